Source: an optimization exercise on an open RTL-to-GDS flow (aim: small area and a short achievable clock period). Production flows keep margins and buffers that such runs may drop.
RTL that was checked went through simulation tests only; none was proved equivalent to the original.
The runs stand in the order in which they began. Some may have run side by side, so a run need not build on the results above it, and the first need not be the original design.
Not every run is shown, and edits may drop behaviour that the tests do not exercise.
The RTL of runs 2 to 5 was laid out without a check of its function.
Power and IR drop assume default switching activity.

[flow/config.mk]
export PLATFORM = sky130hd
export DESIGN_NAME = arm_core
export DESIGN_NICKNAME = arm_core
export VERILOG_FILES = /design/flow/design.v
export SDC_FILE = /design/flow/constraint.sdc
export NUM_CORES = 4
export LEC_CHECK = 0
export CAP_MARGIN = 20
export CORE_MARGIN = 2
export CORE_UTILIZATION = 40
export SLEW_MARGIN = 20
[flow/constraint.sdc]
create_clock -name core_clock -period 10.0 [get_ports {clk}]
set_input_delay 2.0000 -clock core_clock [delete_from_list [all_inputs] [get_ports {clk}]]
set_output_delay 2.0000 -clock core_clock [all_outputs]
set_load 0.01 [all_outputs]
[flow/design.v]
module flopr #(parameter int unsigned N = 64)
    (input logic clk,
     input logic reset,
     input logic [N-1:0] d,
     output logic [N-1:0] q );
    always_ff @(posedge clk, posedge reset)
        if (reset) q <= '0;
        else q <= d;
endmodule
module flopenr #(parameter int unsigned N = 64)
    (input logic clk,
     input logic reset,
     input logic enable,         
     input logic [N-1:0] d,
     output logic [N-1:0] q );
    always_ff @(posedge clk, posedge reset) begin
        if (reset)
            q <= '0;               
        else if (enable)
            q <= d;                
    end
endmodule
module mux2 #(parameter N = 64)
                (input logic [N-1:0] d0, d1,
                input logic s,
                output logic [N-1:0] y);
    assign y = s ? d1 : d0;
endmodule
module adder #(parameter N = 64)
                    (input logic [N-1:0] a, b,
                    output logic [N-1:0] y);
    assign y = a + b;
endmodule
module sl2 #(parameter N = 64)
				(input logic [N-1:0] a,
				output logic [N-1:0] y);
	assign y[0] = 1'b0;
	assign y[1] = 1'b0;
	assign y[63:2] = a[61:0];
endmodule
module signext (
    input logic [31:0] a,
    output logic [63:0] y );
    always_comb
        casez (a[31:21])
             11'b111_1100_0010: y = {{55{a[20]}}, a[20:12]};         
             11'b111_1100_0000: y = {{55{a[20]}}, a[20:12]};         
             11'b101_1010_0???: y = {{45{a[23]}}, a[23:5]};          
             11'b010_1010_0???: y = {{45{a[23]}}, a[23:5]};          
             11'b1001000100?: y = {{52'b0}, a[21:10]};               
             11'b1101000100?: y = {{52'b0}, a[21:10]};               
             11'b1011000100?: y = {{52'b0}, a[21:10]};               
             11'b1111000100?: y = {{52'b0}, a[21:10]};               
             default: y = '0;
        endcase
endmodule
module regfile(
    input logic clk,
    input logic we3,              
    input logic [4:0] ra1, ra2,   
    input logic [4:0] wa3,        
    input logic [63:0] wd3,       
    output logic [63:0] rd1, rd2  
    );
    logic [63:0] regs [0:30];
    always_comb begin
        rd1 = (we3 && wa3 !== 31 && wa3 === ra1 ? wd3 : (ra1 == 5'd31 ? 64'd0 : regs[ra1]));
        rd2 = (we3 && wa3 !== 31 && wa3 === ra2 ? wd3 : (ra2 == 5'd31 ? 64'd0 : regs[ra2]));
    end
    always_ff @(posedge clk) begin
        if (we3 === '1 & wa3 < 32'd31 & wa3 >= '0) begin
            regs[wa3] <= wd3;
        end
    end
endmodule
module alu
    #(parameter int unsigned N = 64)
    (input logic [N-1:0] a, b,
     input logic [3:0] ALUControl,
     output logic [N-1:0] result,
     output logic zero, zero_flag,
     output logic negative,
     output logic carry,
     output logic overflow,
     output logic write_flags);
    logic [N:0] aux_result;  
    always_comb begin
        aux_result = '0;
        write_flags = ALUControl[3];
        zero = 1'b0;
        zero_flag = 1'b0;
        negative = 1'b0;
        carry = 1'b0;
        overflow = 1'b0;
        casez (ALUControl)
            4'b0000: aux_result = a & b;   
            4'b0001: aux_result = a | b;   
            4'b0111: aux_result = b;       
            4'b?010: begin  
                aux_result = a + b;
                if (write_flags === '1) begin  
                    overflow = (((~a[N-1]) && (~b[N-1]) && (aux_result[N-1])) ||
                                ((a[N-1])  && (b[N-1]) && (~aux_result[N-1])));
                end
            end
            4'b?110: begin  
                logic [N-1:0] complemento_b;         
                complemento_b = ~b + 1'b1;           
                aux_result = a + complemento_b;      
                if (write_flags === '1) begin  
                    overflow = (((~a[N-1]) && (b[N-1]) && (aux_result[N-1])) ||
                                ((a[N-1]) && (~b[N-1]) && (~aux_result[N-1])));
                end
            end
            default: result = '0;
        endcase
        if (write_flags === 1) begin  
            carry = (aux_result[N] === '1);
            zero_flag = (aux_result[N-1:0] === '0) ? 1'b1 : 1'b0;
            negative = aux_result[N-1];
        end
        zero = (aux_result[N-1:0] === '0) ? 1'b1 : 1'b0;
        result = aux_result[N-1:0];
    end
endmodule
module aludec (input  logic [10:0] funct,
                    input  logic [1:0]  aluop,
                    output logic [3:0] alucontrol);
    always_comb
        if (aluop == 2'b00) alucontrol = 4'b0010;                                            
        else if (aluop == 2'b01) alucontrol = 4'b0111;                                       
        else if((aluop == 2'b10)  & (funct == 11'b10001011000)) alucontrol = 4'b0010;        
        else if((aluop == 2'b10)  & (funct == 11'b11001011000)) alucontrol = 4'b0110;        
        else if((aluop == 2'b10)  & (funct == 11'b10001010000)) alucontrol = 4'b0000;        
        else if((aluop == 2'b10)  & (funct == 11'b10101010000)) alucontrol = 4'b0001;        
        else if((aluop == 2'b11)  & (funct[10:1] == 10'b1001000100)) alucontrol = 4'b0010;   
        else if((aluop == 2'b11)  & (funct[10:1] == 10'b1101000100)) alucontrol = 4'b0110;   
        else if((aluop == 2'b11)  & (funct[10:1] == 10'b1011000100)) alucontrol = 4'b1010;   
        else if((aluop == 2'b11)  & (funct[10:1] == 10'b1111000100)) alucontrol = 4'b1110;   
        else if((aluop == 2'b10)  & (funct == 11'b10101011000)) alucontrol = 4'b1010;        
        else if((aluop == 2'b10)  & (funct == 11'b11101011000)) alucontrol = 4'b1110;        
        else alucontrol = 4'b0000;
endmodule
module maindec(
    input logic [10:0] Op,
    output logic Reg2Loc, ALUSrc, MemtoReg, RegWrite, MemRead, MemWrite, Branch, condBranch,
    output logic [1:0] ALUOp);
    localparam logic [9:0] OS_R    = 10'b0_0_0_1_0_0_0_0_10;  
    localparam logic [9:0] OS_LDUR = 10'b0_1_1_1_1_0_0_0_00;  
    localparam logic [9:0] OS_STUR = 10'b1_1_0_0_0_1_0_0_00;  
    localparam logic [9:0] OS_CBZ  = 10'b1_0_0_0_0_0_1_0_01;  
    localparam logic [9:0] OS_I    = 10'b0_1_0_1_0_0_0_0_11;  
    localparam logic [9:0] OS_BC   = 10'b0_0_0_0_0_0_1_1_01;  
    localparam logic [9:0] OS_DEF  = 10'b0_0_0_0_0_0_0_0_00;  
    logic [9:0] res;
    assign {Reg2Loc,
            ALUSrc,
            MemtoReg,
            RegWrite,
            MemRead,
            MemWrite,
            Branch,
            condBranch,
            ALUOp } = res;
    always_comb begin
        casez (Op)
            11'b101_0101_1000,  
            11'b111_0101_1000,  
            11'b100_0101_1000,
            11'b110_0101_1000,
            11'b100_0101_0000,
            11'b101_0101_0000: res = OS_R;
            11'b111_1100_0010: res = OS_LDUR;
            11'b111_1100_0000: res = OS_STUR;
            11'b101_1010_0???: res = OS_CBZ;
            11'b101_1000_100?,  
            11'b1111_000_100?,  
            11'b100_1000_100?,  
            11'b110_1000_100?:  
                    res = OS_I;
            11'b010_1010_0???: res = OS_BC;
            default: res = OS_DEF;
        endcase
    end
endmodule
module controller(input logic [10:0] instr,
                        output logic [3:0] AluControl,
                        output logic reg2loc, regWrite, AluSrc, Branch,
                                    memtoReg, memRead, memWrite, condBranch);
    logic [1:0] AluOp_s;
    maindec     decPpal     (.Op(instr),
                            .Reg2Loc(reg2loc),
                            .ALUSrc(AluSrc),
                            .MemtoReg(memtoReg),
                            .RegWrite(regWrite),
                            .MemRead(memRead),
                            .MemWrite(memWrite),
                            .Branch(Branch),
                            .condBranch(condBranch),
                            .ALUOp(AluOp_s));
    aludec     decAlu     (.funct(instr),
                            .aluop(AluOp_s),
                            .alucontrol(AluControl));
endmodule
module bCondCheck (
    input logic zero,
    input logic negative,
    input logic carry,
    input logic overflow,
    input logic bCondCheck,
    input logic [4:0] Rt_B_cond,
    output logic B_cond_is);
    always_comb begin
        B_cond_is = 0;
        if (bCondCheck) begin
            casez (Rt_B_cond)
                5'b00000: B_cond_is = zero;                                              
                5'b00001: B_cond_is = (zero === 0);                                      
                5'b00010: B_cond_is = carry;                                             
                5'b00011: B_cond_is = (carry === 0);                                     
                5'b00100: B_cond_is = negative;                                          
                5'b00101: B_cond_is = (negative === 0);                                  
                5'b00110: B_cond_is = overflow;                                          
                5'b00111: B_cond_is = (overflow === 0);                                  
                5'b01000: B_cond_is = ((zero === 0) && carry);                           
                5'b01001: B_cond_is = ~((zero === 0) && carry);                          
                5'b01010: B_cond_is = (negative === overflow);                           
                5'b01011: B_cond_is = (negative !== overflow);                           
                5'b01100: B_cond_is = ((zero === 0) && (negative === overflow));         
                5'b01101: B_cond_is = ~((zero === 0) && (negative === overflow));        
                default: B_cond_is = 0;
            endcase
        end
    end
endmodule
module fetch
    #(parameter int unsigned N = 64)
    (input logic PCSrc_F, clk, reset,
     input logic [N-1:0] PCBranch_F,
     output logic [N-1:0] imem_addr_F );
    logic [N-1:0] output_adder,output_mux, output_PC;
    mux2 #(N) MUX(.d0(output_adder),
                    .d1(PCBranch_F),
                    .s(PCSrc_F),
                    .y(output_mux));
    flopr #(N) PC(.clk(clk),
                    .reset(reset),
                    .d(output_mux),
                    .q(output_PC));
    adder #(N) Add(.a(output_PC),
                     .b(64'd4),
                     .y(output_adder));
    assign imem_addr_F = output_PC;
endmodule
module decode #(parameter N = 64)
					(input logic regWrite_D, reg2loc_D, clk,
					input logic [N-1:0] writeData3_D,
					input logic [31:0] instr_D,
					output logic [N-1:0] signImm_D, readData1_D, readData2_D, 
					input logic [4:0] wa3_D);  
	logic [4:0] ra2;
	mux2 	#(5) 	ra2mux	(.d0(instr_D[20:16]), .d1(instr_D[4:0]), .s(reg2loc_D), .y(ra2));
	regfile 		registers(.clk(clk), .we3(regWrite_D), .ra1(instr_D[9:5]), .ra2(ra2), .wa3(wa3_D),
								 .wd3(writeData3_D), .rd1(readData1_D), .rd2(readData2_D));
	signext 		ext		(.a(instr_D), .y(signImm_D));
endmodule
module execute
    #(parameter int unsigned N = 64)
    (
     input logic reset, clk,
     input logic AluSrc,
     input logic [3:0] AluControl,
     input logic [N-1:0] PC_E, signImm_E, readData1_E, readData2_E,
     output logic [N-1:0] PCBranch_E, aluResult_E, writeData_E,
     output logic zero_E, zero_flag_E, negative_E, carry_E, overflow_E);
    logic [N-1:0] output_sl2, output_mux;
    logic write_flags_ALU;
    logic zero_flag_ALU, negative_ALU, carry_ALU, overflow_ALU;
    adder #(N) Add(.a(PC_E),
                    .b(output_sl2),
                    .y(PCBranch_E));
    sl2  #(N) ShiftLeft2(.a(signImm_E),
                          .y(output_sl2));
    mux2 #(N) MUX(.d0(readData2_E),
                   .d1(signImm_E),
                   .s(AluSrc),
                   .y(output_mux));
    alu #(N) ALU(.a(readData1_E),
                   .b(output_mux),
                   .ALUControl(AluControl),
                   .result(aluResult_E),
                   .write_flags(write_flags_ALU),
                   .zero(zero_E),
                   .zero_flag(zero_flag_ALU),
                   .negative(negative_ALU),
                   .carry(carry_ALU),
                   .overflow(overflow_ALU));
    flopenr   #(4)      CPSR_flags (.clk(clk),
                                    .reset(reset),
                                    .enable(write_flags_ALU),
                                    .d({
                                        zero_flag_ALU,
                                        negative_ALU,
                                        carry_ALU,
                                        overflow_ALU
                                    }),
                                    .q({
                                        zero_flag_E,
                                        negative_E,
                                        carry_E,
                                        overflow_E
                                    }));
    assign writeData_E = readData2_E;
endmodule
module memory     (input logic Branch_M, zero_M, zero_flag, negative, overflow, carry, bCondCheck,
                    input logic [4:0] Rt_B_cond,
                    output logic PCSrc_M);
    logic B_cond_is;
    logic PCSrc_M_aux_;
    bCondCheck B_cond_check(
        .zero(zero_flag),
        .negative(negative),
        .carry(carry),
        .overflow(overflow),
        .bCondCheck(bCondCheck),
        .Rt_B_cond(Rt_B_cond),
        .B_cond_is(B_cond_is)
    );
    assign PCSrc_M_aux_ = Branch_M && zero_M;
    mux2 #(1) MUX2 (.d0(PCSrc_M_aux_), .d1(B_cond_is), .s(bCondCheck), .y(PCSrc_M));
endmodule
module writeback #(parameter N = 64)
                    (input logic [N-1:0] aluResult_W, DM_readData_W,
                    input logic memtoReg,
                    output logic [N-1:0] writeData3_W);
    mux2 #(64) MtoRmux (.d0(aluResult_W), .d1(DM_readData_W), .s(memtoReg), .y(writeData3_W));
endmodule
module datapath #(parameter N = 64)
                    (input logic reset, clk,
                    input logic reg2loc,
                    input logic AluSrc,
                    input logic [3:0] AluControl,
                    input logic    Branch,
                    input logic memRead,
                    input logic memWrite,
                    input logic regWrite,
                    input logic memtoReg,
                    input logic condBranch,
                    input logic [31:0] IM_readData,
                    input logic [N-1:0] DM_readData,
                    output logic [N-1:0] IM_addr, DM_addr, DM_writeData,
                    output logic DM_writeEnable, DM_readEnable );
    logic PCSrc;
    logic [N-1:0] PCBranch_E, aluResult_E, writeData_E, writeData3;
    logic [N-1:0] signImm_D, readData1_D, readData2_D;
    logic zero_E, zero_flag_E, negative_E, carry_E, overflow_E;
    logic [95:0] qIF_ID;
    logic [271:0] qID_EX;
    logic [207:0] qEX_MEM;
    logic [134:0] qMEM_WB;
    fetch     #(64)     FETCH     (.PCSrc_F(PCSrc),
                                        .clk(clk),
                                        .reset(reset),
                                        .PCBranch_F(qEX_MEM[197:134]),
                                        .imem_addr_F(IM_addr));
    flopr     #(96)        IF_ID     (.clk(clk),
                                        .reset(reset),
                                        .d({
                                            IM_addr,
                                            IM_readData
                                        }),
                                        .q(qIF_ID));
    decode     #(64)     DECODE     (.regWrite_D(qMEM_WB[134]),
                                        .reg2loc_D(reg2loc),
                                        .clk(clk),
                                        .writeData3_D(writeData3),
                                        .instr_D(qIF_ID[31:0]),
                                        .signImm_D(signImm_D),
                                        .readData1_D(readData1_D),
                                        .readData2_D(readData2_D),
                                        .wa3_D(qMEM_WB[4:0]));
    flopr     #(272)    ID_EX     (.clk(clk),
                                        .reset(reset),
                                        .d({condBranch,
                                            AluSrc,
                                            AluControl,
                                            Branch,
                                            memRead,
                                            memWrite,
                                            regWrite,
                                            memtoReg,
                                            qIF_ID[95:32],
                                            signImm_D,
                                            readData1_D,
                                            readData2_D,
                                            qIF_ID[4:0]
                                        }),
                                        .q(qID_EX));
    execute     #(64)     EXECUTE     ( .clk(clk),
                                        .reset(reset),
                                       .AluSrc(qID_EX[270]),
                                       .AluControl(qID_EX[269:266]),
                                       .PC_E(qID_EX[260:197]),
                                       .signImm_E(qID_EX[196:133]),
                                       .readData1_E(qID_EX[132:69]),
                                       .readData2_E(qID_EX[68:5]),
                                       .PCBranch_E(PCBranch_E),
                                       .aluResult_E(aluResult_E),
                                       .writeData_E(writeData_E),
                                       .zero_E(zero_E),
                                       .zero_flag_E(zero_flag_E),
                                       .negative_E(negative_E),
                                       .carry_E(carry_E),
                                       .overflow_E(overflow_E));
    flopr     #(208)    EX_MEM          (.clk(clk),
                                        .reset(reset),
                                        .d({qID_EX[271],  
                                            zero_flag_E,
                                            negative_E,
                                            carry_E,
                                            overflow_E,
                                            qID_EX[265:261],
                                            PCBranch_E,
                                            zero_E,
                                            aluResult_E,
                                            writeData_E,
                                            qID_EX[4:0]  
                                        }),
                                        .q(qEX_MEM));
    memory                MEMORY   (.Branch_M(qEX_MEM[202]),
                                    .zero_M(qEX_MEM[133]),
                                    .PCSrc_M(PCSrc),
                                    .overflow(qEX_MEM[203]),
                                    .carry(qEX_MEM[204]),
                                    .negative(qEX_MEM[205]),
                                    .zero_flag(qEX_MEM[206]),
                                    .bCondCheck(qEX_MEM[207]),
                                    .Rt_B_cond(qEX_MEM[4:0]));
    assign DM_writeData = qEX_MEM[68:5];
    assign DM_addr = qEX_MEM[132:69];
    assign DM_writeEnable = qEX_MEM[200];
    assign DM_readEnable = qEX_MEM[201];
    flopr     #(135)    MEM_WB     (.clk(clk),
                                        .reset(reset),
                                        .d({
                                            qEX_MEM[199:198],
                                            qEX_MEM[132:69],
                                            DM_readData,
                                            qEX_MEM[4:0]
                                        }),
                                        .q(qMEM_WB));
    writeback #(64)     WRITEBACK (.aluResult_W(qMEM_WB[132:69]),
                                        .DM_readData_W(qMEM_WB[68:5]),
                                        .memtoReg(qMEM_WB[133]),
                                        .writeData3_W(writeData3));
endmodule
module arm_core #(parameter N = 64)
                (input  logic clk, reset,
                 output logic [N-1:0] IM_addr,
                 input  logic [31:0] IM_readData,
                 output logic [N-1:0] DM_addr, DM_writeData,
                 output logic DM_writeEnable, DM_readEnable,
                 input  logic [N-1:0] DM_readData);
    logic [3:0] AluControl;
    logic reg2loc, regWrite, AluSrc, Branch, memtoReg, memRead, memWrite;
    logic [10:0] instr;
    logic condBranch;
    controller         c             (.instr(instr),
                                      .AluControl(AluControl),
                                      .reg2loc(reg2loc),
                                      .regWrite(regWrite),
                                      .AluSrc(AluSrc),
                                      .Branch(Branch),
                                      .memtoReg(memtoReg),
                                      .memRead(memRead),
                                      .memWrite(memWrite),
                                      .condBranch(condBranch));
    datapath #(64) dp         (.reset(reset),
                               .clk(clk),
                               .reg2loc(reg2loc),
                               .AluSrc(AluSrc),
                               .AluControl(AluControl),
                               .Branch(Branch),
                               .memRead(memRead),
                               .memWrite(memWrite),
                               .regWrite(regWrite),
                               .memtoReg(memtoReg),
                               .IM_readData(IM_readData),
                               .DM_readData(DM_readData),
                               .IM_addr(IM_addr),
                               .DM_addr(DM_addr),
                               .DM_writeData(DM_writeData),
                               .DM_writeEnable(DM_writeEnable),
                               .DM_readEnable(DM_readEnable),
                               .condBranch(condBranch));
    flopr #(11)        IF_ID_TOP(.clk(clk),
                                 .reset(reset),
                                 .d(IM_readData[31:21]),
                                 .q(instr));
endmodule
[flow/run.sh]
#!/bin/bash
# synth_recipe.tcl (not shown) runs the flow's synth.tcl, then flattens the netlist and writes it again
# the make line also repeats each setting of config.mk as NAME=value (left out here)
make -C /OpenROAD-flow-scripts/flow DESIGN_CONFIG=/design/flow/config.mk WORK_HOME=/design/flow/orfs CLKGATE_MAP_FILE= SYNTH_SCRIPT=/design/flow/synth_recipe.tcl finish
==> impl_metrics.ini, run 1 <==
[outcome]
status = finished clean

[logic_synthesis]
synth_top_family_by_area = multiplexers
synth_compound_area_frac = 0.1007
synth_enable_flop_cells = 1984
mappedNetlistArea_um2 = 135200
netlist_instances = 9957
synth_adder_area_share = 0.02544
syn-mean-instance-area_um2 = 13.57
sequential_share_of_the_synthesized_area = 0.5763
yosys.cell_types.count = 95
postSynth.topFlopCell = sky130_fd_sc_hd__edfxtp_1
synthSimpleGateAreaFrac = 0.07196
synth.ff_latch_count = 2716
synthesis.yosys.warnings = 13
synth-async-reset-ratio = 0.2695
synth_xor_area_frac = 0.01588
synth_mux_area_frac = 0.1748

[worst_hold_path]
holdPathEnd = dp.EX_MEM.q[1]
min_path_cells = 0
hold_path.class = flop to flop
hold_path.startpoint = dp.ID_EX.q[1]

[clock_network]
worstSkewPairLatency_ns = 0.90
root_buffer = sky130_fd_sc_hd__clkbuf_16
clock_tree.htree_level_count = 5
clk_path_buf_depth = 4
cts.clk_slew.worst_paths_ns = 0.07
cts_setup_buffers = 0
cts_hold_buf = 0
numClockSinks = 2716
post_cts.resized_instances = 0
clock_buffers_created_by_tritoncts = 301
cts_tree = yes

[power_and_ir_drop]
fin_total_pwr_w = 0.03099
power.density_cell_area_nw_per_um2 = 204.1
peakVddDrop_mv = 0.1269
p_leak_nw = 54.39

[worst_setup_path]
regToRegEndpoint = dp.EX_MEM.q[133]
arrival_worst_endpoint_ns = 9.84
crit_path_end_kind = flop
setup.worst_path.class = flop to flop
critPathLaunchType = flop
setup.reg_to_reg.worst_slack_ns = 0.94
regToRegStartpoint = dp.ID_EX.q[270]
r2r.worst_path.cells = 27
cp_data_required_time_ns = 10.78
crit_path_start = dp.ID_EX.q[270]
worst-path-max-fanout = 40

[global_route]
number_of_antenna_violations_at_the_first_check_in_global_routing = 36
grt_pass1_wl_mm = 670.1
first_global_vias = 90280
gr-usage-all-layers = 0.2714
grt-ovfl-total = 0
grt_start_max_net_pins = 176

[route]
post_drt_via_cell_ratio = 6.292
first_pass_iters = 8
drt.antenna.violating_nets = 0
drt_iter0_markers = 11450
drt-wirelength-per-cell_um = 32.32
routed_wirelength_mm = 475.1
drcViolationCount = 0
dr_total_vias = 92490

[sta]
report.final.hold_viol_count = 0
timing.max_slew.rel_slack = 0.1826
finalSetupViolations = 0
share_of_the_clock_period_used_by_the_worst_path = 0.9062
post-route-min-period_ns = 9.062
unrepaired_setup_endpoints_after_global_routing = no
final.setup.tns_ns = 0
final.hold.worst_slack_ns = 0.3457
timing.clock.skew_ns = 0.05715
highest_clock_frequency_the_design_can_meet_mhz = 110.3
max_slew.worst_pin.slew_ns = 1.192
slew_viol_final = 0

[placement]
place.gp.congestion = 0.9430
dpl.hpwl_mm = 306.0
place.detailed.instances = 14150
placement.io_buffers = 291

[run]
drv_cap = 0

[floorplan]
floorplan.die.height_um = 585.3
num_io_pins = 292
core_region_area_um2 = 336600
design.die.area_um2 = 342600
floorplan.die.width_um = 585.3
fp-row-count = 213
initial_core_utilization = 0.4016

[final_layout]
areaGrowthSynthToFinish_pct = 12.37
final_core_util = 0.4512
final_instance_count_without_filler_cells = 14700
finalNetCount = 10310
ratio_of_cells_with_drive_above_1_in_the_final_layout = 0.1444
fillerInstances = 29390
-- power breakdown --
| group | total, W | leakage, nW | switching, W | internal [W] |
|---|---|---|---|---|
| combinational | 0.00587 | 22.7 | 0.00414 | 0.00174 |
| sequential | 0.0143 | 27.0 | 0.000560 | 0.0137 |
| clock | 0.0108 | 4.66 | 0.00461 | 0.00624 |
-- layer usage --
| metal | GRT usage | part of all wire | wire length [um] | up-vias |
|---|---|---|---|---|
| met5 | 0 | 0.00012 | 55 | - |
| met4 | 0.09198 | 0.037 | 17670 | 8 |
| met3 | 0.04869 | 0.093 | 44080 | 878 |
| met2 | 0.4338 | 0.47 | 221200 | 4930 |
| met1 | 0.3737 | 0.40 | 192100 | 48140 |
| li1 | - | - | - | 38530 |
-- cell families (layout without fill, tap and decap cells) --
logic type | Yosys count | count (layout)
buffers and inverters | 1083 | 1297
and+or+nand+nor | 2093 | 2093
adders and majority gates | 273 | 273
DFF | 2716 | 2716
AOI/OAI and AO/OA | 2068 | 2068
other | 0 | 14
muxes | 1479 | 1479
xor gates and xnor gates | 245 | 245
-- placed cells by master, fill, tap and decap left out, types with 24 or more instances in the layout --
| cell type | count |
|---|---|
| sky130_fd_sc_hd__edfxtp_1 | 1984 |
| sky130_fd_sc_hd__nand2_1 | 968 |
| sky130_fd_sc_hd__mux2i_1 | 750 |
| sky130_fd_sc_hd__dfrtp_1 | 722 |
| sky130_fd_sc_hd__mux4_2 | 704 |
| sky130_fd_sc_hd__a21oi_1 | 448 |
| sky130_fd_sc_hd__a211oi_1 | 418 |
| sky130_fd_sc_hd__o21ai_0 | 340 |
| sky130_fd_sc_hd__nor2_1 | 335 |
| sky130_fd_sc_hd__clkbuf_16 | 307 |
| sky130_fd_sc_hd__clkdlybuf4s50_1 | 291 |
| sky130_fd_sc_hd__ha_1 | 270 |
| sky130_fd_sc_hd__inv_1 | 263 |
| sky130_fd_sc_hd__and2_1 | 214 |
| sky130_fd_sc_hd__buf_4 | 176 |
| sky130_fd_sc_hd__o22ai_1 | 162 |
| sky130_fd_sc_hd__a31oi_1 | 159 |
| sky130_fd_sc_hd__xnor2_1 | 138 |
| sky130_fd_sc_hd__a311oi_1 | 136 |
| sky130_fd_sc_hd__xor2_1 | 107 |
| sky130_fd_sc_hd__nand4_1 | 96 |
| sky130_fd_sc_hd__nand3_1 | 95 |
| sky130_fd_sc_hd__nor3_1 | 90 |
| sky130_fd_sc_hd__a21o_1 | 77 |
| sky130_fd_sc_hd__clkinv_1 | 57 |
| sky130_fd_sc_hd__clkbuf_1 | 54 |
| sky130_fd_sc_hd__o211ai_1 | 45 |
| sky130_fd_sc_hd__and3_1 | 40 |
| sky130_fd_sc_hd__clkinv_2 | 39 |
| sky130_fd_sc_hd__nor4_1 | 34 |
| sky130_fd_sc_hd__o21a_1 | 33 |
| sky130_fd_sc_hd__o21bai_1 | 33 |
| sky130_fd_sc_hd__nor2_4 | 31 |
| sky130_fd_sc_hd__nand2b_1 | 29 |
| sky130_fd_sc_hd__clkbuf_8 | 27 |
| sky130_fd_sc_hd__buf_12 | 25 |
| sky130_fd_sc_hd__nor2b_1 | 24 |
-- worst max path at each step --
stage                            end  slack [ns]  cells after the start
detailed placement  dp.EX_MEM.q[133]        1.04                     27
global route        dp.EX_MEM.q[133]        0.56                     27
finish              dp.EX_MEM.q[133]        0.94                     27
global placement    dp.EX_MEM.q[133]        0.96                     27
floorplan             IF_ID_TOP.q[0]       -2.03                      1
CTS                 dp.EX_MEM.q[133]        0.98                     27
-- through the flow --
stage / setup slack, ns / instance area, um2
floorplan: -2.030 / 135200
global placement: 0.9615 / 142200
detailed placement: 1.043 / 142300
CTS: 0.9761 / 151800
global route: 0.5573 / 151900
finish: 0.9375 / 151900
-- Yosys cell counts, types with 17 or more instances --
library cell | count | share of area
sky130_fd_sc_hd__nor4_1 | 35 | 0.0016
sky130_fd_sc_hd__o211ai_1 | 45 | 0.0025
sky130_fd_sc_hd__nand2b_1 | 29 | 0.0013
sky130_fd_sc_hd__buf_1 | 105 | 0.0029
sky130_fd_sc_hd__o21bai_1 | 34 | 0.0019
sky130_fd_sc_hd__xor2_1 | 107 | 0.0069
sky130_fd_sc_hd__buf_4 | 130 | 0.0072
sky130_fd_sc_hd__and3_1 | 40 | 0.0019
sky130_fd_sc_hd__inv_1 | 264 | 0.0073
sky130_fd_sc_hd__nand3_1 | 96 | 0.0036
sky130_fd_sc_hd__edfxtp_1 | 1984 | 0.44
sky130_fd_sc_hd__o21a_1 | 33 | 0.0018
sky130_fd_sc_hd__mux2i_1 | 759 | 0.056
sky130_fd_sc_hd__nor2_1 | 366 | 0.010
sky130_fd_sc_hd__a31oi_1 | 159 | 0.0074
sky130_fd_sc_hd__o21ai_0 | 340 | 0.013
sky130_fd_sc_hd__nand2_1 | 970 | 0.027
sky130_fd_sc_hd__a211oi_1 | 418 | 0.023
sky130_fd_sc_hd__clkbuf_1 | 559 | 0.016
sky130_fd_sc_hd__xnor2_1 | 138 | 0.0089
sky130_fd_sc_hd__or3_1 | 22 | 0.0010
sky130_fd_sc_hd__nand4_1 | 96 | 0.0044
sky130_fd_sc_hd__a311oi_1 | 136 | 0.0088
sky130_fd_sc_hd__nor2b_1 | 25 | 0.0012
sky130_fd_sc_hd__ha_1 | 270 | 0.025
sky130_fd_sc_hd__nor3_1 | 90 | 0.0033
sky130_fd_sc_hd__o31ai_1 | 20 | 0.0011
sky130_fd_sc_hd__a221oi_1 | 17 | 0.0011
sky130_fd_sc_hd__a21oi_1 | 450 | 0.017
sky130_fd_sc_hd__mux4_2 | 704 | 0.12
sky130_fd_sc_hd__dfrtp_1 | 732 | 0.14
sky130_fd_sc_hd__o22ai_1 | 162 | 0.0075
sky130_fd_sc_hd__a21o_1 | 77 | 0.0043
sky130_fd_sc_hd__o221ai_1 | 20 | 0.0013
sky130_fd_sc_hd__and2_1 | 215 | 0.010
-- critical path: stages, from the launching register on --
cell and delay, ns:
sky130_fd_sc_hd__dfrtp_4 0.77, sky130_fd_sc_hd__mux2i_1 0.55, sky130_fd_sc_hd__ha_1 0.31, sky130_fd_sc_hd__o211ai_1 0.21, sky130_fd_sc_hd__nor4b_1 0.61, sky130_fd_sc_hd__buf_4 0.28
sky130_fd_sc_hd__nand4_1 0.24, sky130_fd_sc_hd__nor2_1 0.27, sky130_fd_sc_hd__and3_1 0.22, sky130_fd_sc_hd__nand2_1 0.12, sky130_fd_sc_hd__or4_1 0.50, sky130_fd_sc_hd__o21ai_0 0.21
sky130_fd_sc_hd__buf_4 0.21, sky130_fd_sc_hd__o21ai_0 0.16, sky130_fd_sc_hd__ha_1 0.48, sky130_fd_sc_hd__nand2_1 0.13, sky130_fd_sc_hd__o21ai_0 0.64, sky130_fd_sc_hd__nor2_1 0.15
sky130_fd_sc_hd__a21oi_1 0.19, sky130_fd_sc_hd__o21ai_0 0.33, sky130_fd_sc_hd__o31ai_1 0.75, sky130_fd_sc_hd__xor2_1 0.15, sky130_fd_sc_hd__a211oi_1 0.30, sky130_fd_sc_hd__buf_4 0.16
sky130_fd_sc_hd__o2111ai_1 0.14, sky130_fd_sc_hd__nor4_2 0.40, sky130_fd_sc_hd__nand4b_1 0.19, sky130_fd_sc_hd__nor4_2 0.28
-- state kept, by name, indices dropped and copies added (netlist names) --
name                      flops
dp.DECODE.registers.regs   1984
dp.EX_MEM.q                 207
dp.MEM_WB.q                 135
dp.EXECUTE.CPSR_flags.q       4
IF_ID_TOP.q                  10
dp.IF_ID.q                   86
dp.FETCH.PC.q                64
dp.ID_EX.q                  226
-- cell type report --
cell class / count / area (um2) / share of cell area
timing repair buffer: 494 / 4790 / 0.03153
tap: 4515 / 5649 / 0.03719
clock buffer: 388 / 8257 / 0.05436
inverter: 265 / 998.5 / 0.006574
clock inverter: 150 / 1265 / 0.008329
antenna: 14 / 35.03 / 0.0002307
sequential: 2716 / 77930 / 0.5131
multi-input combinational: 6158 / 52960 / 0.3487
==> inputs of run 2 (changes only) <==
==> flow/design.v (replaced) <==
module arm_core #(parameter N = 64)
                (input  logic clk, reset,
                 output logic [N-1:0] IM_addr,
                 input  logic [31:0] IM_readData,
                 output logic [N-1:0] DM_addr, DM_writeData,
                 output logic DM_writeEnable, DM_readEnable,
                 input  logic [N-1:0] DM_readData);
    logic [63:2] pc_f;
    assign IM_addr = {pc_f, 2'b00};
    logic [10:0] op;
    assign op = IM_readData[31:21];
    logic f_rar, f_rlog, f_ld, f_st, f_cbz, f_bc, f_i;
    assign f_rar  = op[10] & (op[7:0] == 8'b01011000);             
    assign f_rlog = op[10] & ~op[9] & (op[7:0] == 8'b01010000);    
    assign f_ld   = (op == 11'b11111000010);
    assign f_st   = (op == 11'b11111000000);
    assign f_cbz  = (op[10:3] == 8'b10110100);
    assign f_bc   = (op[10:3] == 8'b01010100);
    assign f_i    = op[10] & (op[7:1] == 7'b1000100);              
    logic [11:0] f_ctl;
    assign f_ctl = {f_rar | f_rlog | f_ld | f_i,       
                    f_ld,                             
                    f_st,                             
                    (f_rar | f_i) & op[9],            
                    (f_rar | f_i) & op[8],            
                    f_rlog & ~op[8],                  
                    f_rlog & op[8],                   
                    f_cbz,                            
                    f_bc,                             
                    f_ld | f_st,                      
                    f_i,                              
                    f_cbz | f_bc};                    
    logic [4:0] f_ra2;
    assign f_ra2 = (f_st | f_cbz) ? IM_readData[4:0] : IM_readData[20:16];
    logic [11:0] d_ctl;
    logic [63:2] pc_d;
    logic [23:0] ir_d;
    logic [4:0]  ra2_d;
    always_ff @(posedge clk, posedge reset)
        if (reset) d_ctl <= '0;
        else       d_ctl <= f_ctl;
    always_ff @(posedge clk) begin
        pc_d  <= pc_f;
        ir_d  <= IM_readData[23:0];
        ra2_d <= f_ra2;
    end
    logic        w_we;           
    logic [4:0]  w_wa;
    logic [63:0] w_wd;
    logic [64*31-1:0] rf;
    always_ff @(posedge clk)
        for (int j = 0; j < 31; j++)
            if (w_we && w_wa == 5'(j)) rf[64*j +: 64] <= w_wd;
    logic [4:0] ra1;
    assign ra1 = ir_d[9:5];
    logic byp1, byp2;
    assign byp1 = w_we && (w_wa == ra1);
    assign byp2 = w_we && (w_wa == ra2_d);
    logic [63:0] rd1, rd2;
    always_comb begin
        rd1 = byp1 ? w_wd : '0;
        rd2 = byp2 ? w_wd : '0;
        for (int j = 0; j < 31; j++) begin
            if (!byp1 && ra1 == 5'(j))   rd1 = rd1 | rf[64*j +: 64];
            if (!byp2 && ra2_d == 5'(j)) rd2 = rd2 | rf[64*j +: 64];
        end
    end
    logic [20:0] d_imm;
    logic        d_imms;
    always_comb begin
        d_imm  = '0;
        d_imms = 1'b0;
        if (d_ctl[2]) begin           
            d_imm  = {{12{ir_d[20]}}, ir_d[20:12]};
            d_imms = ir_d[20];
        end else if (d_ctl[1]) begin  
            d_imm  = {9'b0, ir_d[21:10]};
        end else begin                
            d_imm  = {ir_d[23:5], 2'b00};
            d_imms = ir_d[23];
        end
    end
    logic [63:0] d_b, d_bx;
    assign d_b  = (|d_ctl[2:0]) ? {{43{d_imms}}, d_imm} : rd2;
    assign d_bx = d_ctl[8] ? ~d_b : d_b;
    logic [9:0]  e_ctl;    
    logic [63:0] e_a, e_bx, e_rd2;
    logic [4:0]  e_rd;
    always_ff @(posedge clk, posedge reset)
        if (reset) e_ctl <= '0;
        else       e_ctl <= {d_ctl[11:3], |d_ctl[2:0]};
    always_ff @(posedge clk) begin
        e_a    <= d_ctl[0] ? {pc_d, 2'b00} : rd1;
        e_bx   <= d_bx;
        e_rd2  <= rd2;
        e_rd   <= ir_d[4:0];
    end
    logic e_sub, e_setf, e_and, e_orr, e_cbz, e_bc;
    assign e_sub    = e_ctl[6];
    assign e_setf   = e_ctl[5];
    assign e_and    = e_ctl[4];
    assign e_orr    = e_ctl[3];
    assign e_cbz    = e_ctl[2];
    assign e_bc     = e_ctl[1];
    logic        arith;
    logic [63:0] g, p, t, c;
    assign arith = ~(e_and | e_orr);
    assign g = e_a & e_bx & {64{arith}};
    assign p = e_a ^ e_bx;
    assign t = e_and ? (e_a & e_bx) : e_orr ? (e_a | e_bx) : p;
    logic [63:0] gg [0:6];
    logic [63:0] pp [0:6];
    always_comb begin
        gg[0] = g;
        pp[0] = p;
        gg[0][0] = g[0] | (p[0] & e_sub);
        for (int l = 0; l < 6; l++)
            for (int i = 0; i < 64; i++)
                if (i >= (1 << l)) begin
                    gg[l+1][i] = gg[l][i] | (pp[l][i] & gg[l][i - (1 << l)]);
                    pp[l+1][i] = pp[l][i] & pp[l][i - (1 << l)];
                end else begin
                    gg[l+1][i] = gg[l][i];
                    pp[l+1][i] = pp[l][i];
                end
    end
    assign c = {gg[6][62:0], e_sub};       
    logic [63:0] res;
    assign res = t ^ c;
    logic fz, fn, fc, fv;
    logic nz, nn, nc, nv;
    assign nz = ~|(p ^ {e_a[62:0] | e_bx[62:0], e_sub});
    assign nn = res[63];
    assign nc = gg[6][63] & ~(e_sub & (&e_bx));      
    assign nv = (e_a[63] == e_bx[63]) & (res[63] != e_a[63]);
    always_ff @(posedge clk, posedge reset)
        if (reset)       {fz, fn, fc, fv} <= '0;
        else if (e_setf) {fz, fn, fc, fv} <= {nz, nn, nc, nv};
    logic bcond;
    always_comb
        case (e_rd)
            5'd0:  bcond = fz;
            5'd1:  bcond = ~fz;
            5'd2:  bcond = fc;
            5'd3:  bcond = ~fc;
            5'd4:  bcond = fn;
            5'd5:  bcond = ~fn;
            5'd6:  bcond = fv;
            5'd7:  bcond = ~fv;
            5'd8:  bcond = ~fz & fc;
            5'd9:  bcond = ~(~fz & fc);
            5'd10: bcond = (fn == fv);
            5'd11: bcond = (fn != fv);
            5'd12: bcond = ~fz & (fn == fv);
            5'd13: bcond = ~(~fz & (fn == fv));
            default: bcond = 1'b0;
        endcase
    logic taken_e;
    assign taken_e = (e_cbz & (e_rd2 == 64'd0)) | (e_bc & bcond);
    logic        m_regw, m_rd, m_wr, m_taken;
    logic [63:0] m_res, m_wd;
    logic [4:0]  m_rdn;
    always_ff @(posedge clk, posedge reset)
        if (reset) {m_regw, m_rd, m_wr, m_taken} <= '0;
        else       {m_regw, m_rd, m_wr, m_taken} <= {e_ctl[9:7], taken_e};
    always_ff @(posedge clk) begin
        m_res <= res;
        m_wd  <= e_rd2;
        m_rdn <= e_rd;
    end
    assign DM_addr        = m_res;
    assign DM_writeData   = m_wd;
    assign DM_writeEnable = m_wr;
    assign DM_readEnable  = m_rd;
    always_ff @(posedge clk, posedge reset)
        if (reset) pc_f <= '0;
        else       pc_f <= m_taken ? m_res[63:2] : pc_f + 62'd1;
    always_ff @(posedge clk, posedge reset)
        if (reset) w_we <= 1'b0;
        else       w_we <= m_regw & (m_rdn != 5'd31);
    always_ff @(posedge clk) begin
        w_wa <= m_rdn;
        w_wd <= m_rd ? DM_readData : m_res;
    end
endmodule
==> impl_metrics.ini, run 2 <==
[sta]
slew_viol_final = 0
highest_clock_frequency_the_design_can_meet_mhz = 157.9
share_of_the_clock_period_used_by_the_worst_path = 0.6332
report.final.hold_viol_count = 0
timing.clock.skew_ns = 0.06327
final.setup.tns_ns = 0
unrepaired_setup_endpoints_after_global_routing = no
max_slew.worst_pin.slew_ns = 1.307
final.hold.worst_slack_ns = 0.3274
timing.max_slew.rel_slack = 0.1285
post-route-min-period_ns = 6.332
finalSetupViolations = 0

[worst_setup_path]
setup.worst_path.class = flop to flop
cp_data_required_time_ns = 10.80
regToRegEndpoint = e_bx[1]
max_stage_delay_ns = 0.90
regToRegStartpoint = ra2_d[2]
worst_path_dominant_cell_family = simple AND/OR/NAND/NOR gates
worst-path-max-fanout = 35
critPathBufInv = 3
arrival_worst_endpoint_ns = 7.14
setup.reg_to_reg.worst_slack_ns = 3.67
critical_path.slowest_cell = sky130_fd_sc_hd__dfxtp_1
path_cells = xnor2_1, and4_1, and2_4, buf_4, nor3_4, buf_4, buf_4, a22oi_1, nand3_1, nor3_1, nand4_1, a221oi_2, xnor2_1
most_common_cell_on_crit_path = sky130_fd_sc_hd__buf_4
crit_path_end_kind = flop
crit_path_start = ra2_d[2]
r2r.worst_path.cells = 13
critPathLaunchType = flop

[global_route]
grt-ovfl-total = 0
grt_start_max_net_pins = 84
gr-usage-all-layers = 0.3989
first_global_vias = 81680
number_of_antenna_violations_at_the_first_check_in_global_routing = 84
grt_pass1_wl_mm = 731.4

[logic_synthesis]
sequential_share_of_the_synthesized_area = 0.6711
mappedNetlistArea_um2 = 106800
yosys.cell_types.count = 91
synth.ff_latch_count = 2566
yosysMostFrequentCell = sky130_fd_sc_hd__edfxtp_1
synth_top_area_cell = sky130_fd_sc_hd__edfxtp_1
yosys-top-cells-count = sky130_fd_sc_hd__edfxtp_1, sky130_fd_sc_hd__a22oi_1, sky130_fd_sc_hd__clkbuf_1
ys_top_cells_by_area = sky130_fd_sc_hd__edfxtp_1, sky130_fd_sc_hd__dfxtp_1, sky130_fd_sc_hd__a22oi_1
postSynth.topFlopCell = sky130_fd_sc_hd__edfxtp_1
syn-mean-instance-area_um2 = 14.05
synth_enable_flop_cells = 1984
synth-async-reset-ratio = 0.03585
synth.top_cell.area_share = 0.5577
netlist_instances = 7605
synthesis.yosys.warnings = 3

[run]
drv_cap = 0

[final_layout]
ratio_of_cells_with_drive_above_1_in_the_final_layout = 0.1230
areaGrowthSynthToFinish_pct = 16.06
largest_register = rf
fillerInstances = 23020
final_instance_count_without_filler_cells = 11700
largest_reg_flops = 1984
mostFrequentLayoutCells = sky130_fd_sc_hd__edfxtp_1, sky130_fd_sc_hd__a22oi_1, sky130_fd_sc_hd__dfxtp_1, sky130_fd_sc_hd__a221oi_1, sky130_fd_sc_hd__nand4_1
finalNetCount = 8077
leading_cell_type_in_the_layout_fill_and_taps_excluded = sky130_fd_sc_hd__edfxtp_1

[clock_network]
cts_tree = yes
post_cts.resized_instances = 0
worstSkewPairLatency_ns = 0.91
cts_setup_buffers = 0
clk_path_buf_depth = 4
clock_buffers_created_by_tritoncts = 270
root_buffer = sky130_fd_sc_hd__clkbuf_16
cts.clk_slew.worst_paths_ns = 0.06
numClockSinks = 2566
clock_tree.htree_level_count = 5
cts_hold_buf = 0

[floorplan]
initial_core_utilization = 0.4026
num_io_pins = 292
design.die.area_um2 = 271200
floorplan.die.width_um = 520.8
floorplan.die.height_um = 520.8
core_region_area_um2 = 265300
fp-row-count = 189

[outcome]
status = complete, but fails checks
so.violations = antenna rules

[placement]
place.gp.congestion = 1.018
dpl.hpwl_mm = 322.6
placement.io_buffers = 289
place.detailed.instances = 11110

[worst_hold_path]
hold_path.class = flop to flop
hold_path.startpoint = ir_d[4]
min_path_cells = 0
holdPathEnd = e_rd[4]

[route]
drt.antenna.violating_nets = 1
first_pass_iters = 13
dr_total_vias = 89660
drcViolationCount = 0
drt-wirelength-per-cell_um = 48.24
drt_iter0_markers = 21440
post_drt_via_cell_ratio = 7.662
routed_wirelength_mm = 564.5

[power_and_ir_drop]
fin_total_pwr_w = 0.02941
peakVddDrop_mv = 0.1182
power.density_cell_area_nw_per_um2 = 237.2
p_leak_nw = 40.43
[run 2: per-stage QoR]
stage / utilization / setup WS (ns) / instance area [um2]
after floorplan: - / 5.608 / 106800
after global placement: 0.4321 / 4.232 / 114700
after detailed placement: 0.4322 / 4.115 / 114700
after CTS: 0.4662 / 4.098 / 123700
after global routing: 0.4665 / 3.805 / 123800
final: 0.4673 / 3.668 / 124000
[run 2: metal layers]
metal / vias up / global-route usage / share of wire
met5: - / 0.02475 / 0.0022
li1: 32120 / - / -
met4: 72 / 0.2627 / 0.084
met3: 2922 / 0.2422 / 0.20
met2: 10880 / 0.5440 / 0.39
met1: 43670 / 0.4639 / 0.32
[run 2: cells by family (layout without fill, tap and decap cells)]
family / Yosys count / after routing / share of synthesized area
AO/OA/AOI/OAI: 2596 / 2596 / 0.1920
flip-flops: 2566 / 2566 / 0.6711
AND/OR/NAND/NOR: 1278 / 1278 / 0.06706
buffers and inverters: 713 / 1167 / 0.02660
XOR/XNOR: 241 / 241 / 0.01976
adder cells (fa/ha/maj): 130 / 130 / 0.01523
multiplexers: 80 / 80 / 0.008304
other: 1 / 111 / 0.00003510
[run 2: layout make-up]
type	count	area, um2	share of cell area
flip-flops and latches	2566	71720	0.5784
multi-input cells	4327	33030	0.2664
clock buffers	356	7566	0.06102
repair buffers	535	4965	0.04004
well taps	3533	4420	0.03565
clock inverters	127	1448	0.01168
inverters	149	564.3	0.004551
diodes	109	272.8	0.002200
[run 2: report_power, final]
group          switching [W]  leakage (nW)  internal (W)
registers            0.00138          23.2        0.0133
logic                0.00290          12.8       0.00134
clock network        0.00448          4.42       0.00606
[run 2: worst max path at each step]
stage,slack [ns],cells past startpoint,to
floorplan,5.61,1,d_ctl[0]
global placement,4.23,13,e_bx[1]
detailed placement,4.12,13,e_bx[1]
CTS,4.10,13,e_bx[1]
global route,3.80,13,e_bx[1]
finish,3.67,13,e_bx[1]
==> inputs of run 3 (changes only) <==
--- a/flow/config.mk
+++ b/flow/config.mk
@@ -8,4 +8,5 @@
 export CAP_MARGIN = 20
 export CORE_MARGIN = 2
 export CORE_UTILIZATION = 40
+export SETUP_SLACK_MARGIN = 5
 export SLEW_MARGIN = 20
==> impl_metrics.ini, run 3 <==
[outcome]
status = finished clean

[global_route]
grt_pass1_wl_mm = 731.4
grt_start_max_net_pins = 84
grt-ovfl-total = 0
number_of_antenna_violations_at_the_first_check_in_global_routing = 79
first_global_vias = 81700
gr-usage-all-layers = 0.3989

[worst_setup_path]
arrival_worst_endpoint_ns = 5.97
crit_path_end_kind = flop
setup.worst_path.class = flop to flop
critPathLaunchType = flop
worst-path-max-fanout = 7
cp_data_required_time_ns = 10.84

[sta]
final.setup.tns_ns = 0
finalSetupViolations = 0
report.final.hold_viol_count = 0
slew_viol_final = 0
unrepaired_setup_endpoints_after_global_routing = no
highest_clock_frequency_the_design_can_meet_mhz = 195.0
post-route-min-period_ns = 5.128
timing.max_slew.rel_slack = 0.1127
max_slew.worst_pin.slew_ns = 1.327
share_of_the_clock_period_used_by_the_worst_path = 0.5128
timing.clock.skew_ns = 0.05553

[clock_network]
cts.clk_slew.worst_paths_ns = 0.06
clock_tree.htree_level_count = 5
clock_buffers_created_by_tritoncts = 270
cts_tree = yes
numClockSinks = 2566
root_buffer = sky130_fd_sc_hd__clkbuf_16
worstSkewPairLatency_ns = 0.92
clk_path_buf_depth = 4

[placement]
place.gp.congestion = 1.018
dpl.hpwl_mm = 322.6
placement.io_buffers = 289

[final_layout]
finalNetCount = 8079
leading_cell_type_in_the_layout_fill_and_taps_excluded = sky130_fd_sc_hd__edfxtp_1
largest_reg_flops = 1984
areaGrowthSynthToFinish_pct = 16.08
ratio_of_cells_with_drive_above_1_in_the_final_layout = 0.1239
mostFrequentLayoutCells = sky130_fd_sc_hd__edfxtp_1, sky130_fd_sc_hd__a22oi_1, sky130_fd_sc_hd__dfxtp_1, sky130_fd_sc_hd__a221oi_1, sky130_fd_sc_hd__nand4_1
final_core_util = 0.4674
largest_register = rf

[logic_synthesis]
netlist_instances = 7605
synth.top_cell.area_share = 0.5577
yosysMostFrequentCell = sky130_fd_sc_hd__edfxtp_1
synthesis.yosys.warnings = 3
synth_xor_area_frac = 0.01976
mappedNetlistArea_um2 = 106800
syn-mean-instance-area_um2 = 14.05
synth_top_family_by_area = compound AO/OA/AOI/OAI gates
ys_top_cells_by_area = sky130_fd_sc_hd__edfxtp_1, sky130_fd_sc_hd__dfxtp_1, sky130_fd_sc_hd__a22oi_1
yosys-top-cells-count = sky130_fd_sc_hd__edfxtp_1, sky130_fd_sc_hd__a22oi_1, sky130_fd_sc_hd__clkbuf_1
synth-async-reset-ratio = 0.03585
synth_enable_flop_cells = 1984
yosys.cell_types.count = 91
synthSimpleGateAreaFrac = 0.06706
synth_mux_area_frac = 0.008304
synth.ff_latch_count = 2566
synth_top_area_cell = sky130_fd_sc_hd__edfxtp_1
postSynth.topFlopCell = sky130_fd_sc_hd__edfxtp_1
synth_adder_area_share = 0.01523
sequential_share_of_the_synthesized_area = 0.6711
synth_compound_area_frac = 0.1920

[power_and_ir_drop]
p_leak_nw = 40.47
power.density_cell_area_nw_per_um2 = 237.3
peakVddDrop_mv = 0.1184

[route]
drcViolationCount = 0
post_drt_via_cell_ratio = 7.650
drt-wirelength-per-cell_um = 48.38
dr_total_vias = 89350
drt.antenna.violating_nets = 0
drt_iter0_markers = 21930
routed_wirelength_mm = 565.1
first_pass_iters = 17

[floorplan]
fp-row-count = 189
floorplan.die.width_um = 520.8
floorplan.die.height_um = 520.8
design.die.area_um2 = 271200
num_io_pins = 292
core_region_area_um2 = 265300
initial_core_utilization = 0.4026

[run]
drv_cap = 0

[worst_hold_path]
hold_path.class = flop to flop
==> run 3: final timing paths <==
check,cells after the start,slack [ns],startpoint,endpoint
setup reg to reg,12,4.87,e_bx[4],m_res[55]
max in group asynchronous,3,7.10,reset,m_rd
min in group asynchronous,2,1.48,reset,pc_f[59]
hold / removal,0,0.33,ir_d[4],e_rd[4]
hold reg to reg,0,0.33,ir_d[4],e_rd[4]
setup / recovery,12,4.87,e_bx[4],m_res[55]
==> run 3: report_power, final <==
group          switching [W]  internal [W]  total, W
registers            0.00138        0.0133    0.0146
clock network        0.00449       0.00606    0.0106
logic                0.00289       0.00134   0.00424
==> run 3: cell type report <==
| class | instances | area (um2) |
|---|---|---|
| diodes | 85 | 212.7 |
| clock buffers | 356 | 7566 |
| clock inverters | 127 | 1448 |
| fillers | 23010 | 141300 |
| inverters | 149 | 564.3 |
| multi-input cells | 4328 | 33070 |
| flip-flops and latches | 2566 | 71720 |
| well taps | 3533 | 4420 |
| repair buffers | 536 | 5011 |
==> run 3: through the flow <==
stage	hold WS [ns]	setup slack [ns]	std cells	instance area, um2	total power, W
2_1_floorplan	0.3096	5.608	7606	106800	0.01596
3_3_place_gp	0.3140	4.232	11110	114700	0.01868
3_5_place_dp	0.3157	4.115	11110	114700	0.01872
4_1_cts	0.3295	5.021	11590	123700	0.02899
5_1_grt	0.3414	4.987	11620	123900	0.02987
6_report	0.3268	4.872	11680	124000	0.02942
==> run 3: repair_timing <==
item	4_1_cts	5_1_grt
buffers inserted	0	1
endpoints found under the setup margin	127	29
resized for setup	10	7
cloned	1	0
hold endpoints to repair	0	0
pin swaps	0	2
hold buffers	0	0
==> run 3: metal layers <==
layer | track usage | wire length, um
met1 | 0.4635 | 183300
met2 | 0.5444 | 221900
met3 | 0.2418 | 110600
met4 | 0.2628 | 48080
met5 | 0.02861 | 1271
==> run 3: kinds of logic (layout without fill, tap and decap cells) <==
kind of cell | after synthesis | in the layout
AOI/OAI and AO/OA | 2596 | 2596
xor gates and xnor gates | 241 | 241
adders and majority gates | 130 | 130
buffers and inverters | 713 | 1168
DFF | 2566 | 2566
muxes | 80 | 80
other | 1 | 87
and+or+nand+nor | 1278 | 1279
==> run 3: worst max-delay path: stages (launching register included) <==
cell and delay (ns):
sky130_fd_sc_hd__dfxtp_1 0.79, sky130_fd_sc_hd__inv_1 0.10, sky130_fd_sc_hd__ha_1 0.58, sky130_fd_sc_hd__or4bb_1 0.43, sky130_fd_sc_hd__o22ai_1 0.20, sky130_fd_sc_hd__o2111ai_1 0.15
sky130_fd_sc_hd__a31oi_1 0.85, sky130_fd_sc_hd__or2_2 0.35, sky130_fd_sc_hd__nand4bb_1 0.28, sky130_fd_sc_hd__o21ai_0 0.53, sky130_fd_sc_hd__o21ai_0 0.32, sky130_fd_sc_hd__o31ai_1 0.36
sky130_fd_sc_hd__xnor2_1 0.15
==> inputs of run 4 (changes only) <==
--- a/flow/design.v
+++ b/flow/design.v
@@ -56,15 +56,17 @@
     logic byp1, byp2;
     assign byp1 = w_we && (w_wa == ra1);
     assign byp2 = w_we && (w_wa == ra2_d);
-    logic [63:0] rd1, rd2;
+    logic [63:0] q1, q2, rd1, rd2;
     always_comb begin
-        rd1 = byp1 ? w_wd : '0;
-        rd2 = byp2 ? w_wd : '0;
+        q1 = '0;
+        q2 = '0;
         for (int j = 0; j < 31; j++) begin
-            if (!byp1 && ra1 == 5'(j))   rd1 = rd1 | rf[64*j +: 64];
-            if (!byp2 && ra2_d == 5'(j)) rd2 = rd2 | rf[64*j +: 64];
+            if (ra1 == 5'(j))   q1 = q1 | rf[64*j +: 64];
+            if (ra2_d == 5'(j)) q2 = q2 | rf[64*j +: 64];
         end
     end
+    assign rd1 = byp1 ? w_wd : q1;
+    assign rd2 = byp2 ? w_wd : q2;
     logic [20:0] d_imm;
     logic        d_imms;
     always_comb begin
==> flow/flow/run.sh (new file) <==
#!/bin/bash
set -euo pipefail
bash standard.sh SETUP_SLACK_MARGIN=6.4 finish > make_finish.log 2>&1
==> flow/standard.sh (new file) <==
#!/bin/bash
# synth_recipe.tcl (not shown) runs the flow's synth.tcl, then flattens the netlist and writes it again
# the make line also repeats each setting of config.mk as NAME=value (left out here)
make -C /OpenROAD-flow-scripts/flow DESIGN_CONFIG=/design/flow/config.mk WORK_HOME=/design/flow/orfs CLKGATE_MAP_FILE= SYNTH_SCRIPT=/design/flow/synth_recipe.tcl "${@:-finish}"
--- a/flow/config.mk
+++ b/flow/config.mk
@@ -8,5 +8,4 @@
 export CAP_MARGIN = 20
 export CORE_MARGIN = 2
 export CORE_UTILIZATION = 40
-export SETUP_SLACK_MARGIN = 5
 export SLEW_MARGIN = 20
removed: flow/run.sh
==> impl_metrics.ini, run 4 <==
[final_layout]
final_core_util = 0.4739
ratio_of_cells_with_drive_above_1_in_the_final_layout = 0.1351
areaGrowthSynthToFinish_pct = 17.89
largest_reg_flops = 1984
final_instance_count_without_filler_cells = 12200
leading_cell_type_in_the_layout_fill_and_taps_excluded = sky130_fd_sc_hd__edfxtp_1
finalNetCount = 8597
largest_register = rf
mostFrequentLayoutCells = sky130_fd_sc_hd__edfxtp_1, sky130_fd_sc_hd__a22oi_1, sky130_fd_sc_hd__nand2_1, sky130_fd_sc_hd__dfxtp_1, sky130_fd_sc_hd__nor2_1

[clock_network]
cts_hold_buf = 0
root_buffer = sky130_fd_sc_hd__clkbuf_16
clock_tree.htree_level_count = 5
worstSkewPairLatency_ns = 0.89
cts.clk_slew.worst_paths_ns = 0.06
clock_buffers_created_by_tritoncts = 267
cts_tree = yes
numClockSinks = 2566
clk_path_buf_depth = 4

[sta]
highest_clock_frequency_the_design_can_meet_mhz = 258.4
timing.clock.skew_ns = 0.05105
max_slew.worst_pin.slew_ns = 1.205
share_of_the_clock_period_used_by_the_worst_path = 0.3870
report.final.hold_viol_count = 0
post-route-min-period_ns = 3.870
finalSetupViolations = 0
timing.max_slew.rel_slack = 0.1959
unrepaired_setup_endpoints_after_global_routing = yes
slew_viol_final = 0
final.setup.tns_ns = 0
setup_ws_ns = 6.130

[route]
drt_iter0_markers = 22080
drcViolationCount = 0
routed_wirelength_mm = 554.9
drt.antenna.violating_nets = 0
drt-wirelength-per-cell_um = 45.50
post_drt_via_cell_ratio = 7.389
first_pass_iters = 17
dr_total_vias = 90110

[placement]
preCtsSetupSlack_ns = 5.267
dpl.hpwl_mm = 308.7
place.detailed.instances = 11540
place.gp.congestion = 1.051
placement.io_buffers = 289

[power_and_ir_drop]
peakVddDrop_mv = 0.1330
p_leak_nw = 42.02
power.share.combinational = 0.137
fin_total_pwr_w = 0.02911
power.density_cell_area_nw_per_um2 = 231.7
p_sw_w = 0.008777
swShare = 0.3016
power.share.sequential = 0.508
share_clk_of_total_power = 0.354
internal_power_w = 0.02033

[floorplan]
design.die.area_um2 = 270600
initial_core_utilization = 0.4020
fp-row-count = 189
num_io_pins = 292
floorplan.die.width_um = 520.2
floorplan.die.height_um = 520.2
core_region_area_um2 = 265100

[global_route]
first_global_vias = 83440
grt-ovfl-total = 0
grt_start_max_net_pins = 89
grt_pass1_wl_mm = 730.2
number_of_antenna_violations_at_the_first_check_in_global_routing = 76
gr-usage-all-layers = 0.3944

[worst_setup_path]
critical_path.slowest_cell = sky130_fd_sc_hd__or3b_2
setup.reg_to_reg.worst_slack_ns = 6.13
crit_path_end_kind = flop
worst-path-max-fanout = 12
critPathLaunchType = flop
cp_data_required_time_ns = 10.74
max_stage_delay_ns = 0.62
setup.worst_path.class = flop to flop
path_cells = or3b_2, nor2_4, buf_4, buf_4, a222oi_1, nand3_1, nor3_1, a31oi_1, a21oi_1, xnor2_2
r2r.worst_path.cells = 10
arrival_worst_endpoint_ns = 4.61
critical_path_cell_count = 10
worst_path_dominant_cell_family = simple AND/OR/NAND/NOR gates
critPathBufInv = 2
regToRegStartpoint = ra2_d[2]
regToRegEndpoint = e_bx[39]
most_common_cell_on_crit_path = sky130_fd_sc_hd__buf_4

[worst_hold_path]
min_path_cells = 0
hold_path.class = flop to flop
hold_path.startpoint = ir_d[2]
holdPathEnd = e_rd[2]

[logic_synthesis]
ys_top_cells_by_area = sky130_fd_sc_hd__edfxtp_1, sky130_fd_sc_hd__a22oi_1, sky130_fd_sc_hd__dfxtp_1
synth_enable_flop_cells = 1984
synth.ff_latch_count = 2566
syn-mean-instance-area_um2 = 13.25
yosysMostFrequentCell = sky130_fd_sc_hd__edfxtp_1
yosys.cell_types.count = 84
sequential_share_of_the_synthesized_area = 0.6727
synth-async-reset-ratio = 0.03585
synth_top_area_cell = sky130_fd_sc_hd__edfxtp_1
postSynth.topFlopCell = sky130_fd_sc_hd__edfxtp_1
synthesis.yosys.warnings = 3
yosys-top-cells-count = sky130_fd_sc_hd__edfxtp_1, sky130_fd_sc_hd__a22oi_1, sky130_fd_sc_hd__clkbuf_1
mappedNetlistArea_um2 = 106600
netlist_instances = 8045
synth.top_cell.area_share = 0.5591

[run]
drv_cap = 0

[outcome]
status = finished clean
==> run 4: logic make-up after synthesis <==
family,count (synthesis),share of synthesized area
AO/OA/AOI/OAI,2638,0.1835
flip-flops,2566,0.6727
AND/OR/NAND/NOR,1674,0.07400
buffers and inverters,706,0.02555
XOR/XNOR,249,0.02046
adder cells (fa/ha/maj),130,0.01526
multiplexers,81,0.008419
other,1,0.00003519
==> run 4: cell type report <==
type                            count  area [um2]
Clock buffer                      348        7471
Fill cell                       23150      139500
Clock inverter                    134        1370
Sequential cell                  2566       71850
Tap cell                         3533        4420
Inverter                          143       540.5
Timing Repair Buffer              616        6075
Multi-Input combinational cell   4775       33700
Antenna cell                       81       202.7
==> run 4: how the worst max path moves through the flow <==
stage	start	endpoint	slack (ns)
2_1_floorplan	w_wa[1]	rf[1152]	5.96
3_3_place_gp	ra2_d[0]	e_bx[5]	4.93
3_5_place_dp	ra2_d[2]	e_bx[34]	5.27
4_1_cts	ir_d[6]	e_a[38]	6.16
5_1_grt	ir_d[8]	e_a[52]	6.34
6_report	ra2_d[2]	e_bx[39]	6.13
==> run 4: power by group through the flow <==
stage          clock network, W  registers [W]  logic [W]
2_1_floorplan                 0         0.0144    0.00151
3_3_place_gp                  0         0.0148    0.00374
3_5_place_dp                  0         0.0149    0.00373
4_1_cts                  0.0102         0.0147    0.00369
5_1_grt                  0.0106         0.0149    0.00406
6_report                 0.0103         0.0148    0.00400
==> run 4: metrics by stage <==
stage                     hold slack, ns  cell area, um2
after global placement            0.3115          114500
final                             0.3316          125600
after detailed placement          0.3211          114600
after CTS                         0.3340          124800
after global routing              0.3384          125500
after floorplan                   0.3096          106600
==> run 4: worst reg2reg max path: stages (launching register included) <==
cell	delay, ns
sky130_fd_sc_hd__dfxtp_1	0.50
sky130_fd_sc_hd__or3b_2	0.62
sky130_fd_sc_hd__nor2_4	0.32
sky130_fd_sc_hd__buf_4	0.33
sky130_fd_sc_hd__buf_4	0.43
sky130_fd_sc_hd__a222oi_1	0.22
sky130_fd_sc_hd__nand3_1	0.14
sky130_fd_sc_hd__nor3_1	0.05
sky130_fd_sc_hd__a31oi_1	0.48
sky130_fd_sc_hd__a21oi_1	0.24
sky130_fd_sc_hd__xnor2_2	0.40
==> run 4: repair_timing <==
item | CTS | global route
resized for setup | 513 | 95
gates cloned | 1 | 0
setup endpoints to repair | 670 | 239
buffers inserted | 88 | 7
pin swaps | 17 | 7
==> run 4: metal layers <==
layer / GRT usage / up-vias / part of all wire
li1: - / 33120 / -
met1: 0.4547 / 43520 / 0.32
met2: 0.5650 / 10440 / 0.41
met3: 0.1929 / 2977 / 0.18
met4: 0.2887 / 60 / 0.094
met5: 0.01667 / - / 0.0012
==> inputs of run 5 (changes only) <==
--- a/flow/config.mk
+++ b/flow/config.mk
@@ -7,5 +7,5 @@
 export LEC_CHECK = 0
 export CAP_MARGIN = 20
 export CORE_MARGIN = 2
-export CORE_UTILIZATION = 40
+export CORE_UTILIZATION = 50
 export SLEW_MARGIN = 20
==> impl_metrics.ini, run 5 <==
[sta]
setup_ws_ns = 6.085
unrepaired_setup_endpoints_after_global_routing = yes
max_slew.worst_pin.slew_ns = 1.219
timing.clock.skew_ns = 0.05127
slew_viol_final = 0
timing.max_slew.rel_slack = 0.1862
finalSetupViolations = 0
highest_clock_frequency_the_design_can_meet_mhz = 255.5
share_of_the_clock_period_used_by_the_worst_path = 0.3915
final.setup.tns_ns = 0
final.hold.worst_slack_ns = 0.3293
report.final.hold_viol_count = 0
post-route-min-period_ns = 3.915

[run]
drv_cap = 0

[worst_setup_path]
critPathLaunchType = flop
cp_data_required_time_ns = 10.77
setup.worst_path.class = flop to flop
arrival_worst_endpoint_ns = 4.69
regToRegEndpoint = e_a[59]
setup.reg_to_reg.worst_slack_ns = 6.09
r2r.worst_path.cells = 10
regToRegStartpoint = ir_d[5]
worst-path-max-fanout = 57
crit_path_end_kind = flop

[route]
drt_iter0_markers = 21450
drcViolationCount = 0
drt.antenna.violating_nets = 0
first_pass_iters = 13
drt-wirelength-per-cell_um = 46.80
dr_total_vias = 89950
routed_wirelength_mm = 539.1
post_drt_via_cell_ratio = 7.809

[logic_synthesis]
synth_top_family_by_area = compound AO/OA/AOI/OAI gates
postSynth.topFlopCell = sky130_fd_sc_hd__edfxtp_1
synth_mux_area_frac = 0.008418
synth.top_cell.area_share = 0.5591
ys_top_cells_by_area = sky130_fd_sc_hd__edfxtp_1, sky130_fd_sc_hd__a22oi_1, sky130_fd_sc_hd__dfxtp_1
synth_enable_flop_cells = 1984
mappedNetlistArea_um2 = 106600
netlist_instances = 8045
yosysMostFrequentCell = sky130_fd_sc_hd__edfxtp_1
synth-async-reset-ratio = 0.03585
synth_adder_area_share = 0.01526
synth_top_area_cell = sky130_fd_sc_hd__edfxtp_1
synthSimpleGateAreaFrac = 0.07400
yosys-top-cells-count = sky130_fd_sc_hd__edfxtp_1, sky130_fd_sc_hd__a22oi_1, sky130_fd_sc_hd__clkbuf_1
yosys.cell_types.count = 84
syn-mean-instance-area_um2 = 13.25
synth.ff_latch_count = 2566
synth_xor_area_frac = 0.02046
sequential_share_of_the_synthesized_area = 0.6727
synthesis.yosys.warnings = 3
synth_compound_area_frac = 0.1835

[worst_hold_path]
hold_path.class = flop to flop
min_path_cells = 0
hold_path.startpoint = ir_d[4]
holdPathEnd = e_rd[4]

[placement]
place.gp.congestion = 1.055
preCtsSetupSlack_ns = 5.263
dpl.hpwl_mm = 288.6
placement.io_buffers = 289

[final_layout]
mostFrequentLayoutCells = sky130_fd_sc_hd__edfxtp_1, sky130_fd_sc_hd__a22oi_1, sky130_fd_sc_hd__nand2_1, sky130_fd_sc_hd__dfxtp_1, sky130_fd_sc_hd__nor2_1
finalNetCount = 8655
fillerInstances = 16620
final_core_util = 0.5907
ratio_of_cells_with_drive_above_1_in_the_final_layout = 0.1462
largest_reg_flops = 1984
largest_register = rf
areaGrowthSynthToFinish_pct = 17.44
leading_cell_type_in_the_layout_fill_and_taps_excluded = sky130_fd_sc_hd__edfxtp_1

[floorplan]
floorplan.die.width_um = 465.7
fp-row-count = 169
core_region_area_um2 = 211900
num_io_pins = 292
floorplan.die.height_um = 465.7
design.die.area_um2 = 216800
initial_core_utilization = 0.5030

[global_route]
grt_pass1_wl_mm = 705.9
first_global_vias = 82490
grt-ovfl-total = 0
grt_start_max_net_pins = 81
number_of_antenna_violations_at_the_first_check_in_global_routing = 56
gr-usage-all-layers = 0.4791

[clock_network]
clock_tree.htree_level_count = 5
clock_buffers_created_by_tritoncts = 283
cts_tree = yes
numClockSinks = 2566
worstSkewPairLatency_ns = 0.97
root_buffer = sky130_fd_sc_hd__clkbuf_16
cts.clk_slew.worst_paths_ns = 0.06
clk_path_buf_depth = 4

[power_and_ir_drop]
fin_total_pwr_w = 0.02935
p_leak_nw = 42.25
power.density_cell_area_nw_per_um2 = 234.5
peakVddDrop_mv = 0.2056

[outcome]
status = finished clean
==> run 5: cell count changes in the layout (fill, tap and decap cells not counted), moves of 11 or more <==
cell | before | now
sky130_fd_sc_hd__dlygate4sd2_1 | 149 | 59
sky130_fd_sc_hd__buf_4 | 217 | 256
sky130_fd_sc_hd__buf_2 | 13 | 40
sky130_fd_sc_hd__clkbuf_1 | 46 | 72
sky130_fd_sc_hd__clkdlybuf4s15_1 | 15 | 40
sky130_fd_sc_hd__clkdlybuf4s15_2 | 14 | 36
sky130_fd_sc_hd__clkbuf_16 | 279 | 296
sky130_fd_sc_hd__diode_2 | 81 | 65
sky130_fd_sc_hd__clkinv_1 | 30 | 16
sky130_fd_sc_hd__buf_6 | 44 | 57
sky130_fd_sc_hd__clkbuf_2 | 0 | 12
sky130_fd_sc_hd__buf_12 | 52 | 41
sky130_fd_sc_hd__dfxtp_1 | 442 | 431
==> run 5: worst max path at each step <==
stage / from / end / slack, ns / cells after the start
2_1_floorplan: w_wa[1] / rf[1152] / 5.96 / 4
3_3_place_gp: ra2_d[2] / e_bx[34] / 5.33 / 10
3_5_place_dp: ra2_d[2] / e_bx[34] / 5.26 / 10
4_1_cts: ra2_d[3] / e_bx[34] / 6.07 / 10
5_1_grt: ir_d[6] / e_a[59] / 6.17 / 11
6_report: ir_d[5] / e_a[59] / 6.09 / 10
==> run 5: power breakdown <==
group / switching (W) / internal [W] / leakage, nW
Sequential: 0.00128 / 0.0133 / 23.1
Clock: 0.00433 / 0.00611 / 4.44
Combinational: 0.00303 / 0.00129 / 14.7
Total: 0.00864 / 0.0207 / 42.2
==> run 5: final cells by class <==
cell class	count	area, um2	area share
Sequential cell	2566	71880	0.5744
Clock buffer	392	7985	0.06381
Inverter	143	540.5	0.004319
Timing Repair Buffer	658	6339	0.05065
Multi-Input combinational cell	4775	33680	0.2691
Tap cell	2821	3530	0.02820
Antenna cell	65	162.7	0.001300
Clock inverter	99	1035	0.008268
==> run 5: critical path, cell delays in order, from the launching register on <==
cell and delay [ns]:
sky130_fd_sc_hd__dfxtp_1 0.45, sky130_fd_sc_hd__nand2b_2 0.46, sky130_fd_sc_hd__nor2_4 0.23, sky130_fd_sc_hd__buf_12 0.27, sky130_fd_sc_hd__a22o_1 0.40, sky130_fd_sc_hd__a221oi_1 0.24, sky130_fd_sc_hd__nand3_1 0.12, sky130_fd_sc_hd__nor2_1 0.12
sky130_fd_sc_hd__nand4_1 0.10, sky130_fd_sc_hd__o22ai_1 0.93, sky130_fd_sc_hd__o21ai_0 0.16
==> run 5: kinds of logic after synthesis <==
group	count (synthesis)
xor gates and xnor gates	249
AOI/OAI and AO/OA	2638
adders and majority gates	130
buffers and inverters	706
muxes	81
other	1
and+or+nand+nor	1674
DFF	2566
==> run 5: stage by stage <==
stage	instances	area (um2)
after global placement	10820	113700
after floorplan	8046	106600
after global routing	11480	125000
after CTS	11430	124300
after detailed placement	10830	113800
final	11520	125100
==> run 5: layer usage <==
| layer | share of wire | vias to the layer above | global-route usage | wire, um |
|---|---|---|---|---|
| li1 | - | 33180 | - | - |
| met1 | 0.32 | 43300 | 0.5769 | 174500 |
| met2 | 0.40 | 10570 | 0.6577 | 214400 |
| met3 | 0.20 | 2826 | 0.2838 | 107600 |
| met4 | 0.077 | 74 | 0.2774 | 41640 |
| met5 | 0.0018 | - | 0.01537 | 983 |
==> run 5: timing repair <==
item                                    in CTS  in global routing
cloned                                       2                  2
pin swaps                                   19                 10
endpoints found under the setup margin     524                468
gates resized for setup                    658                122
hold buffers                                 0                  0
setup buffers                              107                 23
==> inputs of run 6 (changes only) <==
--- a/flow/design.v
+++ b/flow/design.v
@@ -30,43 +30,53 @@
                     f_ld | f_st,                      
                     f_i,                              
                     f_cbz | f_bc};                    
-    logic [4:0] f_ra2;
+    logic [4:0] f_ra1, f_ra2;
+    assign f_ra1 = IM_readData[9:5];
     assign f_ra2 = (f_st | f_cbz) ? IM_readData[4:0] : IM_readData[20:16];
+    logic        m_regw;
+    logic [4:0]  m_rdn;
+    logic        f_wen, f_br, f_byp1, f_byp2;
+    logic [30:0] f_s1, f_s2;
+    assign f_wen  = m_regw & (m_rdn != 5'd31);
+    assign f_br   = f_cbz | f_bc;                   
+    assign f_byp1 = ~f_br & f_wen & (m_rdn == f_ra1);
+    assign f_byp2 = f_wen & (m_rdn == f_ra2);
+    always_comb
+        for (int j = 0; j < 31; j++) begin
+            f_s1[j] = ~f_br & ~f_byp1 & (f_ra1 == 5'(j));
+            f_s2[j] = ~f_byp2 & (f_ra2 == 5'(j));
+        end
     logic [11:0] d_ctl;
     logic [63:2] pc_d;
     logic [23:0] ir_d;
-    logic [4:0]  ra2_d;
+    logic [30:0] d_s1, d_s2;
+    logic        d_byp1, d_byp2;
     always_ff @(posedge clk, posedge reset)
         if (reset) d_ctl <= '0;
         else       d_ctl <= f_ctl;
     always_ff @(posedge clk) begin
-        pc_d  <= pc_f;
-        ir_d  <= IM_readData[23:0];
-        ra2_d <= f_ra2;
+        pc_d   <= pc_f;
+        ir_d   <= IM_readData[23:0];
+        d_s1   <= f_s1;
+        d_s2   <= f_s2;
+        d_byp1 <= f_byp1;
+        d_byp2 <= f_byp2;
     end
-    logic        w_we;           
-    logic [4:0]  w_wa;
+    logic [30:0] w_sel;          
     logic [63:0] w_wd;
     logic [64*31-1:0] rf;
     always_ff @(posedge clk)
         for (int j = 0; j < 31; j++)
-            if (w_we && w_wa == 5'(j)) rf[64*j +: 64] <= w_wd;
-    logic [4:0] ra1;
-    assign ra1 = ir_d[9:5];
-    logic byp1, byp2;
-    assign byp1 = w_we && (w_wa == ra1);
-    assign byp2 = w_we && (w_wa == ra2_d);
-    logic [63:0] q1, q2, rd1, rd2;
+            if (w_sel[j]) rf[64*j +: 64] <= w_wd;
+    logic [63:0] rd1, rd2;
     always_comb begin
-        q1 = '0;
-        q2 = '0;
+        rd1 = ({64{d_byp1}} & w_wd) | ({64{d_ctl[0]}} & {pc_d, 2'b00});
+        rd2 = {64{d_byp2}} & w_wd;
         for (int j = 0; j < 31; j++) begin
-            if (ra1 == 5'(j))   q1 = q1 | rf[64*j +: 64];
-            if (ra2_d == 5'(j)) q2 = q2 | rf[64*j +: 64];
+            rd1 = rd1 | ({64{d_s1[j]}} & rf[64*j +: 64]);
+            rd2 = rd2 | ({64{d_s2[j]}} & rf[64*j +: 64]);
         end
     end
-    assign rd1 = byp1 ? w_wd : q1;
-    assign rd2 = byp2 ? w_wd : q2;
     logic [20:0] d_imm;
     logic        d_imms;
     always_comb begin
@@ -92,7 +102,7 @@
         if (reset) e_ctl <= '0;
         else       e_ctl <= {d_ctl[11:3], |d_ctl[2:0]};
     always_ff @(posedge clk) begin
-        e_a    <= d_ctl[0] ? {pc_d, 2'b00} : rd1;
+        e_a    <= rd1;
         e_bx   <= d_bx;
         e_rd2  <= rd2;
         e_rd   <= ir_d[4:0];
@@ -159,9 +169,8 @@
         endcase
     logic taken_e;
     assign taken_e = (e_cbz & (e_rd2 == 64'd0)) | (e_bc & bcond);
-    logic        m_regw, m_rd, m_wr, m_taken;
+    logic        m_rd, m_wr, m_taken;
     logic [63:0] m_res, m_wd;
-    logic [4:0]  m_rdn;
     always_ff @(posedge clk, posedge reset)
         if (reset) {m_regw, m_rd, m_wr, m_taken} <= '0;
         else       {m_regw, m_rd, m_wr, m_taken} <= {e_ctl[9:7], taken_e};
@@ -178,10 +187,10 @@
         if (reset) pc_f <= '0;
         else       pc_f <= m_taken ? m_res[63:2] : pc_f + 62'd1;
     always_ff @(posedge clk, posedge reset)
-        if (reset) w_we <= 1'b0;
-        else       w_we <= m_regw & (m_rdn != 5'd31);
-    always_ff @(posedge clk) begin
-        w_wa <= m_rdn;
+        if (reset) w_sel <= '0;
+        else
+            for (int j = 0; j < 31; j++)
+                w_sel[j] <= m_regw & (m_rdn == 5'(j));
+    always_ff @(posedge clk)
         w_wd <= m_rd ? DM_readData : m_res;
-    end
 endmodule
==> flow/flow/run.sh (replaced) <==
#!/bin/bash
# Standard ORFS layout (standard.sh, standard synthesis) with:
#  - larger CTS sink clusters and no dummy loads (fewer clock buffers,
#    fewer tree levels).
set -euo pipefail
bash standard.sh SETUP_SLACK_MARGIN=6.6 \
  'CTS_ARGS=-sink_clustering_enable -repair_clock_nets -dont_use_dummy_load -sink_clustering_size 30 -sink_clustering_max_diameter 80' \
  finish > make_finish.log 2>&1
--- a/flow/config.mk
+++ b/flow/config.mk
@@ -7,5 +7,5 @@
 export LEC_CHECK = 0
 export CAP_MARGIN = 20
 export CORE_MARGIN = 2
-export CORE_UTILIZATION = 50
+export CORE_UTILIZATION = 40
 export SLEW_MARGIN = 20
==> impl_metrics.ini, run 6 <==
[outcome]
status = finished clean

[clock_network]
clock_tree.htree_level_count = 3
cts_tree = yes
worstSkewPairLatency_ns = 0.91
cts.clk_slew.worst_paths_ns = 0.11
root_buffer = sky130_fd_sc_hd__clkbuf_16
cts_hold_buf = 0
clock_buffers_created_by_tritoncts = 117
clk_path_buf_depth = 3
numClockSinks = 2650

[placement]
placement.io_buffers = 289
place.gp.congestion = 0.9930
dpl.hpwl_mm = 328.4

[floorplan]
floorplan.die.width_um = 523.8
floorplan.die.height_um = 523.8
fp-row-count = 190
design.die.area_um2 = 274400
core_region_area_um2 = 268400
num_io_pins = 292
initial_core_utilization = 0.4027

[sta]
report.final.hold_viol_count = 0
share_of_the_clock_period_used_by_the_worst_path = 0.3768
slew_viol_final = 0
max_slew.worst_pin.slew_ns = 1.320
post-route-min-period_ns = 3.768
finalSetupViolations = 0
final.hold.worst_slack_ns = 0.3475
highest_clock_frequency_the_design_can_meet_mhz = 265.4
unrepaired_setup_endpoints_after_global_routing = yes
timing.max_slew.rel_slack = 0.1203
timing.clock.skew_ns = 0.1534
final.setup.tns_ns = 0

[power_and_ir_drop]
share_clk_of_total_power = 0.222
p_leak_nw = 39.05
power.share.sequential = 0.611
internal_power_w = 0.01696
peakVddDrop_mv = 0.2168
power.share.combinational = 0.166
p_sw_w = 0.007708
swShare = 0.3125
power.density_cell_area_nw_per_um2 = 205.8

[final_layout]
largest_register = rf
largest_reg_flops = 1984
finalNetCount = 8249
areaGrowthSynthToFinish_pct = 10.92
leading_cell_type_in_the_layout_fill_and_taps_excluded = sky130_fd_sc_hd__edfxtp_1
ratio_of_cells_with_drive_above_1_in_the_final_layout = 0.1299
mostFrequentLayoutCells = sky130_fd_sc_hd__edfxtp_1, sky130_fd_sc_hd__a22oi_1, sky130_fd_sc_hd__dfxtp_1, sky130_fd_sc_hd__a221oi_1, sky130_fd_sc_hd__a22o_1

[logic_synthesis]
sequential_share_of_the_synthesized_area = 0.6802
mappedNetlistArea_um2 = 108100
yosysMostFrequentCell = sky130_fd_sc_hd__edfxtp_1
netlist_instances = 7868
postSynth.topFlopCell = sky130_fd_sc_hd__edfxtp_1
ys_top_cells_by_area = sky130_fd_sc_hd__edfxtp_1, sky130_fd_sc_hd__dfxtp_1, sky130_fd_sc_hd__a22oi_1
synth.top_cell.area_share = 0.5512
synthesis.yosys.warnings = 3
yosys.cell_types.count = 87
yosys-top-cells-count = sky130_fd_sc_hd__edfxtp_1, sky130_fd_sc_hd__a22oi_1, sky130_fd_sc_hd__dfxtp_1
synth.ff_latch_count = 2650
synth_enable_flop_cells = 1984
syn-mean-instance-area_um2 = 13.74
synth_top_area_cell = sky130_fd_sc_hd__edfxtp_1
synth-async-reset-ratio = 0.04604

[run]
drv_cap = 0

[route]
drt_iter0_markers = 22590
dr_total_vias = 90340
first_pass_iters = 12
drt-wirelength-per-cell_um = 48.90
post_drt_via_cell_ratio = 7.737
routed_wirelength_mm = 570.9
drt.antenna.violating_nets = 0
drcViolationCount = 0

[worst_setup_path]
worst-path-max-fanout = 8
arrival_worst_endpoint_ns = 4.45
cp_data_required_time_ns = 10.68
setup.worst_path.class = input pin to flop
critPathLaunchType = input pin
crit_path_end_kind = flop

[global_route]
grt_pass1_wl_mm = 738.4
gr-usage-all-layers = 0.3992
first_global_vias = 81840
number_of_antenna_violations_at_the_first_check_in_global_routing = 98
grt_start_max_net_pins = 76
grt-ovfl-total = 0

[worst_hold_path]
hold_path.class = flop to flop
[run 6: cell families (layout without fill, tap and decap cells)]
family | count (synthesis) | in the layout | share of synthesized area
adder cells (fa/ha/maj) | 130 | 130 | 0.01505
AO/OA/AOI/OAI | 2611 | 2611 | 0.1839
flip-flops | 2650 | 2650 | 0.6802
buffers and inverters | 771 | 921 | 0.02697
multiplexers | 83 | 83 | 0.008566
AND/OR/NAND/NOR | 1390 | 1390 | 0.06648
other | 1 | 106 | 0.00003469
XOR/XNOR | 232 | 232 | 0.01880
[run 6: power by group through the flow]
stage,Clock (W),Combinational [W],Sequential (W)
6_report,0.00548,0.00410,0.0151
3_3_place_gp,0,0.00366,0.0152
2_1_floorplan,0,0.00148,0.0147
4_1_cts,0.00541,0.00380,0.0150
5_1_grt,0.00576,0.00417,0.0151
3_5_place_dp,0,0.00365,0.0153
[run 6: cell type report]
class                      count  area [um2]
antenna                      104       260.3
clock buffer                 117        2928
fill                       23880      148500
inverter                     167       633.1
multi-input combinational   4448       32130
sequential                  2650       74130
tap                         3552        4444
timing repair buffer         637        5358
[run 6: what timing repair did]
item / 4_1_cts / 5_1_grt
endpoints found under the setup margin: 263 / 216
cloned: 0 / 2
pin swaps: 40 / 14
gates resized for setup: 1035 / 64
buffers inserted: 121 / 15
[run 6: critical path: stages]
cell and delay (ns):
sky130_fd_sc_hd__buf_6 0.09, sky130_fd_sc_hd__or3b_4 0.39, sky130_fd_sc_hd__or4b_4 0.59, sky130_fd_sc_hd__inv_4 0.10
sky130_fd_sc_hd__nor2_4 0.07, sky130_fd_sc_hd__mux2i_4 0.19, sky130_fd_sc_hd__xnor2_2 0.17, sky130_fd_sc_hd__nor4_4 0.42
sky130_fd_sc_hd__nand3b_1 0.21, sky130_fd_sc_hd__buf_12 0.17, sky130_fd_sc_hd__nor2_4 0.04
[run 6: per-layer routing]
layer | global-route usage | vias to the layer above | wire (um)
met2 | 0.5472 | 10910 | 222700
met3 | 0.2417 | 3067 | 113300
li1 | - | 32230 | -
met1 | 0.4652 | 44050 | 183800
met4 | 0.2573 | 82 | 49950
met5 | 0.01455 | - | 1206
[run 6: path summary, 6_finish.rpt]
check                      cells after the start       startpoint  slack (ns)        to
max                                           11  IM_readData[27]        6.23   d_s2[8]
min                                            0          e_rd[4]        0.35  m_rdn[4]
max reg2reg                                    7          d_s1[3]        6.32   e_a[35]
min reg2reg                                    0          e_rd[4]        0.35  m_rdn[4]
max in group asynchronous                      4            reset        6.91  pc_f[48]
min in group asynchronous                      2            reset        1.47      m_wr
[run 6: through the flow]
step | util | std cells | cell area (um2) | power, W | setup WS [ns]
after global placement | 0.4293 | 11310 | 115200 | 0.01886 | 4.829
after detailed placement | 0.4294 | 11310 | 115200 | 0.01891 | 4.828
after floorplan | - | 7869 | 108200 | 0.01623 | 5.742
final | 0.4467 | 11680 | 119900 | 0.02467 | 6.232
after global routing | 0.4459 | 11590 | 119700 | 0.02507 | 6.196
after CTS | 0.4440 | 11550 | 119200 | 0.02418 | 6.303
==> inputs of run 7 (changes only) <==
==> flow/flow/run.sh (replaced) <==
#!/bin/bash
# Standard ORFS layout (standard.sh, standard synthesis) with:
#  - larger CTS sink clusters and no dummy loads (fewer clock buffers,
#    fewer tree levels),
#  - port buffers of a plain buffer cell.
set -euo pipefail
bash standard.sh SETUP_SLACK_MARGIN=6.8 \
  'CTS_ARGS=-sink_clustering_enable -repair_clock_nets -dont_use_dummy_load -sink_clustering_size 30 -sink_clustering_max_diameter 80' \
  'BUFFER_PORTS_ARGS=-buffer_cell sky130_fd_sc_hd__buf_4' \
  finish > make_finish.log 2>&1
--- a/flow/config.mk
+++ b/flow/config.mk
@@ -7,5 +7,5 @@
 export LEC_CHECK = 0
 export CAP_MARGIN = 20
 export CORE_MARGIN = 2
-export CORE_UTILIZATION = 40
+export CORE_UTILIZATION = 45
 export SLEW_MARGIN = 20
==> impl_metrics.ini, run 7 <==
[final_layout]
multiInputGateArea_um2 = 32370
mostFrequentLayoutCells = sky130_fd_sc_hd__edfxtp_1, sky130_fd_sc_hd__a22oi_1, sky130_fd_sc_hd__buf_4, sky130_fd_sc_hd__a221oi_1, sky130_fd_sc_hd__a22o_1
fillerInstances = 20050
seqCellArea_um2 = 74220
leading_cell_type_in_the_layout_fill_and_taps_excluded = sky130_fd_sc_hd__edfxtp_1
ratio_of_cells_with_drive_above_1_in_the_final_layout = 0.1625
finalNetCount = 8306
largest_register = rf
largest_reg_flops = 1984
areaGrowthSynthToFinish_pct = 11.91

[floorplan]
initial_core_utilization = 0.4536
design.die.area_um2 = 244100
fp-row-count = 179
core_region_area_um2 = 238300
floorplan.die.height_um = 494.1
floorplan.die.width_um = 494.1
num_io_pins = 292

[sta]
post-route-min-period_ns = 3.739
unrepaired_setup_endpoints_after_global_routing = yes
timing.max_slew.rel_slack = 0.1241
final.hold.worst_slack_ns = 0.3189
share_of_the_clock_period_used_by_the_worst_path = 0.3739
highest_clock_frequency_the_design_can_meet_mhz = 267.5
final.setup.tns_ns = 0
report.final.hold_viol_count = 0
timing.clock.skew_ns = 0.09321
slew_viol_final = 0
max_slew.worst_pin.slew_ns = 1.314
finalSetupViolations = 0

[logic_synthesis]
synth_enable_flop_cells = 1984
yosys-top-cells-count = sky130_fd_sc_hd__edfxtp_1, sky130_fd_sc_hd__a22oi_1, sky130_fd_sc_hd__dfxtp_1
mappedNetlistArea_um2 = 108100
syn-mean-instance-area_um2 = 13.74
synth_top_area_cell = sky130_fd_sc_hd__edfxtp_1
postSynth.topFlopCell = sky130_fd_sc_hd__edfxtp_1
synth-async-reset-ratio = 0.04604
synth.top_cell.area_share = 0.5512
synth.ff_latch_count = 2650
synthesis.yosys.warnings = 3
yosys.cell_types.count = 87
netlist_instances = 7868
ys_top_cells_by_area = sky130_fd_sc_hd__edfxtp_1, sky130_fd_sc_hd__dfxtp_1, sky130_fd_sc_hd__a22oi_1
yosysMostFrequentCell = sky130_fd_sc_hd__edfxtp_1
sequential_share_of_the_synthesized_area = 0.6802

[outcome]
status = finished clean

[worst_hold_path]
hold_path.class = flop to flop
min_path_cells = 0
hold_path.startpoint = e_rd2[14]
holdPathEnd = m_wd[14]

[worst_setup_path]
worst-path-max-fanout = 4
r2r.worst_path.cells = 7
regToRegEndpoint = e_a[46]
setup.worst_path.class = input pin to flop
setup.reg_to_reg.worst_slack_ns = 6.42
critPathLaunchType = input pin
crit_path_start = IM_readData[25]
cp_data_required_time_ns = 10.77
regToRegStartpoint = d_s1[25]
crit_path_end_kind = flop
arrival_worst_endpoint_ns = 4.50

[clock_network]
cts_hold_buf = 0
clock_buffers_created_by_tritoncts = 131
numClockSinks = 2650
root_buffer = sky130_fd_sc_hd__clkbuf_16
clk_path_buf_depth = 3
worstSkewPairLatency_ns = 0.88
cts_tree = yes
cts.clk_slew.worst_paths_ns = 0.11
clock_tree.htree_level_count = 4

[route]
routed_wirelength_mm = 565.2
drcViolationCount = 0
drt-wirelength-per-cell_um = 49.71
first_pass_iters = 13
drt_iter0_markers = 23000
dr_total_vias = 90780
drt.antenna.violating_nets = 0
post_drt_via_cell_ratio = 7.985

[power_and_ir_drop]
p_leak_nw = 39.79
power.density_cell_area_nw_per_um2 = 209.2
peakVddDrop_mv = 0.1421

[run]
drv_cap = 0

[global_route]
first_global_vias = 81870
grt-ovfl-total = 0
grt_start_max_net_pins = 87
gr-usage-all-layers = 0.4460
number_of_antenna_violations_at_the_first_check_in_global_routing = 86
grt_pass1_wl_mm = 734.3

[placement]
place.gp.congestion = 1.028
dpl.hpwl_mm = 326.4
placement.io_buffers = 289
## run 7: final cells by class
class | count | share of cell area
flip-flops and latches | 2650 | 0.6136
multi-input cells | 4449 | 0.2676
repair buffers | 678 | 0.05105
well taps | 3167 | 0.03276
clock buffers | 131 | 0.02710
inverters | 167 | 0.005234
diodes | 125 | 0.002586
repair inverters | 1 | 0.00006207
## run 7: per-layer routing
layer  track usage  wire length, um  vias up  part of all wire
li1              -                -    32380                 -
met1        0.5205           180700    44210              0.32
met2        0.6089           221500    10970              0.39
met3        0.2639           110200     3127              0.20
met4        0.3036            51720       85             0.092
met5       0.01526              947        -            0.0017
## run 7: timing repair
action,CTS,global route
setup buffers,130,49
endpoints found under the setup margin,382,286
gates cloned,2,0
resized for setup,494,107
pin swaps,45,33
## run 7: cells by family after synthesis
family,Yosys count,share of synthesized area
AO/OA/AOI/OAI,2611,0.1839
XOR/XNOR,232,0.01880
adder cells (fa/ha/maj),130,0.01505
buffers and inverters,771,0.02697
flip-flops,2650,0.6802
multiplexers,83,0.008566
other,1,0.00003469
AND/OR/NAND/NOR,1390,0.06648
## run 7: worst max-delay path, stage by stage
cell                       delay [ns]
sky130_fd_sc_hd__buf_6           0.09
sky130_fd_sc_hd__or3b_4          0.39
sky130_fd_sc_hd__or4b_4          0.53
sky130_fd_sc_hd__buf_6           0.15
sky130_fd_sc_hd__a21boi_4        0.15
sky130_fd_sc_hd__buf_6           0.12
sky130_fd_sc_hd__nor3_2          0.03
sky130_fd_sc_hd__o221ai_2        0.28
sky130_fd_sc_hd__nor4_4          0.10
sky130_fd_sc_hd__nand2b_4        0.16
sky130_fd_sc_hd__or3_4           0.39
sky130_fd_sc_hd__nor2_1          0.11
## run 7: how the worst max path moves through the flow
stage	end	slack (ns)	depth (start not counted)
floorplan	d_s2[13]	5.74	9
global placement	d_s2[25]	5.19	9
detailed placement	d_s2[17]	5.25	10
CTS	d_s2[0]	6.36	11
global route	d_s2[12]	6.22	11
finish	d_s2[15]	6.26	12
## run 7: through the flow
| step | cell area [um2] | worst slack (ns) | cells | power, W | util |
|---|---|---|---|---|---|
| after floorplan | 108200 | 5.742 | 7869 | 0.01623 | - |
| after global placement | 114000 | 5.191 | 10930 | 0.01874 | 0.4785 |
| after detailed placement | 114100 | 5.248 | 10930 | 0.01878 | 0.4787 |
| after CTS | 119900 | 6.363 | 11190 | 0.02475 | 0.5030 |
| after global routing | 120700 | 6.223 | 11250 | 0.02571 | 0.5064 |
| final | 121000 | 6.261 | 11370 | 0.02531 | 0.5076 |
## run 7: power by group
group,switching [W],internal (W),total (W)
sequential,0.00137,0.0136,0.0150
combinational,0.00298,0.00149,0.00448
clock,0.00348,0.00235,0.00583
total,0.00782,0.0175,0.0253
==> inputs of run 8 (changes only) <==
--- a/flow/design.v
+++ b/flow/design.v
@@ -30,21 +30,25 @@
                     f_ld | f_st,                      
                     f_i,                              
                     f_cbz | f_bc};                    
-    logic [4:0] f_ra1, f_ra2;
-    assign f_ra1 = IM_readData[9:5];
-    assign f_ra2 = (f_st | f_cbz) ? IM_readData[4:0] : IM_readData[20:16];
     logic        m_regw;
     logic [4:0]  m_rdn;
-    logic        f_wen, f_br, f_byp1, f_byp2;
+    logic [4:0]  f_ra1, f_rn, f_rm;
+    logic        f_wen, f_br, f_r2l, f_byp1, f_bypn, f_bypm, f_byp2;
     logic [30:0] f_s1, f_s2;
+    assign f_ra1  = IM_readData[9:5];
+    assign f_rn   = IM_readData[4:0];                 
+    assign f_rm   = IM_readData[20:16];               
     assign f_wen  = m_regw & (m_rdn != 5'd31);
-    assign f_br   = f_cbz | f_bc;                   
+    assign f_br   = f_cbz | f_bc;                     
+    assign f_r2l  = f_st | f_cbz;                     
     assign f_byp1 = ~f_br & f_wen & (m_rdn == f_ra1);
-    assign f_byp2 = f_wen & (m_rdn == f_ra2);
+    assign f_bypn = f_wen & (m_rdn == f_rn);
+    assign f_bypm = f_wen & (m_rdn == f_rm);
+    assign f_byp2 = f_r2l ? f_bypn : f_bypm;
     always_comb
         for (int j = 0; j < 31; j++) begin
             f_s1[j] = ~f_br & ~f_byp1 & (f_ra1 == 5'(j));
-            f_s2[j] = ~f_byp2 & (f_ra2 == 5'(j));
+            f_s2[j] = f_r2l ? (~f_bypn & (f_rn == 5'(j))) : (~f_bypm & (f_rm == 5'(j)));
         end
     logic [11:0] d_ctl;
     logic [63:2] pc_d;
==> flow/flow/run.sh (replaced) <==
#!/bin/bash
# Standard ORFS layout (standard.sh, standard synthesis) with:
#  - larger CTS sink clusters and no dummy loads (fewer clock buffers,
#    fewer tree levels),
#  - port buffers of a plain buffer cell.
set -euo pipefail
bash standard.sh SETUP_SLACK_MARGIN=6.8 \
  'CTS_ARGS=-sink_clustering_enable -repair_clock_nets -dont_use_dummy_load -sink_clustering_size 20 -sink_clustering_max_diameter 60' \
  'BUFFER_PORTS_ARGS=-buffer_cell sky130_fd_sc_hd__buf_4' \
  finish > make_finish.log 2>&1
==> impl_metrics.ini, run 8 <==
[power_and_ir_drop]
power.share.sequential = 0.572
p_leak_nw = 40.41
internal_power_w = 0.01828
p_sw_w = 0.008054
swShare = 0.3058
power.share.combinational = 0.172
peakVddDrop_mv = 0.1461
share_clk_of_total_power = 0.256
power.density_cell_area_nw_per_um2 = 215.1

[worst_setup_path]
crit_path_start = pc_f[60]
critical_path.slowest_cell = sky130_fd_sc_hd__dfrtp_4
critical_path_cell_count = 1
regToRegStartpoint = d_s1[3]
cp_data_required_time_ns = 8.00
max_stage_delay_ns = 0.54
worst_path_dominant_cell_family = flip-flops
r2r.worst_path.cells = 6
setup.worst_path.class = flop to primary output
path_cells = buf_6
crit_path_end_kind = primary output
worst-path-max-fanout = 2
critPathBufInv = 1
critPathLaunchType = flop
arrival_worst_endpoint_ns = 1.54

[final_layout]
leading_cell_type_in_the_layout_fill_and_taps_excluded = sky130_fd_sc_hd__edfxtp_1
mostFrequentLayoutCells = sky130_fd_sc_hd__edfxtp_1, sky130_fd_sc_hd__a22oi_1, sky130_fd_sc_hd__buf_4, sky130_fd_sc_hd__a221oi_1, sky130_fd_sc_hd__a22o_1
finalNetCount = 8312
ratio_of_cells_with_drive_above_1_in_the_final_layout = 0.1696
largest_register = rf
areaGrowthSynthToFinish_pct = 13.32
largest_reg_flops = 1984
final_instance_count_without_filler_cells = 11390

[worst_hold_path]
min_path_cells = 0
hold_path.class = flop to flop
hold_path.startpoint = ir_d[2]

[sta]
unrepaired_setup_endpoints_after_global_routing = yes
post-route-min-period_ns = 3.542
finalSetupViolations = 0
share_of_the_clock_period_used_by_the_worst_path = 0.3542
max_slew.worst_pin.slew_ns = 1.354
report.final.hold_viol_count = 0
slew_viol_final = 0
timing.clock.skew_ns = 0.1201
final.setup.tns_ns = 0
highest_clock_frequency_the_design_can_meet_mhz = 282.3
timing.max_slew.rel_slack = 0.09738

[logic_synthesis]
syn-mean-instance-area_um2 = 13.79
synth_top_area_cell = sky130_fd_sc_hd__edfxtp_1
yosys-top-cells-count = sky130_fd_sc_hd__edfxtp_1, sky130_fd_sc_hd__a22oi_1, sky130_fd_sc_hd__dfxtp_1
synth.top_cell.area_share = 0.5515
mappedNetlistArea_um2 = 108000
synth-async-reset-ratio = 0.04604
synth.ff_latch_count = 2650
synthesis.yosys.warnings = 3
yosysMostFrequentCell = sky130_fd_sc_hd__edfxtp_1
sequential_share_of_the_synthesized_area = 0.6806
ys_top_cells_by_area = sky130_fd_sc_hd__edfxtp_1, sky130_fd_sc_hd__dfxtp_1, sky130_fd_sc_hd__a22oi_1
synth_enable_flop_cells = 1984
postSynth.topFlopCell = sky130_fd_sc_hd__edfxtp_1
netlist_instances = 7831
yosys.cell_types.count = 86

[global_route]
grt_pass1_wl_mm = 738.4
number_of_antenna_violations_at_the_first_check_in_global_routing = 88
met1_usage = 0.5170
gr-usage-all-layers = 0.4492
globalRouteMet2Util = 0.6182
grt_busiest_layer = met2
grt_start_max_net_pins = 74
grt-ovfl-total = 0
first_global_vias = 82700
met3_usage = 0.2608

[placement]
place.gp.congestion = 1.008
placement.io_buffers = 289
place.detailed.instances = 10880
dpl.hpwl_mm = 329.2

[route]
drcViolationCount = 0
routed_wirelength_mm = 570.1
dr_total_vias = 90970
post_drt_via_cell_ratio = 7.986
drt.antenna.violating_nets = 0
drt-wirelength-per-cell_um = 50.04
first_pass_iters = 11
drt_iter0_markers = 22620

[floorplan]
floorplan.die.width_um = 494.0
floorplan.die.height_um = 494.0
design.die.area_um2 = 244000
initial_core_utilization = 0.4533
num_io_pins = 292
core_region_area_um2 = 238300
fp-row-count = 179

[clock_network]
worstSkewPairLatency_ns = 0.95
cts_tree = yes
clk_path_buf_depth = 3
cts.clk_slew.worst_paths_ns = 0.08
clock_buffers_created_by_tritoncts = 175
clock_tree.htree_level_count = 4
root_buffer = sky130_fd_sc_hd__clkbuf_16
numClockSinks = 2650

[run]
drv_cap = 0

[outcome]
status = finished clean
## run 8: changes by cell type in the layout (fill, tap and decap cells not counted), sizes merged, moves of 11 or more
cell,previous run,this run
nor3,100,85
nand3b,4,16
nand3,240,251
clkbuf,131,175
o22ai,21,51
xor2,84,97
nand4,328,308
xnor2,148,160
a21oi,174,159
diode,125,142
nor2,273,232
## run 8: routing by layer
metal	routed length, um	share of wire
met5	1511	0.0027
met3	111600	0.20
met4	55420	0.097
met2	222300	0.39
met1	179300	0.31
## run 8: repair_timing
| action | in CTS | in global routing |
|---|---|---|
| setup endpoints to repair | 344 | 305 |
| resized for setup | 507 | 136 |
| cloned | 6 | 0 |
| pin swaps | 24 | 40 |
| hold buffers | 0 | 0 |
| buffers inserted | 148 | 38 |
## run 8: worst paths after layout
kind	end	slack, ns
worst max-delay path	IM_addr[60]	6.46
worst min-delay path	e_rd[2]	0.32
worst max register to register	e_a[58]	6.50
worst min register to register	e_rd[2]	0.32
max in group asynchronous	pc_f[53]	7.24
min in group asynchronous	e_ctl[7]	1.34
## run 8: area by class of cell
class	count	area [um2]
antenna	142	355.3
clock buffer	175	4379
fill	19840	115900
inverter	158	596.8
multi-input combinational	4410	32490
sequential	2650	74220
tap	3167	3963
timing repair buffer	689	6400
## run 8: power groups by stage
stage          clock network (W)  registers (W)  logic [W]
2_1_floorplan                  0         0.0148    0.00150
3_3_place_gp                   0         0.0152    0.00365
3_5_place_dp                   0         0.0152    0.00364
4_1_cts                  0.00666         0.0149    0.00414
5_1_grt                  0.00702         0.0151    0.00460
6_report                 0.00675         0.0151    0.00452
## run 8: kinds of logic (layout without fill, tap and decap cells)
logic type / after synthesis / count (layout) / synth area share
xor+xnor: 257 / 257 / 0.02084
buf+inv: 772 / 1022 / 0.02724
simple gates: 1351 / 1351 / 0.06486
other cells: 1 / 144 / 0.00003471
compound gates: 2590 / 2590 / 0.1832
fa+ha+maj: 130 / 130 / 0.01506
mux: 80 / 80 / 0.008177
flops: 2650 / 2650 / 0.6806
## run 8: through the flow
stage | hold WS, ns | total power (W) | util | worst slack, ns | area, um2
finish | 0.3238 | 0.02634 | 0.5137 | 6.458 | 122400
CTS | 0.3285 | 0.02575 | 0.5083 | 6.429 | 121100
floorplan | 0.3096 | 0.01626 | - | 6.082 | 108100
global placement | 0.3128 | 0.01880 | 0.4777 | 5.738 | 113800
global route | 0.3365 | 0.02674 | 0.5127 | 6.443 | 122200
detailed placement | 0.3171 | 0.01883 | 0.4777 | 5.735 | 113800
==> inputs of run 9 (changes only) <==
--- a/flow/flow/run.sh
+++ b/flow/flow/run.sh
@@ -4,7 +4,7 @@
 #    fewer tree levels),
 #  - port buffers of a plain buffer cell.
 set -euo pipefail
-bash standard.sh SETUP_SLACK_MARGIN=6.8 \
+bash standard.sh SETUP_SLACK_MARGIN=7.0 \
   'CTS_ARGS=-sink_clustering_enable -repair_clock_nets -dont_use_dummy_load -sink_clustering_size 20 -sink_clustering_max_diameter 60' \
   'BUFFER_PORTS_ARGS=-buffer_cell sky130_fd_sc_hd__buf_4' \
   finish > make_finish.log 2>&1
==> impl_metrics.ini, run 9 <==
[global_route]
gr-usage-all-layers = 0.4479
grt-ovfl-total = 0
number_of_antenna_violations_at_the_first_check_in_global_routing = 89
first_global_vias = 82760
grt_pass1_wl_mm = 737.8
grt_start_max_net_pins = 72

[logic_synthesis]
sequential_share_of_the_synthesized_area = 0.6806
yosysMostFrequentCell = sky130_fd_sc_hd__edfxtp_1
synth_compound_area_frac = 0.1832
synth_mux_area_frac = 0.008177
synth.top_cell.area_share = 0.5515
synth_top_family_by_area = compound AO/OA/AOI/OAI gates
ys_top_cells_by_area = sky130_fd_sc_hd__edfxtp_1, sky130_fd_sc_hd__dfxtp_1, sky130_fd_sc_hd__a22oi_1
synth_enable_flop_cells = 1984
synthSimpleGateAreaFrac = 0.06486
yosys.cell_types.count = 86
synthesis.yosys.warnings = 3
synth-async-reset-ratio = 0.04604
synth_top_area_cell = sky130_fd_sc_hd__edfxtp_1
netlist_instances = 7831
yosys-top-cells-count = sky130_fd_sc_hd__edfxtp_1, sky130_fd_sc_hd__a22oi_1, sky130_fd_sc_hd__dfxtp_1
synth_adder_area_share = 0.01506
mappedNetlistArea_um2 = 108000
postSynth.topFlopCell = sky130_fd_sc_hd__edfxtp_1
synth.ff_latch_count = 2650
synth_xor_area_frac = 0.02084
syn-mean-instance-area_um2 = 13.79

[sta]
share_of_the_clock_period_used_by_the_worst_path = 0.3571
final.setup.tns_ns = 0
timing.max_slew.rel_slack = 0.07299
slew_viol_final = 0
finalSetupViolations = 0
highest_clock_frequency_the_design_can_meet_mhz = 280.0
post-route-min-period_ns = 3.571
unrepaired_setup_endpoints_after_global_routing = yes
max_slew.worst_pin.slew_ns = 1.391
final.hold.worst_slack_ns = 0.3320
report.final.hold_viol_count = 0
timing.clock.skew_ns = 0.1147

[final_layout]
largest_register = rf
areaGrowthSynthToFinish_pct = 14.41
largest_reg_flops = 1984
ratio_of_cells_with_drive_above_1_in_the_final_layout = 0.1852
fillerInstances = 19780
leading_cell_type_in_the_layout_fill_and_taps_excluded = sky130_fd_sc_hd__edfxtp_1
finalNetCount = 8385
mostFrequentLayoutCells = sky130_fd_sc_hd__edfxtp_1, sky130_fd_sc_hd__a22oi_1, sky130_fd_sc_hd__buf_4, sky130_fd_sc_hd__a221oi_1, sky130_fd_sc_hd__a22o_1

[power_and_ir_drop]
power.share.sequential = 0.563
p_sw_w = 0.008099
share_clk_of_total_power = 0.256
power.density_cell_area_nw_per_um2 = 215.0
p_leak_nw = 40.96
swShare = 0.3048
internal_power_w = 0.01847
power.share.combinational = 0.182
peakVddDrop_mv = 0.1505

[placement]
placement.io_buffers = 289
dpl.hpwl_mm = 323.1
place.gp.congestion = 1.011

[clock_network]
worstSkewPairLatency_ns = 0.91
cts_hold_buf = 0
clock_buffers_created_by_tritoncts = 177
cts_tree = yes
clock_tree.htree_level_count = 4
root_buffer = sky130_fd_sc_hd__clkbuf_16
clk_path_buf_depth = 3
numClockSinks = 2650
cts.clk_slew.worst_paths_ns = 0.08

[worst_setup_path]
max_stage_delay_ns = 0.55
arrival_worst_endpoint_ns = 1.57
path_cells = buf_6
worst-path-max-fanout = 2
worst_path_dominant_cell_family = flip-flops
critical_path.slowest_cell = sky130_fd_sc_hd__dfrtp_4
critPathLaunchType = flop
cp_data_required_time_ns = 8.00
critPathBufInv = 1
crit_path_end_kind = primary output
setup.worst_path.class = flop to primary output

[route]
first_pass_iters = 22
drcViolationCount = 0
routed_wirelength_mm = 570.0
drt_iter0_markers = 23570
post_drt_via_cell_ratio = 8.008
drt.antenna.violating_nets = 0
drt-wirelength-per-cell_um = 49.93
dr_total_vias = 91420

[worst_hold_path]
hold_path.class = flop to flop

[run]
drv_cap = 0

[floorplan]
initial_core_utilization = 0.4533
core_region_area_um2 = 238300
floorplan.die.width_um = 494.0
design.die.area_um2 = 244000
fp-row-count = 179
num_io_pins = 292
floorplan.die.height_um = 494.0

[outcome]
status = finished clean
==> run 9: cell count changes in the layout (fill, tap and decap cells not counted), sizes merged <==
cell	change
buf	+69
a21o	+1
diode	-48
clkbuf	+3
==> run 9: timing repair <==
action | in CTS | in global routing
setup endpoints to repair | 377 | 324
cloned | 7 | 1
setup buffers | 193 | 52
resized for setup | 634 | 171
pin swaps | 61 | 34
==> run 9: area by class of cell <==
type                            count  area (um2)  area share
Antenna cell                       94       235.2    0.001903
Clock buffer                      177        4429     0.03584
Inverter                          158       596.8    0.004829
Multi-Input combinational cell   4411       32920      0.2663
Sequential cell                  2650       74240      0.6007
Tap cell                         3167        3963     0.03206
Timing Repair Buffer              759        7213     0.05836
==> run 9: logic make-up (layout without fill, tap and decap cells) <==
kind of cell | count (synthesis) | after routing
flops | 2650 | 2650
compound gates | 2590 | 2591
simple gates | 1351 | 1351
buf+inv | 772 | 1094
xor+xnor | 257 | 257
fa+ha+maj | 130 | 130
mux | 80 | 80
other cells | 1 | 96
==> run 9: path summary, 6_finish.rpt <==
path	cells after the start	end	startpoint	slack [ns]
max	1	IM_addr[63]	pc_f[63]	6.43
min	0	e_rd[3]	ir_d[3]	0.33
max reg2reg	11	m_res[56]	e_ctl[4]	6.70
min reg2reg	0	e_rd[3]	ir_d[3]	0.33
max in group asynchronous	3	pc_f[45]	reset	7.31
min in group asynchronous	2	m_wr	reset	1.26
==> run 9: power groups by stage <==
| stage | combinational (W) | sequential, W | clock [W] |
|---|---|---|---|
| finish | 0.00483 | 0.0150 | 0.00679 |
| global route | 0.00491 | 0.0150 | 0.00707 |
| CTS | 0.00440 | 0.0148 | 0.00669 |
| detailed placement | 0.00373 | 0.0151 | 0 |
| global placement | 0.00373 | 0.0151 | 0 |
| floorplan | 0.00150 | 0.0148 | 0 |
==> run 9: stage by stage <==
step	utilization	power (W)	instance area (um2)	std cells	setup slack [ns]
detailed placement	0.4781	0.01882	113900	10890	5.692
global placement	0.4781	0.01879	113900	10890	5.703
global route	0.5179	0.02698	123400	11340	6.426
floorplan	-	0.01626	108100	7832	6.082
finish	0.5187	0.02657	123600	11420	6.429
CTS	0.5130	0.02594	122300	11270	6.401
==> run 9: per-layer routing <==
layer / GRT usage / vias to the layer above / wire, um
li1: - / 32430 / -
met1: 0.5243 / 44390 / 181800
met2: 0.6092 / 11220 / 221400
met3: 0.2767 / 3299 / 115600
met4: 0.2848 / 81 / 50300
met5: 0.02250 / - / 892
==> inputs of run 10 (changes only) <==
--- a/flow/flow/run.sh
+++ b/flow/flow/run.sh
@@ -4,7 +4,7 @@
 #    fewer tree levels),
 #  - port buffers of a plain buffer cell.
 set -euo pipefail
-bash standard.sh SETUP_SLACK_MARGIN=7.0 \
+bash standard.sh SETUP_SLACK_MARGIN=6.65 \
   'CTS_ARGS=-sink_clustering_enable -repair_clock_nets -dont_use_dummy_load -sink_clustering_size 20 -sink_clustering_max_diameter 60' \
   'BUFFER_PORTS_ARGS=-buffer_cell sky130_fd_sc_hd__buf_4' \
   finish > make_finish.log 2>&1
--- a/flow/config.mk
+++ b/flow/config.mk
@@ -5,7 +5,7 @@
 export SDC_FILE = /design/flow/constraint.sdc
 export NUM_CORES = 4
 export LEC_CHECK = 0
-export CAP_MARGIN = 20
+export CAP_MARGIN = 10
 export CORE_MARGIN = 2
 export CORE_UTILIZATION = 45
-export SLEW_MARGIN = 20
+export SLEW_MARGIN = 10
==> impl_metrics.ini, run 10 <==
[sta]
finalSetupViolations = 0
timing.max_slew.rel_slack = 0.05461
final.hold.worst_slack_ns = 0.3298
timing.clock.skew_ns = 0.08407
slew_viol_final = 0
unrepaired_setup_endpoints_after_global_routing = yes
share_of_the_clock_period_used_by_the_worst_path = 0.3644
final.setup.tns_ns = 0
max_slew.worst_pin.slew_ns = 1.418
highest_clock_frequency_the_design_can_meet_mhz = 274.4
post-route-min-period_ns = 3.644
report.final.hold_viol_count = 0

[floorplan]
fp-row-count = 179
core_region_area_um2 = 238300
num_io_pins = 292
floorplan.die.height_um = 494.0
design.die.area_um2 = 244000
floorplan.die.width_um = 494.0
initial_core_utilization = 0.4533

[logic_synthesis]
yosys.cell_types.count = 86
postSynth.topFlopCell = sky130_fd_sc_hd__edfxtp_1
synthesis.yosys.warnings = 3
synth_top_area_cell = sky130_fd_sc_hd__edfxtp_1
synth.top_cell.area_share = 0.5515
yosysMostFrequentCell = sky130_fd_sc_hd__edfxtp_1
synth_enable_flop_cells = 1984
syn-mean-instance-area_um2 = 13.79
mappedNetlistArea_um2 = 108000
netlist_instances = 7831
sequential_share_of_the_synthesized_area = 0.6806
yosys-top-cells-count = sky130_fd_sc_hd__edfxtp_1, sky130_fd_sc_hd__a22oi_1, sky130_fd_sc_hd__dfxtp_1
ys_top_cells_by_area = sky130_fd_sc_hd__edfxtp_1, sky130_fd_sc_hd__dfxtp_1, sky130_fd_sc_hd__a22oi_1
synth-async-reset-ratio = 0.04604
synth.ff_latch_count = 2650

[power_and_ir_drop]
power.density_cell_area_nw_per_um2 = 216.0
peakVddDrop_mv = 0.2034
p_leak_nw = 40.19
fin_total_pwr_w = 0.02626

[worst_setup_path]
regToRegEndpoint = e_bx[60]
cp_data_required_time_ns = 10.71
worst-path-max-fanout = 28
regToRegStartpoint = d_byp2
max_stage_delay_ns = 0.72
critical_path.slowest_cell = sky130_fd_sc_hd__buf_4
path_cells = buf_6, buf_4, a22oi_1, nand3_1, or4_1, o21ai_0, xnor2_1
r2r.worst_path.cells = 7
setup.worst_path.class = flop to flop
setup.reg_to_reg.worst_slack_ns = 6.36
arrival_worst_endpoint_ns = 4.36
critPathLaunchType = flop
crit_path_end_kind = flop

[final_layout]
largest_reg_flops = 1984
finalNetCount = 8285
mostFrequentLayoutCells = sky130_fd_sc_hd__edfxtp_1, sky130_fd_sc_hd__a22oi_1, sky130_fd_sc_hd__buf_4, sky130_fd_sc_hd__a221oi_1, sky130_fd_sc_hd__a22o_1
ratio_of_cells_with_drive_above_1_in_the_final_layout = 0.1570
final_instance_count_without_filler_cells = 11310
largest_register = rf
design_area_um2 = 121600
areaGrowthSynthToFinish_pct = 12.58
leading_cell_type_in_the_layout_fill_and_taps_excluded = sky130_fd_sc_hd__edfxtp_1

[route]
drt_iter0_markers = 21560
first_pass_iters = 13
post_drt_via_cell_ratio = 7.959
drt-wirelength-per-cell_um = 49.66
drcViolationCount = 0
drt.antenna.violating_nets = 0
routed_wirelength_mm = 561.8
dr_total_vias = 90030

[clock_network]
clock_tree.htree_level_count = 4
cts_hold_buf = 0
clock_buffers_created_by_tritoncts = 177
cts_tree = yes
root_buffer = sky130_fd_sc_hd__clkbuf_16
cts.clk_slew.worst_paths_ns = 0.08
numClockSinks = 2650
worstSkewPairLatency_ns = 0.90
clk_path_buf_depth = 3

[worst_hold_path]
holdPathEnd = e_rd[3]
hold_path.class = flop to flop
min_path_cells = 0
hold_path.startpoint = ir_d[3]

[run]
drv_cap = 0

[global_route]
grt_pass1_wl_mm = 728.4
grt_start_max_net_pins = 76
number_of_antenna_violations_at_the_first_check_in_global_routing = 83
gr-usage-all-layers = 0.4426
first_global_vias = 81310
grt-ovfl-total = 0

[placement]
place.gp.congestion = 1.010
placedInstanceArea_um2 = 113800
placement.io_buffers = 289
dpl.hpwl_mm = 321.8
place.detailed.instances = 10870

[outcome]
status = finished clean
==> run 10: changes by cell type in the layout (fill, tap and decap cells not counted), sizes merged <==
cell,delta
a21o,-1
buf,-99
diode,-4
==> run 10: power by group <==
| part | internal [W] | switching, W | total, W |
|---|---|---|---|
| logic | 0.00148 | 0.00292 | 0.00440 |
| registers | 0.0136 | 0.00144 | 0.0151 |
| clock network | 0.00312 | 0.00367 | 0.00678 |
==> run 10: kinds of logic after synthesis <==
family | Yosys count | share of synthesized area
AOI/OAI and AO/OA | 2590 | 0.1832
other | 1 | 0.00003471
adders and majority gates | 130 | 0.01506
muxes | 80 | 0.008177
and+or+nand+nor | 1351 | 0.06486
xor gates and xnor gates | 257 | 0.02084
DFF | 2650 | 0.6806
buffers and inverters | 772 | 0.02724
==> run 10: how the worst max path moves through the flow <==
stage	start	endpoint	cells past startpoint
2_1_floorplan	IM_readData[23]	d_s2[28]	9
3_3_place_gp	e_ctl[4]	m_res[58]	12
3_5_place_dp	IM_readData[23]	d_s2[28]	9
4_1_cts	m_rd	DM_readEnable	1
5_1_grt	m_rd	DM_readEnable	1
6_report	d_byp2	e_bx[60]	7
==> run 10: worst max-delay path: cells and delay by family (launching register included) <==
family	cells	cell delay, ns
buffers and inverters	2	1.27
AND/OR/NAND/NOR	2	0.76
AO/OA/AOI/OAI	2	0.47
flip-flops	1	0.67
XOR/XNOR	1	0.16
==> run 10: layout make-up <==
cell class	instances	area [um2]
fill	19960	116700
sequential	2650	74160
multi-input combinational	4410	32270
timing repair buffer	660	5968
clock buffer	177	4429
tap	3167	3963
inverter	158	596.8
antenna	90	225.2
==> run 10: layer usage <==
| layer | global-route usage | routed length (um) | vias to the layer above |
|---|---|---|---|
| met5 | 0.006458 | 988 | - |
| met4 | 0.2955 | 50770 | 77 |
| met3 | 0.2552 | 109800 | 3114 |
| met2 | 0.6107 | 222000 | 10910 |
| met1 | 0.5184 | 178200 | 43720 |
| li1 | - | - | 32200 |
==> run 10: what timing repair did <==
| action | CTS | global route |
|---|---|---|
| setup endpoints to repair | 271 | 223 |
| hold endpoints to repair | 0 | 0 |
| setup buffers | 130 | 35 |
| pin swaps | 18 | 41 |
| gates resized for setup | 380 | 104 |
| cloned | 6 | 1 |
==> run 10: through the flow <==
step / utilization / setup slack [ns]
final: 0.5104 / 6.356
after global placement: 0.4776 / 5.680
after global routing: 0.5095 / 6.438
after floorplan: - / 6.081
after CTS: 0.5061 / 6.425
after detailed placement: 0.4776 / 5.651
==> inputs of run 11 (changes only) <==
--- a/flow/flow/run.sh
+++ b/flow/flow/run.sh
@@ -4,7 +4,7 @@
 #    fewer tree levels),
 #  - port buffers of a plain buffer cell.
 set -euo pipefail
-bash standard.sh SETUP_SLACK_MARGIN=6.65 \
+bash standard.sh SETUP_SLACK_MARGIN=7.0 \
   'CTS_ARGS=-sink_clustering_enable -repair_clock_nets -dont_use_dummy_load -sink_clustering_size 20 -sink_clustering_max_diameter 60' \
   'BUFFER_PORTS_ARGS=-buffer_cell sky130_fd_sc_hd__buf_4' \
   finish > make_finish.log 2>&1
==> flow/config.mk (replaced) <==
export PLATFORM = sky130hd
export DESIGN_NAME = arm_core
export DESIGN_NICKNAME = arm_core
export VERILOG_FILES = /design/flow/design.v
export SDC_FILE = /design/flow/constraint.sdc
export NUM_CORES = 4
export LEC_CHECK = 0
export CAP_MARGIN = 20
export CORE_MARGIN = 2
export CORE_UTILIZATION = 55
export SLEW_MARGIN = 20
==> impl_metrics.ini, run 11 <==
[worst_setup_path]
worst-path-max-fanout = 2
worst_path_dominant_cell_family = flip-flops
max_stage_delay_ns = 0.55
setup.reg_to_reg.worst_slack_ns = 6.64
cp_data_required_time_ns = 8.00
path_cells = buf_6
crit_path_end_kind = primary output
setup.worst_path.class = flop to primary output
arrival_worst_endpoint_ns = 1.54
critical_path.slowest_cell = sky130_fd_sc_hd__dfrtp_4
critPathBufInv = 1
critPathLaunchType = flop

[clock_network]
numClockSinks = 2650
worstSkewPairLatency_ns = 0.90
cts_tree = yes
cts_hold_buf = 0
cts.clk_slew.worst_paths_ns = 0.07
clock_buffers_created_by_tritoncts = 183
root_buffer = sky130_fd_sc_hd__clkbuf_16
clock_tree.htree_level_count = 4
clk_path_buf_depth = 3

[final_layout]
final_instance_count_without_filler_cells = 10870
largest_register = rf
mostFrequentLayoutCells = sky130_fd_sc_hd__edfxtp_1, sky130_fd_sc_hd__a22oi_1, sky130_fd_sc_hd__buf_4, sky130_fd_sc_hd__a221oi_1, sky130_fd_sc_hd__a22o_1
leading_cell_type_in_the_layout_fill_and_taps_excluded = sky130_fd_sc_hd__edfxtp_1
areaGrowthSynthToFinish_pct = 13.70
ratio_of_cells_with_drive_above_1_in_the_final_layout = 0.1815
finalNetCount = 8342
largest_reg_flops = 1984

[route]
post_drt_via_cell_ratio = 8.438
drt_iter0_markers = 23540
dr_total_vias = 91750
drt-wirelength-per-cell_um = 51.62
routed_wirelength_mm = 561.3
drcViolationCount = 0
drt.antenna.violating_nets = 0
first_pass_iters = 13

[logic_synthesis]
yosys-top-cells-count = sky130_fd_sc_hd__edfxtp_1, sky130_fd_sc_hd__a22oi_1, sky130_fd_sc_hd__dfxtp_1
synth_top_family_by_area = compound AO/OA/AOI/OAI gates
synthesis.yosys.warnings = 3
sequential_share_of_the_synthesized_area = 0.6806
synth.top_cell.area_share = 0.5515
synth_compound_area_frac = 0.1832
synth_top_area_cell = sky130_fd_sc_hd__edfxtp_1
postSynth.topFlopCell = sky130_fd_sc_hd__edfxtp_1
synth_adder_area_share = 0.01506
syn-mean-instance-area_um2 = 13.79
synth.ff_latch_count = 2650
synthSimpleGateAreaFrac = 0.06486
yosys.cell_types.count = 86
synth_xor_area_frac = 0.02084
netlist_instances = 7831
synth_mux_area_frac = 0.008177
synth-async-reset-ratio = 0.04604
synth_enable_flop_cells = 1984
ys_top_cells_by_area = sky130_fd_sc_hd__edfxtp_1, sky130_fd_sc_hd__dfxtp_1, sky130_fd_sc_hd__a22oi_1
mappedNetlistArea_um2 = 108000
yosysMostFrequentCell = sky130_fd_sc_hd__edfxtp_1

[sta]
max_slew.worst_pin.slew_ns = 1.290
unrepaired_setup_endpoints_after_global_routing = yes
finalSetupViolations = 0
timing.max_slew.rel_slack = 0.1398
share_of_the_clock_period_used_by_the_worst_path = 0.3540
slew_viol_final = 0
timing.clock.skew_ns = 0.09383
final.hold.worst_slack_ns = 0.2958
final.setup.tns_ns = 0
post-route-min-period_ns = 3.540
highest_clock_frequency_the_design_can_meet_mhz = 282.5
setup_ws_ns = 6.460
report.final.hold_viol_count = 0

[placement]
placement.io_buffers = 289
preCtsSetupSlack_ns = 5.652
place.detailed.instances = 10340
place.gp.congestion = 1.016
dpl.hpwl_mm = 316.3

[power_and_ir_drop]
peakVddDrop_mv = 0.2083
swShare = 0.3050
p_leak_nw = 40.78
power.share.sequential = 0.566
power.density_cell_area_nw_per_um2 = 216.9
p_sw_w = 0.008128
share_clk_of_total_power = 0.260
power.share.combinational = 0.175
internal_power_w = 0.01852

[floorplan]
floorplan.die.height_um = 447.2
initial_core_utilization = 0.5540
floorplan.die.width_um = 447.2
fp-row-count = 162
design.die.area_um2 = 200000
num_io_pins = 292
core_region_area_um2 = 195000

[global_route]
gr-usage-all-layers = 0.5429
grt-ovfl-total = 0
number_of_antenna_violations_at_the_first_check_in_global_routing = 81
grt_start_max_net_pins = 76
first_global_vias = 82160
grt_pass1_wl_mm = 723.0

[outcome]
status = finished clean

[worst_hold_path]
hold_path.class = flop to flop

[run]
drv_cap = 0
-- run 11: cell counts after synthesis --
Identical to the previous run, type by type.
-- run 11: worst reg2reg max path: cells and delay by family, from the launching register on --
family / cells / cell delay [ns]
DFF: 1 / 1.11
and+or+nand+nor: 2 / 0.74
buffers and inverters: 1 / 0.66
AOI/OAI and AO/OA: 2 / 0.54
xor gates and xnor gates: 1 / 0.16
-- run 11: kinds of logic after synthesis --
family          Yosys count
compound gates         2590
xor+xnor                257
buf+inv                 772
simple gates           1351
other cells               1
fa+ha+maj               130
flops                  2650
mux                      80
-- run 11: power groups by stage --
stage / Combinational (W) / Clock [W] / Sequential [W]
2_1_floorplan: 0.00150 / 0 / 0.0148
3_3_place_gp: 0.00357 / 0 / 0.0152
3_5_place_dp: 0.00356 / 0 / 0.0152
4_1_cts: 0.00419 / 0.00681 / 0.0149
5_1_grt: 0.00470 / 0.00718 / 0.0151
6_report: 0.00465 / 0.00692 / 0.0151
-- run 11: layout make-up --
| type | instances | area, um2 |
|---|---|---|
| Sequential cell | 2650 | 74250 |
| Fill cell | 14530 | 72170 |
| Multi-Input combinational cell | 4411 | 32910 |
| Timing Repair Buffer | 710 | 6859 |
| Clock buffer | 183 | 4579 |
| Tap cell | 2624 | 3283 |
| Inverter | 158 | 601.8 |
| Antenna cell | 138 | 345.3 |
-- run 11: what timing repair did --
item	4_1_cts	5_1_grt
endpoints found under the setup margin	381	328
pin swaps	43	45
cloned	5	3
buffers inserted	152	54
resized for setup	621	182
-- run 11: final timing paths --
check,startpoint,endpoint,cells after the start
max,pc_f[63],IM_addr[63],1
min,e_rd2[19],m_wd[19],0
max in group asynchronous,reset,pc_f[63],4
min reg2reg,e_rd2[19],m_wd[19],0
max reg2reg,d_s2[11],e_bx[56],6
min in group asynchronous,reset,m_wr,3
-- run 11: metal layers --
layer | up-vias | share of wire | global-route usage
li1 | 32410 | - | -
met1 | 44630 | 0.32 | 0.6455
met2 | 11300 | 0.39 | 0.7193
met3 | 3305 | 0.21 | 0.3478
met4 | 105 | 0.085 | 0.3342
met5 | - | 0.0039 | 0.08278
-- run 11: through the flow --
step           utilization  cell area, um2  power, W
2_1_floorplan            -          108100   0.01626
3_3_place_gp        0.5805          113200   0.01872
3_5_place_dp        0.5806          113200   0.01876
4_1_cts             0.6215          121200   0.02595
5_1_grt             0.6290          122600   0.02699
6_report            0.6299          122800   0.02665
==> inputs of run 12 (changes only) <==
--- a/flow/design.v
+++ b/flow/design.v
@@ -55,6 +55,8 @@
     logic [23:0] ir_d;
     logic [30:0] d_s1, d_s2;
     logic        d_byp1, d_byp2;
+    logic [30:0] d_s1n, d_s2n;
+    logic        d_byp1n, d_byp2n, d_brn;
     always_ff @(posedge clk, posedge reset)
         if (reset) d_ctl <= '0;
         else       d_ctl <= f_ctl;
@@ -65,6 +67,11 @@
         d_s2   <= f_s2;
         d_byp1 <= f_byp1;
         d_byp2 <= f_byp2;
+        d_s1n   <= ~f_s1;
+        d_s2n   <= ~f_s2;
+        d_byp1n <= ~f_byp1;
+        d_byp2n <= ~f_byp2;
+        d_brn   <= ~f_br;
     end
     logic [30:0] w_sel;          
     logic [63:0] w_wd;
@@ -74,11 +81,15 @@
             if (w_sel[j]) rf[64*j +: 64] <= w_wd;
     logic [63:0] rd1, rd2;
     always_comb begin
-        rd1 = ({64{d_byp1}} & w_wd) | ({64{d_ctl[0]}} & {pc_d, 2'b00});
-        rd2 = {64{d_byp2}} & w_wd;
+        rd1[31:0]  = ({32{d_byp1}} & w_wd[31:0]) | ({32{d_ctl[0]}} & {pc_d[31:2], 2'b00});
+        rd2[31:0]  = {32{d_byp2}} & w_wd[31:0];
+        rd1[63:32] = ({32{~d_byp1n}} & w_wd[63:32]) | ({32{~d_brn}} & pc_d[63:32]);
+        rd2[63:32] = {32{~d_byp2n}} & w_wd[63:32];
         for (int j = 0; j < 31; j++) begin
-            rd1 = rd1 | ({64{d_s1[j]}} & rf[64*j +: 64]);
-            rd2 = rd2 | ({64{d_s2[j]}} & rf[64*j +: 64]);
+            rd1[31:0]  = rd1[31:0]  | ({32{d_s1[j]}}   & rf[64*j +: 32]);
+            rd2[31:0]  = rd2[31:0]  | ({32{d_s2[j]}}   & rf[64*j +: 32]);
+            rd1[63:32] = rd1[63:32] | ({32{~d_s1n[j]}} & rf[64*j+32 +: 32]);
+            rd2[63:32] = rd2[63:32] | ({32{~d_s2n[j]}} & rf[64*j+32 +: 32]);
         end
     end
     logic [20:0] d_imm;
--- a/flow/config.mk
+++ b/flow/config.mk
@@ -7,5 +7,5 @@
 export LEC_CHECK = 0
 export CAP_MARGIN = 20
 export CORE_MARGIN = 2
-export CORE_UTILIZATION = 55
+export CORE_UTILIZATION = 45
 export SLEW_MARGIN = 20
==> impl_metrics.ini, run 12 <==
[sta]
finalSetupViolations = 0
final.setup.tns_ns = 0
highest_clock_frequency_the_design_can_meet_mhz = 272.1
report.final.hold_viol_count = 0
max_slew.worst_pin.slew_ns = 1.340
timing.max_slew.rel_slack = 0.1069
share_of_the_clock_period_used_by_the_worst_path = 0.3675
slew_viol_final = 0
unrepaired_setup_endpoints_after_global_routing = yes
post-route-min-period_ns = 3.675
timing.clock.skew_ns = 0.1109

[logic_synthesis]
mappedNetlistArea_um2 = 110200
yosys-top-cells-count = sky130_fd_sc_hd__edfxtp_1, sky130_fd_sc_hd__a22oi_1, sky130_fd_sc_hd__a22o_1
netlist_instances = 7987
sequential_share_of_the_synthesized_area = 0.6790
synth.top_cell.area_share = 0.5406
synth.ff_latch_count = 2715
synth-async-reset-ratio = 0.04494
synth_top_area_cell = sky130_fd_sc_hd__edfxtp_1
postSynth.topFlopCell = sky130_fd_sc_hd__edfxtp_1
syn-mean-instance-area_um2 = 13.80
synthesis.yosys.warnings = 3
yosys.cell_types.count = 93
yosysMostFrequentCell = sky130_fd_sc_hd__edfxtp_1
synth_enable_flop_cells = 1984
ys_top_cells_by_area = sky130_fd_sc_hd__edfxtp_1, sky130_fd_sc_hd__dfxtp_1, sky130_fd_sc_hd__a22o_1

[clock_network]
clk_path_buf_depth = 3
clock_tree.htree_level_count = 4
clock_buffers_created_by_tritoncts = 184
cts_tree = yes
numClockSinks = 2715
worstSkewPairLatency_ns = 0.92
cts.clk_slew.worst_paths_ns = 0.09
root_buffer = sky130_fd_sc_hd__clkbuf_16

[power_and_ir_drop]
p_sw_w = 0.008244
power.share.combinational = 0.183
peakVddDrop_mv = 0.2290
power.share.sequential = 0.559
p_leak_nw = 43.29
internal_power_w = 0.01881
power.density_cell_area_nw_per_um2 = 214.8
swShare = 0.3048
share_clk_of_total_power = 0.258

[final_layout]
leading_cell_type_in_the_layout_fill_and_taps_excluded = sky130_fd_sc_hd__edfxtp_1
multiInputGateArea_um2 = 33210
finalNetCount = 8643
areaGrowthSynthToFinish_pct = 14.26
fillerInstances = 20450
largest_register = rf
largest_reg_flops = 1984
mostFrequentLayoutCells = sky130_fd_sc_hd__edfxtp_1, sky130_fd_sc_hd__a22oi_1, sky130_fd_sc_hd__a22o_1, sky130_fd_sc_hd__a221oi_1, sky130_fd_sc_hd__buf_4
seqCellArea_um2 = 75530
ratio_of_cells_with_drive_above_1_in_the_final_layout = 0.1846
final_instance_count_without_filler_cells = 11720

[route]
routed_wirelength_mm = 582.2
drcViolationCount = 0
drt.antenna.violating_nets = 0
drt_iter0_markers = 24050
drt-wirelength-per-cell_um = 49.67
dr_total_vias = 93910
first_pass_iters = 15
post_drt_via_cell_ratio = 8.013

[worst_setup_path]
regToRegEndpoint = fn
max_stage_delay_ns = 0.59
worst_path_dominant_cell_family = flip-flops
path_cells = buf_6
setup.worst_path.class = flop to primary output
worst-path-max-fanout = 2
crit_path_end_kind = primary output
r2r.worst_path.cells = 13
critical_path.slowest_cell = sky130_fd_sc_hd__dfrtp_4
critPathLaunchType = flop
setup.reg_to_reg.worst_slack_ns = 6.75
regToRegStartpoint = e_ctl[3]
critPathBufInv = 1
arrival_worst_endpoint_ns = 1.68
cp_data_required_time_ns = 8.00

[placement]
place.detailed.instances = 11170
dpl.hpwl_mm = 327.9
placement.io_buffers = 289
place.gp.congestion = 0.9797

[worst_hold_path]
hold_path.startpoint = ir_d[4]
holdPathEnd = e_rd[4]
hold_path.class = flop to flop
min_path_cells = 0

[global_route]
number_of_antenna_violations_at_the_first_check_in_global_routing = 106
gr-usage-all-layers = 0.4485
first_global_vias = 83810
grt-ovfl-total = 0
grt_pass1_wl_mm = 753.3
grt_start_max_net_pins = 71

[floorplan]
floorplan.die.width_um = 498.9
num_io_pins = 292
floorplan.die.height_um = 498.9
fp-row-count = 181
initial_core_utilization = 0.4527
core_region_area_um2 = 243500
design.die.area_um2 = 248900

[outcome]
status = finished clean

[run]
drv_cap = 0
## run 12: cell count changes in the layout (fill, tap and decap cells not counted), moves of 83 or more
cell	previous run	this run
sky130_fd_sc_hd__a221oi_1	384	520
sky130_fd_sc_hd__a22o_1	382	617
sky130_fd_sc_hd__a22oi_1	1234	690
sky130_fd_sc_hd__buf_4	419	510
sky130_fd_sc_hd__inv_1	154	338
sky130_fd_sc_hd__nand3_1	243	160
## run 12: layout make-up
cell class | instances | share of cell area
Sequential cell | 2715 | 0.5998
Tap cell | 3202 | 0.03182
Timing Repair Buffer | 753 | 0.05390
Antenna cell | 105 | 0.002087
Clock buffer | 184 | 0.03657
Multi-Input combinational cell | 4378 | 0.2637
Inverter | 383 | 0.01204
## run 12: power groups by stage
stage          clock [W]  combinational, W  sequential, W
2_1_floorplan          0           0.00150         0.0150
3_3_place_gp           0           0.00393         0.0152
3_5_place_dp           0           0.00395         0.0152
4_1_cts          0.00689           0.00450         0.0150
5_1_grt          0.00728           0.00500         0.0151
6_report         0.00698           0.00494         0.0151
## run 12: how the worst max path moves through the flow
stage / startpoint / endpoint / slack (ns) / depth (start not counted)
finish: m_rd / DM_readEnable / 6.32 / 1
floorplan: IM_readData[28] / d_s2n[1] / 6.43 / 7
detailed placement: e_ctl[4] / fn / 5.66 / 11
CTS: m_rd / DM_readEnable / 6.29 / 1
global placement: IM_readData[21] / d_s2n[24] / 5.46 / 9
global route: m_rd / DM_readEnable / 6.30 / 1
## run 12: cells by family (layout without fill, tap and decap cells)
family	Yosys count	count (layout)	share of synthesized area
flip-flops	2715	2715	0.6790
AO/OA/AOI/OAI	2614	2614	0.1870
AND/OR/NAND/NOR	1303	1306	0.06073
buffers and inverters	898	1320	0.03095
XOR/XNOR	248	248	0.01971
adder cells (fa/ha/maj)	130	130	0.01476
multiplexers	78	78	0.007834
other	1	107	0.00003403
## run 12: metal layers
metal | track usage | vias up | part of all wire
li1 | - | 33080 | -
met4 | 0.2734 | 112 | 0.083
met1 | 0.5532 | 45860 | 0.33
met3 | 0.2695 | 3179 | 0.20
met2 | 0.5881 | 11680 | 0.38
met5 | 0.02894 | - | 0.0028
## run 12: repair_timing
| action | 4_1_cts | 5_1_grt |
|---|---|---|
| setup buffers | 192 | 61 |
| setup endpoints to repair | 475 | 410 |
| resized for setup | 576 | 170 |
| hold buffers | 0 | 0 |
| gates cloned | 7 | 1 |
| pin swaps | 64 | 71 |
## run 12: through the flow
step / setup slack [ns] / hold WS, ns / total power (W) / area, um2 / util
floorplan: 6.425 / 0.3096 / 0.01653 / 110400 / -
CTS: 6.292 / 0.3164 / 0.02641 / 124500 / 0.5114
global placement: 5.457 / 0.3169 / 0.01914 / 116400 / 0.4782
global route: 6.301 / 0.3335 / 0.02743 / 125700 / 0.5163
finish: 6.325 / 0.3170 / 0.02705 / 125900 / 0.5172
detailed placement: 5.663 / 0.3121 / 0.01918 / 116400 / 0.4782
==> inputs of run 13 (changes only) <==
--- a/flow/design.v
+++ b/flow/design.v
@@ -55,8 +55,6 @@
     logic [23:0] ir_d;
     logic [30:0] d_s1, d_s2;
     logic        d_byp1, d_byp2;
-    logic [30:0] d_s1n, d_s2n;
-    logic        d_byp1n, d_byp2n, d_brn;
     always_ff @(posedge clk, posedge reset)
         if (reset) d_ctl <= '0;
         else       d_ctl <= f_ctl;
@@ -67,11 +65,6 @@
         d_s2   <= f_s2;
         d_byp1 <= f_byp1;
         d_byp2 <= f_byp2;
-        d_s1n   <= ~f_s1;
-        d_s2n   <= ~f_s2;
-        d_byp1n <= ~f_byp1;
-        d_byp2n <= ~f_byp2;
-        d_brn   <= ~f_br;
     end
     logic [30:0] w_sel;          
     logic [63:0] w_wd;
@@ -81,15 +74,11 @@
             if (w_sel[j]) rf[64*j +: 64] <= w_wd;
     logic [63:0] rd1, rd2;
     always_comb begin
-        rd1[31:0]  = ({32{d_byp1}} & w_wd[31:0]) | ({32{d_ctl[0]}} & {pc_d[31:2], 2'b00});
-        rd2[31:0]  = {32{d_byp2}} & w_wd[31:0];
-        rd1[63:32] = ({32{~d_byp1n}} & w_wd[63:32]) | ({32{~d_brn}} & pc_d[63:32]);
-        rd2[63:32] = {32{~d_byp2n}} & w_wd[63:32];
+        rd1 = ({64{d_byp1}} & w_wd) | ({64{d_ctl[0]}} & {pc_d, 2'b00});
+        rd2 = {64{d_byp2}} & w_wd;
         for (int j = 0; j < 31; j++) begin
-            rd1[31:0]  = rd1[31:0]  | ({32{d_s1[j]}}   & rf[64*j +: 32]);
-            rd2[31:0]  = rd2[31:0]  | ({32{d_s2[j]}}   & rf[64*j +: 32]);
-            rd1[63:32] = rd1[63:32] | ({32{~d_s1n[j]}} & rf[64*j+32 +: 32]);
-            rd2[63:32] = rd2[63:32] | ({32{~d_s2n[j]}} & rf[64*j+32 +: 32]);
+            rd1 = rd1 | ({64{d_s1[j]}} & rf[64*j +: 64]);
+            rd2 = rd2 | ({64{d_s2[j]}} & rf[64*j +: 64]);
         end
     end
     logic [20:0] d_imm;
--- a/flow/config.mk
+++ b/flow/config.mk
@@ -8,4 +8,5 @@
 export CAP_MARGIN = 20
 export CORE_MARGIN = 2
 export CORE_UTILIZATION = 45
+export PLACE_DENSITY = 0.75
 export SLEW_MARGIN = 20
==> impl_metrics.ini, run 13 <==
[sta]
unrepaired_setup_endpoints_after_global_routing = yes
highest_clock_frequency_the_design_can_meet_mhz = 280.6
final.setup.tns_ns = 0
report.final.hold_viol_count = 0
timing.clock.skew_ns = 0.09240
finalSetupViolations = 0
timing.max_slew.rel_slack = 0.08046
share_of_the_clock_period_used_by_the_worst_path = 0.3564
post-route-min-period_ns = 3.564
slew_viol_final = 0
max_slew.worst_pin.slew_ns = 1.379

[worst_setup_path]
worst-path-max-fanout = 2
critPathBufInv = 1
crit_path_end_kind = primary output
crit_path_start = pc_f[54]
regToRegStartpoint = d_s1[15]
worst_path_dominant_cell_family = flip-flops
max_stage_delay_ns = 0.51
arrival_worst_endpoint_ns = 1.56
critPathLaunchType = flop
setup.reg_to_reg.worst_slack_ns = 6.57
critical_path.slowest_cell = sky130_fd_sc_hd__dfrtp_2
setup.worst_path.class = flop to primary output
path_cells = buf_6
cp_data_required_time_ns = 8.00

[final_layout]
final_instance_count_without_filler_cells = 11380
areaGrowthSynthToFinish_pct = 13.51
finalNetCount = 8298
mostFrequentLayoutCells = sky130_fd_sc_hd__edfxtp_1, sky130_fd_sc_hd__a22oi_1, sky130_fd_sc_hd__buf_4, sky130_fd_sc_hd__a221oi_1, sky130_fd_sc_hd__a22o_1
design_area_um2 = 122600
largest_register = rf
leading_cell_type_in_the_layout_fill_and_taps_excluded = sky130_fd_sc_hd__edfxtp_1
ratio_of_cells_with_drive_above_1_in_the_final_layout = 0.1753
final_core_util = 0.5146
fillerInstances = 19530
largest_reg_flops = 1984

[floorplan]
fp-row-count = 179
core_region_area_um2 = 238300
initial_core_utilization = 0.4533
num_io_pins = 292
floorplan.die.height_um = 494.0
floorplan.die.width_um = 494.0
design.die.area_um2 = 244000

[route]
first_pass_iters = 15
routed_wirelength_mm = 547.7
dr_total_vias = 92770
drcViolationCount = 0
post_drt_via_cell_ratio = 8.154
drt-wirelength-per-cell_um = 48.13
drt.antenna.violating_nets = 0
drt_iter0_markers = 26930

[placement]
placedInstanceArea_um2 = 113700
placement.io_buffers = 289
place.gp.congestion = 1.029
dpl.hpwl_mm = 307.0
place.detailed.instances = 10860

[global_route]
number_of_antenna_violations_at_the_first_check_in_global_routing = 84
first_global_vias = 84370
grt_start_max_net_pins = 75
grt_pass1_wl_mm = 714.6
gr-usage-all-layers = 0.4286
grt-ovfl-total = 0

[logic_synthesis]
synthesis.yosys.warnings = 3
synth_enable_flop_cells = 1984
syn-mean-instance-area_um2 = 13.79
ys_top_cells_by_area = sky130_fd_sc_hd__edfxtp_1, sky130_fd_sc_hd__dfxtp_1, sky130_fd_sc_hd__a22oi_1
postSynth.topFlopCell = sky130_fd_sc_hd__edfxtp_1
synth.ff_latch_count = 2650
mappedNetlistArea_um2 = 108000
synth-async-reset-ratio = 0.04604
synth_top_area_cell = sky130_fd_sc_hd__edfxtp_1
yosys.cell_types.count = 86
sequential_share_of_the_synthesized_area = 0.6806
netlist_instances = 7831
synth.top_cell.area_share = 0.5515
yosys-top-cells-count = sky130_fd_sc_hd__edfxtp_1, sky130_fd_sc_hd__a22oi_1, sky130_fd_sc_hd__dfxtp_1
yosysMostFrequentCell = sky130_fd_sc_hd__edfxtp_1

[clock_network]
cts_tree = yes
numClockSinks = 2650
clock_tree.htree_level_count = 4
worstSkewPairLatency_ns = 0.89
clk_path_buf_depth = 3
root_buffer = sky130_fd_sc_hd__clkbuf_16
clock_buffers_created_by_tritoncts = 165
cts.clk_slew.worst_paths_ns = 0.08

[power_and_ir_drop]
peakVddDrop_mv = 0.1298
p_leak_nw = 40.37
power.density_cell_area_nw_per_um2 = 213.7

[worst_hold_path]
hold_path.class = flop to flop
hold_path.startpoint = ir_d[2]

[outcome]
status = finished clean

[run]
drv_cap = 0
-- run 13: cell types whose count changed after synthesis, sizes merged, moves of 72 or more --
cell,previous run,this run
nand3,168,251
inv,372,158
a221oi,522,385
a22oi,692,1234
buf,103,185
a22o,618,382
a221o,75,3
-- run 13: report_power, final --
part           internal [W]  switching [W]  leakage (nW)
Combinational       0.00158        0.00284          14.3
Sequential           0.0137        0.00161          24.0
Clock               0.00292        0.00359          2.03
Total                0.0182        0.00803          40.4
-- run 13: routing by layer --
| metal | up-vias | share of wire | GRT usage |
|---|---|---|---|
| li1 | 32320 | - | - |
| met1 | 43750 | 0.29 | 0.4688 |
| met2 | 12450 | 0.38 | 0.5704 |
| met3 | 4162 | 0.21 | 0.2856 |
| met4 | 91 | 0.12 | 0.3383 |
| met5 | - | 0.0038 | 0.05910 |
-- run 13: kinds of logic after synthesis --
group,synth area share
AO/OA/AOI/OAI,0.1832
XOR/XNOR,0.02084
buffers and inverters,0.02724
multiplexers,0.008177
AND/OR/NAND/NOR,0.06486
flip-flops,0.6806
adder cells (fa/ha/maj),0.01506
other,0.00003471
-- run 13: what timing repair did --
action / CTS / global route
setup endpoints to repair: 364 / 335
gates cloned: 7 / 1
hold buffers: 0 / 0
gates resized for setup: 608 / 162
buffers inserted: 164 / 43
pin swaps: 55 / 32
hold endpoints to repair: 0 / 0
-- run 13: layout make-up --
| type | count | area, um2 | area share |
|---|---|---|---|
| sequential | 2650 | 74220 | 0.6053 |
| multi-input combinational | 4411 | 32820 | 0.2676 |
| timing repair buffer | 684 | 6535 | 0.05329 |
| clock buffer | 165 | 4129 | 0.03367 |
| tap | 3167 | 3963 | 0.03232 |
| inverter | 158 | 596.8 | 0.004867 |
| antenna | 143 | 357.8 | 0.002918 |
-- run 13: stage by stage --
stage | setup slack (ns) | total power, W | hold WS (ns)
after floorplan | 6.082 | 0.01626 | 0.3096
after detailed placement | 5.727 | 0.01872 | 0.3121
after CTS | 6.436 | 0.02545 | 0.3304
after global routing | 6.433 | 0.02647 | 0.3455
final | 6.436 | 0.02620 | 0.3278
after global placement | 5.663 | 0.01865 | 0.3117
-- run 13: final timing paths --
check / to / cells past startpoint
worst min register to register: e_rd[2] / 0
worst max-delay path: IM_addr[54] / 1
max in group asynchronous: m_taken / 3
min in group asynchronous: e_ctl[3] / 2
worst min-delay path: e_rd[2] / 0
worst max register to register: e_a[36] / 6

==> what the ideal ports hide <==
How much do the figures lean on ideal ports? The routed layouts below were timed once more, with nothing changed but the port constraints. Step 1 sets driving cells, clkbuf_16 on the clock port and buf_2 on the other inputs (assumed; they add their load-dependent delay and slew). Step 2 times the ports against the registers' clock, not the clock port: input delays grow and output delays shrink by t, the midpoint of the rising clock arrivals with the driver on. a / b / c = ideal / step 1 / step 2; a / b = the first two.
run | t (ns) | slack for setup (ns) | slew at the worst register clock pin (ns) | worst slew at a driven data input, ns | cell pins on the clock port's net
run 1 | 0.975 | 0.938 / 0.938 / 0.938 | 0.07 / 0.07 | 0.21 | 1
run 2 | 0.978 | 3.668 / 3.668 / 3.668 | 0.07 / 0.07 | 0.10 | 1
run 3 | 0.987 | 4.872 / 4.872 / 4.872 | 0.07 / 0.07 | 0.09 | 1
run 4 | 0.976 | 6.130 / 6.130 / 5.899 | 0.07 / 0.07 | 0.15 | 1
run 5 | 1.031 | 6.085 / 6.085 / 5.758 | 0.07 / 0.07 | 0.07 | 1
run 6 | 0.949 | 6.232 / 6.308 / 5.359 | 0.12 / 0.12 | 0.15 | 1
run 7 | 0.933 | 6.261 / 6.320 / 5.386 | 0.12 / 0.12 | 0.14 | 1
run 8 | 0.968 | 6.458 / 6.367 / 5.755 | 0.09 / 0.09 | 0.13 | 1
run 9 | 0.955 | 6.429 / 6.336 / 5.800 | 0.09 / 0.09 | 0.08 | 1
run 10 | 0.976 | 6.356 / 6.352 / 5.719 | 0.09 / 0.09 | 0.12 | 1
run 11 | 0.953 | 6.460 / 6.363 / 5.811 | 0.09 / 0.09 | 0.06 | 1
run 12 | 0.967 | 6.325 / 6.223 / 5.960 | 0.09 / 0.09 | 0.24 | 1
run 13 | 0.949 | 6.436 / 6.328 / 5.727 | 0.09 / 0.09 | 0.15 | 1
For run 7, which loses most, drivers alone change the setup slack by +0.059 ns; drivers and shift together by -0.875 ns.
